This design comes from an exercise in tuning for small area on the open sky130 flow, not from production work.
RTL that was checked went through simulation tests only; none was proved equivalent to the original.
The runs stand in the order in which they began. Some may have run side by side, so a run need not build on the results above it, and the first need not be the original design.
The series may have gaps, and a smaller design here may also do less where the tests do not look.
For runs 1, 3 to 8, 10 and 16, only the layout was checked, not whether the RTL still works.
The clock cells of runs 12 to 16, 18 and 19 come from the design's own scripts or RTL, not from TritonCTS.
The clock input has no modelled driver; a real chip could not lean on it and would need a root buffer or a full tree.
Power and IR drop assume default switching activity.

File: design.v
`timescale 1ns / 1ps
module vram_snooper #(
    parameter TILE_SIZE_BYTES = 16,      
    parameter VRAM_TILE_START = 13'h0000,    
    parameter VRAM_TILE_END   = 13'h17FF     
) (
    input  logic        clk,
    input  logic        rst_n,
    input  logic        vram_we,         
    input  logic [12:0] vram_addr,       
    input  logic [7:0]  vram_wdata,      
    output logic        tile_capture_done,   
    output logic [8:0]  tile_index,          
    output logic        tile_is_text_region, 
    output logic        hash_data_valid,     
    output logic [7:0]  hash_data,           
    output logic        hash_data_last,      
    input  logic        cfg_enable,          
    input  logic [8:0]  cfg_text_tile_start, 
    input  logic [8:0]  cfg_text_tile_end    
);
    logic [7:0] tile_buffer [0:TILE_SIZE_BYTES-1];
    logic [8:0]  capturing_tile;         
    logic [3:0]  bytes_captured;         
    logic [15:0] tile_write_mask;        
    logic        capture_in_progress;
    typedef enum logic [2:0] {
        IDLE,
        CAPTURING,
        STREAMING,
        DONE
    } state_t;
    state_t state, next_state;
    logic [3:0] stream_index;
    /*verilator lint_off UNSIGNED*/
    wire in_tile_region = (vram_addr >= VRAM_TILE_START[12:0]) &&
                          (vram_addr <= VRAM_TILE_END[12:0]);
    /*verilator lint_on UNSIGNED*/
    wire [8:0] addr_tile_index = vram_addr[12:4];   
    wire [3:0] addr_byte_offset = vram_addr[3:0];
    wire in_text_range = (addr_tile_index >= cfg_text_tile_start) &&
                         (addr_tile_index <= cfg_text_tile_end);
    always_ff @(posedge clk or negedge rst_n) begin
        if (!rst_n) begin
            for (int i = 0; i < TILE_SIZE_BYTES; i++) begin
                tile_buffer[i] <= 8'h00;
            end
            tile_write_mask <= 16'h0000;
            capturing_tile <= 9'd0;
            capture_in_progress <= 1'b0;
        end else begin
            if (state == DONE) begin
                capture_in_progress <= 1'b0;
                tile_write_mask <= 16'h0000;
            end
            if (cfg_enable && vram_we && in_tile_region) begin
                if (!capture_in_progress || (state == DONE) ||
                    (addr_tile_index != capturing_tile)) begin
                    capturing_tile <= addr_tile_index;
                    capture_in_progress <= 1'b1;
                    tile_write_mask <= 16'h0000;
                    for (int i = 0; i < TILE_SIZE_BYTES; i++) begin
                        tile_buffer[i] <= 8'h00;
                    end
                end
                tile_buffer[addr_byte_offset] <= vram_wdata;
                tile_write_mask[addr_byte_offset] <= 1'b1;
            end
        end
    end
    always_comb begin
        bytes_captured = 4'd0;
        for (int i = 0; i < TILE_SIZE_BYTES; i++) begin
            bytes_captured = bytes_captured + {3'b0, tile_write_mask[i]};
        end
    end
    wire tile_complete = (tile_write_mask == 16'hFFFF);
    always_ff @(posedge clk or negedge rst_n) begin
        if (!rst_n) begin
            state <= IDLE;
        end else begin
            state <= next_state;
        end
    end
    always_comb begin
        next_state = state;
        case (state)
            IDLE: begin
                if (capture_in_progress && tile_complete) begin
                    next_state = STREAMING;
                end
            end
            STREAMING: begin
                if (stream_index == 4'(TILE_SIZE_BYTES - 1)) begin
                    next_state = DONE;
                end
            end
            DONE: begin
                next_state = IDLE;
            end
            default: next_state = IDLE;
        endcase
    end
    always_ff @(posedge clk or negedge rst_n) begin
        if (!rst_n) begin
            stream_index <= 4'd0;
        end else if (state == IDLE) begin
            stream_index <= 4'd0;
        end else if (state == STREAMING) begin
            stream_index <= stream_index + 1;
        end
    end
    assign hash_data_valid = (state == STREAMING);
    assign hash_data = tile_buffer[stream_index];
    assign hash_data_last = (state == STREAMING) && (stream_index == 4'(TILE_SIZE_BYTES - 1));
    assign tile_capture_done = (state == DONE);
    assign tile_index = capturing_tile;
    assign tile_is_text_region = in_text_range;
endmodule
`timescale 1ns / 1ps
module tile_hash_generator (
    input  logic        clk,
    input  logic        rst_n,
    input  logic        data_valid,      
    input  logic [7:0]  data_in,         
    input  logic        data_last,       
    output logic        hash_valid,      
    output logic [15:0] hash_out         
);
    logic [15:0] crc_table [0:255];
    initial begin
        for (int i = 0; i < 256; i++) begin
            logic [15:0] crc;
            crc = {i[7:0], 8'h00};
            for (int j = 0; j < 8; j++) begin
                if (crc[15])
                    crc = (crc << 1) ^ 16'h1021;
                else
                    crc = crc << 1;
            end
            crc_table[i] = crc;
        end
    end
    logic [15:0] crc_reg;
    logic        computing;
    always_ff @(posedge clk or negedge rst_n) begin
        if (!rst_n) begin
            crc_reg <= 16'hFFFF;
            computing <= 1'b0;
            hash_valid <= 1'b0;
            hash_out <= 16'h0000;
        end else begin
            hash_valid <= 1'b0;
            if (data_valid) begin
                logic [7:0] table_index;
                logic [15:0] table_value;
                table_index = crc_reg[15:8] ^ data_in;
                table_value = crc_table[table_index];
                crc_reg <= {crc_reg[7:0], 8'h00} ^ table_value;
                computing <= 1'b1;
                if (data_last) begin
                    hash_out <= {crc_reg[7:0], 8'h00} ^ table_value;
                    hash_valid <= 1'b1;
                    crc_reg <= 16'hFFFF;   
                    computing <= 1'b0;
                end
            end else if (!computing) begin
                crc_reg <= 16'hFFFF;
            end
        end
    end
endmodule
`timescale 1ns / 1ps
module tile_hash_frontend (
    input  logic        clk,
    input  logic        rst_n,
    input  logic        vram_we,
    input  logic [12:0] vram_addr,
    input  logic [7:0]  vram_wdata,
    input  logic        cfg_enable,
    output logic        tile_done,
    output logic [8:0]  tile_index,
    output logic        hash_valid,
    output logic [15:0] hash_out
);
    logic        hash_data_valid;
    logic [7:0]  hash_data;
    logic        hash_data_last;
    logic        tile_is_text_region;
    vram_snooper u_vram_snooper (
        .clk                (clk),
        .rst_n              (rst_n),
        .vram_we            (vram_we),
        .vram_addr          (vram_addr),
        .vram_wdata         (vram_wdata),
        .tile_capture_done  (tile_done),
        .tile_index         (tile_index),
        .tile_is_text_region(tile_is_text_region),
        .hash_data_valid    (hash_data_valid),
        .hash_data          (hash_data),
        .hash_data_last     (hash_data_last),
        .cfg_enable         (cfg_enable),
        .cfg_text_tile_start(9'd0),
        .cfg_text_tile_end  (9'd383)
    );
    tile_hash_generator u_tile_hasher (
        .clk        (clk),
        .rst_n      (rst_n),
        .data_valid (hash_data_valid),
        .data_in    (hash_data),
        .data_last  (hash_data_last),
        .hash_valid (hash_valid),
        .hash_out   (hash_out)
    );
endmodule
File: run.sh
#!/bin/bash
# synth_recipe.tcl (not shown) runs the flow's synth.tcl, then flattens the netlist and writes it again
# the make line also repeats each setting of config.mk as NAME=value (left out here)
make -C /OpenROAD-flow-scripts/flow DESIGN_CONFIG=/design/flow/config.mk WORK_HOME=/design/flow/orfs CLKGATE_MAP_FILE= SYNTH_SCRIPT=/design/flow/synth_recipe.tcl finish
File: config.mk
export PLATFORM = sky130hd
export DESIGN_NAME = tile_hash_frontend
export DESIGN_NICKNAME = tile_hash_frontend
export VERILOG_FILES = /design/flow/design.v
export SDC_FILE = /design/flow/constraint.sdc
export NUM_CORES = 4
export LEC_CHECK = 0
export CAP_MARGIN = 20
export CORE_MARGIN = 2
export CORE_UTILIZATION = 40
export SLEW_MARGIN = 20
File: constraint.sdc
create_clock -name core_clock -period 10.0 [get_ports {clk}]
set_input_delay 2.0000 -clock core_clock [delete_from_list [all_inputs] [get_ports {clk}]]
set_output_delay 2.0000 -clock core_clock [all_outputs]
set_load 0.01 [all_outputs]
==> results of run 1 <==
logic make-up after synthesis:
group / Yosys count / share of synthesized area, %
xor gates and xnor gates: 35 / 3.57
muxes: 22 / 2.63
AOI/OAI and AO/OA: 262 / 17.9
buffers and inverters: 95 / 4.39
and+or+nand+nor: 394 / 17.5
DFF: 194 / 52.8
adders and majority gates: 9 / 1.22
metrics by stage:
step / hold WS, ns / utilization, % / instance area, µm²
finish: 0.475 / 46.5 / 10500
CTS: 0.481 / 46.5 / 10500
detailed placement: 0.464 / 43.8 / 9920
global route: 0.499 / 46.5 / 10500
global placement: 0.460 / 43.8 / 9910
floorplan: 0.450 / - / 9230
power by group:
| part | switching (µW) | internal, µW |
|---|---|---|
| clock network | 302 | 397 |
| registers | 16.7 | 810 |
| logic | 75.0 | 48.1 |
area by class of cell:
type,instances,area (µm²)
Fill cell,2129,12100
Sequential cell,194,4870
Inverter,13,48.8
Multi-Input combinational cell,722,3970
Clock buffer,21,480
Timing Repair Buffer,72,676
Tap cell,285,357
Clock inverter,11,123
path summary, 6_finish.rpt:
path / slack (ns) / end / cells past startpoint / from
min in group asynchronous: 1.53 / u_vram_snooper.stream_index[0]$_DFFE_PN0P_ / 1 / rst_n
max: 4.72 / u_vram_snooper.tile_buffer[10][7]$_DFFE_PN0P_ / 10 / vram_addr[2]
min reg2reg: 0.48 / u_tile_hasher.hash_out[0]$_DFFE_PN0P_ / 2 / u_tile_hasher.hash_out[0]$_DFFE_PN0P_
max in group asynchronous: 6.39 / u_vram_snooper.tile_buffer[7][1]$_DFFE_PN0P_ / 3 / rst_n
min: 0.48 / u_tile_hasher.hash_out[0]$_DFFE_PN0P_ / 2 / u_tile_hasher.hash_out[0]$_DFFE_PN0P_
max reg2reg: 6.36 / u_tile_hasher.hash_out[6]$_DFFE_PN0P_ / 11 / u_vram_snooper.stream_index[0]$_DFFE_PN0P_
critical path, delay by kind of cell:
kind | cells | cell delay [ns]
AOI/OAI and AO/OA | 3 | 0.43
buffers and inverters | 3 | 1.96
and+or+nand+nor | 4 | 1.13
metal layers:
layer  global-route usage, %  up-vias
met4                    6.95        0
met3                    3.17       32
li1                        -     3468
met5                       0        -
met2                    35.3      201
met1                    29.7     3575
cells in the mapped netlist (13+ instances only):
cell	instances
sky130_fd_sc_hd__mux2_2	14
sky130_fd_sc_hd__dfstp_2	16
sky130_fd_sc_hd__nand2_1	307
sky130_fd_sc_hd__buf_1	13
sky130_fd_sc_hd__clkbuf_1	51
sky130_fd_sc_hd__a21oi_1	20
sky130_fd_sc_hd__nor2_1	27
sky130_fd_sc_hd__o21ai_0	144
sky130_fd_sc_hd__xnor2_1	20
sky130_fd_sc_hd__a221oi_1	13
sky130_fd_sc_hd__a22o_1	14
sky130_fd_sc_hd__dfrtp_1	178
sky130_fd_sc_hd__nand3_1	14
==> impl_metrics.toml, run 1 <==
[status]
run_status = "no timing/DRC/antenna violations"

[placed_design]
dp.cells = 1286
dpl_worst_slack_ns = 4.30
portBuffers = 51
final_hpwl_from_detailed_placement_um = 15700
gpl.final_weighted_congestion = 0.837

[clock_tree]
number_of_buffers_created_by_cts = 17
cts.sink_count = 194
cts.hold.buffers_added = 0
clk-insertion-delay-late_ns = 0.43
post_cts_resize_count = 0
cts_tree = "built"
cts_post_setup_buffers_inserted = 0
ctsHtreeMaxLevel = 4
ctsLongestPathBuffers = 2
clk_pin_slew_ns = 0.07
clk_root_buffer_cell = "sky130_fd_sc_hd__clkbuf_16"

[route]
dr_wl_met2_um = 12000
met3_wirelength_um = 922
postRouteWirelength_um = 25200
avgRoutedWirePerCell_um = 19.1
via_cell_ratio = 5.52
num_vias = 7276
initialDrtViolationCount = 646
detailedRoute.firstPassIterationCount = 5
drt_drc_violations_left = 0
drtAntennaViolNets = 0
maxUsedRoutingLayer = "met4"
route.layer.met1.wl_um = 11800

[worst_setup_path]
data_required_time_of_the_worst_path_ns = 10.34
ordered_list_of_cells_on_the_worst_path = "clkdlybuf4s50_1, nand2_1, nor4_1, o21ai_0, and3_1, o41ai_2, buf_4, buf_4, nand2_1, o21ai_0"
setup_crit_end_kind = "flop"
worst_ep_arrival_time_ns = 5.62
timing.critical_path.slowest_cell_delay_ns = 0.78
slowest_cell_on_the_critical_path = "sky130_fd_sc_hd__buf_4"
critical_path.startpoint_type = "input pin"
path_class = "input pin to flop"
critical_path_peak_fanout = 83

[yosys]
synth_top_cell_area_share_pct = 48.3
post_synth_edffs = 0
synth_seq_area_share_pct = 52.8
synth_cell_types = 62
syn_nets = 1045
synth-async-reset-ratio_pct = 100
most_used_flip_flop_cell_after_synthesis = "sky130_fd_sc_hd__dfrtp_1"
synth.top_cells.by_area = "sky130_fd_sc_hd__dfrtp_1 (48%), sky130_fd_sc_hd__nand2_1 (12%), sky130_fd_sc_hd__o21ai_0 (7.8%)"
synthCells = 1011
synth_seq_cells = 194
synthesis.area_per_instance_um2 = 9.13
synth_top_area_cell = "sky130_fd_sc_hd__dfrtp_1"
synthesis.yosys.warnings = 3
post_synth_instance_area_um2 = 9230

[pwr]
power.density_nw_per_um2 = 157
irDropWorstVdd_uv = 98.1
total_leakage_power_uw = 0.00431
p_total_uw = 1650

[final_layout]
most-common-layout-cells = "sky130_fd_sc_hd__nand2_1 (307), sky130_fd_sc_hd__dfrtp_1 (178), sky130_fd_sc_hd__o21ai_0 (144)"
layout.cells.non_filler = 1318
area_delta_synth_final_pct = 14.1
largest_register_ffs = 128
num_antenna_cells = 0
fin_nets = 1054
layout.cells.most_common = "sky130_fd_sc_hd__nand2_1"
fraction_of_final_layout_cells_with_drive_strength_greater_than_1_pct = 9.58
register_containing_the_most_flip_flops_in_the_final_layout = "u_vram_snooper.tile_buffer"

[sta]
max_slew.worst_pin.slew_ns = 0.911
final_period_minus_worst_setup_slack_ns = 5.28
finalSetupViolCount = 0
finClkSkew_ns = 0.00856
final.period_utilization_pct = 52.8
max-slew-margin-rel_pct = 39.3
worst_slack_ns = 4.72
finalMaxSlewViolations = 0
fmax_ghz = 0.190
setup_total_negative_slack_ns = 0
grt_setup_unrepaired = "no"
hold_violations = 0

[die]
rows = 55
die_width_um = 156
floorplan.core_area_um2 = 22600
chipHeight_um = 156
design.die.area_um2 = 24300
initial_core_util_pct = 40.8
ioPinCount = 52

[global_routing]
antenna_found_initial = 0
globalRouteTotalUtil_pct = 21.6
grt_overflow_total = 0
grt_max_degree = 84
wire_length_of_the_first_global_routing_pass_um = 40400
via_count_of_the_first_global_routing_pass = 7090

[run]
drv_cap = 0

[hold_path]
worstHoldPathType = "flop to flop"
==> inputs of run 2 (changes only) <==
==> design.v (replaced) <==
`timescale 1ns / 1ps
module tile_hash_frontend (
    input  logic        clk,
    input  logic        rst_n,
    input  logic        vram_we,
    input  logic [12:0] vram_addr,
    input  logic [7:0]  vram_wdata,
    input  logic        cfg_enable,
    output logic        tile_done,
    output logic [8:0]  tile_index,
    output logic        hash_valid,
    output logic [15:0] hash_out
);
    logic [7:0]  tile_buffer [0:15];
    logic [15:0] written;
    logic [8:0]  cur_tile;
    logic        capture_in_progress;
    logic        streaming;
    logic        done;
    logic [3:0]  stream_index;
    logic [15:0] crc;
    wire cap_we  = cfg_enable & vram_we & ~(vram_addr[12] & vram_addr[11]);
    wire new_cap = cap_we & (~capture_in_progress | done |
                             (vram_addr[12:4] != cur_tile));
    always_ff @(posedge clk) begin
        for (int i = 0; i < 16; i++) begin
            if (cap_we && vram_addr[3:0] == 4'(i)) begin
                tile_buffer[i] <= vram_wdata;
                written[i]     <= 1'b1;
            end else if (new_cap) begin
                written[i]     <= 1'b0;
            end
        end
        if (new_cap)
            cur_tile <= vram_addr[12:4];
    end
    always_ff @(posedge clk or negedge rst_n) begin
        if (!rst_n)
            capture_in_progress <= 1'b0;
        else if (cap_we)
            capture_in_progress <= 1'b1;
        else if (done)
            capture_in_progress <= 1'b0;
    end
    wire start = ~streaming & ~done & capture_in_progress & (&written);
    wire last  = streaming & (&stream_index);
    always_ff @(posedge clk or negedge rst_n) begin
        if (!rst_n) begin
            streaming    <= 1'b0;
            done         <= 1'b0;
            stream_index <= 4'd0;
        end else begin
            streaming    <= start | (streaming & ~last);
            done         <= last;
            if (streaming)
                stream_index <= stream_index + 4'd1;
        end
    end
    wire [7:0] byte_in = written[stream_index] ? tile_buffer[stream_index] : 8'h00;
    wire [7:0] t = crc[15:8] ^ byte_in;
    wire [7:0] x = t ^ {4'h0, t[7:4]};
    wire [15:0] crc_step = {crc[7:0], 8'h00} ^ {x[3:0], 12'h000} ^ {3'b000, x, 5'b00000} ^ {8'h00, x};
    always_ff @(posedge clk) begin
        crc <= streaming ? crc_step : 16'hFFFF;
    end
    assign tile_done  = done;
    assign hash_valid = done;
    assign tile_index = cur_tile;
    assign hash_out   = crc;
endmodule
==> impl_metrics.toml, run 2 <==
[final_layout]
most-common-layout-cells = "sky130_fd_sc_hd__edfxtp_1 (137), sky130_fd_sc_hd__clkdlybuf4s50_1 (51), sky130_fd_sc_hd__nand2_1 (40)"
multiInputGateArea_um2 = 2010
largest_register_ffs = 128
largestRegisters = "tile_buffer x128, crc x16, written x16"
num_antenna_cells = 0
layout.cells.non_filler = 774
register_containing_the_most_flip_flops_in_the_final_layout = "tile_buffer"
fin_nets = 565
fraction_of_final_layout_cells_with_drive_strength_greater_than_1_pct = 11.7
fillCellCount = 1474
area_delta_synth_final_pct = 19.0
layout.cells.most_common = "sky130_fd_sc_hd__edfxtp_1"
area.sequential_um2 = 4930

[clock_tree]
cts_tree = "built"
clk-insertion-delay-late_ns = 0.44
cts_post_setup_buffers_inserted = 0
ctsHtreeMaxLevel = 4
cts.hold.buffers_added = 0
ctsLongestPathBuffers = 2
clk_root_buffer_cell = "sky130_fd_sc_hd__clkbuf_16"
number_of_buffers_created_by_cts = 17
cts.sink_count = 176
clk_pin_slew_ns = 0.06
post_cts_resize_count = 0

[yosys]
synth_seq_cells = 176
synth_top_cell_area_share_pct = 58.2
synth-async-reset-ratio_pct = 3.98
synth_seq_area_share_pct = 69.8
synth_area_in_simple_gates_pct = 8.23
synthesis.area_per_instance_um2 = 14.7
synth_top_family_by_area = "compound AO/OA/AOI/OAI gates"
muxShareOfSynthArea_pct = 4.20
synth.most_common_cell = "sky130_fd_sc_hd__edfxtp_1"
synthCells = 482
syn_nets = 511
synth_top_area_cell = "sky130_fd_sc_hd__edfxtp_1"
synthesis.yosys.warnings = 2
cell_types_with_the_highest_counts_after_synthesis = "sky130_fd_sc_hd__edfxtp_1 (137), sky130_fd_sc_hd__nand2_1 (40), sky130_fd_sc_hd__dfxtp_1 (32)"
synth-compound-area-share_pct = 11.0
synth_adder_area_share_pct = 0.708
most_used_flip_flop_cell_after_synthesis = "sky130_fd_sc_hd__edfxtp_1"
post_synth_instance_area_um2 = 7070
synth_cell_types = 53
synth.top_cells.by_area = "sky130_fd_sc_hd__edfxtp_1 (58%), sky130_fd_sc_hd__dfxtp_1 (9.1%), sky130_fd_sc_hd__a22oi_1 (2.5%)"
synth_xor_area_share_pct = 4.09
post_synth_edffs = 137

[worst_setup_path]
critical_path.startpoint_type = "input pin"
path_class = "input pin to flop"
critical_path_peak_fanout = 9
worst_ep_arrival_time_ns = 3.83
setup_crit_end_kind = "flop"
data_required_time_of_the_worst_path_ns = 10.06

[route]
initialDrtViolationCount = 564
drt_drc_violations_left = 0
detailedRoute.firstPassIterationCount = 6
num_vias = 4368
drtAntennaViolNets = 0
via_cell_ratio = 5.64
avgRoutedWirePerCell_um = 22.4
postRouteWirelength_um = 17300

[placed_design]
portBuffers = 51
dp.cells = 742
final_hpwl_from_detailed_placement_um = 11400
gpl.final_weighted_congestion = 0.832

[run]
drv_cap = 0

[pwr]
p_seq_share_pct = 53.4
total_leakage_power_uw = 0.00284
power_report.internal_total_uw = 1190
power_switching_share_pct = 21.1
power.clock.fraction_pct = 43.4
irDropWorstVdd_uv = 134
p_switching_uw = 318
power.density_nw_per_um2 = 180
comb_power_share_pct = 3.2
p_total_uw = 1510

[global_routing]
antenna_found_initial = 0
wire_length_of_the_first_global_routing_pass_um = 26800
via_count_of_the_first_global_routing_pass = 4377
grt_max_degree = 39
grt_overflow_total = 0
globalRouteTotalUtil_pct = 19.9

[hold_path]
worstHoldPathType = "flop to flop"

[die]
floorplan.core_area_um2 = 17300
die_width_um = 137
design.die.area_um2 = 18700
initial_core_util_pct = 40.9
chipHeight_um = 137
rows = 48
ioPinCount = 52

[sta]
setup_total_negative_slack_ns = 0
hold_violations = 0
final.period_utilization_pct = 37.6
finClkSkew_ns = 0.00802
fmax_ghz = 0.266
max_slew.worst_pin.slew_ns = 1.14
finalSetupViolCount = 0
finalMaxSlewViolations = 0
whs_ns = 0.481
final_period_minus_worst_setup_slack_ns = 3.76
grt_setup_unrepaired = "no"
max-slew-margin-rel_pct = 23.7

[status]
run_status = "no timing/DRC/antenna violations"
==> run 2: worst max-delay path: stages <==
cell and delay [ns]:
sky130_fd_sc_hd__clkdlybuf4s50_1 0.44, sky130_fd_sc_hd__and2_1 0.16, sky130_fd_sc_hd__nand2_1 0.12, sky130_fd_sc_hd__or3_1 0.41
sky130_fd_sc_hd__nor2_1 0.69
==> run 2: kinds of logic after synthesis <==
family	after synthesis
flops	176
simple gates	123
compound gates	97
buf+inv	32
xor+xnor	28
mux	22
fa+ha+maj	4
==> run 2: final timing paths <==
check                                            startpoint                         endpoint  slack (ns)  cells after the start
worst max-delay path                             cfg_enable      tile_buffer[4][6]$_DFFE_PP_        6.24                      5
max in group asynchronous                             rst_n  capture_in_progress$_DFFE_PN0P_        7.94                      1
worst max register to register  stream_index[0]$_DFFE_PN0P_               crc[13]$_SDFF_PN1_        6.44                     10
worst min-delay path                written[5]$_SDFFE_PP1P_          written[5]$_SDFFE_PP1P_        0.48                      1
worst min register to register      written[5]$_SDFFE_PP1P_          written[5]$_SDFFE_PP1P_        0.48                      1
min in group asynchronous                             rst_n      stream_index[0]$_DFFE_PN0P_        1.82                      1
==> run 2: layer usage <==
| metal | up-vias | routed length, µm | GRT usage (%) |
|---|---|---|---|
| met5 | - | 0 | 0 |
| met4 | 0 | 308 | 6.93 |
| met3 | 24 | 1130 | 4.19 |
| met2 | 160 | 8210 | 30.6 |
| met1 | 2220 | 7680 | 28.0 |
| li1 | 1964 | - | - |
==> run 2: through the flow <==
step | cell area, µm² | worst slack (ns) | utilization, %
6_report | 8410 | 6.24 | 48.6
5_1_grt | 8410 | 6.09 | 48.6
4_1_cts | 8400 | 6.02 | 48.6
3_5_place_dp | 7820 | 5.57 | 45.2
3_3_place_gp | 7820 | 5.66 | 45.2
2_1_floorplan | 7070 | 6.36 | -
==> run 2: power groups by stage <==
stage | clock, µW | combinational [µW] | sequential (µW)
detailed placement | 0 | 48.8 | 821
CTS | 664 | 49.0 | 805
global route | 697 | 52.9 | 806
finish | 656 | 48.5 | 806
floorplan | 0 | 17.4 | 820
global placement | 0 | 47.6 | 820
==> run 2: layout make-up <==
type / count / area share (%)
Clock inverter: 14 / 1.87
Inverter: 6 / 0.268
Tap cell: 225 / 3.35
Clock buffer: 18 / 5.10
Multi-Input combinational cell: 274 / 23.8
Sequential cell: 176 / 58.6
Timing Repair Buffer: 61 / 6.96
==> inputs of run 3 (changes only) <==
--- a/design.v
+++ b/design.v
@@ -56,7 +56,13 @@
                 stream_index <= stream_index + 4'd1;
         end
     end
-    wire [7:0] byte_in = written[stream_index] ? tile_buffer[stream_index] : 8'h00;
+    logic [7:0] byte_in;
+    always_comb begin
+        byte_in = 8'h00;
+        for (int i = 0; i < 16; i++)
+            if (written[i] && stream_index == 4'(i))
+                byte_in = byte_in | tile_buffer[i];
+    end
     wire [7:0] t = crc[15:8] ^ byte_in;
     wire [7:0] x = t ^ {4'h0, t[7:4]};
     wire [15:0] crc_step = {crc[7:0], 8'h00} ^ {x[3:0], 12'h000} ^ {3'b000, x, 5'b00000} ^ {8'h00, x};
==> flow/run.sh (new file) <==
#!/bin/bash
cp standard.sh standard.sh.txt
export BUFFER_PORTS_ARGS="-buffer_cell sky130_fd_sc_hd__buf_1"
export CTS_ARGS="-sink_clustering_enable -repair_clock_nets -buf_list {sky130_fd_sc_hd__clkbuf_4 sky130_fd_sc_hd__clkbuf_8} -dont_use_dummy_load"
bash standard.sh > standard.log 2>&1
==> standard.sh (new file) <==
#!/bin/bash
# synth_recipe.tcl (not shown) runs the flow's synth.tcl, then flattens the netlist and writes it again
# the make line also repeats each setting of config.mk as NAME=value (left out here)
make -C /OpenROAD-flow-scripts/flow DESIGN_CONFIG=/design/flow/config.mk WORK_HOME=/design/flow/orfs CLKGATE_MAP_FILE= SYNTH_SCRIPT=/design/flow/synth_recipe.tcl "${@:-finish}"
removed: run.sh
==> impl_metrics.toml, run 3 <==
[sta]
final_period_minus_worst_setup_slack_ns = 3.55
setup_total_negative_slack_ns = 0
max_slew.worst_pin.slew_ns = 1.04
hold_violations = 0
finClkSkew_ns = 0.0213
finalSetupViolCount = 0
final.period_utilization_pct = 35.5
max-slew-margin-rel_pct = 30.3
finalMaxSlewViolations = 0
grt_setup_unrepaired = "no"
fmax_ghz = 0.282

[yosys]
muxShareOfSynthArea_pct = 0.994
synth_adder_area_share_pct = 0.736
synth.most_common_cell = "sky130_fd_sc_hd__edfxtp_1"
synthesis.area_per_instance_um2 = 15.8
synth.top_cells.by_area = "sky130_fd_sc_hd__edfxtp_1 (61%), sky130_fd_sc_hd__dfxtp_1 (9.4%), sky130_fd_sc_hd__a221oi_1 (3.1%)"
synth_top_area_cell = "sky130_fd_sc_hd__edfxtp_1"
most_used_flip_flop_cell_after_synthesis = "sky130_fd_sc_hd__edfxtp_1"
synthesis.yosys.warnings = 2
synth_seq_cells = 176
synth_seq_area_share_pct = 72.5
synth_xor_area_share_pct = 3.57
synth_area_in_simple_gates_pct = 8.56
post_synth_instance_area_um2 = 6800
synth_top_family_by_area = "compound AO/OA/AOI/OAI gates"
synth_top_cell_area_share_pct = 60.5
synthCells = 431
post_synth_edffs = 137
synth-async-reset-ratio_pct = 3.98
cell_types_with_the_highest_counts_after_synthesis = "sky130_fd_sc_hd__edfxtp_1 (137), sky130_fd_sc_hd__dfxtp_1 (32), sky130_fd_sc_hd__a221oi_1 (24), sky130_fd_sc_hd__a22o_1 (24), sky130_fd_sc_hd__nand2_1 (24)"
syn_nets = 460
synth-compound-area-share_pct = 11.5
synth_cell_types = 48

[placed_design]
placement.cell_area_um2 = 7170
portBuffers = 51
gpl.final_weighted_congestion = 0.858
dp.cells = 683
final_hpwl_from_detailed_placement_um = 10400

[route]
postRouteWirelength_um = 15700
detailedRoute.firstPassIterationCount = 5
num_vias = 3936
via_cell_ratio = 5.62
initialDrtViolationCount = 335
avgRoutedWirePerCell_um = 22.4
drtAntennaViolNets = 0
drt_drc_violations_left = 0

[clock_tree]
clk_root_buffer_cell = "sky130_fd_sc_hd__clkbuf_8"
cts_tree = "built"
ctsHtreeMaxLevel = 4
post_cts_resize_count = 0
clk-insertion-delay-late_ns = 0.45
cts.hold.buffers_added = 0
cts_post_setup_buffers_inserted = 0
cts.sink_count = 176
ctsLongestPathBuffers = 2
clk_pin_slew_ns = 0.07
number_of_buffers_created_by_cts = 17

[pwr]
power.density_nw_per_um2 = 163
irDropWorstVdd_uv = 98.3
total_leakage_power_uw = 0.00248
p_total_uw = 1210

[global_routing]
grt_max_degree = 29
antenna_found_initial = 0
wire_length_of_the_first_global_routing_pass_um = 23400
grt_overflow_total = 0
globalRouteTotalUtil_pct = 18.1
via_count_of_the_first_global_routing_pass = 3959

[worst_setup_path]
reg2reg_to = "crc[13]$_SDFF_PN1_"
path_class = "input pin to flop"
critical_path.startpoint_type = "input pin"
setup_crit_end_kind = "flop"
worst-r2r-cell-count = 9
data_required_time_of_the_worst_path_ns = 10.12
reg2reg_setup_slack_ns = 6.66
critical_path.reg2reg.startpoint = "stream_index[0]$_DFFE_PN0P_"
worst_ep_arrival_time_ns = 3.67
critPathLaunch = "vram_addr[9]"
critical_path_peak_fanout = 17
timing.critical_path.to = "cur_tile[6]$_DFFE_PP_"

[die]
chipHeight_um = 134
design.die.area_um2 = 18000
floorplan.core_area_um2 = 16600
die_width_um = 134
ioPinCount = 52
initial_core_util_pct = 41.0
rows = 47

[final_layout]
fraction_of_final_layout_cells_with_drive_strength_greater_than_1_pct = 7.92
register_containing_the_most_flip_flops_in_the_final_layout = "tile_buffer"
largest_register_ffs = 128
most-common-layout-cells = "sky130_fd_sc_hd__edfxtp_1 (137), sky130_fd_sc_hd__buf_1 (51), sky130_fd_sc_hd__dfxtp_1 (32)"
layout.cells.non_filler = 700
fin_nets = 511
area_delta_synth_final_pct = 8.89
post-route-cell-area_um2 = 7400
num_antenna_cells = 0
layout.cells.most_common = "sky130_fd_sc_hd__edfxtp_1"
largestRegisters = "tile_buffer x128, crc x16, written x16"

[run]
drv_cap = 0

[status]
run_status = "no timing/DRC/antenna violations"

[hold_path]
worstHoldStart = "written[1]$_SDFFE_PP1P_"
worstHoldPathType = "flop to flop"
[run 3: cell count changes in the layout (fill, tap and decap cells not counted), moves of 17 or more]
| cell | previous run | this run |
|---|---|---|
| sky130_fd_sc_hd__clkdlybuf4s50_1 | 51 | 0 |
| sky130_fd_sc_hd__clkbuf_8 | 0 | 17 |
| sky130_fd_sc_hd__clkbuf_16 | 17 | 0 |
| sky130_fd_sc_hd__buf_1 | 0 | 51 |
| sky130_fd_sc_hd__a22o_1 | 5 | 24 |
| sky130_fd_sc_hd__a221oi_1 | 5 | 24 |
[run 3: through the flow]
| stage | utilization, % | hold WS (ns) | setup WS [ns] |
|---|---|---|---|
| 4_1_cts | 44.6 | 0.478 | 6.50 |
| 6_report | 44.6 | 0.482 | 6.45 |
| 5_1_grt | 44.6 | 0.496 | 6.36 |
| 2_1_floorplan | - | 0.441 | 6.38 |
| 3_3_place_gp | 43.2 | 0.454 | 5.94 |
| 3_5_place_dp | 43.2 | 0.457 | 6.02 |
[run 3: worst min-delay path by stage]
stage | depth (start not counted) | endpoint
final | 1 | written[1]$_SDFFE_PP1P_
after global routing | 1 | written[5]$_SDFFE_PP1P_
after CTS | 1 | written[10]$_SDFFE_PP1P_
after detailed placement | 1 | written[10]$_SDFFE_PP1P_
after global placement | 1 | written[10]$_SDFFE_PP1P_
after floorplan | 1 | written[12]$_SDFFE_PP1P_
[run 3: cells by family (layout without fill, tap and decap cells)]
kind of cell	count (synthesis)	count (layout)
compound gates	93	93
buf+inv	27	76
fa+ha+maj	4	4
mux	6	6
flops	176	176
xor+xnor	26	26
simple gates	99	99
[run 3: area by class of cell]
type	count	area, µm²
Multi-Input combinational cell	228	1730
Clock buffer	17	234
Tap cell	220	275
Fill cell	1501	9180
Sequential cell	176	4930
Inverter	4	15.0
Timing Repair Buffer	55	221
[run 3: report_power, final]
part           internal, µW  total [µW]  switching [µW]  leakage, µW
clock                   150         363             213     0.000122
combinational          11.7        38.0            26.2     0.000770
sequential              799         804            5.68      0.00159
[run 3: critical path, stage by stage]
cell                      delay (ns)
sky130_fd_sc_hd__buf_1          0.12
sky130_fd_sc_hd__xnor2_1        0.14
sky130_fd_sc_hd__nand4_1        0.10
sky130_fd_sc_hd__or4_1          0.48
sky130_fd_sc_hd__nand2_1        0.47
sky130_fd_sc_hd__inv_1          0.36
[run 3: per-layer routing]
layer  GRT usage, %  vias up  routed length [µm]
li1               -     1790                   -
met1           23.4     1995                6710
met2           29.5      136                7680
met3           5.25       15                1050
met4           5.67        0                 238
met5              0        -                   0
==> inputs of run 4 (changes only) <==
==> flow/run.sh (replaced) <==
#!/bin/bash
cp standard.sh standard.sh.txt
export BUFFER_PORTS_ARGS="-buffer_cell sky130_fd_sc_hd__buf_1"
export CTS_ARGS="-sink_clustering_enable -repair_clock_nets -buf_list {sky130_fd_sc_hd__clkbuf_8} -sink_clustering_size 30 -sink_clustering_max_diameter 80 -dont_use_dummy_load"
bash standard.sh > standard.log 2>&1
==> impl_metrics.toml, run 4 <==
[sta]
fmax_ghz = 0.282
finalSetupViolCount = 0
setup_total_negative_slack_ns = 0
hold_violations = 0
finClkSkew_ns = 0.0213
whs_ns = 0.482
max-slew-margin-rel_pct = 30.3
finalMaxSlewViolations = 0
final_period_minus_worst_setup_slack_ns = 3.55
final.period_utilization_pct = 35.5
grt_setup_unrepaired = "no"
max_slew.worst_pin.slew_ns = 1.04

[die]
design.die.area_um2 = 18000
ioPinCount = 52
floorplan.core_area_um2 = 16600
chipHeight_um = 134
die_width_um = 134
initial_core_util_pct = 41.0
rows = 47

[hold_path]
worstHoldPathType = "flop to flop"
worstHoldStart = "written[1]$_SDFFE_PP1P_"
worstHoldPathCells = 1

[global_routing]
grt_overflow_total = 0
wire_length_of_the_first_global_routing_pass_um = 23400
globalRouteTotalUtil_pct = 18.1
via_count_of_the_first_global_routing_pass = 3959
antenna_found_initial = 0
grt_max_degree = 29

[yosys]
synth_seq_area_share_pct = 72.5
synth.top_cells.by_area = "sky130_fd_sc_hd__edfxtp_1 (61%), sky130_fd_sc_hd__dfxtp_1 (9.4%), sky130_fd_sc_hd__a221oi_1 (3.1%)"
synth_top_cell_area_share_pct = 60.5
syn_nets = 460
synth_top_area_cell = "sky130_fd_sc_hd__edfxtp_1"
post_synth_edffs = 137
post_synth_instance_area_um2 = 6800
cell_types_with_the_highest_counts_after_synthesis = "sky130_fd_sc_hd__edfxtp_1 (137), sky130_fd_sc_hd__dfxtp_1 (32), sky130_fd_sc_hd__a221oi_1 (24), sky130_fd_sc_hd__a22o_1 (24), sky130_fd_sc_hd__nand2_1 (24)"
synthesis.area_per_instance_um2 = 15.8
synth-async-reset-ratio_pct = 3.98
synth_seq_cells = 176
synth_cell_types = 48
synth.most_common_cell = "sky130_fd_sc_hd__edfxtp_1"
most_used_flip_flop_cell_after_synthesis = "sky130_fd_sc_hd__edfxtp_1"
synthCells = 431
synthesis.yosys.warnings = 2

[route]
postRouteWirelength_um = 15700
detailedRoute.firstPassIterationCount = 5
drt_drc_violations_left = 0
drtAntennaViolNets = 0
num_vias = 3936
avgRoutedWirePerCell_um = 22.4
initialDrtViolationCount = 335
via_cell_ratio = 5.62

[worst_setup_path]
worst-r2r-cell-count = 9
path_class = "input pin to flop"
worst_ep_arrival_time_ns = 3.67
timing.critical_path.to = "cur_tile[6]$_DFFE_PP_"
critical_path.startpoint_type = "input pin"
critPathLaunch = "vram_addr[9]"
reg2reg_to = "crc[13]$_SDFF_PN1_"
setup_crit_end_kind = "flop"
reg2reg_setup_slack_ns = 6.66
data_required_time_of_the_worst_path_ns = 10.12
critical_path.reg2reg.startpoint = "stream_index[0]$_DFFE_PN0P_"
critical_path_peak_fanout = 17

[final_layout]
layout.cells.most_common = "sky130_fd_sc_hd__edfxtp_1"
num_antenna_cells = 0
area_delta_synth_final_pct = 8.89
fin_nets = 511
post-route-cell-area_um2 = 7400
largestRegisters = "tile_buffer x128, crc x16, written x16"
fraction_of_final_layout_cells_with_drive_strength_greater_than_1_pct = 7.92
fillCellCount = 1501
largest_register_ffs = 128
register_containing_the_most_flip_flops_in_the_final_layout = "tile_buffer"
most-common-layout-cells = "sky130_fd_sc_hd__edfxtp_1 (137), sky130_fd_sc_hd__buf_1 (51), sky130_fd_sc_hd__dfxtp_1 (32)"

[run]
drv_cap = 0

[placed_design]
portBuffers = 51
gpl.final_weighted_congestion = 0.858
final_hpwl_from_detailed_placement_um = 10400
placement.cell_area_um2 = 7170

[clock_tree]
number_of_buffers_created_by_cts = 17
clk_pin_slew_ns = 0.07
cts_tree = "built"
cts.sink_count = 176
cts_post_setup_buffers_inserted = 0
clk_root_buffer_cell = "sky130_fd_sc_hd__clkbuf_8"
cts.hold.buffers_added = 0
ctsHtreeMaxLevel = 4
ctsLongestPathBuffers = 2
post_cts_resize_count = 0
clk-insertion-delay-late_ns = 0.45

[pwr]
total_leakage_power_uw = 0.00248
irDropWorstVdd_uv = 98.3
power.density_nw_per_um2 = 163

[status]
run_status = "no timing/DRC/antenna violations"
-- run 4: cell counts after synthesis --
Identical to the previous run, type by type.
-- run 4: layout make-up --
class | count | area (µm²) | area share [%]
inverter | 4 | 15.0 | 0.203
sequential | 176 | 4930 | 66.6
clock buffer | 17 | 234 | 3.16
tap | 220 | 275 | 3.72
multi-input combinational | 228 | 1730 | 23.3
timing repair buffer | 55 | 221 | 2.99
-- run 4: cell families after synthesis --
group / share of synthesized area (%)
DFF: 72.5
and+or+nand+nor: 8.56
AOI/OAI and AO/OA: 11.5
buffers and inverters: 2.15
xor gates and xnor gates: 3.57
muxes: 0.994
adders and majority gates: 0.736
-- run 4: critical path: stages --
cell and delay, ns:
sky130_fd_sc_hd__buf_1 0.12, sky130_fd_sc_hd__xnor2_1 0.14, sky130_fd_sc_hd__nand4_1 0.10, sky130_fd_sc_hd__or4_1 0.48, sky130_fd_sc_hd__nand2_1 0.47, sky130_fd_sc_hd__inv_1 0.36
-- run 4: stage by stage --
step | worst slack (ns) | power (µW) | std cells | util (%)
after floorplan | 6.38 | 837 | 431 | -
after global placement | 5.94 | 857 | 683 | 43.2
after detailed placement | 6.02 | 859 | 683 | 43.2
after CTS | 6.50 | 1210 | 700 | 44.6
after global routing | 6.36 | 1240 | 700 | 44.6
final | 6.45 | 1210 | 700 | 44.6
-- run 4: worst min path at each step --
stage,to
floorplan,written[12]$_SDFFE_PP1P_
global placement,written[10]$_SDFFE_PP1P_
detailed placement,written[10]$_SDFFE_PP1P_
CTS,written[10]$_SDFFE_PP1P_
global route,written[5]$_SDFFE_PP1P_
finish,written[1]$_SDFFE_PP1P_
-- run 4: report_power, final --
group	leakage (µW)	switching (µW)	internal (µW)	total (µW)
registers	0.00159	5.68	799	804
logic	0.000770	26.2	11.7	38.0
clock network	0.000122	213	150	363
total	0.00248	245	961	1210
-- run 4: per-layer routing --
layer	track usage (%)	vias to the layer above	routed length (µm)
li1	-	1790	-
met1	23.4	1995	6710
met2	29.5	136	7680
met3	5.25	15	1050
met4	5.67	0	238
met5	0	-	0
==> inputs of run 5 (changes only) <==
==> flow/run.sh (replaced) <==
#!/bin/bash
cp standard.sh standard.sh.txt
export BUFFER_PORTS_ARGS="-buffer_cell sky130_fd_sc_hd__buf_1"
export CTS_ARGS="-sink_clustering_enable -repair_clock_nets -buf_list {sky130_fd_sc_hd__clkbuf_4 sky130_fd_sc_hd__clkbuf_8} -sink_clustering_size 40 -sink_clustering_max_diameter 100 -dont_use_dummy_load"
bash standard.sh > standard.log 2>&1
--- a/config.mk
+++ b/config.mk
@@ -7,5 +7,5 @@
 export LEC_CHECK = 0
 export CAP_MARGIN = 20
 export CORE_MARGIN = 2
-export CORE_UTILIZATION = 40
+export CORE_UTILIZATION = 60
 export SLEW_MARGIN = 20
==> impl_metrics.toml, run 5 <==
[status]
run_status = "no timing/DRC/antenna violations"

[route]
postRouteWirelength_um = 14800
avgRoutedWirePerCell_um = 23.9
num_vias = 3948
initialDrtViolationCount = 431
drtAntennaViolNets = 0
via_cell_ratio = 6.39
detailedRoute.firstPassIterationCount = 5
drt_drc_violations_left = 0

[die]
chipHeight_um = 110
ioPinCount = 52
initial_core_util_pct = 62.2
rows = 38
floorplan.core_area_um2 = 10900
design.die.area_um2 = 12200
die_width_um = 110

[sta]
setup_total_negative_slack_ns = 0
whs_ns = 0.487
grt_setup_unrepaired = "no"
max-slew-margin-rel_pct = 24.1
hold_violations = 0
max_slew.worst_pin.slew_ns = 1.13
finClkSkew_ns = 0.0268
final_period_minus_worst_setup_slack_ns = 3.47
fmax_ghz = 0.288
finalMaxSlewViolations = 0
finalSetupViolCount = 0
final.period_utilization_pct = 34.7

[placed_design]
gpl.final_weighted_congestion = 0.826
portBuffers = 51
final_hpwl_from_detailed_placement_um = 10100

[final_layout]
utilization_pct = 66.7
area_delta_synth_final_pct = 7.35
layout.cells.most_common = "sky130_fd_sc_hd__edfxtp_1"
largest_register_ffs = 128
most-common-layout-cells = "sky130_fd_sc_hd__edfxtp_1 (137), sky130_fd_sc_hd__buf_1 (51), sky130_fd_sc_hd__dfxtp_1 (32)"
fin_nets = 509
fraction_of_final_layout_cells_with_drive_strength_greater_than_1_pct = 7.95
largestRegisters = "tile_buffer x128, crc x16, written x16"
fillCellCount = 780
register_containing_the_most_flip_flops_in_the_final_layout = "tile_buffer"
num_antenna_cells = 0

[global_routing]
grt_max_degree = 29
antenna_found_initial = 0
grt_overflow_total = 0
via_count_of_the_first_global_routing_pass = 3783
wire_length_of_the_first_global_routing_pass_um = 22300
globalRouteTotalUtil_pct = 25.2

[clock_tree]
clk_root_buffer_cell = "sky130_fd_sc_hd__clkbuf_8"
cts_tree = "built"
post_cts_resize_count = 0
cts_post_setup_buffers_inserted = 0
cts.hold.buffers_added = 0
clk-insertion-delay-late_ns = 0.46
cts.sink_count = 176
ctsHtreeMaxLevel = 4
clk_pin_slew_ns = 0.07
number_of_buffers_created_by_cts = 17
ctsLongestPathBuffers = 2

[yosys]
most_used_flip_flop_cell_after_synthesis = "sky130_fd_sc_hd__edfxtp_1"
post_synth_instance_area_um2 = 6800
synth_cell_types = 48
synth_seq_area_share_pct = 72.5
synthesis.area_per_instance_um2 = 15.8
synth-async-reset-ratio_pct = 3.98
synth.most_common_cell = "sky130_fd_sc_hd__edfxtp_1"
synthCells = 431
synth_top_cell_area_share_pct = 60.5
synth_seq_cells = 176
syn_nets = 460
post_synth_edffs = 137
synth.top_cells.by_area = "sky130_fd_sc_hd__edfxtp_1 (61%), sky130_fd_sc_hd__dfxtp_1 (9.4%), sky130_fd_sc_hd__a221oi_1 (3.1%)"
cell_types_with_the_highest_counts_after_synthesis = "sky130_fd_sc_hd__edfxtp_1 (137), sky130_fd_sc_hd__dfxtp_1 (32), sky130_fd_sc_hd__a221oi_1 (24), sky130_fd_sc_hd__a22o_1 (24), sky130_fd_sc_hd__nand2_1 (24)"
synth_top_area_cell = "sky130_fd_sc_hd__edfxtp_1"
synthesis.yosys.warnings = 2

[hold_path]
worstHoldStart = "written[5]$_SDFFE_PP1P_"
worstHoldPathCells = 1
worstHoldPathType = "flop to flop"
min_delay_worst_endpoint = "written[5]$_SDFFE_PP1P_"

[run]
drv_cap = 0

[worst_setup_path]
critical_path.startpoint_type = "input pin"
path_class = "input pin to flop"
critical_path.n_buffers_inverters = 2
critical_path_peak_fanout = 17
cp_top_family = "simple AND/OR/NAND/NOR gates"
worst_ep_arrival_time_ns = 3.60
timing.critical_path.slowest_cell_delay_ns = 0.47
reg2reg_to = "crc[5]$_SDFF_PN1_"
reg2reg_setup_slack_ns = 6.75
critical_path.reg2reg.startpoint = "stream_index[0]$_DFFE_PN0P_"
data_required_time_of_the_worst_path_ns = 10.12
setup_crit_end_kind = "flop"
slowest_cell_on_the_critical_path = "sky130_fd_sc_hd__or4_1"
ordered_list_of_cells_on_the_worst_path = "buf_1, xnor2_1, nand4_1, or4_1, nand2_1, inv_1"
worst-r2r-cell-count = 9

[pwr]
total_leakage_power_uw = 0.00247
power.density_nw_per_um2 = 165
p_total_uw = 1200
irDropWorstVdd_uv = 112
-- run 5: cell counts after synthesis --
No cell type changed its count.
-- run 5: how the worst max path moves through the flow --
stage	from	endpoint	slack [ns]	cells after the start
detailed placement	vram_addr[7]	cur_tile[2]$_DFFE_PP_	6.08	6
finish	vram_addr[7]	cur_tile[7]$_DFFE_PP_	6.53	6
global route	vram_addr[10]	cur_tile[7]$_DFFE_PP_	6.40	6
CTS	vram_addr[7]	cur_tile[7]$_DFFE_PP_	6.55	6
global placement	vram_addr[11]	tile_buffer[2][0]$_DFFE_PP_	6.01	6
floorplan	vram_addr[7]	cur_tile[0]$_DFFE_PP_	6.38	6
-- run 5: final cells by class --
cell class	count	area, µm²	share of cell area (%)
Tap cell	140	175	2.40
Multi-Input combinational cell	228	1740	23.8
Inverter	4	15.0	0.206
Sequential cell	176	4930	67.6
Clock buffer	17	234	3.21
Timing Repair Buffer	53	206	2.83
-- run 5: metal layers --
layer  up-vias  wire, µm  track usage, %
li1       1788         -               -
met1      1979      6260            35.8
met2       167      7190            39.4
met3        14      1150            6.04
met4         0       150            7.42
met5         -         0               0
-- run 5: cell families after synthesis --
kind of cell    count (synthesis)  share of synthesized area, %
compound gates                 93                          11.5
xor+xnor                       26                          3.57
fa+ha+maj                       4                         0.736
buf+inv                        27                          2.15
flops                         176                          72.5
mux                             6                         0.994
simple gates                   99                          8.56
-- run 5: power breakdown --
group          leakage, µW  switching [µW]  internal [µW]
sequential         0.00159            5.80            799
combinational     0.000762            25.3           11.7
clock             0.000122             209            150
total              0.00247             240            961
-- run 5: metrics by stage --
| step | cells | worst slack (ns) | area, µm² |
|---|---|---|---|
| 6_report | 618 | 6.53 | 7300 |
| 3_5_place_dp | 601 | 6.08 | 7060 |
| 3_3_place_gp | 601 | 6.01 | 7050 |
| 5_1_grt | 618 | 6.40 | 7300 |
| 4_1_cts | 618 | 6.55 | 7300 |
| 2_1_floorplan | 431 | 6.38 | 6800 |
==> inputs of run 6 (changes only) <==
==> flow/run.sh (replaced) <==
#!/bin/bash
# Layout flow: the standard flow (standard.sh) with these changes:
#  * after the standard synthesis, the combinational logic is re-mapped for
#    area with ABC (remap.ys / remap.abc); the registers are left exactly as
#    the standard synthesis made them (same instances, names and cells)
#  * port buffers are the smallest buffer (buf_1)
#  * CTS uses clkbuf_8 and inserts no dummy loads
# Each tool's output goes to its own log in this folder (and ORFS's logs).
set -euo pipefail
R=orfs/results/sky130hd/tile_hash_frontend/base
export BUFFER_PORTS_ARGS="-buffer_cell sky130_fd_sc_hd__buf_1"
export CTS_ARGS="-sink_clustering_enable -repair_clock_nets -buf_list {sky130_fd_sc_hd__clkbuf_8} -dont_use_dummy_load"

bash standard.sh synth > standard_synth.log 2>&1
cp $R/1_2_yosys.v standard_1_2_yosys.v
LIB=$FLOW_HOME/platforms/sky130hd/lib/sky130_fd_sc_hd__tt_025C_1v80.lib
FFS=$(grep -o "sky130_fd_sc_hd__[a-z0-9_]*" standard_1_2_yosys.v | sort -u | grep -E "__(df|edf|sdf|dl)" | tr '\n' ' ')
sed -e "s|@LIB@|$LIB|g" -e "s|@FFS@|$FFS|g" -e "s|@ABC@|$PWD/flow/remap.abc|g" \
    -e "s|@IN@|$PWD/standard_1_2_yosys.v|g" -e "s|@OUT@|$PWD/remapped.v|g" flow/remap.ys > remap_run.ys
yosys -l remap.log -s remap_run.ys > /dev/null 2>&1
cp remapped.v $R/1_2_yosys.v
touch $R/1_2_yosys.v
bash standard.sh > standard.log 2>&1
==> flow/remap.abc (new file) <==
strash
dch
amap -F 50 -A 50
==> flow/remap.ys (new file) <==
# Re-map the standard synthesis's combinational logic for area.
# Register cells (@FFS@) are kept as black boxes, so they stay as they are.
read_liberty -ignore_miss_func @LIB@
blackbox @FFS@
read_verilog @IN@
hierarchy -top tile_hash_frontend
flatten
opt_clean
tee -o remap_before.txt stat -liberty @LIB@
techmap
opt -fast
abc -liberty @LIB@ -dont_use *probe* -dont_use *lpflow* -dont_use *clkbuf* -dont_use *clkinv* -dont_use *dlygate* -dont_use *clkdly* -dont_use *buf_* -script @ABC@
opt_clean -purge
rename -enumerate
tee -o remap_after.txt stat -liberty @LIB@
write_verilog -noattr -noexpr @OUT@
--- a/config.mk
+++ b/config.mk
@@ -7,5 +7,5 @@
 export LEC_CHECK = 0
 export CAP_MARGIN = 20
 export CORE_MARGIN = 2
-export CORE_UTILIZATION = 60
+export CORE_UTILIZATION = 40
 export SLEW_MARGIN = 20
==> impl_metrics.toml, run 6 <==
[placed_design]
gpl.final_weighted_congestion = 0.841
dpl_worst_slack_ns = 5.79
portBuffers = 51
final_hpwl_from_detailed_placement_um = 11000

[worst_setup_path]
critical_path_peak_fanout = 8
worst_ep_arrival_time_ns = 3.79
data_required_time_of_the_worst_path_ns = 10.05
setup_crit_end_kind = "flop"
path_class = "input pin to flop"
critical_path.startpoint_type = "input pin"

[sta]
finClkSkew_ns = 0.0312
grt_setup_unrepaired = "no"
fmax_ghz = 0.268
worst_slack_ns = 6.26
max_slew.worst_pin.slew_ns = 1.10
hold_violations = 0
final.period_utilization_pct = 37.4
setup_total_negative_slack_ns = 0
finalSetupViolCount = 0
final_period_minus_worst_setup_slack_ns = 3.74
finalMaxSlewViolations = 0
max-slew-margin-rel_pct = 25.8

[final_layout]
fraction_of_final_layout_cells_with_drive_strength_greater_than_1_pct = 6.26
fillCellCount = 1449
largestRegisters = "tile_buffer x128, crc x16, written x16"
layout.cells.most_common = "sky130_fd_sc_hd__edfxtp_1"
register_containing_the_most_flip_flops_in_the_final_layout = "tile_buffer"
most-common-layout-cells = "sky130_fd_sc_hd__edfxtp_1 (137), sky130_fd_sc_hd__buf_1 (51), sky130_fd_sc_hd__inv_1 (40)"
area_delta_synth_final_pct = 12.8
fin_nets = 554
num_antenna_cells = 0
largest_register_ffs = 128

[route]
avgRoutedWirePerCell_um = 21.5
drt_drc_violations_left = 0
postRouteWirelength_um = 16000
num_vias = 4193
via_cell_ratio = 5.64
detailedRoute.firstPassIterationCount = 4
drtAntennaViolNets = 0
initialDrtViolationCount = 538

[die]
ioPinCount = 52
die_width_um = 131
initial_core_util_pct = 40.6
floorplan.core_area_um2 = 15800
chipHeight_um = 131
design.die.area_um2 = 17100
rows = 46

[clock_tree]
cts_post_setup_buffers_inserted = 0
cts.hold.buffers_added = 0
clk_pin_slew_ns = 0.07
cts.sink_count = 176
ctsLongestPathBuffers = 2
ctsHtreeMaxLevel = 4
post_cts_resize_count = 0
clk-insertion-delay-late_ns = 0.46
clk_root_buffer_cell = "sky130_fd_sc_hd__clkbuf_8"
cts_tree = "built"
number_of_buffers_created_by_cts = 17

[global_routing]
antenna_found_initial = 0
grt_max_degree = 26
via_count_of_the_first_global_routing_pass = 4016
globalRouteTotalUtil_pct = 19.8
wire_length_of_the_first_global_routing_pass_um = 24000
grt_overflow_total = 0

[yosys]
post_synth_instance_area_um2 = 6430
synthesis.area_per_instance_um2 = 14.4
syn_nets = 471
synthesis.yosys.warnings = 2
synthCells = 446

[hold_path]
worstHoldPathType = "flop to flop"

[pwr]
irDropWorstVdd_uv = 123
power.density_nw_per_um2 = 178
total_leakage_power_uw = 0.00232

[run]
drv_cap = 0

[status]
run_status = "no timing/DRC/antenna violations"
-- run 6: metrics by stage --
step | power [µW] | area (µm²) | hold slack [ns] | std cells | util [%]
floorplan | 893 | 6430 | 0.464 | 446 | -
global placement | 934 | 7000 | 0.481 | 726 | 44.2
detailed placement | 937 | 7000 | 0.489 | 726 | 44.2
CTS | 1290 | 7230 | 0.502 | 743 | 45.7
global route | 1340 | 7250 | 0.521 | 743 | 45.8
finish | 1290 | 7250 | 0.503 | 743 | 45.8
-- run 6: layer usage --
layer	share of wire (%)	global-route usage (%)	up-vias	routed length, µm
met4	1.5	6.32	0	243
li1	-	-	1904	-
met5	0	0	-	0
met3	6.2	4.93	19	991
met1	44	26.3	2106	6980
met2	49	32.1	164	7760
-- run 6: report_power, final --
part / internal [µW] / switching [µW]
combinational: 27.2 / 77.5
clock: 150 / 214
sequential: 807 / 11.8
-- run 6: final timing paths --
path | start | to | slack, ns | depth (start not counted)
worst max register to register | stream_index[0]$_DFFE_PN0P_ | crc[15]$_SDFF_PN1_ | 6.59 | 15
worst min-delay path | written[12]$_SDFFE_PP1P_ | written[12]$_SDFFE_PP1P_ | 0.50 | 2
max in group asynchronous | rst_n | capture_in_progress$_DFFE_PN0P_ | 8.28 | 1
worst min register to register | written[12]$_SDFFE_PP1P_ | written[12]$_SDFFE_PP1P_ | 0.50 | 2
min in group asynchronous | rst_n | streaming$_DFF_PN0_ | 1.44 | 1
worst max-delay path | vram_addr[11] | tile_buffer[0][6]$_DFFE_PP_ | 6.26 | 4
-- run 6: layout make-up --
type / instances / area, µm² / area share [%]
multi-input combinational: 230 / 1380 / 19.0
inverter: 40 / 150 / 2.07
clock buffer: 17 / 234 / 3.23
sequential: 176 / 4930 / 68.0
timing repair buffer: 64 / 289 / 3.98
tap: 216 / 270 / 3.73
-- run 6: worst max-delay path: stages --
cell                      delay (ns)
sky130_fd_sc_hd__buf_1          0.11
sky130_fd_sc_hd__a21oi_1        0.40
sky130_fd_sc_hd__nand3_1        0.42
sky130_fd_sc_hd__nor2_1         0.85
==> inputs of run 7 (changes only) <==
--- a/config.mk
+++ b/config.mk
@@ -7,5 +7,5 @@
 export LEC_CHECK = 0
 export CAP_MARGIN = 20
 export CORE_MARGIN = 2
-export CORE_UTILIZATION = 40
+export CORE_UTILIZATION = 60
 export SLEW_MARGIN = 20
==> impl_metrics.toml, run 7 <==
[clock_tree]
cts_post_setup_buffers_inserted = 0
clk_pin_slew_ns = 0.07
number_of_buffers_created_by_cts = 17
cts.hold.buffers_added = 0
clk_root_buffer_cell = "sky130_fd_sc_hd__clkbuf_8"
cts.sink_count = 176
cts_tree = "built"
clk-insertion-delay-late_ns = 0.46
ctsHtreeMaxLevel = 4
post_cts_resize_count = 0
ctsLongestPathBuffers = 2

[die]
die_width_um = 108
ioPinCount = 52
chipHeight_um = 108
floorplan.core_area_um2 = 10400
rows = 37
initial_core_util_pct = 62.0
design.die.area_um2 = 11600

[yosys]
synthCells = 446
synthesis.yosys.warnings = 2
synthesis.area_per_instance_um2 = 14.4
syn_nets = 471
post_synth_instance_area_um2 = 6430

[global_routing]
globalRouteTotalUtil_pct = 27.7
grt_overflow_total = 0
grt_max_degree = 26
via_count_of_the_first_global_routing_pass = 3989
antenna_found_initial = 0
wire_length_of_the_first_global_routing_pass_um = 22300

[placed_design]
placement.cell_area_um2 = 6910
portBuffers = 51
gpl.final_weighted_congestion = 0.867
dpl_worst_slack_ns = 5.90
final_hpwl_from_detailed_placement_um = 10200

[worst_setup_path]
cp_top_family = "simple AND/OR/NAND/NOR gates"
worst_ep_arrival_time_ns = 3.63
critical_path.n_buffers_inverters = 1
timing.critical_path.slowest_cell_delay_ns = 0.79
path_class = "input pin to flop"
critical_path_peak_fanout = 8
worst-r2r-cell-count = 15
slowest_cell_on_the_critical_path = "sky130_fd_sc_hd__nor2_1"
setup_crit_end_kind = "flop"
data_required_time_of_the_worst_path_ns = 10.08
critical_path.startpoint_type = "input pin"
cp_num_cells = 4
ordered_list_of_cells_on_the_worst_path = "buf_1, a21oi_1, nand3_1, nor2_1"

[hold_path]
worstHoldPathCells = 1
worstHoldPathType = "flop to flop"

[final_layout]
num_antenna_cells = 0
largestRegisters = "tile_buffer x128, crc x16, written x16"
fin_nets = 555
fillCellCount = 749
largest_register_ffs = 128
layout.cells.most_common = "sky130_fd_sc_hd__edfxtp_1"
multiInputGateArea_um2 = 1380
area.sequential_um2 = 4930
fraction_of_final_layout_cells_with_drive_strength_greater_than_1_pct = 6.25
area_delta_synth_final_pct = 11.3
register_containing_the_most_flip_flops_in_the_final_layout = "tile_buffer"
post-route-cell-area_um2 = 7160
most-common-layout-cells = "sky130_fd_sc_hd__edfxtp_1 (137), sky130_fd_sc_hd__buf_1 (51), sky130_fd_sc_hd__inv_1 (40)"

[sta]
hold_violations = 0
final_period_minus_worst_setup_slack_ns = 3.55
fmax_ghz = 0.282
finalMaxSlewViolations = 0
grt_setup_unrepaired = "no"
finClkSkew_ns = 0.0229
final.period_utilization_pct = 35.5
max_slew.worst_pin.slew_ns = 1.19
finalSetupViolCount = 0
setup_total_negative_slack_ns = 0
worst_slack_ns = 6.45
max-slew-margin-rel_pct = 20.3

[pwr]
total_leakage_power_uw = 0.00233
power.density_nw_per_um2 = 178
irDropWorstVdd_uv = 147

[route]
avgRoutedWirePerCell_um = 22.4
detailedRoute.firstPassIterationCount = 6
via_cell_ratio = 6.26
drt_drc_violations_left = 0
postRouteWirelength_um = 14900
drtAntennaViolNets = 0
num_vias = 4154
initialDrtViolationCount = 481

[status]
run_status = "no timing/DRC/antenna violations"

[run]
drv_cap = 0
-- run 7: worst register-to-register path: stages (launching register included) --
cell and delay (ns):
sky130_fd_sc_hd__dfrtp_1 0.41, sky130_fd_sc_hd__inv_1 0.10, sky130_fd_sc_hd__nor2_1 0.06, sky130_fd_sc_hd__inv_1 0.16, sky130_fd_sc_hd__nor3_1 0.09, sky130_fd_sc_hd__buf_4 0.18
sky130_fd_sc_hd__a22o_1 0.24, sky130_fd_sc_hd__a221o_1 0.28, sky130_fd_sc_hd__a221oi_1 0.43, sky130_fd_sc_hd__nand3_1 0.19, sky130_fd_sc_hd__nor3_1 0.32, sky130_fd_sc_hd__nor2_1 0.07
sky130_fd_sc_hd__a21oi_1 0.22, sky130_fd_sc_hd__o21ai_0 0.24, sky130_fd_sc_hd__a21oi_1 0.20, sky130_fd_sc_hd__o21ai_0 0.11
-- run 7: per-stage QoR --
stage               std cells  power (µW)  hold slack, ns  utilization (%)
floorplan                 446         893           0.464                -
global placement          647         932           0.464             66.6
detailed placement        647         935           0.481             66.6
CTS                       664        1280           0.491             68.9
global route              664        1320           0.523             69.0
finish                    664        1280           0.491             69.0
-- run 7: report_power, final --
group / leakage, µW / switching, µW / total (µW) / internal (µW)
Clock: 0.000122 / 206 / 356 / 150
Combinational: 0.000622 / 74.9 / 102 / 27.2
Sequential: 0.00159 / 12.3 / 819 / 807
-- run 7: final timing paths --
| kind | start | to | slack, ns |
|---|---|---|---|
| max in group asynchronous | rst_n | stream_index[1]$_DFFE_PN0P_ | 8.26 |
| setup reg to reg | stream_index[0]$_DFFE_PN0P_ | crc[15]$_SDFF_PN1_ | 6.57 |
| setup / recovery | vram_addr[12] | tile_buffer[5][0]$_DFFE_PP_ | 6.45 |
| hold reg to reg | crc[3]$_SDFF_PN1_ | crc[11]$_SDFF_PN1_ | 0.49 |
| min in group asynchronous | rst_n | capture_in_progress$_DFFE_PN0P_ | 1.45 |
| hold / removal | crc[3]$_SDFF_PN1_ | crc[11]$_SDFF_PN1_ | 0.49 |
-- run 7: final cells by class --
class / instances / share of cell area [%]
Tap cell: 136 / 2.38
Timing Repair Buffer: 65 / 4.14
Clock buffer: 17 / 3.27
Inverter: 40 / 2.10
Multi-Input combinational cell: 230 / 19.2
Sequential cell: 176 / 68.9
-- run 7: layer usage --
layer  part of all wire, %  GRT usage, %  vias up  wire (µm)
li1                      -             -     1902          -
met1                    41          36.7     2018       6040
met2                    48          43.0      209       7080
met3                   8.4          7.38       25       1240
met4                   3.4          13.3        0        508
met5                     0             0        -          0
==> inputs of run 8 (changes only) <==
--- a/config.mk
+++ b/config.mk
@@ -5,7 +5,7 @@
 export SDC_FILE = /design/flow/constraint.sdc
 export NUM_CORES = 4
 export LEC_CHECK = 0
-export CAP_MARGIN = 20
+export CAP_MARGIN = 0
 export CORE_MARGIN = 2
 export CORE_UTILIZATION = 60
-export SLEW_MARGIN = 20
+export SLEW_MARGIN = 0
==> impl_metrics.toml, run 8 <==
[placed_design]
final_hpwl_from_detailed_placement_um = 10200
dpl_worst_slack_ns = 5.90
portBuffers = 51
gpl.final_weighted_congestion = 0.867

[sta]
final.period_utilization_pct = 35.6
finClkSkew_ns = 0.0224
finalMaxSlewViolations = 0
final_period_minus_worst_setup_slack_ns = 3.56
finalSetupViolCount = 0
worst_slack_ns = 6.44
setup_total_negative_slack_ns = 0
max_slew.worst_pin.slew_ns = 1.23
hold_violations = 0
fmax_ghz = 0.281
grt_setup_unrepaired = "no"
max-slew-margin-rel_pct = 17.7

[route]
avgRoutedWirePerCell_um = 22.5
initialDrtViolationCount = 482
via_cell_ratio = 6.27
detailedRoute.firstPassIterationCount = 5
num_vias = 4165
drt_drc_violations_left = 0
postRouteWirelength_um = 14900
drtAntennaViolNets = 0

[die]
rows = 37
floorplan.core_area_um2 = 10400
initial_core_util_pct = 62.0
ioPinCount = 52
chipHeight_um = 108
design.die.area_um2 = 11600
die_width_um = 108

[final_layout]
num_antenna_cells = 0
largest_register_ffs = 128
area_delta_synth_final_pct = 11.0
fin_nets = 555
layout.cells.most_common = "sky130_fd_sc_hd__edfxtp_1"
fillCellCount = 752
fraction_of_final_layout_cells_with_drive_strength_greater_than_1_pct = 6.06
register_containing_the_most_flip_flops_in_the_final_layout = "tile_buffer"
most-common-layout-cells = "sky130_fd_sc_hd__edfxtp_1 (137), sky130_fd_sc_hd__buf_1 (51), sky130_fd_sc_hd__inv_1 (40)"
largestRegisters = "tile_buffer x128, crc x16, written x16"

[worst_setup_path]
reg2reg_setup_slack_ns = 6.56
worst-r2r-cell-count = 17
reg2reg_to = "crc[12]$_SDFF_PN1_"
data_required_time_of_the_worst_path_ns = 9.94
worst_ep_arrival_time_ns = 3.50
critical_path.startpoint_type = "input pin"
critical_path.reg2reg.startpoint = "stream_index[0]$_DFFE_PN0P_"
setup_crit_end_kind = "flop"
path_class = "input pin to flop"
critical_path_peak_fanout = 25

[clock_tree]
ctsHtreeMaxLevel = 4
cts.hold.buffers_added = 0
cts_tree = "built"
clk_pin_slew_ns = 0.06
clk_root_buffer_cell = "sky130_fd_sc_hd__clkbuf_8"
ctsLongestPathBuffers = 2
post_cts_resize_count = 0
cts.sink_count = 176
cts_post_setup_buffers_inserted = 0
clk-insertion-delay-late_ns = 0.45
number_of_buffers_created_by_cts = 17

[hold_path]
worstHoldStart = "crc[3]$_SDFF_PN1_"
worstHoldPathCells = 1
worstHoldPathType = "flop to flop"
min_delay_worst_endpoint = "crc[11]$_SDFF_PN1_"

[yosys]
synthesis.area_per_instance_um2 = 14.4
synthesis.yosys.warnings = 2
post_synth_instance_area_um2 = 6430
syn_nets = 471
synthCells = 446

[global_routing]
globalRouteTotalUtil_pct = 27.7
via_count_of_the_first_global_routing_pass = 3989
antenna_found_initial = 0
grt_overflow_total = 0
grt_max_degree = 26
wire_length_of_the_first_global_routing_pass_um = 22300

[pwr]
irDropWorstVdd_uv = 148
power.density_nw_per_um2 = 179
total_leakage_power_uw = 0.00233

[run]
drv_cap = 0

[status]
run_status = "no timing/DRC/antenna violations"
run 8: layout make-up:
type | instances | area, µm² | area share, %
Inverter | 40 | 150 | 2.10
Timing Repair Buffer | 65 | 297 | 4.15
Sequential cell | 176 | 4930 | 69.0
Clock buffer | 17 | 234 | 3.28
Tap cell | 136 | 170 | 2.38
Multi-Input combinational cell | 230 | 1360 | 19.0
run 8: power breakdown:
group | total (µW) | internal [µW] | switching, µW
Combinational | 101 | 27.0 | 73.6
Sequential | 819 | 807 | 12.3
Clock | 356 | 150 | 206
run 8: through the flow:
step / hold WS, ns / util, % / instances / instance area, µm² / power [µW]
3_5_place_dp: 0.481 / 66.6 / 647 / 6910 / 935
2_1_floorplan: 0.464 / - / 446 / 6430 / 893
6_report: 0.491 / 68.9 / 664 / 7140 / 1280
4_1_cts: 0.491 / 68.9 / 664 / 7140 / 1280
3_3_place_gp: 0.464 / 66.6 / 647 / 6910 / 932
5_1_grt: 0.523 / 68.9 / 664 / 7140 / 1320
run 8: worst max-delay path by stage:
stage,start,to,slack (ns),depth (start not counted)
after floorplan,vram_we,cur_tile[0]$_DFFE_PP_,6.08,4
after global placement,vram_addr[11],tile_buffer[6][3]$_DFFE_PP_,6.05,4
after detailed placement,vram_addr[12],tile_buffer[11][5]$_DFFE_PP_,5.90,4
after CTS,vram_addr[12],tile_buffer[11][6]$_DFFE_PP_,6.41,4
after global routing,stream_index[0]$_DFFE_PN0P_,crc[12]$_SDFF_PN1_,6.26,17
final,vram_addr[11],cur_tile[8]$_DFFE_PP_,6.44,6
run 8: critical path: stages:
cell,delay [ns]
sky130_fd_sc_hd__buf_1,0.13
sky130_fd_sc_hd__nand2_1,0.06
sky130_fd_sc_hd__o21ai_0,0.06
sky130_fd_sc_hd__nand2_1,0.06
sky130_fd_sc_hd__a2111oi_0,0.47
sky130_fd_sc_hd__a41oi_2,0.71
run 8: layer usage:
layer  track usage (%)  wire length, µm
met3              7.38             1250
met2              43.0             7160
met1              36.7             5990
met4              13.3              536
met5                 0                0
==> inputs of run 9 (changes only) <==
==> design.v (replaced) <==
`timescale 1ns / 1ps
module tile_hash_frontend (
    input  logic        clk,
    input  logic        rst_n,
    input  logic        vram_we,
    input  logic [12:0] vram_addr,
    input  logic [7:0]  vram_wdata,
    input  logic        cfg_enable,
    output logic        tile_done,
    output logic [8:0]  tile_index,
    output logic        hash_valid,
    output logic [15:0] hash_out
);
    logic [7:0]  tile_buffer [0:15];
    logic [15:0] written;
    logic [8:0]  cur_tile;
    logic        capture_in_progress;
    logic        streaming;
    logic        done;
    logic [3:0]  stream_index;
    logic [15:0] crc;
    wire cap_we  = cfg_enable & vram_we & ~(vram_addr[12] & vram_addr[11]);
    wire new_cap = cap_we & (~capture_in_progress | (vram_addr[12:4] != cur_tile));
    logic [3:0]  wr_lo, wr_hi;
    logic [15:0] wr_en;
    always_comb begin
        for (int i = 0; i < 4; i++) begin
            wr_lo[i] = vram_addr[1:0] == 2'(i);
            wr_hi[i] = cap_we & (vram_addr[3:2] == 2'(i));
        end
        for (int i = 0; i < 16; i++)
            wr_en[i] = wr_lo[i % 4] & wr_hi[i / 4];
    end
    always_ff @(posedge clk) begin
        for (int i = 0; i < 16; i++)
            if (wr_en[i])
                tile_buffer[i] <= vram_wdata;
        written <= wr_en | (written & ~{16{new_cap}});
        if (new_cap)
            cur_tile <= vram_addr[12:4];
    end
    wire last  = streaming & (&stream_index);
    wire start = ~streaming & capture_in_progress & (&written);
    always_ff @(posedge clk or negedge rst_n) begin
        if (!rst_n) begin
            capture_in_progress <= 1'b0;
            streaming           <= 1'b0;
            done                <= 1'b0;
        end else begin
            capture_in_progress <= ~last & (cap_we | capture_in_progress);
            streaming           <= start | (streaming & ~last);
            done                <= last;
        end
    end
    logic [7:0] byte_in;
    always_comb begin
        byte_in = 8'h00;
        for (int i = 0; i < 16; i++)
            if (written[i] && stream_index == 4'(i))
                byte_in = byte_in | tile_buffer[i];
    end
    wire [7:0]  t = crc[15:8] ^ byte_in;
    wire [7:0]  x = t ^ {4'h0, t[7:4]};
    wire [15:0] crc_step = {crc[7:0], 8'h00} ^ {x[3:0], 12'h000} ^ {3'b000, x, 5'b00000} ^ {8'h00, x};
    always_ff @(posedge clk) begin
        stream_index <= streaming ? stream_index + 4'd1 : 4'd0;
        crc          <= streaming ? crc_step : 16'hFFFF;
    end
    assign tile_done  = done;
    assign hash_valid = done;
    assign tile_index = cur_tile;
    assign hash_out   = crc;
endmodule
--- a/config.mk
+++ b/config.mk
@@ -8,4 +8,5 @@
 export CAP_MARGIN = 0
 export CORE_MARGIN = 2
 export CORE_UTILIZATION = 60
+export GPL_TIMING_DRIVEN = 0
 export SLEW_MARGIN = 0
==> impl_metrics.toml, run 9 <==
[die]
ioPinCount = 52
initial_core_util_pct = 61.8
chipHeight_um = 107
design.die.area_um2 = 11500
rows = 37
die_width_um = 107
floorplan.core_area_um2 = 10400

[status]
violations = "capacitance limit, slew limit"
run_status = "finished with violations"

[sta]
grt_setup_unrepaired = "no"
setup_total_negative_slack_ns = 0
fmax_ghz = 0.256
worst_slack_ns = 6.09
finClkSkew_ns = 0.0182
finalMaxSlewViolations = 9
max_slew.worst_pin.slew_ns = 1.51
hold_violations = 0
final.period_utilization_pct = 39.1
max-slew-margin-rel_pct = -1.23
final_period_minus_worst_setup_slack_ns = 3.91
finalSetupViolCount = 0

[final_layout]
fin_nets = 537
utilization_pct = 68.0
post-route-cell-area_um2 = 7050
register_containing_the_most_flip_flops_in_the_final_layout = "tile_buffer"
largestRegisters = "tile_buffer x128, crc x16, written x16"
fraction_of_final_layout_cells_with_drive_strength_greater_than_1_pct = 4.71
layout.cells.most_common = "sky130_fd_sc_hd__edfxtp_1"
area_delta_synth_final_pct = 10.1
largest_register_ffs = 128
num_antenna_cells = 0
most-common-layout-cells = "sky130_fd_sc_hd__edfxtp_1 (137), sky130_fd_sc_hd__buf_1 (51), sky130_fd_sc_hd__nor2_1 (40)"

[worst_setup_path]
timing.critical_path.slowest_cell_delay_ns = 0.97
path_class = "input pin to flop"
cp_top_family = "simple AND/OR/NAND/NOR gates"
worst_ep_arrival_time_ns = 3.96
slowest_cell_on_the_critical_path = "sky130_fd_sc_hd__nor2_1"
critical_path.startpoint_type = "input pin"
critical_path.reg2reg.startpoint = "stream_index[0]$_SDFF_PN0_"
critical_path_peak_fanout = 8
reg2reg_setup_slack_ns = 6.41
critical_path.n_buffers_inverters = 1
ordered_list_of_cells_on_the_worst_path = "buf_1, a21oi_1, nand3_1, nor2_1"
worst-r2r-cell-count = 12
reg2reg_to = "crc[12]$_SDFF_PN1_"
data_required_time_of_the_worst_path_ns = 10.05
setup_crit_end_kind = "flop"

[route]
drtAntennaViolNets = 0
initialDrtViolationCount = 510
drt_drc_violations_left = 0
avgRoutedWirePerCell_um = 22.7
postRouteWirelength_um = 14700
num_vias = 4110
via_cell_ratio = 6.36
detailedRoute.firstPassIterationCount = 7

[placed_design]
gpl.final_weighted_congestion = 0.899
placement.cell_area_um2 = 6810
final_hpwl_from_detailed_placement_um = 9780
portBuffers = 51
dpl_worst_slack_ns = 5.66

[global_routing]
globalRouteTotalUtil_pct = 27.2
via_count_of_the_first_global_routing_pass = 3881
wire_length_of_the_first_global_routing_pass_um = 22000
grt_max_degree = 17
antenna_found_initial = 0
grt_overflow_total = 0

[clock_tree]
number_of_buffers_created_by_cts = 17
ctsHtreeMaxLevel = 4
cts.hold.buffers_added = 0
cts_post_setup_buffers_inserted = 0
post_cts_resize_count = 0
clk-insertion-delay-late_ns = 0.45
clk_root_buffer_cell = "sky130_fd_sc_hd__clkbuf_8"
ctsLongestPathBuffers = 2
cts.sink_count = 176
cts_tree = "built"
clk_pin_slew_ns = 0.08

[yosys]
syn_nets = 464
synthCells = 439
synthesis.yosys.warnings = 2
synthesis.area_per_instance_um2 = 14.6
post_synth_instance_area_um2 = 6410

[hold_path]
worstHoldStart = "stream_index[0]$_SDFF_PN0_"
worstHoldPathCells = 1
min_delay_worst_endpoint = "stream_index[0]$_SDFF_PN0_"
worstHoldPathType = "flop to flop"

[pwr]
power.density_nw_per_um2 = 171
irDropWorstVdd_uv = 121
p_total_uw = 1210
total_leakage_power_uw = 0.00228

[run]
drv_cap = 1
## run 9: worst max path at each step
stage,start,to,slack (ns),depth (start not counted)
floorplan,vram_we,cur_tile[0]$_DFFE_PP_,6.09,4
global placement,vram_addr[11],cur_tile[3]$_DFFE_PP_,5.39,4
detailed placement,vram_addr[11],tile_buffer[14][2]$_DFFE_PP_,5.66,4
CTS,vram_addr[11],tile_buffer[14][6]$_DFFE_PP_,6.13,4
global route,vram_addr[11],tile_buffer[14][6]$_DFFE_PP_,5.94,4
finish,vram_addr[11],tile_buffer[14][6]$_DFFE_PP_,6.09,4
## run 9: worst register-to-register path, cell delays in order, from the launching register on
cell and delay [ns]:
sky130_fd_sc_hd__dfxtp_1 0.38, sky130_fd_sc_hd__inv_1 0.07, sky130_fd_sc_hd__nor2_1 0.25, sky130_fd_sc_hd__inv_1 0.15, sky130_fd_sc_hd__nor3_1 1.20, sky130_fd_sc_hd__a22oi_1 0.28, sky130_fd_sc_hd__nor4b_1 0.23, sky130_fd_sc_hd__nand3_1 0.12
sky130_fd_sc_hd__nand2_1 0.06, sky130_fd_sc_hd__o21ai_0 0.20, sky130_fd_sc_hd__nor2_1 0.10, sky130_fd_sc_hd__a21oi_1 0.30, sky130_fd_sc_hd__o21ai_0 0.14
## run 9: where the power goes
group	total, µW	switching [µW]	internal (µW)
clock network	355	205	150
logic	45.5	33.1	12.3
registers	805	5.28	800
## run 9: metrics by stage
stage          hold WS (ns)  instances
2_1_floorplan         0.410        439
3_3_place_gp          0.427        626
3_5_place_dp          0.434        629
4_1_cts               0.448        646
5_1_grt               0.470        646
6_report              0.452        646
## run 9: routing by layer
metal / vias up / track usage, % / routed length (µm)
li1: 1871 / - / -
met1: 1971 / 35.6 / 5810
met2: 224 / 43.7 / 7000
met3: 44 / 5.99 / 1290
met4: 0 / 12.7 / 552
met5: - / 0 / 0
## run 9: cell type report
class | instances | area [µm²]
inverter | 37 | 139
fill | 755 | 3320
timing repair buffer | 54 | 219
tap | 136 | 170
multi-input combinational | 226 | 1380
sequential | 176 | 4910
clock buffer | 17 | 234
==> inputs of run 10 (changes only) <==
==> design.v: back to that of run 3 <==
==> impl_metrics.toml, run 10 <==
[clock_tree]
post_cts_resize_count = 0
cts_tree = "built"
cts.sink_count = 176
number_of_buffers_created_by_cts = 17
ctsHtreeMaxLevel = 4
cts_post_setup_buffers_inserted = 0
clk_root_buffer_cell = "sky130_fd_sc_hd__clkbuf_8"
clk_pin_slew_ns = 0.07
clk-insertion-delay-late_ns = 0.45
cts.hold.buffers_added = 0
ctsLongestPathBuffers = 2

[global_routing]
groute.layer.met3.usage_pct = 5.69
grt_overflow_total = 0
antenna_found_initial = 0
wire_length_of_the_first_global_routing_pass_um = 22000
grtUsageMet1_pct = 36.1
grt-busiest-layer = "met2"
met2_resource_use_gr_pct = 42.5
grt_max_degree = 21
via_count_of_the_first_global_routing_pass = 3967
globalRouteTotalUtil_pct = 27.2

[final_layout]
largestRegisters = "tile_buffer x128, crc x16, written x16"
register_containing_the_most_flip_flops_in_the_final_layout = "tile_buffer"
area.sequential_um2 = 4930
num_antenna_cells = 0
multiInputGateArea_um2 = 1370
fraction_of_final_layout_cells_with_drive_strength_greater_than_1_pct = 4.07
most-common-layout-cells = "sky130_fd_sc_hd__edfxtp_1 (137), sky130_fd_sc_hd__buf_1 (51), sky130_fd_sc_hd__inv_1 (40)"
layout.cells.most_common = "sky130_fd_sc_hd__edfxtp_1"
area_delta_synth_final_pct = 9.80
largest_register_ffs = 128
fin_nets = 543
fillCellCount = 757

[yosys]
syn_nets = 471
post_synth_instance_area_um2 = 6430
synthesis.yosys.warnings = 2
synthesis.area_per_instance_um2 = 14.4
synthCells = 446

[worst_setup_path]
worst-r2r-cell-count = 11
critical_path.n_buffers_inverters = 1
path_class = "input pin to flop"
reg2reg_to = "crc[6]$_SDFF_PN1_"
data_required_time_of_the_worst_path_ns = 10.06
reg2reg_setup_slack_ns = 6.36
worst_ep_arrival_time_ns = 3.74
timing.critical_path.slowest_cell_delay_ns = 0.94
critical_path.reg2reg.startpoint = "stream_index[0]$_DFFE_PN0P_"
slowest_cell_on_the_critical_path = "sky130_fd_sc_hd__nor2_1"
critical_path.startpoint_type = "input pin"
setup_crit_end_kind = "flop"
cp_top_family = "simple AND/OR/NAND/NOR gates"
critical_path_peak_fanout = 8
ordered_list_of_cells_on_the_worst_path = "buf_1, a21oi_1, nand3_1, nor2_1"

[placed_design]
final_hpwl_from_detailed_placement_um = 9730
gpl.final_weighted_congestion = 0.904
portBuffers = 51

[hold_path]
worstHoldPathCells = 1
min_delay_worst_endpoint = "crc[11]$_SDFF_PN1_"
worstHoldStart = "crc[3]$_SDFF_PN1_"
worstHoldPathType = "flop to flop"

[sta]
max-slew-margin-rel_pct = -0.324
grt_setup_unrepaired = "no"
max_slew.worst_pin.slew_ns = 1.49
hold_violations = 0
setup_total_negative_slack_ns = 0
finalSetupViolCount = 0
final.period_utilization_pct = 36.8
finalMaxSlewViolations = 1
fmax_ghz = 0.272
finClkSkew_ns = 0.0168
final_period_minus_worst_setup_slack_ns = 3.68

[pwr]
p_total_uw = 1270
total_leakage_power_uw = 0.00226
power.density_nw_per_um2 = 180
irDropWorstVdd_uv = 128

[route]
num_vias = 4137
drtAntennaViolNets = 0
detailedRoute.firstPassIterationCount = 7
drt_drc_violations_left = 0
initialDrtViolationCount = 498
avgRoutedWirePerCell_um = 22.4
postRouteWirelength_um = 14600
via_cell_ratio = 6.35

[die]
rows = 37
initial_core_util_pct = 62.0
chipHeight_um = 108
design.die.area_um2 = 11600
die_width_um = 108
floorplan.core_area_um2 = 10400
ioPinCount = 52

[status]
violations = "capacitance limit, slew limit"
run_status = "finished with violations"

[run]
drv_cap = 2
==> run 10: final cells by class <==
cell class	count	share of cell area, %
Clock buffer	17	3.31
Timing Repair Buffer	53	3.03
Multi-Input combinational cell	230	19.3
Sequential cell	176	69.8
Inverter	40	2.13
Tap cell	136	2.41
==> run 10: worst max path at each step <==
| stage | start | endpoint | slack (ns) | cells past startpoint |
|---|---|---|---|---|
| 2_1_floorplan | vram_we | cur_tile[0]$_DFFE_PP_ | 6.08 | 4 |
| 3_3_place_gp | vram_addr[11] | cur_tile[4]$_DFFE_PP_ | 5.45 | 4 |
| 3_5_place_dp | vram_addr[11] | tile_buffer[5][0]$_DFFE_PP_ | 5.84 | 4 |
| 4_1_cts | vram_addr[11] | tile_buffer[5][6]$_DFFE_PP_ | 6.31 | 4 |
| 5_1_grt | stream_index[0]$_DFFE_PN0P_ | crc[6]$_SDFF_PN1_ | 6.12 | 12 |
| 6_report | vram_addr[11] | tile_buffer[0][1]$_DFFE_PP_ | 6.32 | 4 |
==> run 10: worst reg2reg max path, delay by kind of cell (launching register included) <==
family / cells / cell delay [ns]
compound gates: 5 / 1.14
buf+inv: 1 / 0.11
flops: 1 / 0.41
simple gates: 5 / 1.84
==> run 10: power by group <==
| group | switching, µW | internal [µW] |
|---|---|---|
| clock | 205 | 150 |
| sequential | 11.5 | 807 |
| combinational | 73.2 | 26.9 |
| total | 290 | 984 |
==> run 10: layer usage <==
metal / vias up / wire length (µm)
met4: 0 / 478
met2: 213 / 7110
met3: 35 / 1180
met5: - / 0
li1: 1881 / -
met1: 2008 / 5830
==> run 10: per-stage QoR <==
step / std cells / cell area, µm² / utilization (%) / hold slack [ns] / setup WS [ns]
after detailed placement: 635 / 6830 / 65.9 / 0.472 / 5.84
after global routing: 652 / 7060 / 68.1 / 0.519 / 6.12
after CTS: 652 / 7060 / 68.1 / 0.487 / 6.31
after global placement: 633 / 6790 / 65.5 / 0.463 / 5.45
after floorplan: 446 / 6430 / - / 0.464 / 6.08
final: 652 / 7060 / 68.1 / 0.481 / 6.32
==> inputs of run 11 (changes only) <==
==> design.v: back to that of run 9 <==
==> flow/run.sh (replaced) <==
#!/bin/bash
# Layout flow: the standard flow (standard.sh) with these changes:
#  * after the standard synthesis, the combinational logic is re-mapped for
#    area with ABC (remap.ys, with each remap_*.abc script; the smallest
#    result is kept). The registers are left exactly as the standard
#    synthesis made them (same instances, names and cells).
#  * upsize.py then gives a larger drive strength to the few gates whose
#    estimated load is over their max capacitance, so that placement does not
#    have to add buffers for them.
#  * port buffers are the smallest buffer (buf_1)
#  * CTS uses clkbuf_8 and inserts no dummy loads
# Each tool's output goes to its own log in this folder (and ORFS's logs).
set -euo pipefail
R=orfs/results/sky130hd/tile_hash_frontend/base
export BUFFER_PORTS_ARGS="-buffer_cell sky130_fd_sc_hd__buf_1"
export CTS_ARGS="-sink_clustering_enable -repair_clock_nets -buf_list {sky130_fd_sc_hd__clkbuf_8} -dont_use_dummy_load"

bash standard.sh synth > standard_synth.log 2>&1
cp $R/1_2_yosys.v standard_1_2_yosys.v
LIB=$FLOW_HOME/platforms/sky130hd/lib/sky130_fd_sc_hd__tt_025C_1v80.lib
FFS=$(grep -o "sky130_fd_sc_hd__[a-z0-9_]*" standard_1_2_yosys.v | sort -u | grep -E "__(df|edf|sdf|dl)" | tr '\n' ' ')
best=""; best_area=""
for abc in flow/remap_*.abc; do
  n=$(basename $abc .abc)
  sed -e "s|@LIB@|$LIB|g" -e "s|@FFS@|$FFS|g" -e "s|@ABC@|$PWD/$abc|g" \
      -e "s|@IN@|$PWD/standard_1_2_yosys.v|g" -e "s|@OUT@|$PWD/$n.v|g" flow/remap.ys > $n.ys
  if yosys -l $n.log -s $n.ys > /dev/null 2>&1; then
    a=$(grep "Chip area" $n.v.stat | awk '{print $NF}')
    echo "$n: $a" >> remap_areas.log
    if [[ -z "$best" ]] || awk "BEGIN{exit !($a < $best_area)}"; then best=$n; best_area=$a; fi
  fi
done
echo "kept $best ($best_area)" >> remap_areas.log
python3 flow/upsize.py $LIB $best.v remapped.v 0.2 0.004 > upsize.log 2>&1
cp remapped.v $R/1_2_yosys.v
touch $R/1_2_yosys.v
bash standard.sh > standard.log 2>&1
--- a/flow/remap.ys
+++ b/flow/remap.ys
@@ -6,11 +6,10 @@
 hierarchy -top tile_hash_frontend
 flatten
 opt_clean
-tee -o remap_before.txt stat -liberty @LIB@
 techmap
 opt -fast
 abc -liberty @LIB@ -dont_use *probe* -dont_use *lpflow* -dont_use *clkbuf* -dont_use *clkinv* -dont_use *dlygate* -dont_use *clkdly* -dont_use *buf_* -script @ABC@
 opt_clean -purge
 rename -enumerate
-tee -o remap_after.txt stat -liberty @LIB@
+tee -o @OUT@.stat stat -liberty @LIB@
 write_verilog -noattr -noexpr @OUT@
==> flow/remap_t6.abc (new file) <==
strash
dch
amap -F 50 -A 50
==> flow/remap_u2.abc (new file) <==
strash
dc2
dch -f
amap -F 50 -A 50
==> flow/remap_u3.abc (new file) <==
strash
ifraig
dch
amap -F 50 -A 50
==> flow/remap_u4.abc (new file) <==
strash
dch
amap -F 50 -A 50
topo
strash
dch
amap -F 50 -A 50
==> flow/upsize.py (new file) <==
#!/usr/bin/env python3
"""Upsize gates whose estimated load exceeds their max capacitance (less a margin).

usage: upsize.py LIB IN.v OUT.v [margin] [wire_cap_per_load_pF]
The load is the sum of the driven pins' capacitances plus a fixed wire
estimate per load. A driver over its limit is swapped for the smallest
larger drive strength of the same cell family that can take the load.
"""
import re, sys
libf, inf, outf = sys.argv[1:4]
margin = float(sys.argv[4]) if len(sys.argv) > 4 else 0.2
wire = float(sys.argv[5]) if len(sys.argv) > 5 else 0.006
lib = open(libf).read()
cells = {}
for m in re.finditer(r'\n    cell \("(\w+)"\)', lib):
    s = m.end(); e = lib.find('\n    cell ("', s); e = len(lib) if e < 0 else e
    blk = lib[s:e]; pins = {}
    area = float(re.search(r'area : ([\d.]+)', blk).group(1))
    for pm in re.finditer(r'\n        pin \("(\w+)"\) \{', blk):
        ps = pm.end(); pe = blk.find('\n        pin ("', ps); pe = len(blk) if pe < 0 else pe
        pb = blk[ps:pe]
        d = re.search(r'direction : "?(\w+)', pb).group(1)
        c = re.search(r'\n            capacitance : ([\d.]+)', pb)
        mc = re.search(r'max_capacitance : ([\d.]+)', pb)
        pins[pm.group(1)] = (d, float(c.group(1)) if c else 0.0, float(mc.group(1)) if mc else None)
    cells[m.group(1)] = (area, pins)
txt = open(inf).read()
inst_re = re.compile(r'(sky130_fd_sc_hd__\w+)(\s+)(\S+)(\s*\()(.*?)(\);)', re.S)
drv = {}; load = {}
for m in inst_re.finditer(txt):
    typ, name, body = m.group(1), m.group(3), m.group(5)
    for pin, net in re.findall(r'\.(\w+)\(([^()]*)\)', body):
        net = net.strip(); p = cells[typ][1].get(pin)
        if not p: continue
        if p[0] == 'output': drv[net] = (typ, name, pin)
        else: load.setdefault(net, []).append(p[1])
swap = {}
for net, (typ, name, pin) in drv.items():
    l = load.get(net, []); c = sum(l) + wire * len(l)
    mc = cells[typ][1][pin][2]
    if mc is None or c <= mc * (1 - margin): continue
    fam, size = typ.rsplit('_', 1)
    best = None
    for cand, (area, pins) in cells.items():
        if not cand.startswith(fam + '_') or cand.rsplit('_', 1)[0] != fam or cand == typ: continue
        if set(pins) != set(cells[typ][1]): continue
        cm = pins[pin][2]
        if cm and c <= cm * (1 - margin) and (best is None or area < cells[best][0]):
            best = cand
    if best:
        swap[name] = best
        print(f"{name}: {typ} -> {best} (load {c*1000:.1f} fF)")
    else:
        print(f"{name}: {typ} load {c*1000:.1f} fF, no larger cell; left to the flow")
def rep(m):
    return (swap[m.group(3)] if m.group(3) in swap else m.group(1)) + ''.join(m.group(i) for i in range(2, 7))
open(outf, 'w').write(inst_re.sub(rep, txt))
print(f"upsized {len(swap)} cells, area +{sum(cells[b][0]-cells[t][0] for t,b in [(drv_t,swap[n]) for n in swap for drv_t in [next(d[0] for d in drv.values() if d[1]==n)]]):.1f}")
--- a/config.mk
+++ b/config.mk
@@ -5,8 +5,7 @@
 export SDC_FILE = /design/flow/constraint.sdc
 export NUM_CORES = 4
 export LEC_CHECK = 0
-export CAP_MARGIN = 0
+export CAP_MARGIN = 20
 export CORE_MARGIN = 2
 export CORE_UTILIZATION = 60
-export GPL_TIMING_DRIVEN = 0
-export SLEW_MARGIN = 0
+export SLEW_MARGIN = 20
removed: flow/remap.abc
==> impl_metrics.toml, run 11 <==
[die]
initial_core_util_pct = 62.2
rows = 37
ioPinCount = 52
design.die.area_um2 = 11600
die_width_um = 108
chipHeight_um = 108
floorplan.core_area_um2 = 10400

[placed_design]
placement.cell_area_um2 = 6830
gpl.final_weighted_congestion = 0.889
portBuffers = 51
final_hpwl_from_detailed_placement_um = 11100
dpl_worst_slack_ns = 5.93
dp.cells = 624

[worst_setup_path]
worst_ep_arrival_time_ns = 3.69
setup_crit_end_kind = "flop"
timing.critical_path.to = "tile_buffer[6][7]$_DFFE_PP_"
critical_path_peak_fanout = 8
data_required_time_of_the_worst_path_ns = 10.07
critical_path.startpoint_type = "input pin"
critPathLaunch = "vram_addr[11]"
worst-r2r-cell-count = 12
reg2reg_setup_slack_ns = 6.79
reg2reg_to = "crc[14]$_SDFF_PN1_"
path_class = "input pin to flop"
critical_path.reg2reg.startpoint = "stream_index[3]$_SDFF_PN0_"

[sta]
max-slew-margin-rel_pct = 37.2
grt_setup_unrepaired = "no"
finalMaxSlewViolations = 0
fmax_ghz = 0.276
max_slew.worst_pin.slew_ns = 0.942
finClkSkew_ns = 0.0202
final.period_utilization_pct = 36.3
setup_total_negative_slack_ns = 0
final_period_minus_worst_setup_slack_ns = 3.63
worst_slack_ns = 6.37
hold_violations = 0
finalSetupViolCount = 0

[final_layout]
area.sequential_um2 = 4910
fraction_of_final_layout_cells_with_drive_strength_greater_than_1_pct = 6.93
largestRegisters = "tile_buffer x128, crc x16, written x16"
multiInputGateArea_um2 = 1420
layout.cells.non_filler = 641
fin_nets = 532
most-common-layout-cells = "sky130_fd_sc_hd__edfxtp_1 (137), sky130_fd_sc_hd__buf_1 (51), sky130_fd_sc_hd__nor2_1 (41)"
fillCellCount = 753
area_delta_synth_final_pct = 9.46
layout.cells.most_common = "sky130_fd_sc_hd__edfxtp_1"
largest_register_ffs = 128
utilization_pct = 68.1
post-route-cell-area_um2 = 7060
num_antenna_cells = 0
register_containing_the_most_flip_flops_in_the_final_layout = "tile_buffer"

[global_routing]
grt_max_degree = 26
antenna_found_initial = 0
wire_length_of_the_first_global_routing_pass_um = 24100
globalRouteTotalUtil_pct = 29.7
grt_overflow_total = 0
via_count_of_the_first_global_routing_pass = 4113

[yosys]
post_synth_instance_area_um2 = 6450
synthesis.yosys.warnings = 2
syn_nets = 460
synthCells = 435
synthesis.area_per_instance_um2 = 14.8

[clock_tree]
number_of_buffers_created_by_cts = 17
post_cts_resize_count = 0
ctsHtreeMaxLevel = 4
clk_root_buffer_cell = "sky130_fd_sc_hd__clkbuf_8"
clk-insertion-delay-late_ns = 0.44
ctsLongestPathBuffers = 2
cts_tree = "built"
clk_pin_slew_ns = 0.08
cts_post_setup_buffers_inserted = 0
cts.hold.buffers_added = 0
cts.sink_count = 176

[route]
initialDrtViolationCount = 700
postRouteWirelength_um = 16000
avgRoutedWirePerCell_um = 25.0
drt_drc_violations_left = 0
detailedRoute.firstPassIterationCount = 6
drtAntennaViolNets = 0
via_cell_ratio = 6.52
num_vias = 4177

[pwr]
irDropWorstVdd_uv = 105
power.density_nw_per_um2 = 171
total_leakage_power_uw = 0.00221

[hold_path]
worstHoldPathType = "flop to flop"

[run]
drv_cap = 0

[status]
run_status = "no timing/DRC/antenna violations"
## run 11: where the power goes
part | leakage, µW | switching [µW] | internal [µW]
combinational | 0.000524 | 34.5 | 11.3
sequential | 0.00156 | 6.15 | 800
clock | 0.000122 | 207 | 150
total | 0.00221 | 248 | 961
## run 11: metal layers
| metal | share of wire (%) | routed length (µm) | vias up | global-route usage [%] |
|---|---|---|---|---|
| met1 | 38 | 6090 | 1989 | 39.5 |
| met2 | 47 | 7530 | 294 | 45.2 |
| met4 | 3.8 | 616 | 0 | 14.3 |
| li1 | - | - | 1851 | - |
| met3 | 11 | 1770 | 43 | 8.72 |
| met5 | 0 | 0 | - | 0 |
## run 11: cell type report
| type | instances | area share (%) |
|---|---|---|
| sequential | 176 | 69.5 |
| multi-input combinational | 227 | 20.1 |
| clock buffer | 17 | 3.31 |
| timing repair buffer | 53 | 2.92 |
| tap | 136 | 2.41 |
| inverter | 32 | 1.70 |
## run 11: critical path: stages
cell and delay [ns]:
sky130_fd_sc_hd__buf_1 0.10, sky130_fd_sc_hd__a21oi_1 0.42, sky130_fd_sc_hd__nand3_1 0.49, sky130_fd_sc_hd__nor2_1 0.68
## run 11: worst min path at each step
stage                                    start                          to  slack (ns)  cells after the start
finish              stream_index[0]$_SDFF_PN0_  stream_index[0]$_SDFF_PN0_        0.45                      1
global route                written[8]$_DFF_P_         streaming$_DFF_PN0_        0.50                      2
CTS                 stream_index[0]$_SDFF_PN0_  stream_index[0]$_SDFF_PN0_        0.45                      1
detailed placement  stream_index[0]$_SDFF_PN0_  stream_index[0]$_SDFF_PN0_        0.44                      1
global placement    stream_index[0]$_SDFF_PN0_  stream_index[0]$_SDFF_PN0_        0.42                      1
floorplan           stream_index[0]$_SDFF_PN0_  stream_index[0]$_SDFF_PN0_        0.41                      1
## run 11: metrics by stage
stage	hold WS, ns	total power (µW)
floorplan	0.410	842
global placement	0.417	867
detailed placement	0.435	868
CTS	0.453	1210
global route	0.497	1250
finish	0.451	1210
==> inputs of run 12 (changes only) <==
--- a/flow/run.sh
+++ b/flow/run.sh
@@ -8,12 +8,14 @@
 #    estimated load is over their max capacitance, so that placement does not
 #    have to add buffers for them.
 #  * port buffers are the smallest buffer (buf_1)
-#  * CTS uses clkbuf_8 and inserts no dummy loads
+#  * the clock tree is built by manual_cts.tcl (ORFS PRE_CTS_TCL hook): a root
+#    buffer and 7 clkbuf_16, one per k-means cluster of flip-flops
 # Each tool's output goes to its own log in this folder (and ORFS's logs).
 set -euo pipefail
 R=orfs/results/sky130hd/tile_hash_frontend/base
 export BUFFER_PORTS_ARGS="-buffer_cell sky130_fd_sc_hd__buf_1"
-export CTS_ARGS="-sink_clustering_enable -repair_clock_nets -buf_list {sky130_fd_sc_hd__clkbuf_8} -dont_use_dummy_load"
+export PRE_CTS_TCL=$PWD/flow/manual_cts.tcl
+export MANUAL_CTS_LEAVES=7 MANUAL_CTS_LEAF_BUF=sky130_fd_sc_hd__clkbuf_16 MANUAL_CTS_ROOT_BUF=sky130_fd_sc_hd__clkbuf_4
 
 bash standard.sh synth > standard_synth.log 2>&1
 cp $R/1_2_yosys.v standard_1_2_yosys.v
==> flow/manual_cts.tcl (new file) <==
# Manual clock tree, run as ORFS's PRE_CTS_TCL hook (placed design loaded).
# The clock port drives one root buffer; the root drives one leaf buffer per
# cluster of flip-flops (k-means on their placed locations); each leaf buffer
# sits at its cluster's centre. clock_tree_synthesis is then made a no-op, and
# the rest of cts.tcl (legalisation, timing repair) runs as usual.
set cts_leaves   [expr {[info exists ::env(MANUAL_CTS_LEAVES)] ? $::env(MANUAL_CTS_LEAVES) : 6}]
set cts_leaf_buf [expr {[info exists ::env(MANUAL_CTS_LEAF_BUF)] ? $::env(MANUAL_CTS_LEAF_BUF) : "sky130_fd_sc_hd__clkbuf_8"}]
set cts_root_buf [expr {[info exists ::env(MANUAL_CTS_ROOT_BUF)] ? $::env(MANUAL_CTS_ROOT_BUF) : "sky130_fd_sc_hd__clkbuf_4"}]

set db    [ord::get_db]
set block [ord::get_db_block]
set clk_net [$block findNet clk]

set sinks {}
foreach it [$clk_net getITerms] {
  set inst [$it getInst]
  set loc [$inst getLocation]
  set m [$inst getMaster]
  set x [expr {[lindex $loc 0] + [$m getWidth] / 2}]
  set y [expr {[lindex $loc 1] + [$m getHeight] / 2}]
  lappend sinks [list $it $x $y]
}
set n [llength $sinks]
puts "manual CTS: $n sinks, $cts_leaves leaf buffers ($cts_leaf_buf), root $cts_root_buf"

# k-means, seeded from the sinks sorted by x then split evenly
set sorted [lsort -integer -index 1 $sinks]
set centers {}
for {set k 0} {$k < $cts_leaves} {incr k} {
  set lo [expr {$k * $n / $cts_leaves}]
  set hi [expr {($k + 1) * $n / $cts_leaves - 1}]
  set sx 0; set sy 0; set c 0
  foreach s [lrange $sorted $lo $hi] { incr sx [lindex $s 1]; incr sy [lindex $s 2]; incr c }
  lappend centers [list [expr {$sx / $c}] [expr {$sy / $c}]]
}
for {set iter 0} {$iter < 30} {incr iter} {
  set assign {}
  foreach s $sinks {
    set best 0; set bd -1
    for {set k 0} {$k < $cts_leaves} {incr k} {
      set dx [expr {[lindex $s 1] - [lindex $centers $k 0]}]
      set dy [expr {[lindex $s 2] - [lindex $centers $k 1]}]
      set d [expr {abs($dx) + abs($dy)}]
      if {$bd < 0 || $d < $bd} { set bd $d; set best $k }
    }
    lappend assign $best
  }
  set newc {}
  for {set k 0} {$k < $cts_leaves} {incr k} {
    set sx 0; set sy 0; set c 0
    foreach s $sinks a $assign {
      if {$a == $k} { incr sx [lindex $s 1]; incr sy [lindex $s 2]; incr c }
    }
    if {$c == 0} { lappend newc [lindex $centers $k] } else { lappend newc [list [expr {$sx / $c}] [expr {$sy / $c}]] }
  }
  set centers $newc
}

# root buffer at the centre of the leaf buffers
set rx 0; set ry 0
foreach c $centers { incr rx [lindex $c 0]; incr ry [lindex $c 1] }
set rx [expr {$rx / $cts_leaves}]; set ry [expr {$ry / $cts_leaves}]

set root_master [$db findMaster $cts_root_buf]
set leaf_master [$db findMaster $cts_leaf_buf]
set root [odb::dbInst_create $block $root_master "clkbuf_root_clk"]
set root_net [odb::dbNet_create $block "clknet_root_clk"]
$root_net setSigType CLOCK
[$root findITerm A] connect $clk_net
[$root findITerm X] connect $root_net
$root setLocation [expr {$rx - [$root_master getWidth] / 2}] [expr {$ry - [$root_master getHeight] / 2}]
$root setPlacementStatus PLACED

for {set k 0} {$k < $cts_leaves} {incr k} {
  set leaf [odb::dbInst_create $block $leaf_master "clkbuf_leaf_${k}_clk"]
  set net [odb::dbNet_create $block "clknet_leaf_${k}_clk"]
  $net setSigType CLOCK
  [$leaf findITerm A] connect $root_net
  [$leaf findITerm X] connect $net
  set c [lindex $centers $k]
  $leaf setLocation [expr {[lindex $c 0] - [$leaf_master getWidth] / 2}] [expr {[lindex $c 1] - [$leaf_master getHeight] / 2}]
  $leaf setPlacementStatus PLACED
  set cnt 0
  foreach s $sinks a $assign {
    if {$a == $k} {
      set it [lindex $s 0]
      $it disconnect
      $it connect $net
      incr cnt
    }
  }
  puts "manual CTS: leaf $k at $c drives $cnt sinks"
}

proc clock_tree_synthesis {args} {
  puts "clock_tree_synthesis skipped: the manual clock tree is built"
}
==> impl_metrics.toml, run 12 <==
[status]
run_status = "no timing/DRC/antenna violations"

[sta]
fmax_ghz = 0.287
finalSetupViolCount = 0
finalMaxSlewViolations = 0
grt_setup_unrepaired = "no"
whs_ns = 0.456
finClkSkew_ns = 0.0281
setup_total_negative_slack_ns = 0
max_slew.worst_pin.slew_ns = 0.954
final.period_utilization_pct = 34.8
hold_violations = 0
final_period_minus_worst_setup_slack_ns = 3.48
max-slew-margin-rel_pct = 36.4

[yosys]
synthesis.yosys.warnings = 2
post_synth_instance_area_um2 = 6450
syn_nets = 460
synthesis.area_per_instance_um2 = 14.8
synthCells = 435

[hold_path]
worstHoldPathType = "flop to flop"
worstHoldPathCells = 1

[global_routing]
globalRouteTotalUtil_pct = 28.1
via_count_of_the_first_global_routing_pass = 4026
wire_length_of_the_first_global_routing_pass_um = 23900
grt_max_degree = 31
antenna_found_initial = 0
grt_overflow_total = 0

[pwr]
total_leakage_power_uw = 0.00218
irDropWorstVdd_uv = 162
power.density_nw_per_um2 = 168

[worst_setup_path]
worst-r2r-cell-count = 12
critPathLaunch = "vram_addr[11]"
setup_crit_end_kind = "flop"
critical_path.reg2reg.startpoint = "stream_index[3]$_SDFF_PN0_"
worst_ep_arrival_time_ns = 3.68
timing.critical_path.to = "tile_buffer[6][2]$_DFFE_PP_"
critical_path_peak_fanout = 8
data_required_time_of_the_worst_path_ns = 10.20
reg2reg_setup_slack_ns = 6.76
reg2reg_to = "crc[14]$_SDFF_PN1_"
critical_path.startpoint_type = "input pin"
path_class = "input pin to flop"

[final_layout]
fillCellCount = 748
register_containing_the_most_flip_flops_in_the_final_layout = "tile_buffer"
area_delta_synth_final_pct = 8.67
num_antenna_cells = 0
most-common-layout-cells = "sky130_fd_sc_hd__edfxtp_1 (137), sky130_fd_sc_hd__buf_1 (51), sky130_fd_sc_hd__nor2_1 (41)"
fin_nets = 523
fraction_of_final_layout_cells_with_drive_strength_greater_than_1_pct = 5.24
largestRegisters = "tile_buffer x128, crc x16, written x16"
layout.cells.most_common = "sky130_fd_sc_hd__edfxtp_1"
largest_register_ffs = 128

[route]
via_cell_ratio = 6.55
avgRoutedWirePerCell_um = 25.4
num_vias = 4137
initialDrtViolationCount = 633
drtAntennaViolNets = 0
detailedRoute.firstPassIterationCount = 6
postRouteWirelength_um = 16000
drt_drc_violations_left = 0

[run]
drv_cap = 0

[placed_design]
portBuffers = 51
gpl.final_weighted_congestion = 0.889
final_hpwl_from_detailed_placement_um = 11100

[die]
ioPinCount = 52
initial_core_util_pct = 62.2
design.die.area_um2 = 11600
rows = 37
chipHeight_um = 108
floorplan.core_area_um2 = 10400
die_width_um = 108

[clock_tree]
clk_pin_slew_ns = 0.11
clk-insertion-delay-late_ns = 0.56
cts.hold.buffers_added = 0
cts_post_setup_buffers_inserted = 0
post_cts_resize_count = 0
## run 12: report_power, final
group	switching, µW	total (µW)	internal, µW
Clock	201	329	128
Sequential	6.18	806	799
Combinational	35.0	46.3	11.3
## run 12: layout make-up
type	count	area, µm²	share of cell area [%]
Tap cell	136	170	2.43
Buffer	8	183	2.61
Inverter	32	120	1.71
Multi-Input combinational cell	227	1420	20.3
Sequential cell	176	4910	70.0
Timing Repair Buffer	53	206	2.94
## run 12: metrics by stage
step / cell area, µm² / util, % / power (µW) / setup WS (ns) / cells
6_report: 7010 / 67.6 / 1180 / 6.52 / 632
5_1_grt: 7010 / 67.6 / 1210 / 6.37 / 632
4_1_cts: 7010 / 67.6 / 1120 / 5.95 / 632
3_5_place_dp: 6830 / 65.8 / 868 / 5.93 / 624
3_3_place_gp: 6830 / 65.8 / 867 / 6.08 / 624
2_1_floorplan: 6450 / - / 842 / 6.61 / 435
## run 12: worst min path at each step
stage                          startpoint                         end  slack [ns]
5_1_grt                written[8]$_DFF_P_         streaming$_DFF_PN0_        0.50
2_1_floorplan  stream_index[0]$_SDFF_PN0_  stream_index[0]$_SDFF_PN0_        0.41
3_5_place_dp   stream_index[0]$_SDFF_PN0_  stream_index[0]$_SDFF_PN0_        0.44
6_report       stream_index[0]$_SDFF_PN0_  stream_index[0]$_SDFF_PN0_        0.46
3_3_place_gp   stream_index[0]$_SDFF_PN0_  stream_index[0]$_SDFF_PN0_        0.42
4_1_cts        stream_index[0]$_SDFF_PN0_  stream_index[0]$_SDFF_PN0_        0.43
## run 12: per-layer routing
metal  wire (µm)  track usage, %  vias up
li1            -               -     1838
met1        6130            40.0     1992
met2        7570            45.3      274
met3        1780            4.36       33
met4         541            8.70        0
met5           0               0        -
## run 12: worst max-delay path, stage by stage
cell and delay [ns]:
sky130_fd_sc_hd__buf_1 0.10, sky130_fd_sc_hd__a21oi_1 0.40, sky130_fd_sc_hd__nand3_1 0.48, sky130_fd_sc_hd__nor2_1 0.69
==> inputs of run 13 (changes only) <==
==> flow/run.sh (replaced) <==
#!/bin/bash
# Layout flow: the standard flow (standard.sh) with these changes:
#  * after the standard synthesis, the combinational logic is re-mapped for
#    area with ABC (remap.ys, with each remap_*.abc script and cell set; the
#    smallest result after upsize.py is kept). The registers are left exactly
#    as the standard synthesis made them (same instances, names and cells).
#  * upsize.py then gives a larger drive strength to the few gates whose
#    estimated load is over their max capacitance, so that placement does not
#    have to add buffers for them.
#  * port buffers are the smallest buffer (buf_1)
#  * the clock tree is built by manual_cts.tcl (ORFS PRE_CTS_TCL hook): a root
#    buffer and 7 clkbuf_16, one per k-means cluster of flip-flops
# Each tool's output goes to its own log in this folder (and ORFS's logs).
set -euo pipefail
R=orfs/results/sky130hd/tile_hash_frontend/base
export BUFFER_PORTS_ARGS="-buffer_cell sky130_fd_sc_hd__buf_1"
export PRE_CTS_TCL=$PWD/flow/manual_cts.tcl
export MANUAL_CTS_LEAVES=7 MANUAL_CTS_LEAF_BUF=sky130_fd_sc_hd__clkbuf_16 MANUAL_CTS_ROOT_BUF=sky130_fd_sc_hd__clkbuf_4

bash standard.sh synth > standard_synth.log 2>&1
cp $R/1_2_yosys.v standard_1_2_yosys.v
LIB=$FLOW_HOME/platforms/sky130hd/lib/sky130_fd_sc_hd__tt_025C_1v80.lib
FFS=$(grep -o "sky130_fd_sc_hd__[a-z0-9_]*" standard_1_2_yosys.v | sort -u | grep -E "__(df|edf|sdf|dl)" | tr '\n' ' ')
best=""; best_area=""; k=0
for du in "" "-dont_use *nor3_1 -dont_use *nor4_1" "-dont_use *nor3_1"; do
  for abc in flow/remap_*.abc; do
    k=$((k+1)); n=remap_$k
    sed -e "s|@LIB@|$LIB|g" -e "s|@FFS@|$FFS|g" -e "s|@ABC@|$PWD/$abc|g" -e "s|@DU@|$du|g" \
        -e "s|@IN@|$PWD/standard_1_2_yosys.v|g" -e "s|@OUT@|$PWD/$n.v|g" flow/remap.ys > $n.ys
    if yosys -l $n.log -s $n.ys > /dev/null 2>&1 && \
       python3 flow/upsize.py $LIB $n.v ${n}_up.v 0.2 0.004 > ${n}_upsize.log 2>&1; then
      a=$(grep "total area" ${n}_upsize.log | awk '{print $NF}')
      echo "$n: $(basename $abc) [$du] $a" >> remap_areas.log
      if [[ -z "$best" ]] || awk "BEGIN{exit !($a < $best_area)}"; then best=$n; best_area=$a; fi
    fi
  done
done
echo "kept $best ($best_area)" >> remap_areas.log
cp ${best}_up.v remapped.v
cp remapped.v $R/1_2_yosys.v
touch $R/1_2_yosys.v
bash standard.sh > standard.log 2>&1
--- a/flow/remap.ys
+++ b/flow/remap.ys
@@ -8,7 +8,7 @@
 opt_clean
 techmap
 opt -fast
-abc -liberty @LIB@ -dont_use *probe* -dont_use *lpflow* -dont_use *clkbuf* -dont_use *clkinv* -dont_use *dlygate* -dont_use *clkdly* -dont_use *buf_* -script @ABC@
+abc -liberty @LIB@ -dont_use *probe* -dont_use *lpflow* -dont_use *clkbuf* -dont_use *clkinv* -dont_use *dlygate* -dont_use *clkdly* -dont_use *buf_* @DU@ -script @ABC@
 opt_clean -purge
 rename -enumerate
 tee -o @OUT@.stat stat -liberty @LIB@
--- a/flow/upsize.py
+++ b/flow/upsize.py
@@ -54,5 +54,8 @@
         print(f"{name}: {typ} load {c*1000:.1f} fF, no larger cell; left to the flow")
 def rep(m):
     return (swap[m.group(3)] if m.group(3) in swap else m.group(1)) + ''.join(m.group(i) for i in range(2, 7))
-open(outf, 'w').write(inst_re.sub(rep, txt))
+out = inst_re.sub(rep, txt)
+open(outf, 'w').write(out)
+total = sum(cells[m.group(1)][0] for m in inst_re.finditer(out))
 print(f"upsized {len(swap)} cells, area +{sum(cells[b][0]-cells[t][0] for t,b in [(drv_t,swap[n]) for n in swap for drv_t in [next(d[0] for d in drv.values() if d[1]==n)]]):.1f}")
+print(f"total area {total:.4f}")
==> impl_metrics.toml, run 13 <==
[status]
run_status = "no timing/DRC/antenna violations"

[sta]
fmax_ghz = 0.285
final.period_utilization_pct = 35.1
setup_total_negative_slack_ns = 0
finalMaxSlewViolations = 0
finalSetupViolCount = 0
grt_setup_unrepaired = "no"
max_slew.worst_pin.slew_ns = 1.01
final_period_minus_worst_setup_slack_ns = 3.51
finClkSkew_ns = 0.0250
max-slew-margin-rel_pct = 32.6
hold_violations = 0

[global_routing]
via_count_of_the_first_global_routing_pass = 3874
antenna_found_initial = 0
grt_overflow_total = 0
globalRouteTotalUtil_pct = 28.7
grt_max_degree = 32
wire_length_of_the_first_global_routing_pass_um = 23900

[final_layout]
largest_register_ffs = 128
area_delta_synth_final_pct = 8.51
utilization_pct = 67.2
fraction_of_final_layout_cells_with_drive_strength_greater_than_1_pct = 1.81
fin_nets = 525
layout.cells.most_common = "sky130_fd_sc_hd__edfxtp_1"
register_containing_the_most_flip_flops_in_the_final_layout = "tile_buffer"
largestRegisters = "tile_buffer x128, crc x16, written x16"
num_antenna_cells = 0
most-common-layout-cells = "sky130_fd_sc_hd__edfxtp_1 (137), sky130_fd_sc_hd__buf_1 (51), sky130_fd_sc_hd__nor2_1 (49)"

[run]
drv_cap = 0

[die]
rows = 37
ioPinCount = 52
chipHeight_um = 107
design.die.area_um2 = 11500
floorplan.core_area_um2 = 10300
die_width_um = 107
initial_core_util_pct = 61.9

[yosys]
synthesis.area_per_instance_um2 = 14.6
syn_nets = 464
post_synth_instance_area_um2 = 6390
synthCells = 439
synthesis.yosys.warnings = 2

[worst_setup_path]
path_class = "input pin to flop"
worst_ep_arrival_time_ns = 3.68
timing.critical_path.slowest_cell_delay_ns = 0.74
ordered_list_of_cells_on_the_worst_path = "buf_1, a21oi_1, nand3_1, nor2_1"
setup_crit_end_kind = "flop"
critical_path_peak_fanout = 8
data_required_time_of_the_worst_path_ns = 10.18
worst-r2r-cell-count = 12
slowest_cell_on_the_critical_path = "sky130_fd_sc_hd__nor2_1"
critical_path.startpoint_type = "input pin"

[route]
drt_drc_violations_left = 0
detailedRoute.firstPassIterationCount = 9
via_cell_ratio = 6.61
num_vias = 4188
postRouteWirelength_um = 16100
avgRoutedWirePerCell_um = 25.5
initialDrtViolationCount = 686
drtAntennaViolNets = 0

[hold_path]
worstHoldPathCells = 1
worstHoldPathType = "flop to flop"

[placed_design]
final_hpwl_from_detailed_placement_um = 11000
gpl.final_weighted_congestion = 0.912
portBuffers = 51

[pwr]
power_switching_share_pct = 20.2
power_report.internal_total_uw = 939
comb_power_share_pct = 3.8
total_leakage_power_uw = 0.00225
p_seq_share_pct = 68.6
power.density_nw_per_um2 = 170
p_switching_uw = 238
irDropWorstVdd_uv = 167
power.clock.fraction_pct = 27.7

[clock_tree]
cts.hold.buffers_added = 0
post_cts_resize_count = 0
clk_pin_slew_ns = 0.09
cts_post_setup_buffers_inserted = 0
clk-insertion-delay-late_ns = 0.56
run 13: per-layer routing:
metal | GRT usage (%) | wire length [µm] | vias up
met5 | 0 | 0 | -
met4 | 4.73 | 387 | 0
met3 | 6.02 | 1970 | 30
met2 | 44.2 | 7410 | 284
met1 | 43.7 | 6380 | 2023
li1 | - | - | 1851
run 13: critical path: cells and delay by family:
| family | cells | cell delay [ns] |
|---|---|---|
| buffers and inverters | 1 | 0.10 |
| AO/OA/AOI/OAI | 1 | 0.37 |
| AND/OR/NAND/NOR | 2 | 1.21 |
run 13: path summary, 6_finish.rpt:
kind                                             from  slack (ns)                             to
setup / recovery                        vram_addr[11]        6.49   tile_buffer[14][2]$_DFFE_PP_
hold / removal             stream_index[0]$_SDFF_PN0_        0.45     stream_index[0]$_SDFF_PN0_
setup reg to reg           stream_index[2]$_SDFF_PN0_        6.82              crc[6]$_SDFF_PN1_
hold reg to reg            stream_index[0]$_SDFF_PN0_        0.45     stream_index[0]$_SDFF_PN0_
max in group asynchronous                       rst_n        8.59                 done$_DFF_PN0_
min in group asynchronous                       rst_n        1.26  capture_in_progress$_DFF_PN0_
run 13: power groups by stage:
stage | Combinational [µW] | Clock, µW | Sequential [µW]
after floorplan | 19.1 | 0 | 822
after CTS | 44.4 | 254 | 823
final | 44.4 | 325 | 807
after detailed placement | 44.4 | 0 | 823
after global routing | 49.0 | 349 | 808
after global placement | 43.4 | 0 | 823
run 13: per-stage QoR:
stage	worst slack [ns]	power [µW]	hold slack (ns)	area [µm²]	cells
after floorplan	6.61	841	0.410	6390	439
after global placement	6.05	866	0.422	6760	626
after detailed placement	5.94	867	0.433	6760	626
after CTS	5.94	1120	0.433	6940	634
after global routing	6.33	1210	0.483	6940	634
final	6.49	1180	0.446	6940	634
run 13: cell type report:
type                       count  area, µm²
tap                          136        170
sequential                   176       4910
inverter                      33        124
buffer                         8        183
fill                         722       3380
timing repair buffer          51        191
multi-input combinational    230       1360
==> inputs of run 14 (changes only) <==
--- a/flow/run.sh
+++ b/flow/run.sh
@@ -9,13 +9,13 @@
 #    have to add buffers for them.
 #  * port buffers are the smallest buffer (buf_1)
 #  * the clock tree is built by manual_cts.tcl (ORFS PRE_CTS_TCL hook): a root
-#    buffer and 7 clkbuf_16, one per k-means cluster of flip-flops
+#    buffer and 10 clkbuf_8, one per balanced k-means cluster of flip-flops
 # Each tool's output goes to its own log in this folder (and ORFS's logs).
 set -euo pipefail
 R=orfs/results/sky130hd/tile_hash_frontend/base
 export BUFFER_PORTS_ARGS="-buffer_cell sky130_fd_sc_hd__buf_1"
 export PRE_CTS_TCL=$PWD/flow/manual_cts.tcl
-export MANUAL_CTS_LEAVES=7 MANUAL_CTS_LEAF_BUF=sky130_fd_sc_hd__clkbuf_16 MANUAL_CTS_ROOT_BUF=sky130_fd_sc_hd__clkbuf_4
+export MANUAL_CTS_LEAVES=10 MANUAL_CTS_LEAF_BUF=sky130_fd_sc_hd__clkbuf_8 MANUAL_CTS_ROOT_BUF=sky130_fd_sc_hd__clkbuf_4
 
 bash standard.sh synth > standard_synth.log 2>&1
 cp $R/1_2_yosys.v standard_1_2_yosys.v
--- a/flow/manual_cts.tcl
+++ b/flow/manual_cts.tcl
@@ -33,17 +33,27 @@
   foreach s [lrange $sorted $lo $hi] { incr sx [lindex $s 1]; incr sy [lindex $s 2]; incr c }
   lappend centers [list [expr {$sx / $c}] [expr {$sy / $c}]]
 }
-for {set iter 0} {$iter < 30} {incr iter} {
-  set assign {}
+# capacity-limited k-means: each round, sink/centre pairs are taken nearest
+# first and a centre takes at most cap sinks, so the clusters stay balanced
+set cap [expr {($n + $cts_leaves - 1) / $cts_leaves + 1}]
+for {set iter 0} {$iter < 20} {incr iter} {
+  set pairs {}
+  set si 0
   foreach s $sinks {
-    set best 0; set bd -1
     for {set k 0} {$k < $cts_leaves} {incr k} {
-      set dx [expr {[lindex $s 1] - [lindex $centers $k 0]}]
-      set dy [expr {[lindex $s 2] - [lindex $centers $k 1]}]
-      set d [expr {abs($dx) + abs($dy)}]
-      if {$bd < 0 || $d < $bd} { set bd $d; set best $k }
+      set d [expr {abs([lindex $s 1] - [lindex $centers $k 0]) + abs([lindex $s 2] - [lindex $centers $k 1])}]
+      lappend pairs [list $d $si $k]
     }
-    lappend assign $best
+    incr si
+  }
+  set pairs [lsort -integer -index 0 $pairs]
+  set assign [lrepeat $n -1]
+  set fill [lrepeat $cts_leaves 0]
+  foreach p $pairs {
+    lassign $p d si k
+    if {[lindex $assign $si] >= 0 || [lindex $fill $k] >= $cap} { continue }
+    lset assign $si $k
+    lset fill $k [expr {[lindex $fill $k] + 1}]
   }
   set newc {}
   for {set k 0} {$k < $cts_leaves} {incr k} {
==> impl_metrics.toml, run 14 <==
[clock_tree]
clk-insertion-delay-late_ns = 0.56
post_cts_resize_count = 0
cts_post_setup_buffers_inserted = 0
cts.hold.buffers_added = 0
clk_pin_slew_ns = 0.12

[route]
via_cell_ratio = 6.61
drt_drc_violations_left = 0
postRouteWirelength_um = 16300
detailedRoute.firstPassIterationCount = 7
drtAntennaViolNets = 0
initialDrtViolationCount = 669
avgRoutedWirePerCell_um = 25.5
num_vias = 4212

[die]
floorplan.core_area_um2 = 10300
initial_core_util_pct = 61.9
ioPinCount = 52
die_width_um = 107
design.die.area_um2 = 11500
rows = 37
chipHeight_um = 107

[status]
run_status = "no timing/DRC/antenna violations"

[hold_path]
worstHoldPathCells = 1
worstHoldStart = "stream_index[0]$_SDFF_PN0_"
worstHoldPathType = "flop to flop"

[global_routing]
grt_overflow_total = 0
globalRouteTotalUtil_pct = 28.6
antenna_found_initial = 0
met2_resource_use_gr_pct = 42.8
groute.layer.met3.usage_pct = 6.38
grt-busiest-layer = "met1"
via_count_of_the_first_global_routing_pass = 3864
grt_max_degree = 26
wire_length_of_the_first_global_routing_pass_um = 23700
grtUsageMet1_pct = 43.2

[worst_setup_path]
critPathLaunch = "vram_addr[11]"
path_class = "input pin to flop"
critical_path.startpoint_type = "input pin"
worst-r2r-cell-count = 12
critical_path.reg2reg.startpoint = "stream_index[2]$_SDFF_PN0_"
worst_ep_arrival_time_ns = 3.72
setup_crit_end_kind = "flop"
critical_path_peak_fanout = 8
data_required_time_of_the_worst_path_ns = 10.20

[placed_design]
dpl_worst_slack_ns = 5.94
placement.cell_area_um2 = 6760
portBuffers = 51
final_hpwl_from_detailed_placement_um = 11000
gpl.final_weighted_congestion = 0.912

[final_layout]
post-route-cell-area_um2 = 6900
largestRegisters = "tile_buffer x128, crc x16, written x16"
area_delta_synth_final_pct = 7.92
largest_register_ffs = 128
layout.cells.most_common = "sky130_fd_sc_hd__edfxtp_1"
fillCellCount = 728
register_containing_the_most_flip_flops_in_the_final_layout = "tile_buffer"
most-common-layout-cells = "sky130_fd_sc_hd__edfxtp_1 (137), sky130_fd_sc_hd__buf_1 (51), sky130_fd_sc_hd__nor2_1 (49)"
fin_nets = 528
fraction_of_final_layout_cells_with_drive_strength_greater_than_1_pct = 2.40
num_antenna_cells = 0

[sta]
whs_ns = 0.456
worst_slack_ns = 6.48
fmax_ghz = 0.284
setup_total_negative_slack_ns = 0
finalSetupViolCount = 0
finalMaxSlewViolations = 0
final_period_minus_worst_setup_slack_ns = 3.52
hold_violations = 0
max-slew-margin-rel_pct = 32.2
grt_setup_unrepaired = "no"
final.period_utilization_pct = 35.2
finClkSkew_ns = 0.0231
max_slew.worst_pin.slew_ns = 1.02

[pwr]
irDropWorstVdd_uv = 121
p_total_uw = 1150
power.density_nw_per_um2 = 166
total_leakage_power_uw = 0.00223

[yosys]
synthesis.area_per_instance_um2 = 14.6
post_synth_instance_area_um2 = 6390
synthesis.yosys.warnings = 2
synthCells = 439
syn_nets = 464

[run]
drv_cap = 0
[run 14: cell types whose count changed in the layout (fill, tap and decap cells not counted)]
cell,before,now
sky130_fd_sc_hd__clkbuf_16,7,0
sky130_fd_sc_hd__clkbuf_8,0,10
[run 14: where the power goes]
part | switching, µW | leakage [µW] | internal [µW]
Sequential | 7.22 | 0.00156 | 799
Clock | 202 | 0.0000765 | 93.4
Combinational | 33.6 | 0.000594 | 11.2
Total | 243 | 0.00223 | 904
[run 14: worst max-delay path, cell delays in order]
cell and delay [ns]:
sky130_fd_sc_hd__buf_1 0.10, sky130_fd_sc_hd__a21oi_1 0.38, sky130_fd_sc_hd__nand3_1 0.48, sky130_fd_sc_hd__nor2_1 0.75
[run 14: worst paths after layout]
path,slack [ns],end
worst max register to register,6.84,crc[6]$_SDFF_PN1_
worst min register to register,0.46,stream_index[0]$_SDFF_PN0_
min in group asynchronous,1.22,streaming$_DFF_PN0_
max in group asynchronous,8.62,capture_in_progress$_DFF_PN0_
worst max-delay path,6.48,tile_buffer[14][6]$_DFFE_PP_
worst min-delay path,0.46,stream_index[0]$_SDFF_PN0_
[run 14: final cells by class]
class | instances | area (µm²) | share of cell area (%)
well taps | 136 | 170 | 2.47
plain buffers | 11 | 145 | 2.10
multi-input cells | 230 | 1360 | 19.7
repair buffers | 51 | 191 | 2.77
flip-flops and latches | 176 | 4910 | 71.1
inverters | 33 | 124 | 1.79
[run 14: per-layer routing]
metal	wire (µm)	part of all wire, %
met4	443	2.7
met1	6500	40
met3	2050	13
met5	0	0
met2	7270	45
[run 14: per-stage QoR]
| step | instances | util (%) |
|---|---|---|
| floorplan | 439 | - |
| global placement | 626 | 65.4 |
| detailed placement | 626 | 65.4 |
| CTS | 637 | 66.9 |
| global route | 637 | 66.9 |
| finish | 637 | 66.9 |
==> inputs of run 15 (changes only) <==
--- a/config.mk
+++ b/config.mk
@@ -7,5 +7,5 @@
 export LEC_CHECK = 0
 export CAP_MARGIN = 20
 export CORE_MARGIN = 2
-export CORE_UTILIZATION = 60
+export CORE_UTILIZATION = 70
 export SLEW_MARGIN = 20
==> impl_metrics.toml, run 15 <==
[pwr]
comb_power_share_pct = 3.9
power_report.internal_total_uw = 904
p_seq_share_pct = 70.9
power.density_nw_per_um2 = 166
p_switching_uw = 233
power_switching_share_pct = 20.5
total_leakage_power_uw = 0.00223
power.clock.fraction_pct = 25.2
irDropWorstVdd_uv = 134

[final_layout]
fin_nets = 528
fraction_of_final_layout_cells_with_drive_strength_greater_than_1_pct = 2.40
largestRegisters = "tile_buffer x128, crc x16, written x16"
most-common-layout-cells = "sky130_fd_sc_hd__edfxtp_1 (137), sky130_fd_sc_hd__buf_1 (51), sky130_fd_sc_hd__nor2_1 (49)"
area_delta_synth_final_pct = 7.38
utilization_pct = 78.0
num_antenna_cells = 0
fillCellCount = 568
largest_register_ffs = 128
register_containing_the_most_flip_flops_in_the_final_layout = "tile_buffer"
layout.cells.most_common = "sky130_fd_sc_hd__edfxtp_1"

[die]
floorplan.core_area_um2 = 8810
ioPinCount = 52
chipHeight_um = 99.6
initial_core_util_pct = 72.6
rows = 34
design.die.area_um2 = 9920
die_width_um = 99.6

[clock_tree]
cts.hold.buffers_added = 0
clk-insertion-delay-late_ns = 0.54
clk_pin_slew_ns = 0.11
cts_post_setup_buffers_inserted = 0
post_cts_resize_count = 0

[placed_design]
gpl.final_weighted_congestion = 0.935
portBuffers = 51
final_hpwl_from_detailed_placement_um = 10200

[route]
num_vias = 4122
drt_drc_violations_left = 0
postRouteWirelength_um = 15100
initialDrtViolationCount = 645
drtAntennaViolNets = 0
detailedRoute.firstPassIterationCount = 7
via_cell_ratio = 6.77
avgRoutedWirePerCell_um = 24.7

[sta]
finalSetupViolCount = 0
hold_violations = 0
setup_total_negative_slack_ns = 0
max_slew.worst_pin.slew_ns = 0.927
final_period_minus_worst_setup_slack_ns = 3.49
finalMaxSlewViolations = 0
finClkSkew_ns = 0.0221
max-slew-margin-rel_pct = 38.2
fmax_ghz = 0.287
final.period_utilization_pct = 34.9
grt_setup_unrepaired = "no"

[yosys]
synthesis.yosys.warnings = 2
post_synth_instance_area_um2 = 6390
syn_nets = 464
synthCells = 439
synthesis.area_per_instance_um2 = 14.6

[worst_setup_path]
ordered_list_of_cells_on_the_worst_path = "buf_1, a21oi_1, nand3_1, nor2_1"
critical_path_peak_fanout = 8
critical_path.startpoint_type = "input pin"
slowest_cell_on_the_critical_path = "sky130_fd_sc_hd__nor2_1"
setup_crit_end_kind = "flop"
worst_ep_arrival_time_ns = 3.66
data_required_time_of_the_worst_path_ns = 10.17
path_class = "input pin to flop"
timing.critical_path.slowest_cell_delay_ns = 0.67

[run]
drv_cap = 0

[global_routing]
via_count_of_the_first_global_routing_pass = 3680
antenna_found_initial = 0
grt_overflow_total = 0
wire_length_of_the_first_global_routing_pass_um = 22300
grt_max_degree = 26
globalRouteTotalUtil_pct = 30.9

[hold_path]
worstHoldPathType = "flop to flop"

[status]
run_status = "no timing/DRC/antenna violations"
==> run 15: cell counts in the layout (fill, tap and decap cells not counted) <==
No cell type changed its count.
==> run 15: critical path: cells and delay by family <==
| family | cells | cell delay (ns) |
|---|---|---|
| AND/OR/NAND/NOR | 2 | 1.15 |
| AO/OA/AOI/OAI | 1 | 0.41 |
| buffers and inverters | 1 | 0.10 |
==> run 15: area by class of cell <==
cell class | instances | area, µm² | area share, %
repair buffers | 51 | 191 | 2.79
flip-flops and latches | 176 | 4910 | 71.5
multi-input cells | 230 | 1360 | 19.8
well taps | 108 | 135 | 1.97
inverters | 33 | 124 | 1.80
plain buffers | 11 | 145 | 2.11
==> run 15: layer usage <==
layer | part of all wire, % | GRT usage [%] | vias to the layer above
met2 | 44 | 44.4 | 333
met4 | 2.4 | 5.90 | 0
met3 | 16 | 9.35 | 29
met1 | 38 | 48.2 | 1908
met5 | 0 | 0 | -
li1 | - | - | 1852
==> run 15: final timing paths <==
| check | startpoint | endpoint | slack, ns | depth (start not counted) |
|---|---|---|---|---|
| max | vram_addr[11] | tile_buffer[4][5]$_DFFE_PP_ | 6.51 | 4 |
| min | stream_index[0]$_SDFF_PN0_ | stream_index[0]$_SDFF_PN0_ | 0.46 | 1 |
| min reg2reg | stream_index[0]$_SDFF_PN0_ | stream_index[0]$_SDFF_PN0_ | 0.46 | 1 |
| max in group asynchronous | rst_n | streaming$_DFF_PN0_ | 8.62 | 1 |
| min in group asynchronous | rst_n | done$_DFF_PN0_ | 1.23 | 1 |
| max reg2reg | stream_index[2]$_SDFF_PN0_ | crc[6]$_SDFF_PN1_ | 6.85 | 12 |
==> run 15: stage by stage <==
step / hold WS [ns] / area, µm² / total power, µW / setup slack (ns) / instances
3_3_place_gp: 0.431 / 6720 / 865 / 6.09 / 598
4_1_cts: 0.438 / 6870 / 1080 / 5.99 / 609
2_1_floorplan: 0.410 / 6390 / 841 / 6.61 / 439
6_report: 0.456 / 6870 / 1140 / 6.51 / 609
3_5_place_dp: 0.439 / 6720 / 867 / 5.99 / 598
5_1_grt: 0.495 / 6870 / 1170 / 6.37 / 609
==> run 15: power groups by stage <==
| stage | combinational [µW] | clock [µW] | sequential, µW |
|---|---|---|---|
| detailed placement | 44.1 | 0 | 823 |
| floorplan | 19.1 | 0 | 822 |
| finish | 44.4 | 286 | 807 |
| global placement | 42.9 | 0 | 823 |
| CTS | 44.0 | 215 | 823 |
| global route | 48.6 | 310 | 808 |
==> inputs of run 16 (changes only) <==
--- a/design.v
+++ b/design.v
@@ -39,18 +39,25 @@
         if (new_cap)
             cur_tile <= vram_addr[12:4];
     end
+    logic       stream_index_lo;
+    logic [2:0] stream_index_hi;
+    assign stream_index = {stream_index_hi, stream_index_lo};
     wire last  = streaming & (&stream_index);
     wire start = ~streaming & capture_in_progress & (&written);
+    assign done = ~streaming & stream_index_lo;
     always_ff @(posedge clk or negedge rst_n) begin
         if (!rst_n) begin
             capture_in_progress <= 1'b0;
             streaming           <= 1'b0;
-            done                <= 1'b0;
+            stream_index_lo     <= 1'b0;
         end else begin
             capture_in_progress <= ~last & (cap_we | capture_in_progress);
             streaming           <= start | (streaming & ~last);
-            done                <= last;
+            stream_index_lo     <= streaming & (~stream_index_lo | last);
         end
+    end
+    always_ff @(posedge clk) begin
+        stream_index_hi <= streaming ? stream_index_hi + {2'b00, stream_index_lo} : 3'd0;
     end
     logic [7:0] byte_in;
     always_comb begin
@@ -63,7 +70,6 @@
     wire [7:0]  x = t ^ {4'h0, t[7:4]};
     wire [15:0] crc_step = {crc[7:0], 8'h00} ^ {x[3:0], 12'h000} ^ {3'b000, x, 5'b00000} ^ {8'h00, x};
     always_ff @(posedge clk) begin
-        stream_index <= streaming ? stream_index + 4'd1 : 4'd0;
         crc          <= streaming ? crc_step : 16'hFFFF;
     end
     assign tile_done  = done;
==> impl_metrics.toml, run 16 <==
[sta]
finalMaxSlewViolations = 0
max_slew.worst_pin.slew_ns = 1.05
finalSetupViolCount = 0
fmax_ghz = 0.282
hold_violations = 0
max-slew-margin-rel_pct = 29.5
whs_ns = 0.492
setup_total_negative_slack_ns = 0
final.period_utilization_pct = 35.4
finClkSkew_ns = 0.0156
final_period_minus_worst_setup_slack_ns = 3.54
grt_setup_unrepaired = "no"

[global_routing]
met2_resource_use_gr_pct = 44.7
wire_length_of_the_first_global_routing_pass_um = 22300
grtUsageMet1_pct = 45.6
grt-busiest-layer = "met1"
groute.layer.met3.usage_pct = 5.97
grt_overflow_total = 0
globalRouteTotalUtil_pct = 29.8
antenna_found_initial = 0
via_count_of_the_first_global_routing_pass = 3907
grt_max_degree = 26

[worst_setup_path]
reg2reg_setup_slack_ns = 6.58
path_class = "input pin to flop"
timing.critical_path.to = "tile_buffer[9][0]$_DFFE_PP_"
worst-r2r-cell-count = 13
critical_path.startpoint_type = "input pin"
critical_path_peak_fanout = 8
setup_crit_end_kind = "flop"
critPathLaunch = "vram_addr[12]"
worst_ep_arrival_time_ns = 3.69
critical_path.reg2reg.startpoint = "stream_index_lo$_DFF_PN0_"
data_required_time_of_the_worst_path_ns = 10.15
reg2reg_to = "crc[12]$_SDFF_PN1_"

[final_layout]
num_antenna_cells = 0
layout.cells.most_common = "sky130_fd_sc_hd__edfxtp_1"
fraction_of_final_layout_cells_with_drive_strength_greater_than_1_pct = 2.37
fillCellCount = 545
largestRegisters = "tile_buffer x128, crc x16, written x16"
fin_nets = 533
area_delta_synth_final_pct = 7.37
register_containing_the_most_flip_flops_in_the_final_layout = "tile_buffer"
largest_register_ffs = 128
most-common-layout-cells = "sky130_fd_sc_hd__edfxtp_1 (137), sky130_fd_sc_hd__buf_1 (51), sky130_fd_sc_hd__nor2_1 (45)"

[hold_path]
worstHoldPathType = "flop to flop"

[die]
ioPinCount = 52
initial_core_util_pct = 72.7
rows = 34
design.die.area_um2 = 9930
die_width_um = 99.6
floorplan.core_area_um2 = 8810
chipHeight_um = 99.6

[run]
drv_cap = 0

[yosys]
syn_nets = 469
post_synth_instance_area_um2 = 6400
synthesis.yosys.warnings = 2
synthesis.area_per_instance_um2 = 14.4
synthCells = 444

[pwr]
irDropWorstVdd_uv = 120
total_leakage_power_uw = 0.00225
power.density_nw_per_um2 = 164
p_total_uw = 1130

[placed_design]
portBuffers = 51
final_hpwl_from_detailed_placement_um = 10100
gpl.final_weighted_congestion = 0.901

[route]
drtAntennaViolNets = 0
via_cell_ratio = 6.76
avgRoutedWirePerCell_um = 23.7
num_vias = 4153
detailedRoute.firstPassIterationCount = 8
initialDrtViolationCount = 564
drt_drc_violations_left = 0
postRouteWirelength_um = 14600

[clock_tree]
cts.hold.buffers_added = 0
cts_post_setup_buffers_inserted = 0
clk-insertion-delay-late_ns = 0.53
clk_pin_slew_ns = 0.12
post_cts_resize_count = 0

[status]
run_status = "no timing/DRC/antenna violations"
run 16: layout make-up:
| cell class | count | area (µm²) | share of cell area, % |
|---|---|---|---|
| Buffer | 11 | 145 | 2.11 |
| Inverter | 38 | 143 | 2.07 |
| Timing Repair Buffer | 51 | 191 | 2.78 |
| Multi-Input combinational cell | 231 | 1370 | 19.9 |
| Tap cell | 108 | 135 | 1.97 |
| Sequential cell | 175 | 4890 | 71.1 |
run 16: critical path, stage by stage:
cell and delay [ns]:
sky130_fd_sc_hd__buf_1 0.08, sky130_fd_sc_hd__inv_1 0.08, sky130_fd_sc_hd__o211ai_1 0.17, sky130_fd_sc_hd__inv_1 0.17
sky130_fd_sc_hd__nand3_1 0.29, sky130_fd_sc_hd__nor2_1 0.89
run 16: where the power goes:
| part | total [µW] | switching, µW | internal [µW] |
|---|---|---|---|
| Clock | 287 | 194 | 93.4 |
| Sequential | 802 | 6.74 | 795 |
| Combinational | 41.3 | 30.7 | 10.7 |
| Total | 1130 | 231 | 899 |
run 16: worst min path at each step:
stage                     cells after the start                   to                start  slack [ns]
after floorplan                               2  written[13]$_DFF_P_  written[13]$_DFF_P_        0.45
after global placement                        1   crc[14]$_SDFF_PN1_    crc[6]$_SDFF_PN1_        0.47
after detailed placement                      2  written[13]$_DFF_P_  written[13]$_DFF_P_        0.47
after CTS                                     2  written[13]$_DFF_P_  written[13]$_DFF_P_        0.48
after global routing                          2   written[8]$_DFF_P_   written[8]$_DFF_P_        0.52
final                                         2  written[13]$_DFF_P_  written[13]$_DFF_P_        0.49
run 16: per-stage QoR:
| step | std cells | setup WS (ns) | area, µm² | util, % |
|---|---|---|---|---|
| after floorplan | 444 | 6.41 | 6400 | - |
| after global placement | 603 | 6.11 | 6730 | 76.4 |
| after detailed placement | 603 | 6.03 | 6730 | 76.4 |
| after CTS | 614 | 6.02 | 6870 | 78.1 |
| after global routing | 614 | 6.28 | 6870 | 78.1 |
| final | 614 | 6.46 | 6870 | 78.1 |
run 16: metal layers:
metal	routed length [µm]	share of wire, %	vias to the layer above
li1	-	-	1863
met1	5780	40	1974
met2	6610	45	276
met3	1680	12	40
met4	479	3.3	0
met5	0	0	-
==> inputs of run 17 (changes only) <==
--- a/design.v
+++ b/design.v
@@ -39,25 +39,18 @@
         if (new_cap)
             cur_tile <= vram_addr[12:4];
     end
-    logic       stream_index_lo;
-    logic [2:0] stream_index_hi;
-    assign stream_index = {stream_index_hi, stream_index_lo};
     wire last  = streaming & (&stream_index);
     wire start = ~streaming & capture_in_progress & (&written);
-    assign done = ~streaming & stream_index_lo;
     always_ff @(posedge clk or negedge rst_n) begin
         if (!rst_n) begin
             capture_in_progress <= 1'b0;
             streaming           <= 1'b0;
-            stream_index_lo     <= 1'b0;
+            done                <= 1'b0;
         end else begin
             capture_in_progress <= ~last & (cap_we | capture_in_progress);
             streaming           <= start | (streaming & ~last);
-            stream_index_lo     <= streaming & (~stream_index_lo | last);
+            done                <= last;
         end
-    end
-    always_ff @(posedge clk) begin
-        stream_index_hi <= streaming ? stream_index_hi + {2'b00, stream_index_lo} : 3'd0;
     end
     logic [7:0] byte_in;
     always_comb begin
@@ -70,6 +63,7 @@
     wire [7:0]  x = t ^ {4'h0, t[7:4]};
     wire [15:0] crc_step = {crc[7:0], 8'h00} ^ {x[3:0], 12'h000} ^ {3'b000, x, 5'b00000} ^ {8'h00, x};
     always_ff @(posedge clk) begin
+        stream_index <= streaming ? stream_index + 4'd1 : 4'd0;
         crc          <= streaming ? crc_step : 16'hFFFF;
     end
     assign tile_done  = done;
--- a/flow/run.sh
+++ b/flow/run.sh
@@ -9,13 +9,14 @@
 #    have to add buffers for them.
 #  * port buffers are the smallest buffer (buf_1)
 #  * the clock tree is built by manual_cts.tcl (ORFS PRE_CTS_TCL hook): a root
-#    buffer and 10 clkbuf_8, one per balanced k-means cluster of flip-flops
+#    inverter (inv_8) and 6 inv_12, one per balanced k-means cluster of
+#    flip-flops; two inversions, so the flip-flops see the clock in phase
 # Each tool's output goes to its own log in this folder (and ORFS's logs).
 set -euo pipefail
 R=orfs/results/sky130hd/tile_hash_frontend/base
 export BUFFER_PORTS_ARGS="-buffer_cell sky130_fd_sc_hd__buf_1"
 export PRE_CTS_TCL=$PWD/flow/manual_cts.tcl
-export MANUAL_CTS_LEAVES=10 MANUAL_CTS_LEAF_BUF=sky130_fd_sc_hd__clkbuf_8 MANUAL_CTS_ROOT_BUF=sky130_fd_sc_hd__clkbuf_4
+export MANUAL_CTS_LEAVES=6 MANUAL_CTS_LEAF_BUF=sky130_fd_sc_hd__inv_12 MANUAL_CTS_ROOT_BUF=sky130_fd_sc_hd__inv_8
 
 bash standard.sh synth > standard_synth.log 2>&1
 cp $R/1_2_yosys.v standard_1_2_yosys.v
--- a/flow/manual_cts.tcl
+++ b/flow/manual_cts.tcl
@@ -1,11 +1,19 @@
 # Manual clock tree, run as ORFS's PRE_CTS_TCL hook (placed design loaded).
-# The clock port drives one root buffer; the root drives one leaf buffer per
-# cluster of flip-flops (k-means on their placed locations); each leaf buffer
-# sits at its cluster's centre. clock_tree_synthesis is then made a no-op, and
+# The clock port drives one root cell; the root drives one leaf cell per
+# cluster of flip-flops (balanced k-means on their placed locations); each
+# leaf sits at its cluster's centre. Root and leaf are both buffers or both
+# inverters, so every flip-flop gets the clock through two stages, in phase. clock_tree_synthesis is then made a no-op, and
 # the rest of cts.tcl (legalisation, timing repair) runs as usual.
 set cts_leaves   [expr {[info exists ::env(MANUAL_CTS_LEAVES)] ? $::env(MANUAL_CTS_LEAVES) : 6}]
 set cts_leaf_buf [expr {[info exists ::env(MANUAL_CTS_LEAF_BUF)] ? $::env(MANUAL_CTS_LEAF_BUF) : "sky130_fd_sc_hd__clkbuf_8"}]
 set cts_root_buf [expr {[info exists ::env(MANUAL_CTS_ROOT_BUF)] ? $::env(MANUAL_CTS_ROOT_BUF) : "sky130_fd_sc_hd__clkbuf_4"}]
+
+proc out_iterm {inst} {
+  foreach it [$inst getITerms] {
+    if {[$it getSigType] eq "SIGNAL" && [$it isOutputSignal]} { return $it }
+  }
+  error "no output pin on [$inst getName]"
+}
 
 set db    [ord::get_db]
 set block [ord::get_db_block]
@@ -73,20 +81,20 @@
 
 set root_master [$db findMaster $cts_root_buf]
 set leaf_master [$db findMaster $cts_leaf_buf]
-set root [odb::dbInst_create $block $root_master "clkbuf_root_clk"]
-set root_net [odb::dbNet_create $block "clknet_root_clk"]
+set root [odb::dbInst_create $block $root_master "clktree_root"]
+set root_net [odb::dbNet_create $block "clktree_root_net"]
 $root_net setSigType CLOCK
 [$root findITerm A] connect $clk_net
-[$root findITerm X] connect $root_net
+[out_iterm $root] connect $root_net
 $root setLocation [expr {$rx - [$root_master getWidth] / 2}] [expr {$ry - [$root_master getHeight] / 2}]
 $root setPlacementStatus PLACED
 
 for {set k 0} {$k < $cts_leaves} {incr k} {
-  set leaf [odb::dbInst_create $block $leaf_master "clkbuf_leaf_${k}_clk"]
-  set net [odb::dbNet_create $block "clknet_leaf_${k}_clk"]
+  set leaf [odb::dbInst_create $block $leaf_master "clktree_leaf_${k}"]
+  set net [odb::dbNet_create $block "clktree_leaf_${k}_net"]
   $net setSigType CLOCK
   [$leaf findITerm A] connect $root_net
-  [$leaf findITerm X] connect $net
+  [out_iterm $leaf] connect $net
   set c [lindex $centers $k]
   $leaf setLocation [expr {[lindex $c 0] - [$leaf_master getWidth] / 2}] [expr {[lindex $c 1] - [$leaf_master getHeight] / 2}]
   $leaf setPlacementStatus PLACED
==> impl_metrics.toml, run 17 <==
[placed_design]
portBuffers = 51
gpl.final_weighted_congestion = 0.935
placement.cell_area_um2 = 6720
final_hpwl_from_detailed_placement_um = 10200
dp.cells = 598

[die]
rows = 34
die_width_um = 99.6
ioPinCount = 52
chipHeight_um = 99.6
initial_core_util_pct = 72.6

[yosys]
syn_nets = 464
synthesis.area_per_instance_um2 = 14.6
synthCells = 439
synthesis.yosys.warnings = 2
post_synth_instance_area_um2 = 6390

[status]
run_status = "aborted with a tool error"
error = "[ERROR DPL-0038] Utilization greater than 100%, impossible to legalize"
lastStage = "4_1_cts"
## run 17: stage by stage
| stage | setup WS (ns) | total power [µW] | hold slack (ns) | utilization (%) |
|---|---|---|---|---|
| after floorplan | 6.61 | 841 | 0.410 | - |
| after global placement | 6.09 | 865 | 0.431 | 76.3 |
| after detailed placement | 5.99 | 867 | 0.439 | 76.3 |
## run 17: power by group through the flow
stage / registers, µW / clock network, µW / logic (µW)
3_5_place_dp: 823 / 0 / 44.1
2_1_floorplan: 822 / 0 / 19.1
3_3_place_gp: 823 / 0 / 42.9
## run 17: worst min-delay path by stage
stage                                          start                          to  slack [ns]  cells after the start
after floorplan           stream_index[0]$_SDFF_PN0_  stream_index[0]$_SDFF_PN0_        0.41                      1
after global placement    stream_index[0]$_SDFF_PN0_  stream_index[0]$_SDFF_PN0_        0.43                      1
after detailed placement  stream_index[0]$_SDFF_PN0_  stream_index[0]$_SDFF_PN0_        0.44                      1
==> inputs of run 18 (changes only) <==
--- a/design.v
+++ b/design.v
@@ -31,13 +31,29 @@
         for (int i = 0; i < 16; i++)
             wr_en[i] = wr_lo[i % 4] & wr_hi[i / 4];
     end
+    logic [7:0] buffer_next [0:15];
+    logic [8:0] cur_tile_next;
+    for (genvar g = 0; g < 16; g++) begin : g_hold
+        hold_mux #(.W(8)) u_hold (
+            .en   (wr_en[g]),
+            .en_n (~wr_en[g]),
+            .d    (vram_wdata),
+            .q    (tile_buffer[g]),
+            .y    (buffer_next[g])
+        );
+    end
+    hold_mux #(.W(9)) u_tile_hold (
+        .en   (new_cap),
+        .en_n (~new_cap),
+        .d    (vram_addr[12:4]),
+        .q    (cur_tile),
+        .y    (cur_tile_next)
+    );
     always_ff @(posedge clk) begin
         for (int i = 0; i < 16; i++)
-            if (wr_en[i])
-                tile_buffer[i] <= vram_wdata;
-        written <= wr_en | (written & ~{16{new_cap}});
-        if (new_cap)
-            cur_tile <= vram_addr[12:4];
+            tile_buffer[i] <= buffer_next[i];
+        written  <= wr_en | (written & ~{16{new_cap}});
+        cur_tile <= cur_tile_next;
     end
     wire last  = streaming & (&stream_index);
     wire start = ~streaming & capture_in_progress & (&written);
@@ -71,3 +87,14 @@
     assign tile_index = cur_tile;
     assign hash_out   = crc;
 endmodule
+module hold_mux #(
+    parameter int W = 8
+) (
+    input  logic         en,
+    input  logic         en_n,
+    input  logic [W-1:0] d,
+    input  logic [W-1:0] q,
+    output logic [W-1:0] y
+);
+    assign y = ({W{en}} & d) | ({W{en_n}} & q);
+endmodule
==> flow/run.sh (replaced) <==
#!/bin/bash
# Layout flow: the standard flow (standard.sh) with these changes:
#  * after the standard synthesis, the combinational logic is re-mapped for
#    area with ABC (remap.ys, with each remap_*.abc script and cell set; the
#    smallest result after resize.py is kept). The registers are left exactly
#    as the standard synthesis made them (same instances, names and cells).
#  * resize.py then gives each gate the smallest drive strength whose max
#    capacitance covers its estimated load, so that placement does not have
#    to add buffers.
#  * port buffers are the smallest buffer (buf_1)
#  * the clock tree is built by manual_cts.tcl (ORFS PRE_CTS_TCL hook): a root
#    buffer and 10 clkbuf_8, one per balanced k-means cluster of flip-flops
# Each tool's output goes to its own log in this folder (and ORFS's logs).
set -euo pipefail
R=orfs/results/sky130hd/tile_hash_frontend/base
export BUFFER_PORTS_ARGS="-buffer_cell sky130_fd_sc_hd__buf_1"
export PRE_CTS_TCL=$PWD/flow/manual_cts.tcl
export MANUAL_CTS_LEAVES=10 MANUAL_CTS_LEAF_BUF=sky130_fd_sc_hd__clkbuf_8 MANUAL_CTS_ROOT_BUF=sky130_fd_sc_hd__clkbuf_4

bash standard.sh synth > standard_synth.log 2>&1
cp $R/1_2_yosys.v standard_1_2_yosys.v
LIB=$FLOW_HOME/platforms/sky130hd/lib/sky130_fd_sc_hd__tt_025C_1v80.lib
FFS=$(grep -o "sky130_fd_sc_hd__[a-z0-9_]*" standard_1_2_yosys.v | sort -u | grep -E "__(df|edf|sdf|dl)" | tr '\n' ' ')
best=""; best_area=""; k=0
for du in "" "-dont_use *nor3_1 -dont_use *nor4_1" "-dont_use *nor3_1"; do
  for abc in flow/remap_*.abc; do
    k=$((k+1)); n=remap_$k
    sed -e "s|@LIB@|$LIB|g" -e "s|@FFS@|$FFS|g" -e "s|@ABC@|$PWD/$abc|g" -e "s|@DU@|$du|g" \
        -e "s|@IN@|$PWD/standard_1_2_yosys.v|g" -e "s|@OUT@|$PWD/$n.v|g" flow/remap.ys > $n.ys
    if yosys -l $n.log -s $n.ys > /dev/null 2>&1 && \
       python3 flow/resize.py $LIB $n.v ${n}_up.v 0.2 0.004 > ${n}_resize.log 2>&1; then
      a=$(grep "total area" ${n}_resize.log | awk '{print $NF}')
      echo "$n: $(basename $abc) [$du] $a" >> remap_areas.log
      if [[ -z "$best" ]] || awk "BEGIN{exit !($a < $best_area)}"; then best=$n; best_area=$a; fi
    fi
  done
done
echo "kept $best ($best_area)" >> remap_areas.log
cp ${best}_up.v remapped.v
cp remapped.v $R/1_2_yosys.v
touch $R/1_2_yosys.v
bash standard.sh > standard.log 2>&1
==> flow/manual_cts.tcl: back to that of run 14 <==
==> flow/remap.ys (replaced) <==
# Re-map the standard synthesis's combinational logic for area.
# Register cells (@FFS@) are kept as black boxes, so they stay as they are.
# The gates that drive buffer_next and cur_tile_next (the hold_mux modules'
# outputs, one AND-OR gate per register bit) are kept as they are too.
read_liberty -ignore_miss_func @LIB@
blackbox @FFS@
read_verilog @IN@
hierarchy -top tile_hash_frontend
select -set holdw w:*buffer_next* w:*cur_tile_next*
select -set hold @holdw %ci1 @holdw %d
setattr -set keep_hierarchy 1 @hold
select -clear
flatten
opt_clean
techmap
opt -fast
abc -liberty @LIB@ -dont_use *probe* -dont_use *lpflow* -dont_use *clkbuf* -dont_use *clkinv* -dont_use *dlygate* -dont_use *clkdly* -dont_use *buf_* @DU@ -script @ABC@
opt_clean -purge
rename -enumerate
tee -o @OUT@.stat stat -liberty @LIB@ tile_hash_frontend
select tile_hash_frontend
write_verilog -noattr -noexpr -selected @OUT@
==> flow/resize.py (new file) <==
#!/usr/bin/env python3
"""Give each gate the smallest drive strength of its family that takes its load.

usage: upsize.py LIB IN.v OUT.v [margin] [wire_cap_per_load_pF]
The load is the sum of the driven pins' capacitances plus a fixed wire
estimate per load. Each driver becomes the smallest-area cell of its family
(same pins) whose max capacitance, less the margin, covers that load; a
driver that no cell of its family can take is left as it is.
"""
import re, sys
libf, inf, outf = sys.argv[1:4]
margin = float(sys.argv[4]) if len(sys.argv) > 4 else 0.2
wire = float(sys.argv[5]) if len(sys.argv) > 5 else 0.006
lib = open(libf).read()
cells = {}
for m in re.finditer(r'\n    cell \("(\w+)"\)', lib):
    s = m.end(); e = lib.find('\n    cell ("', s); e = len(lib) if e < 0 else e
    blk = lib[s:e]; pins = {}
    area = float(re.search(r'area : ([\d.]+)', blk).group(1))
    for pm in re.finditer(r'\n        pin \("(\w+)"\) \{', blk):
        ps = pm.end(); pe = blk.find('\n        pin ("', ps); pe = len(blk) if pe < 0 else pe
        pb = blk[ps:pe]
        d = re.search(r'direction : "?(\w+)', pb).group(1)
        c = re.search(r'\n            capacitance : ([\d.]+)', pb)
        mc = re.search(r'max_capacitance : ([\d.]+)', pb)
        pins[pm.group(1)] = (d, float(c.group(1)) if c else 0.0, float(mc.group(1)) if mc else None)
    cells[m.group(1)] = (area, pins)
txt = open(inf).read()
inst_re = re.compile(r'(sky130_fd_sc_hd__\w+)(\s+)(\S+)(\s*\()(.*?)(\);)', re.S)
drv = {}; load = {}
for m in inst_re.finditer(txt):
    typ, name, body = m.group(1), m.group(3), m.group(5)
    for pin, net in re.findall(r'\.(\w+)\(([^()]*)\)', body):
        net = net.strip(); p = cells[typ][1].get(pin)
        if not p: continue
        if p[0] == 'output': drv[net] = (typ, name, pin)
        else: load.setdefault(net, []).append(p[1])
swap = {}
for net, (typ, name, pin) in drv.items():
    l = load.get(net, []); c = sum(l) + wire * len(l)
    mc = cells[typ][1][pin][2]
    if mc is None: continue
    fam = typ.rsplit('_', 1)[0]
    fits = lambda cand: cells[cand][1][pin][2] and c <= cells[cand][1][pin][2] * (1 - margin)
    cands = [cand for cand, (area, pins) in cells.items()
             if cand.rsplit('_', 1)[0] == fam and set(pins) == set(cells[typ][1])]
    ok = [cand for cand in cands if fits(cand)]
    if not ok:
        print(f"{name}: {typ} load {c*1000:.1f} fF, no cell of the family takes it; left to the flow")
        continue
    best = min(ok, key=lambda cand: (cells[cand][0], cand != typ))
    if best != typ:
        swap[name] = best
        print(f"{name}: {typ} -> {best} (load {c*1000:.1f} fF)")
def rep(m):
    return (swap[m.group(3)] if m.group(3) in swap else m.group(1)) + ''.join(m.group(i) for i in range(2, 7))
out = inst_re.sub(rep, txt)
open(outf, 'w').write(out)
total = sum(cells[m.group(1)][0] for m in inst_re.finditer(out))
print(f"resized {len(swap)} cells")
print(f"total area {total:.4f}")
--- a/config.mk
+++ b/config.mk
@@ -9,3 +9,5 @@
 export CORE_MARGIN = 2
 export CORE_UTILIZATION = 70
 export SLEW_MARGIN = 20
+export SYNTH_HIERARCHICAL = 1
+export SYNTH_MINIMUM_KEEP_SIZE = 0
removed: flow/upsize.py
==> impl_metrics.toml, run 18 <==
[status]
run_status = "no timing/DRC/antenna violations"

[placed_design]
dp.cells = 759
dpl_worst_slack_ns = 5.52
portBuffers = 51
gpl.final_weighted_congestion = 0.984
final_hpwl_from_detailed_placement_um = 13200

[die]
floorplan.core_area_um2 = 8720
rows = 34
initial_core_util_pct = 71.9
chipHeight_um = 98.6
ioPinCount = 52
design.die.area_um2 = 9730
die_width_um = 98.6

[final_layout]
num_antenna_cells = 0
layout.cells.most_common = "sky130_fd_sc_hd__dfxtp_1"
most-common-layout-cells = "sky130_fd_sc_hd__dfxtp_1 (173), sky130_fd_sc_hd__a22o_1 (140), sky130_fd_sc_hd__nand2_1 (59)"
fin_nets = 689
layout.cells.non_filler = 770
largestRegisters = "tile_buffer x128, crc x16, written x16"
fraction_of_final_layout_cells_with_drive_strength_greater_than_1_pct = 2.27
area_delta_synth_final_pct = 7.97
largest_register_ffs = 128
register_containing_the_most_flip_flops_in_the_final_layout = "tile_buffer"

[yosys]
synthesis.area_per_instance_um2 = 10.5
post_synth_instance_area_um2 = 6270
synthesis.yosys.warnings = 10
synthCells = 597
syn_nets = 622

[route]
drtAntennaViolNets = 0
avgRoutedWirePerCell_um = 24.5
via_cell_ratio = 7.22
detailedRoute.firstPassIterationCount = 9
postRouteWirelength_um = 18900
num_vias = 5559
drt_drc_violations_left = 0
initialDrtViolationCount = 741

[worst_setup_path]
path_class = "input pin to flop"
critical_path.n_buffers_inverters = 2
cp_top_family = "simple AND/OR/NAND/NOR gates"
setup_crit_end_kind = "flop"
reg2reg_setup_slack_ns = 6.54
critical_path.reg2reg.startpoint = "stream_index[0]$_SDFF_PN0_"
critical_path.startpoint_type = "input pin"
reg2reg_to = "crc[13]$_SDFF_PN1_"
slowest_cell_on_the_critical_path = "sky130_fd_sc_hd__nor2_1"
timing.critical_path.slowest_cell_delay_ns = 0.81
ordered_list_of_cells_on_the_worst_path = "buf_1, a21oi_1, nand3_1, nor2_1, inv_1, a22o_1"
worst-r2r-cell-count = 13
data_required_time_of_the_worst_path_ns = 10.46
worst_ep_arrival_time_ns = 4.55
critical_path_peak_fanout = 9

[sta]
fmax_ghz = 0.244
hold_violations = 0
final_period_minus_worst_setup_slack_ns = 4.09
finalMaxSlewViolations = 0
max_slew.worst_pin.slew_ns = 1.15
final.period_utilization_pct = 40.9
max-slew-margin-rel_pct = 23.1
grt_setup_unrepaired = "no"
worst_slack_ns = 5.91
finalSetupViolCount = 0
setup_total_negative_slack_ns = 0
finClkSkew_ns = 0.0127

[clock_tree]
clk-insertion-delay-late_ns = 0.56
clk_pin_slew_ns = 0.11
post_cts_resize_count = 0
cts_post_setup_buffers_inserted = 0
cts.hold.buffers_added = 0

[global_routing]
wire_length_of_the_first_global_routing_pass_um = 29400
via_count_of_the_first_global_routing_pass = 5320
grt_overflow_total = 0
grt_max_degree = 20
globalRouteTotalUtil_pct = 38.2
antenna_found_initial = 0

[hold_path]
min_delay_worst_endpoint = "written[14]$_DFF_P_"
worstHoldPathType = "flop to flop"
worstHoldStart = "written[14]$_DFF_P_"
worstHoldPathCells = 2

[pwr]
power.density_nw_per_um2 = 192
irDropWorstVdd_uv = 142
total_leakage_power_uw = 0.00285

[run]
drv_cap = 0
[run 18: per-stage QoR]
stage	hold WS (ns)	cell area [µm²]	total power (µW)	utilization, %
detailed placement	0.452	6620	1010	75.9
CTS	0.454	6770	1230	77.6
global placement	0.446	6620	1000	75.9
global route	0.487	6770	1340	77.6
floorplan	0.426	6270	951	-
finish	0.471	6770	1300	77.6
[run 18: area by class of cell]
type                    count  area (µm²)
multi-input cells         377        2570
plain buffers              11         145
repair buffers             54         214
inverters                  44         165
fillers                   571        1950
well taps                 108         135
flip-flops and latches    176        3540
[run 18: layer usage]
| layer | vias to the layer above | global-route usage [%] | share of wire (%) |
|---|---|---|---|
| met5 | - | 0 | 0 |
| met4 | 0 | 16.9 | 4.4 |
| met3 | 71 | 8.09 | 14 |
| met2 | 439 | 58.5 | 45 |
| met1 | 2615 | 52.8 | 37 |
| li1 | 2434 | - | - |
[run 18: power by group]
group	leakage (µW)	total, µW	switching (µW)	internal, µW
combinational	0.00131	132	58.7	73.1
sequential	0.00147	870	67.9	803
clock	0.0000765	298	204	93.4
total	0.00285	1300	331	969
[run 18: worst max-delay path by stage]
stage / startpoint / to / slack [ns] / cells past startpoint
2_1_floorplan: vram_addr[12] / cur_tile[7]$_DFF_P_ / 5.44 / 5
3_3_place_gp: vram_addr[11] / tile_buffer[0][1]$_DFF_P_ / 5.52 / 6
3_5_place_dp: vram_addr[11] / tile_buffer[0][0]$_DFF_P_ / 5.52 / 6
4_1_cts: vram_addr[11] / tile_buffer[0][2]$_DFF_P_ / 5.51 / 6
5_1_grt: vram_addr[11] / tile_buffer[0][5]$_DFF_P_ / 5.92 / 6
6_report: vram_addr[11] / tile_buffer[0][4]$_DFF_P_ / 5.91 / 6
[run 18: worst min-delay path, stage by stage (launching register included)]
cell and delay, ns:
sky130_fd_sc_hd__dfxtp_1 0.34, sky130_fd_sc_hd__nand2_1 0.06, sky130_fd_sc_hd__nand2_1 0.05
==> inputs of run 19 (changes only) <==
--- a/design.v
+++ b/design.v
@@ -55,18 +55,25 @@
         written  <= wr_en | (written & ~{16{new_cap}});
         cur_tile <= cur_tile_next;
     end
+    logic       stream_index_lo;
+    logic [2:0] stream_index_hi;
+    assign stream_index = {stream_index_hi, stream_index_lo};
     wire last  = streaming & (&stream_index);
     wire start = ~streaming & capture_in_progress & (&written);
+    assign done = ~streaming & stream_index_lo;
     always_ff @(posedge clk or negedge rst_n) begin
         if (!rst_n) begin
             capture_in_progress <= 1'b0;
             streaming           <= 1'b0;
-            done                <= 1'b0;
+            stream_index_lo     <= 1'b0;
         end else begin
             capture_in_progress <= ~last & (cap_we | capture_in_progress);
             streaming           <= start | (streaming & ~last);
-            done                <= last;
+            stream_index_lo     <= streaming & (~stream_index_lo | last);
         end
+    end
+    always_ff @(posedge clk) begin
+        stream_index_hi <= streaming ? stream_index_hi + {2'b00, stream_index_lo} : 3'd0;
     end
     logic [7:0] byte_in;
     always_comb begin
@@ -79,7 +86,6 @@
     wire [7:0]  x = t ^ {4'h0, t[7:4]};
     wire [15:0] crc_step = {crc[7:0], 8'h00} ^ {x[3:0], 12'h000} ^ {3'b000, x, 5'b00000} ^ {8'h00, x};
     always_ff @(posedge clk) begin
-        stream_index <= streaming ? stream_index + 4'd1 : 4'd0;
         crc          <= streaming ? crc_step : 16'hFFFF;
     end
     assign tile_done  = done;
==> impl_metrics.toml, run 19 <==
[status]
run_status = "no timing/DRC/antenna violations"

[final_layout]
post-route-cell-area_um2 = 6730
fin_nets = 680
most-common-layout-cells = "sky130_fd_sc_hd__dfxtp_1 (172), sky130_fd_sc_hd__a22o_1 (139), sky130_fd_sc_hd__nand2_1 (51), sky130_fd_sc_hd__buf_1 (51), sky130_fd_sc_hd__inv_1 (43)"
largestRegisters = "tile_buffer x128, crc x16, written x16"
fillCellCount = 640
area.sequential_um2 = 3520
multiInputGateArea_um2 = 2560
largest_register_ffs = 128
fraction_of_final_layout_cells_with_drive_strength_greater_than_1_pct = 2.14
num_antenna_cells = 0
area_delta_synth_final_pct = 7.80
layout.cells.most_common = "sky130_fd_sc_hd__dfxtp_1"
utilization_pct = 77.5
register_containing_the_most_flip_flops_in_the_final_layout = "tile_buffer"

[route]
avgRoutedWirePerCell_um = 24.1
detailedRoute.firstPassIterationCount = 5
via_cell_ratio = 7.15
postRouteWirelength_um = 18300
drt_drc_violations_left = 0
drtAntennaViolNets = 0
initialDrtViolationCount = 801
num_vias = 5439

[run]
drv_cap = 0

[placed_design]
final_hpwl_from_detailed_placement_um = 12700
portBuffers = 51
placement.cell_area_um2 = 6580
gpl.final_weighted_congestion = 1.07

[sta]
finalMaxSlewViolations = 0
final_period_minus_worst_setup_slack_ns = 3.91
final.period_utilization_pct = 39.1
finClkSkew_ns = 0.0189
max_slew.worst_pin.slew_ns = 1.07
fmax_ghz = 0.256
whs_ns = 0.473
finalSetupViolCount = 0
setup_total_negative_slack_ns = 0
grt_setup_unrepaired = "no"
max-slew-margin-rel_pct = 28.4
hold_violations = 0

[pwr]
power.density_nw_per_um2 = 192
p_total_uw = 1290
total_leakage_power_uw = 0.00278
irDropWorstVdd_uv = 140

[yosys]
synthesis.area_per_instance_um2 = 10.6
post_synth_instance_area_um2 = 6240
syn_nets = 614
synthesis.yosys.warnings = 10
synthCells = 589

[global_routing]
globalRouteTotalUtil_pct = 37.3
via_count_of_the_first_global_routing_pass = 5241
antenna_found_initial = 0
grt_overflow_total = 0
grt_max_degree = 23
wire_length_of_the_first_global_routing_pass_um = 28800

[clock_tree]
cts.hold.buffers_added = 0
post_cts_resize_count = 0
clk-insertion-delay-late_ns = 0.56
cts_post_setup_buffers_inserted = 0
clk_pin_slew_ns = 0.10

[hold_path]
worstHoldStart = "written[8]$_DFF_P_"
worstHoldPathType = "flop to flop"

[die]
design.die.area_um2 = 9680
die_width_um = 98.4
ioPinCount = 52
initial_core_util_pct = 71.9
rows = 34
floorplan.core_area_um2 = 8680
chipHeight_um = 98.4

[worst_setup_path]
critPathLaunch = "vram_addr[11]"
critical_path.reg2reg.startpoint = "stream_index_lo$_DFF_PN0_"
path_class = "input pin to flop"
worst_ep_arrival_time_ns = 4.36
critical_path_peak_fanout = 9
setup_crit_end_kind = "flop"
data_required_time_of_the_worst_path_ns = 10.45
critical_path.startpoint_type = "input pin"
==> run 19: critical path, stage by stage <==
cell                      delay (ns)
sky130_fd_sc_hd__buf_1          0.12
sky130_fd_sc_hd__a21oi_1        0.52
sky130_fd_sc_hd__nand3_1        0.27
sky130_fd_sc_hd__nor2_1         0.71
sky130_fd_sc_hd__inv_1          0.43
sky130_fd_sc_hd__a22o_1         0.31
==> run 19: path summary, 6_finish.rpt <==
check	to	slack (ns)	cells after the start
max in group asynchronous	capture_in_progress$_DFF_PN0_	8.63	1
min in group asynchronous	streaming$_DFF_PN0_	1.22	1
hold reg to reg	written[8]$_DFF_P_	0.47	2
setup reg to reg	crc[12]$_SDFF_PN1_	6.51	13
hold / removal	written[8]$_DFF_P_	0.47	2
setup / recovery	tile_buffer[8][4]$_DFF_P_	6.09	6
==> run 19: area by class of cell <==
type | instances | share of cell area (%)
Tap cell | 108 | 2.01
Multi-Input combinational cell | 371 | 38.0
Sequential cell | 175 | 52.3
Timing Repair Buffer | 53 | 3.07
Buffer | 11 | 2.16
Inverter | 43 | 2.40
==> run 19: metal layers <==
| metal | GRT usage, % | part of all wire (%) |
|---|---|---|
| met1 | 52.8 | 39 |
| met2 | 57.6 | 44 |
| met3 | 6.80 | 13 |
| met4 | 13.8 | 4.3 |
| met5 | 0 | 0 |
==> run 19: through the flow <==
step / instances / setup WS, ns
floorplan: 589 / 6.44
global placement: 750 / 5.74
detailed placement: 750 / 5.64
CTS: 761 / 5.64
global route: 761 / 5.94
finish: 761 / 6.09
==> run 19: where the power goes <==
| group | switching, µW | internal, µW |
|---|---|---|
| sequential | 64.1 | 799 |
| clock | 203 | 93.4 |
| combinational | 56.9 | 72.2 |
| total | 324 | 964 |

what the ideal ports hide:
The results above use ideal ports. As a check the final layouts listed here were re-extracted and re-timed, cells and wires unchanged.
Step 1 assumes that a clkbuf_16 drives the clock port and a buf_2 every other input.
Step 2 adds t to the input delays and takes it off the output delays; t is the mean of the earliest and latest rising clock arrival at the registers after step 1. Input paths then give back, and output paths get back, about the clock's delay inside the block.
Three values: ideal, step 1, step 2; two values: the first two.
run | shift t [ns] | setup slack, ns | clock arrival spread, ns | worst slew at a driven data input, ns
run 1 | 0.473 | 4.724 / 4.743 / 4.270 | 0.009 / 0.008 | 0.04
run 2 | 0.473 | 6.237 / 6.248 / 5.776 | 0.009 / 0.009 | 0.04
run 3 | 0.473 | 6.450 / 6.463 / 5.990 | 0.022 / 0.022 | 0.04
run 4 | 0.473 | 6.450 / 6.463 / 5.990 | 0.022 / 0.022 | 0.04
run 5 | 0.482 | 6.529 / 6.539 / 6.056 | 0.027 / 0.027 | 0.04
run 6 | 0.483 | 6.264 / 6.280 / 5.798 | 0.036 / 0.035 | 0.04
run 7 | 0.477 | 6.448 / 6.463 / 5.986 | 0.030 / 0.029 | 0.03
run 8 | 0.475 | 6.438 / 6.451 / 5.977 | 0.031 / 0.031 | 0.03
run 9 | 0.474 | 6.087 / 6.100 / 5.627 | 0.021 / 0.021 | 0.03
run 10 | 0.475 | 6.323 / 6.338 / 5.864 | 0.023 / 0.023 | 0.04
run 11 | 0.469 | 6.375 / 6.394 / 5.926 | 0.023 / 0.023 | 0.03
run 12 | 0.574 | 6.521 / 6.534 / 5.960 | 0.028 / 0.028 | 0.03
run 13 | 0.577 | 6.495 / 6.508 / 5.931 | 0.025 / 0.025 | 0.04
run 14 | 0.581 | 6.483 / 6.494 / 5.913 | 0.023 / 0.023 | 0.04
run 15 | 0.562 | 6.513 / 6.524 / 5.961 | 0.023 / 0.023 | 0.03
run 16 | 0.562 | 6.458 / 6.472 / 5.911 | 0.024 / 0.024 | 0.04
run 18 | 0.581 | 5.908 / 5.917 / 5.336 | 0.017 / 0.017 | 0.03
run 19 | 0.588 | 6.089 / 6.103 / 5.515 | 0.020 / 0.020 | 0.04
For run 19, which loses most, drivers alone change the setup slack by +0.014 ns; drivers and shift together by -0.574 ns.
